What follows belongs to an exercise in optimizing a design on an open flow for small area and a short achievable clock period; a production flow would make more cautious choices.
Where RTL was checked, it was by simulation tests only, not by an equivalence proof against the original.
The runs stand in the order in which they began. Some may have run side by side, so a run need not build on the results above it, and the first need not be the original design.
Some runs may be left out. An edit can pass the tests and still lose a function that they never use.
The RTL of runs 3 to 6, 8 and 11 was laid out without a check of its function.

### flow/run.sh
#!/bin/bash
# synth_recipe.tcl (not shown) runs the flow's synth.tcl, then flattens the netlist and writes it again
# the make line also repeats each setting of config.mk as NAME=value (left out here)
make -C /OpenROAD-flow-scripts/flow DESIGN_CONFIG=/design/flow/config.mk WORK_HOME=/design/flow/orfs CLKGATE_MAP_FILE= SYNTH_SCRIPT=/design/flow/synth_recipe.tcl finish
### flow/config.mk
export PLATFORM = sky130hd
export DESIGN_NAME = dpu_pe_operator_top
export DESIGN_NICKNAME = dpu_pe_operator_top
export VERILOG_FILES = /design/flow/design.v
export SDC_FILE = /design/flow/constraint.sdc
export NUM_CORES = 4
export LEC_CHECK = 0
export CAP_MARGIN = 20
export CORE_MARGIN = 2
export CORE_UTILIZATION = 40
export SLEW_MARGIN = 20
### flow/constraint.sdc
create_clock -name core_clock -period 30.0 [get_ports {clk}]
set_input_delay 6.0000 -clock core_clock [delete_from_list [all_inputs] [get_ports {clk}]]
set_output_delay 6.0000 -clock core_clock [all_outputs]
set_load 0.01 [all_outputs]
### flow/design.v
module posit_decode (
  input  logic [31:0]     x,
  input  logic            m16,
  input  logic            m8,
  output logic [24:0]     mw,
  output logic [11:0]     e32,
  output logic [1:0][8:0] e16,
  output logic [3:0][5:0] e8
);
  logic            m32;
  logic [3:0]      f;           
  logic [5:0][31:0] c;          
  logic [4:0][3:0] d;           
  logic            f32;
  logic [1:0]      f16;
  logic [3:0]      f8;
  logic            nz32;
  logic [1:0]      nz16;
  logic [3:0]      nz8;
  logic [4:0]      run32;
  logic [1:0][3:0] run16;
  logic [3:0][2:0] run8;
  logic [5:0]      r32;
  logic [1:0][4:0] r16;
  logic [3:0][3:0] r8;
  assign m32 = ~m16 & ~m8;
  assign f32 = x[31];
  assign f16 = {x[31], x[15]};
  assign f8  = {x[31], x[23], x[15], x[7]};
  assign nz32 = |x;
  assign nz16 = {|x[31:16], |x[15:0]};
  assign nz8  = {|x[31:24], |x[23:16], |x[15:8], |x[7:0]};
  function automatic logic alleq(input logic [15:0] v, input integer k, input logic b);
    alleq = ((v ^ {16{b}}) & ((17'd1 << k) - 17'd1)) == 16'd0;
  endfunction
  always_comb begin
    c[0] = x;
    for (integer t = 0; t < 5; t = t + 1) begin
      integer k;
      k = 16 >> t;
      for (integer s = 0; s < 4; s = s + 1) begin
        logic c32, c16, c8;
        c32 = alleq(16'(c[t][31 -: 16] >> (16 - k)), k, f32);
        c16 = (k <= 8)  ? alleq(16'(c[t][16*(s/2)+15 -: 16] >> (16 - k)), k, f16[s/2]) : 1'b0;
        c8  = (k <= 4)  ? alleq(16'({8'b0, c[t][8*s+7 -: 8]} >> (8 - k)), k, f8[s]) : 1'b0;
        d[t][s] = m8 ? c8 : (m16 ? c16 : c32);
      end
      for (integer j = 0; j < 32; j = j + 1) begin
        logic src;
        integer s;
        s = j / 8;
        if (j - k >= 8 * s)            src = c[t][j-k];
        else if (j - k >= 16 * (s/2))  src = m8 ? 1'b0 : c[t][j-k];
        else if (j - k >= 0)           src = m32 ? c[t][j-k] : 1'b0;
        else                           src = 1'b0;
        c[t+1][j] = d[t][s] ? src : c[t][j];
      end
    end
  end
  assign run32 = {d[0][3], d[1][3], d[2][3], d[3][3], d[4][3]};
  assign run16[1] = {d[1][3], d[2][3], d[3][3], d[4][3]};
  assign run16[0] = {d[1][1], d[2][1], d[3][1], d[4][1]};
  always_comb begin
    for (integer i = 0; i < 4; i = i + 1) run8[i] = {d[2][i], d[3][i], d[4][i]};
  end
  assign r32 = f32 ? ({1'b0, run32} - 6'd1) : (6'd0 - {1'b0, run32});
  always_comb begin
    for (integer i = 0; i < 2; i = i + 1)
      r16[i] = f16[i] ? ({1'b0, run16[i]} - 5'd1) : (5'd0 - {1'b0, run16[i]});
    for (integer i = 0; i < 4; i = i + 1)
      r8[i] = f8[i] ? ({1'b0, run8[i]} - 4'd1) : (4'd0 - {1'b0, run8[i]});
  end
  assign e32 = {r32, c[5][30:25]};
  assign e16[1] = {r16[1], c[5][30:27]};
  assign e16[0] = {r16[0], c[5][14:11]};
  always_comb begin
    for (integer i = 0; i < 4; i = i + 1) e8[i] = {r8[i], c[5][8*i+6 -: 2]};
  end
  always_comb begin
    if (m8) begin
      mw = '0;
      for (integer i = 0; i < 4; i = i + 1) mw[5*i +: 5] = {nz8[i], c[5][8*i+4 -: 4]};
    end else if (m16) begin
      mw = '0;
      mw[10:0]  = {nz16[0], c[5][10:1]};
      mw[24:14] = {nz16[1], c[5][26:17]};
    end else begin
      mw = {nz32, c[5][24:1]};
    end
  end
endmodule
module posit_mul_mant (
  input  logic [24:0] a,
  input  logic [24:0] b,
  input  logic        m16,
  input  logic        m8,
  output logic [49:0] p
);
  logic m32;
  assign m32 = ~m16 & ~m8;
  function automatic integer lane16(input integer i);
    lane16 = (i <= 12) ? 0 : 1;
  endfunction
  function automatic integer lane8(input integer i);
    lane8 = i / 5;
  endfunction
  logic [24:0][49:0] rows;
  always_comb begin
    for (integer i = 0; i < 25; i = i + 1) begin
      rows[i] = '0;
      for (integer j = 0; j < 25; j = j + 1) begin
        logic en;
        en = m32 | (m16 & (lane16(i) == lane16(j))) | (m8 & (lane8(i) == lane8(j)));
        rows[i][i+j] = a[i] & b[j] & en;
      end
    end
    p = '0;
    for (integer i = 0; i < 25; i = i + 1) p = p + rows[i];
  end
endmodule
module posit_add_mant (
  input  logic [27:0]     big,
  input  logic [27:0]     sml,
  input  logic [4:0]      sh32,      
  input  logic [1:0][3:0] sh16,      
  input  logic [3:0][2:0] sh8,       
  input  logic            m16,
  input  logic            m8,
  output logic [27:0]     sum
);
  logic m32;
  logic [5:0][27:0] c;
  logic [4:0][3:0]  d;
  assign m32 = ~m16 & ~m8;
  always_comb begin
    for (integer s = 0; s < 4; s = s + 1) begin
      d[0][s] = m32 & sh32[4];
      d[1][s] = m8 ? 1'b0 : (m16 ? sh16[s/2][3] : sh32[3]);
      d[2][s] = m8 ? sh8[s][2] : (m16 ? sh16[s/2][2] : sh32[2]);
      d[3][s] = m8 ? sh8[s][1] : (m16 ? sh16[s/2][1] : sh32[1]);
      d[4][s] = m8 ? sh8[s][0] : (m16 ? sh16[s/2][0] : sh32[0]);
    end
    c[0] = sml;
    for (integer t = 0; t < 5; t = t + 1) begin
      integer k;
      k = 16 >> t;
      for (integer j = 0; j < 28; j = j + 1) begin
        logic src;
        integer s;
        s = j / 7;
        if (j + k > 27)                     src = 1'b0;
        else if (j + k <= 7 * s + 6)        src = c[t][j+k];
        else if (j + k <= 14 * (s/2) + 13)  src = m8 ? 1'b0 : c[t][j+k];
        else                                src = m32 ? c[t][j+k] : 1'b0;
        c[t+1][j] = d[t][s] ? src : c[t][j];
      end
    end
    sum = big + c[5];
  end
endmodule
module posit_encode (
  input  logic [31:0]     w,
  input  logic [3:0]      g,         
  input  logic [4:0]      s32,
  input  logic [1:0][3:0] s16,
  input  logic [3:0][2:0] s8,
  input  logic            m16,
  input  logic            m8,
  output logic [31:0]     out
);
  logic m32;
  logic [5:0][31:0] c;
  logic [5:0]       r32;
  logic [5:0][1:0]  r16;
  logic [5:0][3:0]  r8;
  logic [4:0][3:0]  d;
  logic [3:0]       fill;
  logic [31:0]      rb;
  assign m32 = ~m16 & ~m8;
  always_comb begin
    for (integer s = 0; s < 4; s = s + 1) begin
      d[0][s] = m32 & s32[4];
      d[1][s] = m8 ? 1'b0 : (m16 ? s16[s/2][3] : s32[3]);
      d[2][s] = m8 ? s8[s][2] : (m16 ? s16[s/2][2] : s32[2]);
      d[3][s] = m8 ? s8[s][1] : (m16 ? s16[s/2][1] : s32[1]);
      d[4][s] = m8 ? s8[s][0] : (m16 ? s16[s/2][0] : s32[0]);
      fill[s] = m8 ? w[8*s+7] : (m16 ? w[16*(s/2)+15] : w[31]);
    end
    c[0] = w;
    r32[0] = g[0];
    r16[0] = {g[2], g[0]};
    r8[0]  = g;
    for (integer t = 0; t < 5; t = t + 1) begin
      integer k;
      k = 16 >> t;
      for (integer j = 0; j < 32; j = j + 1) begin
        logic src;
        integer s;
        s = j / 8;
        if (j + k > 31)                     src = fill[s];
        else if (j + k <= 8 * s + 7)        src = c[t][j+k];
        else if (j + k <= 16 * (s/2) + 15)  src = m8 ? fill[s] : c[t][j+k];
        else                                src = m32 ? c[t][j+k] : fill[s];
        c[t+1][j] = d[t][s] ? src : c[t][j];
      end
      r32[t+1] = d[t][0] ? c[t][k-1] : r32[t];
      for (integer i = 0; i < 2; i = i + 1)
        r16[t+1][i] = (k <= 8 && d[t][2*i]) ? c[t][16*i + k - 1] : r16[t][i];
      for (integer i = 0; i < 4; i = i + 1)
        r8[t+1][i] = (k <= 4 && d[t][i]) ? c[t][8*i + ((k <= 4) ? k : 1) - 1] : r8[t][i];
    end
    rb = '0;
    rb[0]  = m8 ? r8[5][0] : (m16 ? r16[5][0] : r32[5]);
    rb[8]  = m8 ? r8[5][1] : 1'b0;
    rb[16] = m8 ? r8[5][2] : (m16 ? r16[5][1] : 1'b0);
    rb[24] = m8 ? r8[5][3] : 1'b0;
    out = c[5] + rb;
  end
endmodule
module posit_unit (
  input  logic [31:0] in_0,
  input  logic [31:0] in_1,
  input  logic        mul,
  input  logic        m16,
  input  logic        m8,
  output logic [31:0] out
);
  logic m32;
  assign m32 = ~m16 & ~m8;
  logic [24:0]     mw0, mw1;
  logic [11:0]     e32_0, e32_1;
  logic [1:0][8:0] e16_0, e16_1;
  logic [3:0][5:0] e8_0, e8_1;
  posit_decode DEC0 (.x(in_0), .m16(m16), .m8(m8), .mw(mw0), .e32(e32_0), .e16(e16_0), .e8(e8_0));
  posit_decode DEC1 (.x(in_1), .m16(m16), .m8(m8), .mw(mw1), .e32(e32_1), .e16(e16_1), .e8(e8_1));
  logic [49:0] p;
  posit_mul_mant MUL (.a(mw0), .b(mw1), .m16(m16), .m8(m8), .p(p));
  logic [26:0]      pm32;
  logic [1:0][12:0] pm16;
  logic [3:0][6:0]  pm8;
  assign pm32    = p[49:23];
  assign pm16[0] = p[21:9];
  assign pm16[1] = p[49:37];
  always_comb for (integer i = 0; i < 4; i = i + 1) pm8[i] = p[10*i+3 +: 7];
  logic [24:0]      a32_0, a32_1;
  logic [1:0][10:0] a16_0, a16_1;
  logic [3:0][4:0]  a8_0, a8_1;
  assign a32_0 = mw0;
  assign a32_1 = mw1;
  assign a16_0[0] = mw0[10:0];
  assign a16_0[1] = mw0[24:14];
  assign a16_1[0] = mw1[10:0];
  assign a16_1[1] = mw1[24:14];
  always_comb for (integer i = 0; i < 4; i = i + 1) begin
    a8_0[i] = mw0[5*i +: 5];
    a8_1[i] = mw1[5*i +: 5];
  end
  logic            sel32;
  logic [1:0]      sel16;
  logic [3:0]      sel8;
  logic [12:0]     dd32;
  logic [1:0][9:0] dd16;
  logic [3:0][6:0] dd8;
  logic [12:0]     ad32;
  logic [1:0][9:0] ad16;
  logic [3:0][6:0] ad8;
  logic [4:0]      sh32;
  logic [1:0][3:0] sh16;
  logic [3:0][2:0] sh8;
  logic            kill32;
  logic [1:0]      kill16;
  logic [3:0]      kill8;
  logic [11:0]     eb32;
  logic [1:0][8:0] eb16;
  logic [3:0][5:0] eb8;
  always_comb begin
    dd32 = {e32_0[11], e32_0} - {e32_1[11], e32_1};
    sel32 = ~(~mw1[24] | (mw0[24] & ~dd32[12] & (dd32 != 0)));
    ad32 = sel32 ? (13'd0 - dd32) : dd32;
    kill32 = (ad32 > 13'd26);
    sh32 = ad32[4:0];
    eb32 = sel32 ? e32_1 : e32_0;
    for (integer i = 0; i < 2; i = i + 1) begin
      dd16[i] = {e16_0[i][8], e16_0[i]} - {e16_1[i][8], e16_1[i]};
      sel16[i] = ~(~a16_1[i][10] | (a16_0[i][10] & ~dd16[i][9] & (dd16[i] != 0)));
      ad16[i] = sel16[i] ? (10'd0 - dd16[i]) : dd16[i];
      kill16[i] = (ad16[i] > 10'd12);
      sh16[i] = ad16[i][3:0];
      eb16[i] = sel16[i] ? e16_1[i] : e16_0[i];
    end
    for (integer i = 0; i < 4; i = i + 1) begin
      dd8[i] = {e8_0[i][5], e8_0[i]} - {e8_1[i][5], e8_1[i]};
      sel8[i] = ~(~a8_1[i][4] | (a8_0[i][4] & ~dd8[i][6] & (dd8[i] != 0)));
      ad8[i] = sel8[i] ? (7'd0 - dd8[i]) : dd8[i];
      kill8[i] = (ad8[i] > 7'd6);
      sh8[i] = ad8[i][2:0];
      eb8[i] = sel8[i] ? e8_1[i] : e8_0[i];
    end
  end
  logic [27:0] fbig, fsmall, fsum;
  always_comb begin
    fbig = '0;
    fsmall = '0;
    if (m8) begin
      for (integer i = 0; i < 4; i = i + 1) begin
        fbig[7*i+1 +: 5]   = sel8[i] ? a8_1[i] : a8_0[i];
        fsmall[7*i+1 +: 5] = kill8[i] ? 5'd0 : (sel8[i] ? a8_0[i] : a8_1[i]);
      end
    end else if (m16) begin
      for (integer i = 0; i < 2; i = i + 1) begin
        fbig[14*i+1 +: 11]   = sel16[i] ? a16_1[i] : a16_0[i];
        fsmall[14*i+1 +: 11] = kill16[i] ? 11'd0 : (sel16[i] ? a16_0[i] : a16_1[i]);
      end
    end else begin
      fbig[1 +: 25]   = sel32 ? a32_1 : a32_0;
      fsmall[1 +: 25] = kill32 ? 25'd0 : (sel32 ? a32_0 : a32_1);
    end
  end
  posit_add_mant ADD (.big(fbig), .sml(fsmall), .sh32(sh32), .sh16(sh16), .sh8(sh8),
                      .m16(m16), .m8(m8), .sum(fsum));
  logic [26:0]      mo32;
  logic [1:0][12:0] mo16;
  logic [3:0][6:0]  mo8;
  logic [12:0]      eo32;
  logic [1:0][9:0]  eo16;
  logic [3:0][6:0]  eo8;
  always_comb begin
    mo32 = mul ? pm32 : fsum[26:0];
    eo32 = mul ? ({e32_0[11], e32_0} + {e32_1[11], e32_1}) : {eb32[11], eb32};
    for (integer i = 0; i < 2; i = i + 1) begin
      mo16[i] = mul ? pm16[i] : fsum[14*i +: 13];
      eo16[i] = mul ? ({e16_0[i][8], e16_0[i]} + {e16_1[i][8], e16_1[i]}) : {eb16[i][8], eb16[i]};
    end
    for (integer i = 0; i < 4; i = i + 1) begin
      mo8[i] = mul ? pm8[i] : fsum[7*i +: 7];
      eo8[i] = mul ? ({e8_0[i][5], e8_0[i]} + {e8_1[i][5], e8_1[i]}) : {eb8[i][5], eb8[i]};
    end
  end
  logic [12:0]      en32;
  logic [1:0][9:0]  en16;
  logic [3:0][6:0]  en8;
  logic [25:0]      mn32;
  logic [1:0][11:0] mn16;
  logic [3:0][5:0]  mn8;
  always_comb begin
    en32 = eo32 + {12'd0, mo32[26]};
    mn32 = mo32[26] ? mo32[26:1] : mo32[25:0];
    for (integer i = 0; i < 2; i = i + 1) begin
      en16[i] = eo16[i] + {9'd0, mo16[i][12]};
      mn16[i] = mo16[i][12] ? mo16[i][12:1] : mo16[i][11:0];
    end
    for (integer i = 0; i < 4; i = i + 1) begin
      en8[i] = eo8[i] + {6'd0, mo8[i][6]};
      mn8[i] = mo8[i][6] ? mo8[i][6:1] : mo8[i][5:0];
    end
  end
  logic            z32;
  logic [1:0]      z16;
  logic [3:0]      z8;
  logic [32:0]     wd32;
  logic [1:0][16:0] wd16;
  logic [3:0][8:0] wd8;
  logic [4:0]      s32;
  logic [1:0][3:0] s16;
  logic [3:0][2:0] s8;
  always_comb begin
    z32 = ~mn32[25] | ($signed(en32) > $signed(13'd1920)) | ($signed(en32) < $signed(-13'd1984));
    s32 = en32[12] ? ~en32[10:6] : en32[10:6];
    wd32 = z32 ? 33'd0 : {~en32[12], en32[12], en32[5:0], mn32[24:0]};
    for (integer i = 0; i < 2; i = i + 1) begin
      z16[i] = ~mn16[i][11] | ($signed(en16[i]) > $signed(10'd224)) | ($signed(en16[i]) < $signed(-10'd240));
      s16[i] = en16[i][9] ? ~en16[i][7:4] : en16[i][7:4];
      wd16[i] = z16[i] ? 17'd0 : {~en16[i][9], en16[i][9], en16[i][3:0], mn16[i][10:0]};
    end
    for (integer i = 0; i < 4; i = i + 1) begin
      z8[i] = ~mn8[i][5] | ($signed(en8[i]) > $signed(7'd24)) | ($signed(en8[i]) < $signed(-7'd28));
      s8[i] = en8[i][6] ? ~en8[i][4:2] : en8[i][4:2];
      wd8[i] = z8[i] ? 9'd0 : {~en8[i][6], en8[i][6], en8[i][1:0], mn8[i][4:0]};
    end
  end
  logic [31:0] ew;
  logic [3:0]  eg;
  always_comb begin
    if (m8) begin
      for (integer i = 0; i < 4; i = i + 1) begin
        ew[8*i +: 8] = wd8[i][8:1];
        eg[i] = wd8[i][0];
      end
    end else if (m16) begin
      ew = {wd16[1][16:1], wd16[0][16:1]};
      eg = {1'b0, wd16[1][0], 1'b0, wd16[0][0]};
    end else begin
      ew = wd32[32:1];
      eg = {3'b0, wd32[0]};
    end
  end
  posit_encode ENC (.w(ew), .g(eg), .s32(s32), .s16(s16), .s8(s8), .m16(m16), .m8(m8), .out(out));
endmodule
module dpu_pe_operator_top (
  input               clk,
  input        [31:0] in_0,
  input        [31:0] in_1,
  input        [3:0]  opcode,
  input        [1:0]  precision_config,
  output logic [31:0] out
);
  logic [31:0] in_0_q;
  logic [31:0] in_1_q;
  logic [3:0]  opcode_q;
  logic [1:0]  precision_config_q;
  logic [31:0] out_d;
  logic [31:0] posit_out;
  logic        in_0_bigger;
  always_ff @(posedge clk) begin
    in_0_q             <= in_0;
    in_1_q             <= in_1;
    opcode_q           <= opcode;
    precision_config_q <= precision_config;
    out                <= out_d;
  end
  posit_unit PU (.in_0(in_0_q), .in_1(in_1_q), .mul(opcode_q == 4'd2),
                 .m16(precision_config_q == 2'd1), .m8(precision_config_q == 2'd2),
                 .out(posit_out));
  assign in_0_bigger = in_0_q > in_1_q;
  always_comb begin
    case (opcode_q)
      4'd1, 4'd2: out_d = posit_out;
      4'd6:       out_d = in_0_q;
      4'd7:       out_d = in_0_bigger ? in_0_q : in_1_q;
      4'd8:       out_d = in_0_bigger ? in_1_q : in_0_q;
      default:    out_d = '0;
    endcase
  end
endmodule
==> impl_metrics.env, run 1 <==
export IMPL_async_flop_share_pct=0
export IMPL_timing_final_crit_share_pct=86.0
export IMPL_cts_hold_buf=0
export IMPL_postCtsSetupBuffers=0
export IMPL_die_x_um=376
export IMPL_fin_skew_ns=0.0195
export IMPL_syn_area_per_cell_um2=7.29
export IMPL_clockBufferDepth=2
export IMPL_setup_viol=0
export IMPL_dieArea_um2=141000
export IMPL_final_hold_viol_count=0
export IMPL_path_clk_slew_ns=0.08
export IMPL_cts_tree="built"
export IMPL_slew_violations=0
export IMPL_synth_top_area_share_pct=19.0
export IMPL_synthesis_area_um2=55300
export IMPL_start_util_pct=40.3
export IMPL_place_detailed_hpwl_um=234000
export IMPL_drv_cap=0
export IMPL_drt_antenna_violating_nets=0
export IMPL_cp_max_fo=31
export IMPL_worstSetupPathType="register to register"
export IMPL_synth_cell_type_count=154
export IMPL_slowest_stage="o21ai_0"
export IMPL_core_area_um2=137000
export IMPL_design_area_um2=58600
export IMPL_wire_per_inst_um=31.1
export IMPL_grt_max_degree=110
export IMPL_grt_pass1_wl_um=413000
export IMPL_io_buffers=102
export IMPL_final_util_pct=42.7
export IMPL_io_pins=103
export IMPL_drc_errors=0
export IMPL_dieHeight_um=376
export IMPL_antenna_found_initial=15
export IMPL_synthTopCellsByArea="fa_1 19%, ha_1 8.3%, nand2_1 6.2%, inv_1 4.8%, nor2_1 4.7%"
export IMPL_wl_um=288000
export IMPL_crit_path_start_kind="register"
export IMPL_synth_edff_count=0
export IMPL_nets=8404
export IMPL_status="complete, no violations"
export IMPL_synthesis_nets=8555
export IMPL_htree_num_levels=3
export IMPL_syn2layout_area_growth_pct=5.83
export IMPL_hold_class="register to register"
export IMPL_drtIter0Drc=9126
export IMPL_place_gp_congestion=1.10
export IMPL_worst_pin_slew_ns=1.36
export IMPL_required_ns=30.32
export IMPL_synth_ff_type="dfxtp_1"
export IMPL_cts_buffers=9
export IMPL_first_global_vias=57647
export IMPL_finalSetupTns_ns=0
export IMPL_vias=61895
export IMPL_slew_headroom_pct=9.30
export IMPL_cts_root_buf="clkbuf_16"
export IMPL_ctsResizeCount=0
export IMPL_clkLatencyLatePin_ns=0.39
export IMPL_period_needed_ns=25.80
export IMPL_netlist_instances=7594
export IMPL_rsz0062_at_grt="false"
export IMPL_drive_gt1_share_pct=7.55
export IMPL_place_area_um2=58200
export IMPL_synth_top_area_cell="fa_1"
export IMPL_fill_cells=14256
export IMPL_critPathCaptureType="register"
export IMPL_dr_pass1_iters=7
export IMPL_grt_util_all_layers_pct=39.4
export IMPL_yosysWarnings=6
export IMPL_ys_seq_elements=102
export IMPL_std_cell_rows=136
export IMPL_clock_fmax_ghz=0.0388
export IMPL_clock_sink_count=102
export IMPL_instances_no_fill=9251
export IMPL_grt_ovfl_total=0
export IMPL_critPathMostFrequentCell="a21oi_1"
export IMPL_vias_per_cell=6.69
export IMPL_ys_seq_area_share_pct=3.69
export IMPL_max_stage_delay_ns=0.96
export IMPL_dp_cells=9225
export IMPL_critPathArrivalTime_ns=26.13
==> cell usage in the layout, fill, tap and decap left out, types with 102 or more instances in the layout <==
cell type,count
nand3_1,197
dfxtp_1,102
a21oi_1,462
o21ai_0,329
nor2_1,683
inv_1,710
clkdlybuf4s50_1,102
buf_4,177
fa_1,525
nor3_1,209
xnor2_1,205
and2_1,113
a31oi_1,112
nand2_1,918
mux2i_1,173
a21o_1,103
o211ai_1,102
ha_1,363
==> synthesized netlist by cell type, types with 52 or more instances <==
master	number
a31oi_1	112
inv_1	712
clkbuf_1	294
a211oi_1	85
o21bai_1	56
nor4_1	71
nand2b_1	66
xor2_1	64
a21oi_1	465
o31ai_1	52
and3_1	80
xnor2_1	205
nand4_1	86
o21ai_0	334
a21o_1	103
ha_1	365
nor2b_1	58
fa_1	525
nand2_1	919
o21a_1	65
dfxtp_1	102
buf_2	58
and2_1	113
nor3_1	211
a22oi_1	54
mux2i_1	176
nor2_1	689
or3_1	58
o211ai_1	102
o22ai_1	63
mux2_2	71
nand3_1	197
==> final cells by class <==
class	instances	area (um^2)	share of cell area, %
antenna	9	22.5	0.0385
clock buffer	9	225	0.385
clock inverter	7	76.3	0.130
inverter	734	2760	4.72
multi-input combinational	6313	48800	83.3
sequential	102	2040	3.49
tap	1794	2240	3.83
timing repair buffer	283	2420	4.13
==> flip-flops by register name, indices dropped and copies added, names as in the netlist <==
name / flops
in_1_q: 32
in_0_q: 32
out: 32
precision_config_q: 2
opcode_q: 4
==> critical path, delay by kind of cell (launching register included) <==
family          cells  cell delay [ns]
flops               1             0.49
xor+xnor            2             0.55
compound gates     46            12.01
mux                 2             0.28
fa+ha+maj          13             5.38
buf+inv             8             1.50
simple gates       23             5.44
==> path summary, 6_finish.rpt <==
path | from | to | slack (ns) | cells past startpoint
worst min-delay path | opcode_q[3] | out[1] | 0.64 | 1
worst max register to register | in_1_q[30] | out[19] | 4.20 | 94
worst max-delay path | in_1_q[30] | out[19] | 4.20 | 94
worst min register to register | opcode_q[3] | out[1] | 0.64 | 1
==> stage by stage <==
stage	hold WS (ns)	setup slack, ns
finish	0.640	4.20
global route	0.680	3.05
CTS	0.652	4.95
detailed placement	0.630	5.02
global placement	0.647	5.31
floorplan	0.506	10.21
==> kinds of logic (layout without fill, tap and decap cells) <==
family	Yosys count	count (layout)	share of synthesized area, %
AO/OA/AOI/OAI	2145	2145	27.6
XOR/XNOR	271	271	4.32
adder cells (fa/ha/maj)	890	890	27.2
buffers and inverters	1179	1033	8.56
flip-flops	102	102	3.69
multiplexers	260	260	4.99
other	0	9	0
AND/OR/NAND/NOR	2747	2747	23.6
==> per-layer routing <==
layer / up-vias / part of all wire, % / wire [um] / track usage [%]
met5: - / 0.094 / 270 / 0.755
met4: 20 / 5.0 / 14400 / 15.7
met2: 4050 / 40 / 116000 / 56.4
met3: 656 / 13 / 36500 / 11.0
met1: 30400 / 42 / 121000 / 55.4
li1: 26769 / - / - / -
Power of run 1 is not shown: default switching activity piles up to over one toggle a cycle in this logic, so the estimate is an artifact.
==> run 2: too many edits to list; what changed since run 1 <==
flow/design.v: 434 -> 3997 lines; modules unchanged: 1
  posit_mul_mant: edited, 29 -> 3471 lines, shown in part
  posit_decode: edited, 91 -> 72 lines
  posit_expo: new, 36 lines
  lane_add28: new, 16 lines
  posit_encode: edited, 59 -> 61 lines
  posit_core: new, 218 lines
  dpu_pe_operator_top: edited, 36 -> 83 lines
  removed: posit_unit
==> module posit_mul_mant, changes in run 2, first 82 of 3493 lines <==
@@ -3,27 +3,3469 @@
   input  logic [24:0] b,
-  input  logic        m16,
-  input  logic        m8,
+  input  logic        m32,    
+  input  logic        n8,     
+  input  logic        n16,    
   output logic [49:0] p
 );
-  logic m32;
-  assign m32 = ~m16 & ~m8;
-  function automatic integer lane16(input integer i);
-    lane16 = (i <= 12) ? 0 : 1;
-  endfunction
-  function automatic integer lane8(input integer i);
-    lane8 = i / 5;
-  endfunction
-  logic [24:0][49:0] rows;
-  always_comb begin
-    for (integer i = 0; i < 25; i = i + 1) begin
-      rows[i] = '0;
-      for (integer j = 0; j < 25; j = j + 1) begin
-        logic en;
-        en = m32 | (m16 & (lane16(i) == lane16(j))) | (m8 & (lane8(i) == lane8(j)));
-        rows[i][i+j] = a[i] & b[j] & en;
-      end
-    end
-    p = '0;
-    for (integer i = 0; i < 25; i = i + 1) p = p + rows[i];
-  end
+  logic pp_0_0;
+  logic pp_0_1;
+  logic pp_0_2;
+  logic pp_0_3;
+  logic pp_0_4;
+  logic pp_0_5;
+  logic pp_0_6;
+  logic pp_0_7;
+  logic pp_0_8;
+  logic pp_0_9;
+  logic pp_0_10;
+  logic pp_0_11;
+  logic pp_0_12;
+  logic pp_0_13;
+  logic pp_0_14;
+  logic pp_0_15;
+  logic pp_0_16;
+  logic pp_0_17;
+  logic pp_0_18;
+  logic pp_0_19;
+  logic pp_0_20;
+  logic pp_0_21;
+  logic pp_0_22;
+  logic pp_0_23;
+  logic pp_0_24;
+  logic pp_1_0;
+  logic pp_1_1;
+  logic pp_1_2;
+  logic pp_1_3;
+  logic pp_1_4;
+  logic pp_1_5;
+  logic pp_1_6;
+  logic pp_1_7;
+  logic pp_1_8;
+  logic pp_1_9;
+  logic pp_1_10;
+  logic pp_1_11;
+  logic pp_1_12;
+  logic pp_1_13;
+  logic pp_1_14;
+  logic pp_1_15;
+  logic pp_1_16;
+  logic pp_1_17;
+  logic pp_1_18;
+  logic pp_1_19;
+  logic pp_1_20;
+  logic pp_1_21;
+  logic pp_1_22;
+  logic pp_1_23;
+  logic pp_1_24;
+  logic pp_2_0;
+  logic pp_2_1;
==> module posit_decode as of run 2 <==
module posit_decode (
  input  logic [31:0] x,
  input  logic        m16,
  input  logic        m8,
  output logic [24:0] mw,
  output logic [7:0]  esw,
  output logic [14:0] dr,
  output logic [3:0]  fl
);
  logic             m32;
  logic [5:0][31:0] c;          
  logic [4:0][3:0]  d;          
  logic             f32;
  logic [1:0]       f16;
  logic [3:0]       f8;
  logic             nz32;
  logic [1:0]       nz16;
  logic [3:0]       nz8;
  assign m32 = ~m16 & ~m8;
  assign f32 = x[31];
  assign f16 = {x[31], x[15]};
  assign f8  = {x[31], x[23], x[15], x[7]};
  assign fl  = f8;
  assign nz8  = {|x[31:24], |x[23:16], |x[15:8], |x[7:0]};
  assign nz16 = {nz8[3] | nz8[2], nz8[1] | nz8[0]};
  assign nz32 = |nz8;
  function automatic logic alleq(input logic [15:0] v, input integer k, input logic b);
    alleq = ((v ^ {16{b}}) & ((17'd1 << k) - 17'd1)) == 16'd0;
  endfunction
  always_comb begin
    c[0] = x;
    for (integer t = 0; t < 5; t = t + 1) begin
      integer k;
      k = 16 >> t;
      for (integer s = 0; s < 4; s = s + 1) begin
        logic c32, c16, c8;
        c32 = alleq(16'(c[t][31 -: 16] >> (16 - k)), k, f32);
        c16 = (k <= 8)  ? alleq(16'(c[t][16*(s/2)+15 -: 16] >> (16 - k)), k, f16[s/2]) : 1'b0;
        c8  = (k <= 4)  ? alleq(16'({8'b0, c[t][8*s+7 -: 8]} >> (8 - k)), k, f8[s]) : 1'b0;
        d[t][s] = m8 ? c8 : (m16 ? c16 : c32);
      end
      for (integer j = 0; j < 32; j = j + 1) begin
        logic src;
        integer s;
        s = j / 8;
        if (j - k >= 8 * s)            src = c[t][j-k];
        else if (j - k >= 16 * (s/2))  src = m8 ? 1'b0 : c[t][j-k];
        else if (j - k >= 0)           src = m32 ? c[t][j-k] : 1'b0;
        else                           src = 1'b0;
        c[t+1][j] = d[t][s] ? src : c[t][j];
      end
    end
  end
  assign dr = {d[0][3], d[1][3], d[1][1], d[2], d[3], d[4]};
  always_comb begin
    if (m8) begin
      mw = '0;
      for (integer i = 0; i < 4; i = i + 1) begin
        mw[5*i +: 5]  = {nz8[i], c[5][8*i+4 -: 4]};
        esw[2*i +: 2] = c[5][8*i+6 -: 2];
      end
    end else if (m16) begin
      mw = '0;
      mw[10:0]  = {nz16[0], c[5][10:1]};
      mw[24:14] = {nz16[1], c[5][26:17]};
      esw = {c[5][30:27], c[5][14:11]};
    end else begin
      mw = {nz32, c[5][24:1]};
      esw = {2'b0, c[5][30:25]};
    end
  end
endmodule
==> module posit_expo as of run 2 <==
module posit_expo (
  input  logic [7:0]  esw,
  input  logic [14:0] dr,
  input  logic [3:0]  fl,
  input  logic        m16,
  input  logic        m8,
  output logic [27:0] ew
);
  logic [4:0]      run32;
  logic [1:0][3:0] run16;
  logic [3:0][2:0] run8;
  logic [5:0]      r32;
  logic [1:0][4:0] r16;
  logic [3:0][3:0] r8;
  logic [3:0]      d4, d2, d1;
  assign {d4, d2, d1} = dr[11:0];
  assign run32    = {dr[14], dr[13], d4[3], d2[3], d1[3]};
  assign run16[1] = {dr[13], d4[3], d2[3], d1[3]};
  assign run16[0] = {dr[12], d4[1], d2[1], d1[1]};
  always_comb begin
    for (integer i = 0; i < 4; i = i + 1) run8[i] = {d4[i], d2[i], d1[i]};
    r32 = fl[3] ? ({1'b0, run32} - 6'd1) : (6'd0 - {1'b0, run32});
    for (integer i = 0; i < 2; i = i + 1)
      r16[i] = fl[2*i+1] ? ({1'b0, run16[i]} - 5'd1) : (5'd0 - {1'b0, run16[i]});
    for (integer i = 0; i < 4; i = i + 1)
      r8[i] = fl[i] ? ({1'b0, run8[i]} - 4'd1) : (4'd0 - {1'b0, run8[i]});
    ew = '0;
    if (m8) begin
      for (integer i = 0; i < 4; i = i + 1) ew[7*i +: 7] = {r8[i][3], r8[i], esw[2*i +: 2]};
    end else if (m16) begin
      for (integer i = 0; i < 2; i = i + 1) ew[14*i +: 14] = {{5{r16[i][4]}}, r16[i], esw[4*i +: 4]};
    end else begin
      ew[13:0] = {{2{r32[5]}}, r32, esw[5:0]};
    end
  end
endmodule
==> module lane_add28 as of run 2 <==
module lane_add28 (
  input  logic [27:0] a,
  input  logic [27:0] b,
  input  logic [3:0]  cin,
  input  logic        brk,
  output logic [27:0] s
);
  logic [15:0] x0, y0, z0, x1, y1, z1;
  assign x0 = {a[13:7],  brk ? cin[1] : 1'b1, a[6:0],   cin[0]};
  assign y0 = {b[13:7],  brk & cin[1],        b[6:0],   cin[0]};
  assign x1 = {a[27:21], brk ? cin[3] : 1'b1, a[20:14], cin[2]};
  assign y1 = {b[27:21], brk & cin[3],        b[20:14], cin[2]};
  assign z0 = x0 + y0;
  assign z1 = x1 + y1;
  assign s = {z1[15:9], z1[7:1], z0[15:9], z0[7:1]};
endmodule
==> module posit_encode as of run 2 <==
module posit_encode (
  input  logic [31:0] w,
  input  logic [3:0]  g,
  input  logic        d16,         
  input  logic [1:0]  d8,          
  input  logic [3:0]  d4,          
  input  logic [3:0]  d2,
  input  logic [3:0]  d1,
  input  logic        m16,
  input  logic        m8,
  output logic [31:0] out
);
  logic m32;
  logic [5:0][31:0] c;
  logic [5:0]       r32;
  logic [5:0][1:0]  r16;
  logic [5:0][3:0]  r8;
  logic [4:0][3:0]  d;
  logic [3:0]       fill;
  logic [31:0]      rb;
  assign m32 = ~m16 & ~m8;
  always_comb begin
    for (integer s = 0; s < 4; s = s + 1) begin
      d[0][s] = d16;
      d[1][s] = d8[s/2];
      d[2][s] = d4[s];
      d[3][s] = d2[s];
      d[4][s] = d1[s];
      fill[s] = m8 ? w[8*s+7] : (m16 ? w[16*(s/2)+15] : w[31]);
    end
    c[0] = w;
    r32[0] = g[0];
    r16[0] = {g[2], g[0]};
    r8[0]  = g;
    for (integer t = 0; t < 5; t = t + 1) begin
      integer k;
      k = 16 >> t;
      for (integer j = 0; j < 32; j = j + 1) begin
        logic src;
        integer s;
        s = j / 8;
        if (j + k > 31)                     src = fill[s];
        else if (j + k <= 8 * s + 7)        src = c[t][j+k];
        else if (j + k <= 16 * (s/2) + 15)  src = m8 ? fill[s] : c[t][j+k];
        else                                src = m32 ? c[t][j+k] : fill[s];
        c[t+1][j] = d[t][s] ? src : c[t][j];
      end
      r32[t+1] = d[t][0] ? c[t][k-1] : r32[t];
      for (integer i = 0; i < 2; i = i + 1)
        r16[t+1][i] = (k <= 8 && d[t][2*i]) ? c[t][16*i + k - 1] : r16[t][i];
      for (integer i = 0; i < 4; i = i + 1)
        r8[t+1][i] = (k <= 4 && d[t][i]) ? c[t][8*i + ((k <= 4) ? k : 1) - 1] : r8[t][i];
    end
    rb = '0;
    rb[0]  = m8 ? r8[5][0] : (m16 ? r16[5][0] : r32[5]);
    rb[8]  = m8 & r8[5][1];
    rb[16] = m8 ? r8[5][2] : (m16 & r16[5][1]);
    rb[24] = m8 & r8[5][3];
    out = c[5] + rb;
  end
endmodule
==> module posit_core as of run 2 <==
module posit_core (
  input  logic [24:0] mw0,
  input  logic [24:0] mw1,
  input  logic [7:0]  esw0,
  input  logic [7:0]  esw1,
  input  logic [14:0] dr0,
  input  logic [14:0] dr1,
  input  logic [3:0]  fl0,
  input  logic [3:0]  fl1,
  input  logic [31:0] np,
  input  logic        posit,
  input  logic        mul,
  input  logic        m16,
  input  logic        m8,
  input  logic        mm32,        
  input  logic        mn8,         
  input  logic        mn16,        
  output logic [31:0] w,
  output logic [3:0]  g,
  output logic        d16,
  output logic [1:0]  d8,
  output logic [3:0]  d4,
  output logic [3:0]  d2,
  output logic [3:0]  d1
);
  logic       m32;
  assign m32 = ~m16 & ~m8;
  logic       nz0_32, nz1_32;
  logic [1:0] nz0_16, nz1_16;
  logic [3:0] nz0_8,  nz1_8;
  assign nz0_32 = mw0[24];
  assign nz1_32 = mw1[24];
  assign nz0_16 = {mw0[24], mw0[10]};
  assign nz1_16 = {mw1[24], mw1[10]};
  assign nz0_8  = {mw0[19], mw0[14], mw0[9], mw0[4]};
  assign nz1_8  = {mw1[19], mw1[14], mw1[9], mw1[4]};
  logic [27:0] ew0, ew1;
  posit_expo EXP0 (.esw(esw0), .dr(dr0), .fl(fl0), .m16(m16), .m8(m8), .ew(ew0));
  posit_expo EXP1 (.esw(esw1), .dr(dr1), .fl(fl1), .m16(m16), .m8(m8), .ew(ew1));
  logic [49:0] p;
  posit_mul_mant MUL (.a(mw0), .b(mw1), .m32(mm32), .n8(mn8), .n16(mn16), .p(p));
  logic [27:0] dd;
  lane_add28 SUB (.a(ew0), .b(~ew1), .cin(4'b1111), .brk(m8), .s(dd));
  logic       sel32;
  logic [1:0] sel16;
  logic [3:0] sel8;
  logic [3:0] sels;      
  always_comb begin
    sel32 = nz1_32 & (~nz0_32 | dd[13]);
    for (integer i = 0; i < 2; i = i + 1) sel16[i] = nz1_16[i] & (~nz0_16[i] | dd[14*i+13]);
    for (integer i = 0; i < 4; i = i + 1) sel8[i]  = nz1_8[i]  & (~nz0_8[i]  | dd[7*i+6]);
    for (integer s = 0; s < 4; s = s + 1) sels[s] = m8 ? sel8[s] : ((m16 || s >= 2) ? sel16[s/2] : sel32);
  end
  logic [27:0]     ad;
  logic [4:0]      sh32;
  logic [1:0][3:0] sh16;
  logic [3:0][2:0] sh8;
  logic            kill32;
  logic [1:0]      kill16;
  logic [3:0]      kill8;
  always_comb begin
    for (integer s = 0; s < 4; s = s + 1) ad[7*s +: 7] = dd[7*s +: 7] ^ {7{sels[s]}};
    sh32 = ad[4:0];
    kill32 = |ad[13:5];
    for (integer i = 0; i < 2; i = i + 1) begin
      sh16[i] = ad[14*i +: 4];
      kill16[i] = |ad[14*i+4 +: 10];
    end
    for (integer i = 0; i < 4; i = i + 1) begin
      sh8[i] = ad[7*i +: 3];
      kill8[i] = |ad[7*i+3 +: 4];
    end
  end
  logic [24:0]      a32_0, a32_1;
  logic [1:0][10:0] a16_0, a16_1;
  logic [3:0][4:0]  a8_0, a8_1;
  assign a32_0 = mw0;
  assign a32_1 = mw1;
  assign a16_0[0] = mw0[10:0];
  assign a16_0[1] = mw0[24:14];
  assign a16_1[0] = mw1[10:0];
  assign a16_1[1] = mw1[24:14];
  always_comb for (integer i = 0; i < 4; i = i + 1) begin
    a8_0[i] = mw0[5*i +: 5];
    a8_1[i] = mw1[5*i +: 5];
  end
  logic [27:0] fbig, fsml, fsum;
  always_comb begin
    fbig = '0;
    fsml = '0;
    if (m8) begin
      for (integer i = 0; i < 4; i = i + 1) begin
        fbig[7*i+1 +: 5] = sel8[i] ? a8_1[i] : a8_0[i];
        if (!kill8[i]) begin
          if (sel8[i]) fsml[7*i +: 5]   = a8_0[i];
          else         fsml[7*i+1 +: 5] = a8_1[i];
        end
      end
    end else if (m16) begin
      for (integer i = 0; i < 2; i = i + 1) begin
        fbig[14*i+1 +: 11] = sel16[i] ? a16_1[i] : a16_0[i];
        if (!kill16[i]) begin
          if (sel16[i]) fsml[14*i +: 11]   = a16_0[i];
          else          fsml[14*i+1 +: 11] = a16_1[i];
        end
      end
    end else begin
      fbig[1 +: 25] = sel32 ? a32_1 : a32_0;
      if (!kill32) begin
        if (sel32) fsml[0 +: 25] = a32_0;
        else       fsml[1 +: 25] = a32_1;
      end
    end
  end
  posit_add_mant ADD (.big(fbig), .sml(fsml), .sh32(sh32), .sh16(sh16), .sh8(sh8),
                      .m16(m16), .m8(m8), .sum(fsum));
  logic [27:0] ea, eb, en0, en1;
  always_comb begin
    for (integer s = 0; s < 4; s = s + 1) begin
      ea[7*s +: 7] = (mul | ~sels[s]) ? ew0[7*s +: 7] : ew1[7*s +: 7];
      eb[7*s +: 7] = mul ? ew1[7*s +: 7] : 7'd0;
    end
  end
  lane_add28 EADD0 (.a(ea), .b(eb), .cin(4'b0000), .brk(m8), .s(en0));
  lane_add28 EADD1 (.a(ea), .b(eb), .cin(4'b1111), .brk(m8), .s(en1));
  logic [26:0]      mo32;
  logic [1:0][12:0] mo16;
  logic [3:0][6:0]  mo8;
  always_comb begin
    mo32 = mul ? p[49:23] : fsum[26:0];
    mo16[0] = mul ? p[21:9]  : fsum[12:0];
    mo16[1] = mul ? p[49:37] : fsum[26:14];
    for (integer i = 0; i < 4; i = i + 1) mo8[i] = mul ? p[10*i+3 +: 7] : fsum[7*i +: 7];
  end
  logic [1:0][32:0]      wd32_n;
  logic [1:0][4:0]       s32_n;
  logic [1:0][1:0][16:0] wd16_n;
  logic [1:0][1:0][3:0]  s16_n;
  logic [1:0][3:0][8:0]  wd8_n;
  logic [1:0][3:0][2:0]  s8_n;
  always_comb begin
    for (integer n = 0; n < 2; n = n + 1) begin
      logic [27:0] e;
      logic        z;
      e = n ? en1 : en0;
      z = ~mo32[25 + n] | ($signed(e[12:0]) > $signed(13'd1920)) | ($signed(e[12:0]) < $signed(-13'd1984));
      s32_n[n]  = e[12] ? ~e[10:6] : e[10:6];
      wd32_n[n] = z ? 33'd0 : {~e[12], e[12], e[5:0], mo32[n +: 25]};
      for (integer i = 0; i < 2; i = i + 1) begin
        logic [9:0] el;
        el = e[14*i +: 10];
        z = ~mo16[i][11 + n] | ($signed(el) > $signed(10'd224)) | ($signed(el) < $signed(-10'd240));
        s16_n[n][i]  = el[9] ? ~el[7:4] : el[7:4];
        wd16_n[n][i] = z ? 17'd0 : {~el[9], el[9], el[3:0], mo16[i][n +: 11]};
      end
      for (integer i = 0; i < 4; i = i + 1) begin
        logic [6:0] el;
        el = e[7*i +: 7];
        z = ~mo8[i][5 + n] | ($signed(el) > $signed(7'd24)) | ($signed(el) < $signed(-7'd28));
        s8_n[n][i]  = el[6] ? ~el[4:2] : el[4:2];
        wd8_n[n][i] = z ? 9'd0 : {~el[6], el[6], el[1:0], mo8[i][n +: 5]};
      end
    end
  end
  logic [32:0]      wd32;
  logic [4:0]       s32;
  logic [1:0][16:0] wd16;
  logic [1:0][3:0]  s16;
  logic [3:0][8:0]  wd8;
  logic [3:0][2:0]  s8;
  always_comb begin
    wd32 = mo32[26] ? wd32_n[1] : wd32_n[0];
    s32  = mo32[26] ? s32_n[1]  : s32_n[0];
    for (integer i = 0; i < 2; i = i + 1) begin
      wd16[i] = mo16[i][12] ? wd16_n[1][i] : wd16_n[0][i];
      s16[i]  = mo16[i][12] ? s16_n[1][i]  : s16_n[0][i];
    end
    for (integer i = 0; i < 4; i = i + 1) begin
      wd8[i] = mo8[i][6] ? wd8_n[1][i] : wd8_n[0][i];
      s8[i]  = mo8[i][6] ? s8_n[1][i]  : s8_n[0][i];
    end
  end
  always_comb begin
    w = np;
    g = '0;
    d16 = 1'b0;
    d8 = '0;
    d4 = '0;
    d2 = '0;
    d1 = '0;
    if (posit) begin
      if (m8) begin
        for (integer i = 0; i < 4; i = i + 1) begin
          w[8*i +: 8] = wd8[i][8:1];
          g[i]  = wd8[i][0];
          d4[i] = s8[i][2];
          d2[i] = s8[i][1];
          d1[i] = s8[i][0];
        end
      end else if (m16) begin
        w = {wd16[1][16:1], wd16[0][16:1]};
        g = {1'b0, wd16[1][0], 1'b0, wd16[0][0]};
        d8 = {s16[1][3], s16[0][3]};
        d4 = {{2{s16[1][2]}}, {2{s16[0][2]}}};
        d2 = {{2{s16[1][1]}}, {2{s16[0][1]}}};
        d1 = {{2{s16[1][0]}}, {2{s16[0][0]}}};
      end else begin
        w = wd32[32:1];
        g = {3'b0, wd32[0]};
        d16 = s32[4];
        d8 = {2{s32[3]}};
        d4 = {4{s32[2]}};
        d2 = {4{s32[1]}};
        d1 = {4{s32[0]}};
      end
    end
  end
endmodule
==> module dpu_pe_operator_top as of run 2 <==
module dpu_pe_operator_top (
  input               clk,
  input        [31:0] in_0,
  input        [31:0] in_1,
  input        [3:0]  opcode,
  input        [1:0]  precision_config,
  output logic [31:0] out
);
  logic        m16_a, m8_a;
  logic [24:0] mw0_a, mw1_a;
  logic [7:0]  esw0_a, esw1_a;
  logic [14:0] dr0_a, dr1_a;
  logic [3:0]  fl0_a, fl1_a;
  logic [31:0] np_a;
  logic        in_0_bigger;
  assign m16_a = (precision_config == 2'd1);
  assign m8_a  = (precision_config == 2'd2);
  posit_decode DEC0 (.x(in_0), .m16(m16_a), .m8(m8_a), .mw(mw0_a), .esw(esw0_a), .dr(dr0_a), .fl(fl0_a));
  posit_decode DEC1 (.x(in_1), .m16(m16_a), .m8(m8_a), .mw(mw1_a), .esw(esw1_a), .dr(dr1_a), .fl(fl1_a));
  assign in_0_bigger = in_0 > in_1;
  always_comb begin
    case (opcode)
      4'd6:    np_a = in_0;
      4'd7:    np_a = in_0_bigger ? in_0 : in_1;
      4'd8:    np_a = in_0_bigger ? in_1 : in_0;
      default: np_a = '0;
    endcase
  end
  logic [24:0] mw0_q, mw1_q;
  logic [7:0]  esw0_q, esw1_q;
  logic [14:0] dr0_q, dr1_q;
  logic [3:0]  fl0_q, fl1_q;
  logic [31:0] np_q;
  logic        posit_q, mul_q, m16_q, m8_q;
  logic        mm32_q, mn8_q, mn16_q;
  always_ff @(posedge clk) begin
    mw0_q   <= mw0_a;
    mw1_q   <= mw1_a;
    esw0_q  <= esw0_a;
    esw1_q  <= esw1_a;
    dr0_q   <= dr0_a;
    dr1_q   <= dr1_a;
    fl0_q   <= fl0_a;
    fl1_q   <= fl1_a;
    np_q    <= np_a;
    posit_q <= (opcode == 4'd1) | (opcode == 4'd2);
    mul_q   <= (opcode == 4'd2);
    m16_q   <= m16_a;
    m8_q    <= m8_a;
    mm32_q  <= (precision_config == 2'd0);
    mn8_q   <= (precision_config != 2'd2);
    mn16_q  <= (precision_config != 2'd1);
  end
  logic [31:0] w_b;
  logic [3:0]  g_b;
  logic        d16_b;
  logic [1:0]  d8_b;
  logic [3:0]  d4_b, d2_b, d1_b;
  posit_core CORE (.mw0(mw0_q), .mw1(mw1_q), .esw0(esw0_q), .esw1(esw1_q), .dr0(dr0_q), .dr1(dr1_q),
                   .fl0(fl0_q), .fl1(fl1_q), .np(np_q),
                   .posit(posit_q), .mul(mul_q), .m16(m16_q), .m8(m8_q),
                   .mm32(mm32_q), .mn8(mn8_q), .mn16(mn16_q),
                   .w(w_b), .g(g_b), .d16(d16_b), .d8(d8_b), .d4(d4_b), .d2(d2_b), .d1(d1_b));
  logic [31:0] w_q;
  logic [3:0]  g_q;
  logic        d16_q;
  logic [1:0]  d8_q;
  logic [3:0]  d4_q, d2_q, d1_q;
  logic        m16_qq, m8_qq;
  always_ff @(posedge clk) begin
    w_q    <= w_b;
    g_q    <= g_b;
    d16_q  <= d16_b;
    d8_q   <= d8_b;
    d4_q   <= d4_b;
    d2_q   <= d2_b;
    d1_q   <= d1_b;
    m16_qq <= m16_q;
    m8_qq  <= m8_q;
  end
  posit_encode ENC (.w(w_q), .g(g_q), .d16(d16_q), .d8(d8_q), .d4(d4_q), .d2(d2_q), .d1(d1_q),
                    .m16(m16_qq), .m8(m8_qq), .out(out));
endmodule
--- a/flow/config.mk
+++ b/flow/config.mk
@@ -7,2 +7,3 @@
 export LEC_CHECK = 0
+export ABC_AREA = 1
 export CAP_MARGIN = 20
==> run 2 against run 1 <==
Cell area down 14%. Sequential share of layout area up 4.3 points. First-iteration DRC count down 31%. Non-clock buffer count down 82. Register-to-register slack better by 14 ns. Die area down 14%. Critical path depth down 67. Critical endpoint is now out[30]. Still clean. Setup slack better by 13 ns. Sequential cell count up 94. Wire length down 27%. Largest cell class unchanged.
==> impl_metrics.env, run 2 <==
export IMPL_required_ns=24.00
export IMPL_drc_errors=0
export IMPL_synth_ff_type="dfxtp_1"
export IMPL_dr_pass1_iters=9
export IMPL_use_met1_pct=44.3
export IMPL_slew_headroom_pct=13.8
export IMPL_clock_sink_count=196
export IMPL_synth_edff_count=0
export IMPL_clockBufferDepth=2
export IMPL_worstSetupPathType="register to primary output"
export IMPL_setup_viol=0
export IMPL_ctsResizeCount=0
export IMPL_async_flop_share_pct=0
export IMPL_ys_seq_area_share_pct=8.27
export IMPL_critPathArrivalTime_ns=6.81
export IMPL_synth_common_cells="1892 x nand2_1, 1366 x inv_1, 659 x nor2_1"
export IMPL_io_pins=103
export IMPL_wl_um=209000
export IMPL_drv_cap=0
export IMPL_fin_skew_ns=0.0292
export IMPL_die_x_um=348
export IMPL_cts_tree="built"
export IMPL_syn2layout_area_growth_pct=6.51
export IMPL_grt_util_all_layers_pct=33.9
export IMPL_synth_cell_type_count=74
export IMPL_grt_ovfl_total=0
export IMPL_finalSetupTns_ns=0
export IMPL_htree_num_levels=4
export IMPL_path_clk_slew_ns=0.09
export IMPL_cts_buffers=17
export IMPL_synth_top_area_cell="fa_1"
export IMPL_holdWs_ns=0.490
export IMPL_drt_antenna_violating_nets=0
export IMPL_std_cell_rows=126
export IMPL_start_util_pct=40.3
export IMPL_grt_max_degree=101
export IMPL_cp_max_fo=27
export IMPL_grt_busiest_layer="met2"
export IMPL_vias=52059
export IMPL_grt_pass1_wl_um=312000
export IMPL_postCtsSetupBuffers=0
export IMPL_synth_top_area_share_pct=22.6
export IMPL_place_gp_congestion=1.05
export IMPL_largestRegisters="np_q (32), w_q (32)"
export IMPL_hold_class="register to register"
export IMPL_place_ws_ns=17.45
export IMPL_io_buffers=102
export IMPL_setup_slack_ns=17.19
export IMPL_dieHeight_um=348
export IMPL_worst_pin_slew_ns=1.28
export IMPL_synthTopCellsByArea="fa_1 23%, nand2_1 15%, inv_1 11%, dfxtp_1 8.3%, o21ai_0 6.7%"
export IMPL_yosysWarnings=6
export IMPL_layout_commonest_cell="nand2_1"
export IMPL_synthesis_nets=8394
export IMPL_synthesis_area_um2=47500
export IMPL_timing_final_crit_share_pct=42.7
export IMPL_drive_gt1_share_pct=4.11
export IMPL_drtIter0Drc=6333
export IMPL_clock_fmax_ghz=0.0781
export IMPL_vias_per_cell=5.75
export IMPL_cts_hold_buf=0
export IMPL_slew_violations=0
export IMPL_nets=8317
export IMPL_status="complete, no violations"
export IMPL_dieArea_um2=121000
export IMPL_grt_util_met3_pct=7.77
export IMPL_first_global_vias=50151
export IMPL_wire_per_inst_um=23.1
export IMPL_grt_util_met2_pct=53.5
export IMPL_netlist_instances=7585
export IMPL_core_area_um2=118000
export IMPL_rsz0062_at_grt="false"
export IMPL_cts_root_buf="clkbuf_16"
export IMPL_place_detailed_hpwl_um=167000
export IMPL_critPathCaptureType="primary output"
export IMPL_layout_common_cells="1891 x nand2_1, 1365 x inv_1, 656 x nor2_1"
export IMPL_syn_area_per_cell_um2=6.26
export IMPL_clkLatencyLatePin_ns=0.52
export IMPL_yosysMostFrequentCell="nand2_1"
export IMPL_crit_path_start_kind="register"
export IMPL_ys_seq_elements=196
export IMPL_period_needed_ns=12.81
export IMPL_antenna_found_initial=6
export IMPL_final_hold_viol_count=0
-- run 2: logic make-up after synthesis --
group           count (synthesis)  share of synthesized area, %
fa+ha+maj                     738                          27.9
buf+inv                      1725                          13.9
mux                            17                         0.366
flops                         196                          8.27
simple gates                 3317                          29.3
xor+xnor                      170                          3.15
compound gates               1422                          17.1
-- run 2: final cells by class --
type / instances / area, um^2
well taps: 1536 / 1920
multi-input cells: 5664 / 37000
repair buffers: 201 / 1760
clock inverters: 15 / 186
inverters: 1428 / 5360
fillers: 12824 / 67400
clock buffers: 17 / 425
diodes: 3 / 7.51
flip-flops and latches: 196 / 3930
-- run 2: path summary, 6_finish.rpt --
| kind | from | cells after the start | slack (ns) | to |
|---|---|---|---|---|
| min reg2reg | np_q[24] | 2 | 0.49 | w_q[24] |
| max reg2reg | m16_q | 57 | 17.74 | w_q[31] |
| max | m8_qq | 27 | 17.19 | out[30] |
| min | np_q[24] | 2 | 0.49 | w_q[24] |
-- run 2: layer usage --
layer	share of wire (%)	vias up	wire, um
li1	-	23796	-
met1	41	24860	85100
met2	44	2823	91900
met3	10	578	21700
met4	5.2	2	10800
met5	0.0067	-	14
-- run 2: worst max-delay path: stages (launching register included) --
cell	delay, ns
dfxtp_1	0.89
inv_1	0.49
nand2_1	0.62
o21ai_0	0.15
nand2_1	0.13
o21ai_0	0.08
o21ai_0	0.14
inv_1	0.08
o21ai_0	0.25
o21ai_0	0.16
o21ai_0	0.20
ha_1	0.20
ha_1	0.19
nand4_1	0.15
nor2_1	0.21
nand3_1	0.15
o21ai_1	0.31
inv_1	0.10
nor3_1	0.33
nand2_1	0.10
nand2_1	0.09
nand2_1	0.09
nor2_1	0.16
nand2_1	0.07
nand2_1	0.12
nand4_1	0.11
xnor2_1	0.17
clkdlybuf4s50_1	0.55
-- run 2: through the flow --
step	instances	area, um^2	util [%]
6_report	9060	50600	42.9
5_1_grt	9057	50600	42.9
4_1_cts	9057	50600	42.9
3_5_place_dp	9025	49900	42.3
3_3_place_gp	9025	49900	42.3
2_1_floorplan	7585	47500	-
Power of run 2 is left out for the same reason.
## Run 3: large edit since run 2, in outline
flow/design.v: 3997 -> 2705 lines; modules unchanged: 4
  posit_mul_mant: edited, 3471 -> 2179 lines, shown in part
  posit_decode: edited, 72 -> 72 lines
  posit_expo: edited, 36 -> 36 lines
  posit_core: edited, 218 -> 218 lines
==> module posit_mul_mant as of run 3, first 118 of 2179 lines <==
module posit_mul_mant (
  input  logic [24:0] a,
  input  logic [24:0] b,
  input  logic        m32,    
  input  logic        n8,     
  input  logic        n16,    
  output logic [49:0] p
);
  logic one0;
  logic two0;
  logic neg0;
  logic pp1;
  logic pp2;
  logic pp3;
  logic pp4;
  logic pp5;
  logic pp6;
  logic one0_n8;
  logic pp7;
  logic two0_n8;
  logic pp8;
  logic pp9;
  logic pp10;
  logic pp11;
  logic pp12;
  logic pp13;
  logic pp14;
  logic one0_m32;
  logic pp15;
  logic two0_m32;
  logic pp16;
  logic pp17;
  logic one0_n16;
  logic pp18;
  logic two0_n16;
  logic pp19;
  logic pp20;
  logic pp21;
  logic pp22;
  logic pp23;
  logic pp24;
  logic pp25;
  logic pp26;
  logic sx27;
  logic one1;
  logic two1;
  logic neg1;
  logic pp28;
  logic pp29;
  logic pp30;
  logic pp31;
  logic pp32;
  logic pp33;
  logic one1_n8;
  logic pp34;
  logic two1_n8;
  logic pp35;
  logic pp36;
  logic pp37;
  logic pp38;
  logic pp39;
  logic pp40;
  logic pp41;
  logic one1_m32;
  logic pp42;
  logic two1_m32;
  logic pp43;
  logic pp44;
  logic one1_n16;
  logic pp45;
  logic two1_n16;
  logic pp46;
  logic pp47;
  logic pp48;
  logic pp49;
  logic pp50;
  logic pp51;
  logic pp52;
  logic pp53;
  logic sx54;
  logic one2;
  logic two2;
  logic neg2;
  logic pp55;
  logic pp56;
  logic pp57;
  logic pp58;
  logic pp59;
  logic pp60;
  logic one2_n8;
  logic pp61;
  logic two2_n8;
  logic pp62;
  logic pp63;
  logic pp64;
  logic pp65;
  logic pp66;
  logic pp67;
  logic pp68;
  logic one2_m32;
  logic pp69;
  logic two2_m32;
  logic pp70;
  logic pp71;
  logic one2_n16;
  logic pp72;
  logic two2_n16;
  logic pp73;
  logic pp74;
  logic pp75;
  logic pp76;
  logic pp77;
  logic pp78;
  logic pp79;
  logic pp80;
  logic sx81;
  logic one3;
  logic two3;
==> module posit_decode, changes in run 3 <==
@@ -36,5 +36,5 @@
         logic c32, c16, c8;
-        c32 = alleq(16'(c[t][31 -: 16] >> (16 - k)), k, f32);
-        c16 = (k <= 8)  ? alleq(16'(c[t][16*(s/2)+15 -: 16] >> (16 - k)), k, f16[s/2]) : 1'b0;
-        c8  = (k <= 4)  ? alleq(16'({8'b0, c[t][8*s+7 -: 8]} >> (8 - k)), k, f8[s]) : 1'b0;
+        c32 = alleq(16'(c[t][30 -: 16] >> (16 - k)), k, f32);
+        c16 = (k <= 8)  ? alleq(16'({1'b0, c[t][16*(s/2)+14 -: 15]} >> (15 - k)), k, f16[s/2]) : 1'b0;
+        c8  = (k <= 4)  ? alleq(16'({9'b0, c[t][8*s+6 -: 7]} >> (7 - k)), k, f8[s]) : 1'b0;
         d[t][s] = m8 ? c8 : (m16 ? c16 : c32);
@@ -58,4 +58,4 @@
       for (integer i = 0; i < 4; i = i + 1) begin
-        mw[5*i +: 5]  = {nz8[i], c[5][8*i+4 -: 4]};
-        esw[2*i +: 2] = c[5][8*i+6 -: 2];
+        mw[6*i +: 5]  = {nz8[i], c[5][8*i+3 -: 4]};
+        esw[2*i +: 2] = c[5][8*i+5 -: 2];
       end
@@ -63,8 +63,8 @@
       mw = '0;
-      mw[10:0]  = {nz16[0], c[5][10:1]};
-      mw[24:14] = {nz16[1], c[5][26:17]};
-      esw = {c[5][30:27], c[5][14:11]};
+      mw[10:0]  = {nz16[0], c[5][9:0]};
+      mw[24:14] = {nz16[1], c[5][25:16]};
+      esw = {c[5][29:26], c[5][13:10]};
     end else begin
-      mw = {nz32, c[5][24:1]};
-      esw = {2'b0, c[5][30:25]};
+      mw = {nz32, c[5][23:0]};
+      esw = {2'b0, c[5][29:24]};
     end
==> module posit_expo, changes in run 3 <==
@@ -21,7 +21,7 @@
     for (integer i = 0; i < 4; i = i + 1) run8[i] = {d4[i], d2[i], d1[i]};
-    r32 = fl[3] ? ({1'b0, run32} - 6'd1) : (6'd0 - {1'b0, run32});
+    r32 = {~fl[3], run32 ^ {5{~fl[3]}}};
     for (integer i = 0; i < 2; i = i + 1)
-      r16[i] = fl[2*i+1] ? ({1'b0, run16[i]} - 5'd1) : (5'd0 - {1'b0, run16[i]});
+      r16[i] = {~fl[2*i+1], run16[i] ^ {4{~fl[2*i+1]}}};
     for (integer i = 0; i < 4; i = i + 1)
-      r8[i] = fl[i] ? ({1'b0, run8[i]} - 4'd1) : (4'd0 - {1'b0, run8[i]});
+      r8[i] = {~fl[i], run8[i] ^ {3{~fl[i]}}};
     ew = '0;
==> module posit_core, changes in run 3 <==
@@ -34,4 +34,4 @@
   assign nz1_16 = {mw1[24], mw1[10]};
-  assign nz0_8  = {mw0[19], mw0[14], mw0[9], mw0[4]};
-  assign nz1_8  = {mw1[19], mw1[14], mw1[9], mw1[4]};
+  assign nz0_8  = {mw0[22], mw0[16], mw0[10], mw0[4]};
+  assign nz1_8  = {mw1[22], mw1[16], mw1[10], mw1[4]};
   logic [27:0] ew0, ew1;
@@ -83,4 +83,4 @@
   always_comb for (integer i = 0; i < 4; i = i + 1) begin
-    a8_0[i] = mw0[5*i +: 5];
-    a8_1[i] = mw1[5*i +: 5];
+    a8_0[i] = mw0[6*i +: 5];
+    a8_1[i] = mw1[6*i +: 5];
   end
@@ -132,3 +132,3 @@
     mo16[1] = mul ? p[49:37] : fsum[26:14];
-    for (integer i = 0; i < 4; i = i + 1) mo8[i] = mul ? p[10*i+3 +: 7] : fsum[7*i +: 7];
+    for (integer i = 0; i < 4; i = i + 1) mo8[i] = mul ? p[12*i+3 +: 7] : fsum[7*i +: 7];
   end
removed: flow/run.sh
==> flow/flow/run.sh (new file) <==
#!/bin/bash
# Standard layout (standard.sh: the standard synthesis and ORFS
# steps at the design's clock period and constraints), with the timing
# repair steps asked to keep a larger setup slack margin so that they size
# and buffer the critical paths. The log of the whole run is standard.log.
bash standard.sh SETUP_SLACK_MARGIN=20 finish > standard.log 2>&1
==> flow/standard.sh (new file) <==
#!/bin/bash
# synth_recipe.tcl (not shown) runs the flow's synth.tcl, then flattens the netlist and writes it again
# the make line also repeats each setting of config.mk as NAME=value (left out here)
make -C /OpenROAD-flow-scripts/flow DESIGN_CONFIG=/design/flow/config.mk WORK_HOME=/design/flow/orfs CLKGATE_MAP_FILE= SYNTH_SCRIPT=/design/flow/synth_recipe.tcl "${@:-finish}"
==> run 3 against run 2 <==
Clock skew is 0.0033 ns higher. Cell count is 4.1% lower. Critical endpoint is now out[26]. Sequential share of layout area hardly changed. Setup slack better by 1.9 ns. Non-clock buffer count is 225 higher. Wire length is 2.2% lower. Die area is 7.6% lower. Register-to-register slack better by 2.4 ns. Largest cell class unchanged. Still clean. Via count is 0.50% lower. Core utilization is 3.6 points higher.
==> impl_metrics.env, run 3 <==
export IMPL_status="complete, no violations"
export IMPL_dp_cells=8397
export IMPL_path_clk_slew_ns=0.09
export IMPL_synthesis_nets=7677
export IMPL_layout_commonest_cell="nand2_1"
export IMPL_std_cell_rows=121
export IMPL_io_buffers=102
export IMPL_grt_pass1_wl_um=302000
export IMPL_reg2reg_to="w_q[28]"
export IMPL_topRoutingLayerUsed="met5"
export IMPL_syn_area_per_cell_um2=6.15
export IMPL_htree_num_levels=4
export IMPL_final_util_pct=46.5
export IMPL_fin_skew_ns=0.0326
export IMPL_drive_gt1_share_pct=12.2
export IMPL_netlist_instances=7130
export IMPL_timing_final_crit_share_pct=36.3
export IMPL_hold_class="register to register"
export IMPL_place_detailed_hpwl_um=159000
export IMPL_synth_common_cells="1636 x nand2_1, 942 x inv_1, 550 x o21ai_0"
export IMPL_multiInputGateArea_um2=36600
export IMPL_critPathCaptureType="primary output"
export IMPL_slowest_stage="dfxtp_4"
export IMPL_regToRegSetupSlack_ns=20.15
export IMPL_wire_per_inst_um=23.6
export IMPL_reg2reg_from="mw1_q[13]"
export IMPL_dieArea_um2=112000
export IMPL_synth_top_area_cell="nand2_1"
export IMPL_setup_worst_path_end="out[26]"
export IMPL_critPathArrivalTime_ns=4.89
export IMPL_finalSetupTns_ns=0
export IMPL_yosysMostFrequentCell="nand2_1"
export IMPL_synthTopCellsByArea="nand2_1 14%, fa_1 12%, dfxtp_1 9.0%, xor2_1 8.2%, inv_1 8.1%"
export IMPL_rsz0062_at_grt="true"
export IMPL_ys_seq_area_share_pct=8.95
export IMPL_vias=51800
export IMPL_largestRegisters="np_q (32), w_q (32)"
export IMPL_die_x_um=335
export IMPL_drt_met1_wl_um=83300
export IMPL_io_pins=103
export IMPL_grt_max_degree=77
export IMPL_grt_util_all_layers_pct=35.2
export IMPL_cts_root_buf="clkbuf_16"
export IMPL_fill_cells=11401
export IMPL_worstSetupPathType="register to primary output"
export IMPL_drc_errors=0
export IMPL_nets=7806
export IMPL_cts_buffers=17
export IMPL_synth_top_area_share_pct=14.0
export IMPL_synth_ff_type="dfxtp_1"
export IMPL_met3_length_um=20100
export IMPL_setup_viol=0
export IMPL_slew_violations=0
export IMPL_clock_sink_count=196
export IMPL_antenna_found_initial=10
export IMPL_start_util_pct=40.3
export IMPL_synth_edff_count=0
export IMPL_period_needed_ns=10.89
export IMPL_syn2layout_area_growth_pct=15.3
export IMPL_instances_no_fill=8688
export IMPL_clock_fmax_ghz=0.0918
export IMPL_critPathLaunch="m8_qq"
export IMPL_cts_tree="built"
export IMPL_synth_cell_type_count=83
export IMPL_core_area_um2=109000
export IMPL_vias_per_cell=5.96
export IMPL_dr_pass1_iters=9
export IMPL_wl_met2_um=88700
export IMPL_worst_pin_slew_ns=1.25
export IMPL_cts_hold_buf=0
export IMPL_place_gp_congestion=1.04
export IMPL_max_stage_delay_ns=0.40
export IMPL_drtIter0Drc=6223
export IMPL_regArea_um2=3940
export IMPL_drv_cap=0
export IMPL_drt_antenna_violating_nets=0
export IMPL_synthesis_area_um2=43800
export IMPL_final_hold_viol_count=0
export IMPL_hold_start="np_q[20]"
export IMPL_dieHeight_um=335
export IMPL_r2r_cells=37
export IMPL_clockBufferDepth=2
export IMPL_yosysWarnings=6
export IMPL_design_area_um2=50600
export IMPL_place_area_um2=45900
export IMPL_grt_ovfl_total=0
export IMPL_first_global_vias=48235
export IMPL_crit_path_start_kind="register"
export IMPL_clkLatencyLatePin_ns=0.52
export IMPL_layout_common_cells="1554 x nand2_1, 911 x inv_1, 504 x nor2_1"
export IMPL_required_ns=24.00
export IMPL_cp_max_fo=7
export IMPL_wl_um=205000
export IMPL_async_flop_share_pct=0
export IMPL_ys_seq_elements=196
export IMPL_slew_headroom_pct=15.9
run 3: how the worst min path moves through the flow:
| stage | endpoint | depth (start not counted) |
|---|---|---|
| 6_report | w_q[20] | 2 |
| 5_1_grt | w_q[20] | 2 |
| 4_1_cts | w_q[20] | 2 |
| 3_5_place_dp | w_q[12] | 2 |
| 3_3_place_gp | w_q[20] | 2 |
| 2_1_floorplan | m8_qq | 0 |
run 3: layout make-up:
| type | count | share of cell area, % |
|---|---|---|
| multi-input combinational | 5599 | 72.3 |
| sequential | 196 | 7.80 |
| inverter | 1017 | 7.74 |
| timing repair buffer | 426 | 7.48 |
| tap | 1414 | 3.50 |
| clock buffer | 19 | 0.856 |
| clock inverter | 13 | 0.272 |
| timing repair inverter | 2 | 0.0247 |
| antenna | 2 | 0.00990 |
run 3: worst max-delay path: cells and delay by family (launching register included):
family	cells	cell delay [ns]
flip-flops	1	0.40
adder cells (fa/ha/maj)	1	0.19
XOR/XNOR	1	0.14
AO/OA/AOI/OAI	7	1.17
multiplexers	1	0.26
AND/OR/NAND/NOR	14	1.63
buffers and inverters	5	0.59
run 3: cell families after synthesis:
| family | share of synthesized area [%] |
|---|---|
| and+or+nand+nor | 28.8 |
| AOI/OAI and AO/OA | 22.6 |
| buffers and inverters | 12.1 |
| adders and majority gates | 18.1 |
| xor gates and xnor gates | 9.01 |
| DFF | 8.95 |
| muxes | 0.437 |
run 3: metrics by stage:
step,setup slack [ns],hold WS [ns]
2_1_floorplan,20.00,0.332
6_report,19.11,0.466
3_3_place_gp,16.89,0.456
3_5_place_dp,17.15,0.456
5_1_grt,18.83,0.479
4_1_cts,19.11,0.467
run 3: repair_timing:
action,4_1_cts,5_1_grt
cloned,15,8
resized for setup,418,356
setup buffers,144,90
pin swaps,101,133
endpoints found under the setup margin,175,147
run 3: per-layer routing:
metal | GRT usage (%) | up-vias
met5 | 0 | -
met3 | 6.67 | 601
met2 | 55.2 | 2861
li1 | - | 23977
met4 | 18.2 | 10
met1 | 45.9 | 24351
Power of run 3 is left out for the same reason.
==> inputs of run 4 (changes only) <==
==> flow/run.sh (new file) <==
#!/bin/bash
# synth_recipe.tcl (not shown) runs the flow's synth.tcl, then flattens the netlist and writes it again
# the make line also repeats each setting of config.mk as NAME=value (left out here)
make -C /OpenROAD-flow-scripts/flow DESIGN_CONFIG=/design/flow/config.mk WORK_HOME=/design/flow/orfs CLKGATE_MAP_FILE= SYNTH_SCRIPT=/design/flow/synth_recipe.tcl finish
--- a/flow/config.mk
+++ b/flow/config.mk
@@ -8,5 +8,5 @@
 export ABC_AREA = 1
-export CAP_MARGIN = 20
+export CAP_MARGIN = 60
 export CORE_MARGIN = 2
 export CORE_UTILIZATION = 40
-export SLEW_MARGIN = 20
+export SLEW_MARGIN = 80
removed: flow/flow/run.sh
removed: flow/standard.sh
==> run 4 against run 3 <==
Maximum frequency down 9.8%. Non-clock buffer count down 117. Critical path type unchanged. Cell area up 1.7%.
==> impl_metrics.env, run 4 <==
export IMPL_status="complete, no violations"
export IMPL_first_global_vias=47967
export IMPL_io_pins=103
export IMPL_cts_root_buf="clkbuf_16"
export IMPL_yosysWarnings=6
export IMPL_drive_gt1_share_pct=14.1
export IMPL_whs_path_depth=2
export IMPL_period_needed_ns=12.07
export IMPL_clock_sink_count=196
export IMPL_drt_antenna_violating_nets=0
export IMPL_hold_start="np_q[12]"
export IMPL_core_area_um2=109000
export IMPL_design_area_um2=51400
export IMPL_multiInputGateArea_um2=37800
export IMPL_wl_um=199000
export IMPL_regArea_um2=4040
export IMPL_synth_common_cells="1636 x nand2_1, 942 x inv_1, 550 x o21ai_0"
export IMPL_vias_per_cell=5.96
export IMPL_synthAdderAreaFrac_pct=18.1
export IMPL_drtIter0Drc=6081
export IMPL_slew_headroom_pct=76.6
export IMPL_layout_common_cells="1577 x nand2_1, 896 x inv_1, 477 x nor2_1"
export IMPL_place_detailed_hpwl_um=162000
export IMPL_synth_ff_type="dfxtp_1"
export IMPL_synthTopCellsByArea="nand2_1 14%, fa_1 12%, dfxtp_1 9.0%, xor2_1 8.2%, inv_1 8.1%"
export IMPL_dieHeight_um=335
export IMPL_required_ns=24.00
export IMPL_ys_seq_elements=196
export IMPL_r2r_cells=57
export IMPL_drc_errors=0
export IMPL_max_stage_delay_ns=0.57
export IMPL_antenna_found_initial=4
export IMPL_worst_pin_slew_ns=0.351
export IMPL_drv_cap=0
export IMPL_cp_max_fo=20
export IMPL_fill_cells=11384
export IMPL_crit_path_start_kind="register"
export IMPL_dr_pass1_iters=8
export IMPL_netlist_instances=7130
export IMPL_yosysMostFrequentCell="nand2_1"
export IMPL_nets=7670
export IMPL_fin_skew_ns=0.0231
export IMPL_rsz0062_at_grt="false"
export IMPL_synth_xor_area_share_pct=9.01
export IMPL_critPathMostFrequentCell="nand2_1"
export IMPL_async_flop_share_pct=0
export IMPL_grt_pass1_wl_um=298000
export IMPL_ys_seq_area_share_pct=8.95
export IMPL_finalSetupTns_ns=0
export IMPL_cts_tree="built"
export IMPL_syn_area_per_cell_um2=6.15
export IMPL_reg2reg_to="w_q[8]"
export IMPL_std_cell_rows=121
export IMPL_synthesis_nets=7677
export IMPL_clock_fmax_ghz=0.0828
export IMPL_synth_compound_area_share_pct=22.6
export IMPL_hold_class="register to register"
export IMPL_syn2layout_area_growth_pct=17.3
export IMPL_layout_commonest_cell="nand2_1"
export IMPL_synth_area_mux_share_pct=0.437
export IMPL_vias=50976
export IMPL_io_buffers=102
export IMPL_largestRegisters="np_q (32), w_q (32)"
export IMPL_start_util_pct=40.3
export IMPL_dieArea_um2=112000
export IMPL_die_x_um=335
export IMPL_clockBufferDepth=2
export IMPL_critPathArrivalTime_ns=6.07
export IMPL_final_hold_viol_count=0
export IMPL_place_area_um2=49700
export IMPL_worstSetupPathType="register to primary output"
export IMPL_synth_edff_count=0
export IMPL_synth_simple_area_share_pct=28.8
export IMPL_grt_ovfl_total=0
export IMPL_synth_cell_type_count=83
export IMPL_htree_num_levels=4
export IMPL_ctsResizeCount=0
export IMPL_path_clk_slew_ns=0.08
export IMPL_synth_top_family_by_area="simple AND/OR/NAND/NOR gates"
export IMPL_critPathCaptureType="primary output"
export IMPL_timing_final_crit_share_pct=40.2
export IMPL_regToRegSetupSlack_ns=19.75
export IMPL_wire_per_inst_um=23.3
export IMPL_synth_top_area_cell="nand2_1"
export IMPL_cts_hold_buf=0
export IMPL_place_gp_congestion=1.07
export IMPL_slew_violations=0
export IMPL_reg2reg_from="m8_q"
export IMPL_num_antenna_cells=0
export IMPL_grt_max_degree=51
export IMPL_synth_top_area_share_pct=14.0
export IMPL_holdPathEnd="w_q[12]"
export IMPL_synthesis_area_um2=43800
export IMPL_postCtsSetupBuffers=0
export IMPL_slowest_stage="clkdlybuf4s50_1"
export IMPL_clkLatencyLatePin_ns=0.51
export IMPL_grt_util_all_layers_pct=34.6
export IMPL_cts_buffers=17
export IMPL_setup_viol=0
==> run 4: cell counts after synthesis <==
Identical to the previous run, type by type.
==> run 4: stage by stage <==
stage                     util [%]  std cells  setup slack (ns)  hold slack, ns
after global placement        42.2       8404             17.90           0.451
after CTS                     46.3       8529             17.93           0.462
after global routing          47.3       8550             17.18           0.472
after floorplan                  -       7130             19.97           0.332
after detailed placement      45.7       8497             18.27           0.450
final                         47.3       8550             17.93           0.468
==> run 4: worst max-delay path by stage <==
stage | from | to | slack [ns] | cells after the start
2_1_floorplan | m8_qq | out[28] | 19.97 | 27
3_3_place_gp | in_1[15] | mw1_q[15] | 17.90 | 30
6_report | m8_qq | out[28] | 17.93 | 28
4_1_cts | m8_qq | out[28] | 17.93 | 28
5_1_grt | m8_qq | out[28] | 17.18 | 28
3_5_place_dp | in_1[17] | esw1_q[5] | 18.27 | 31
==> run 4: cell type report <==
type | instances | share of cell area, %
clock buffers | 18 | 0.835
clock inverters | 14 | 0.370
inverters | 1017 | 7.63
multi-input cells | 5582 | 73.6
flip-flops and latches | 196 | 7.86
well taps | 1414 | 3.44
repair buffers | 309 | 6.28
==> run 4: logic make-up (layout without fill, tap and decap cells) <==
family                     after synthesis  count (layout)
muxes                                   19              19
and+or+nand+nor                       2944            2944
adders and majority gates              476             476
buffers and inverters                 1352            1358
AOI/OAI and AO/OA                     1693            1693
DFF                                    196             196
xor gates and xnor gates               450             450
==> run 4: metal layers <==
layer | global-route usage [%] | up-vias | part of all wire [%]
met5 | 0 | - | 0.0070
met4 | 18.0 | 2 | 6.1
met3 | 6.02 | 561 | 9.6
met2 | 53.9 | 2866 | 43
met1 | 45.6 | 23831 | 41
li1 | - | 23716 | -
==> run 4: critical path: cells and delay by family (launching register included) <==
kind / cells / cell delay (ns)
xor gates and xnor gates: 1 / 0.15
buffers and inverters: 3 / 0.88
DFF: 1 / 0.44
and+or+nand+nor: 15 / 2.25
adders and majority gates: 2 / 0.37
AOI/OAI and AO/OA: 7 / 1.46
Power of run 4 is left out for the same reason.
==> inputs of run 5 (changes only) <==
--- a/flow/design.v
+++ b/flow/design.v
@@ -2177,3 +2177,63 @@
   assign y = {c972, c970, c968, c966, c964, c962, c960, c958, c956, c954, c952, c950, c948, c946, c944, c942, c940, c938, c936, c934, c932, c930, c928, c926, c924, c922, c920, c918, c916, c914, c912, c910, c908, c906, c904, c902, c900, c898, c896, c894, c892, c890, c888, c886, c884, c882, c880, s879, 1'b0, neg0};
-  assign p = x + y;
+  logic co;
+  padd #(.N(50), .BK(0)) CPA (.a(x), .b(y), .ci(1'b0), .s(p), .co(co));
+endmodule
+module padd #(parameter N = 32, parameter BK = 0) (
+  input  logic [N-1:0] a,
+  input  logic [N-1:0] b,
+  input  logic         ci,
+  output logic [N-1:0] s,
+  output logic         co
+);
+  localparam L = $clog2(N + 1);
+  logic [N:0] g0, p0;
+  logic [2*L:0][N:0] gl, pl;
+  assign g0 = {a & b, ci};
+  assign p0 = {a ^ b, 1'b0};
+  always_comb begin
+    gl = '0;
+    pl = '0;
+    gl[0] = g0;
+    pl[0] = p0;
+    if (BK == 0) begin
+      for (integer l = 0; l < L; l = l + 1) begin
+        for (integer i = 0; i <= N; i = i + 1) begin
+          if ((i >> l) & 1) begin
+            gl[l+1][i] = gl[l][i] | (pl[l][i] & gl[l][((i >> l) << l) - 1]);
+            pl[l+1][i] = pl[l][i] & pl[l][((i >> l) << l) - 1];
+          end else begin
+            gl[l+1][i] = gl[l][i];
+            pl[l+1][i] = pl[l][i];
+          end
+        end
+      end
+      for (integer l = L; l < 2 * L; l = l + 1) begin
+        gl[l+1] = gl[l];
+        pl[l+1] = pl[l];
+      end
+    end else begin
+      for (integer l = 0; l < L; l = l + 1) begin
+        gl[l+1] = gl[l];
+        pl[l+1] = pl[l];
+        for (integer i = 0; i <= N; i = i + 1)
+          if (((i + 1) % (2 << l)) == 0) begin
+            gl[l+1][i] = gl[l][i] | (pl[l][i] & gl[l][i - (1 << l)]);
+            pl[l+1][i] = pl[l][i] & pl[l][i - (1 << l)];
+          end
+      end
+      for (integer l = L - 1; l >= 1; l = l - 1) begin
+        gl[2*L-l] = gl[2*L-l-1];
+        pl[2*L-l] = pl[2*L-l-1];
+        for (integer i = 0; i <= N; i = i + 1)
+          if (((i + 1) % (1 << l)) == (1 << (l - 1)) && i >= (1 << l)) begin
+            gl[2*L-l][i] = gl[2*L-l-1][i] | (pl[2*L-l-1][i] & gl[2*L-l-1][i - (1 << (l-1))]);
+            pl[2*L-l][i] = pl[2*L-l-1][i] & pl[2*L-l-1][i - (1 << (l-1))];
+          end
+      end
+      gl[2*L] = gl[2*L-1];
+      pl[2*L] = pl[2*L-1];
+    end
+  end
+  assign s  = p0[N:1] ^ gl[2*L][N-1:0];
+  assign co = gl[2*L][N];
 endmodule
@@ -2324,4 +2384,5 @@
     end
-    sum = big + c[5];
   end
+  logic co;
+  padd #(.N(28), .BK(0)) ADD (.a(big), .b(c[5]), .ci(1'b0), .s(sum), .co(co));
 endmodule
@@ -2339,4 +2400,5 @@
   assign y1 = {b[27:21], brk & cin[3],        b[20:14], cin[2]};
-  assign z0 = x0 + y0;
-  assign z1 = x1 + y1;
+  logic co0, co1;
+  padd #(.N(16), .BK(0)) ADD0 (.a(x0), .b(y0), .ci(1'b0), .s(z0), .co(co0));
+  padd #(.N(16), .BK(0)) ADD1 (.a(x1), .b(y1), .ci(1'b0), .s(z1), .co(co1));
   assign s = {z1[15:9], z1[7:1], z0[15:9], z0[7:1]};
@@ -2401,4 +2463,5 @@
     rb[24] = m8 & r8[5][3];
-    out = c[5] + rb;
   end
+  logic co;
+  padd #(.N(32), .BK(0)) INC (.a(c[5]), .b(rb), .ci(1'b0), .s(out), .co(co));
 endmodule
@@ -2641,3 +2704,4 @@
   posit_decode DEC1 (.x(in_1), .m16(m16_a), .m8(m8_a), .mw(mw1_a), .esw(esw1_a), .dr(dr1_a), .fl(fl1_a));
-  assign in_0_bigger = in_0 > in_1;
+  logic [31:0] cmp_s;
+  padd #(.N(32), .BK(1)) CMP (.a(in_0), .b(~in_1), .ci(1'b0), .s(cmp_s), .co(in_0_bigger));
   always_comb begin
==> flow/flow/run.sh (new file) <==
#!/bin/bash
# Standard layout (standard.sh: the standard synthesis and ORFS
# steps at the design's clock period and constraints), with the timing
# repair steps asked to keep a larger setup slack margin so that they size
# and buffer the critical paths. The log of the whole run is standard.log.
bash standard.sh SETUP_SLACK_MARGIN=18.5 finish > standard.log 2>&1
==> flow/standard.sh (new file) <==
#!/bin/bash
# synth_recipe.tcl (not shown) runs the flow's synth.tcl, then flattens the netlist and writes it again
# the make line also repeats each setting of config.mk as NAME=value (left out here)
make -C /OpenROAD-flow-scripts/flow DESIGN_CONFIG=/design/flow/config.mk WORK_HOME=/design/flow/orfs CLKGATE_MAP_FILE= SYNTH_SCRIPT=/design/flow/synth_recipe.tcl "${@:-finish}"
--- a/flow/config.mk
+++ b/flow/config.mk
@@ -8,5 +8,5 @@
 export ABC_AREA = 1
-export CAP_MARGIN = 60
+export CAP_MARGIN = 20
 export CORE_MARGIN = 2
 export CORE_UTILIZATION = 40
-export SLEW_MARGIN = 80
+export SLEW_MARGIN = 20
removed: flow/run.sh
==> run 5 against run 4 <==
Setup slack better by 0.98 ns. Hold slack improved by 0.13 ns. Die area is 3.0% lower. Maximum frequency is 8.9% higher. Area after synthesis is 3.0% lower. Synthesized cell count is 3.3% lower. Sequential share of layout area grew 0.73 points. Sequential cell count did not move. Cell area decreased by 11%. Cell count is 3.7% lower. Critical endpoint is now out[17]. Largest cell class unchanged.
==> impl_metrics.env, run 5 <==
export IMPL_synth_cell_type_count=74
export IMPL_topRoutingLayerUsed="met5"
export IMPL_ys_seq_elements=196
export IMPL_period_needed_ns=11.09
export IMPL_cts_buffers=17
export IMPL_r2r_cells=58
export IMPL_path_clk_slew_ns=0.09
export IMPL_netlist_instances=6896
export IMPL_async_flop_share_pct=0
export IMPL_place_gp_congestion=1.03
export IMPL_slew_violations=0
export IMPL_reg2reg_from="m16_q"
export IMPL_antenna_found_initial=8
export IMPL_core_area_um2=105000
export IMPL_drv_cap=0
export IMPL_worstSetupPathType="register to primary output"
export IMPL_synthesis_area_um2=42500
export IMPL_synth_top_area_share_pct=14.8
export IMPL_htree_num_levels=4
export IMPL_drive_gt1_share_pct=5.54
export IMPL_io_buffers=102
export IMPL_vias_per_cell=5.84
export IMPL_clock_sink_count=196
export IMPL_regToRegSetupSlack_ns=19.24
export IMPL_final_hold_viol_count=0
export IMPL_clockBufferDepth=2
export IMPL_clkLatencyLatePin_ns=0.49
export IMPL_grt_ovfl_total=0
export IMPL_hold_class="register to register"
export IMPL_critPathArrivalTime_ns=5.09
export IMPL_start_util_pct=40.4
export IMPL_layout_commonest_cell="nand2_1"
export IMPL_largestRegisters="np_q (32), w_q (32)"
export IMPL_die_x_um=330
export IMPL_layout_common_cells="1665 x nand2_1, 929 x inv_1, 553 x o21ai_0"
export IMPL_dieArea_um2=109000
export IMPL_cp_max_fo=14
export IMPL_holdWs_ns=0.599
export IMPL_fin_skew_ns=0.0201
export IMPL_wire_per_inst_um=23.4
export IMPL_first_global_vias=45164
export IMPL_grt_pass1_wl_um=284000
export IMPL_met3_length_um=18500
export IMPL_clock_fmax_ghz=0.0902
export IMPL_required_ns=24.00
export IMPL_grt_max_degree=110
export IMPL_drt_antenna_violating_nets=0
export IMPL_wl_met2_um=83900
export IMPL_critPathCaptureType="primary output"
export IMPL_wl_um=193000
export IMPL_finalSetupTns_ns=0
export IMPL_ys_seq_area_share_pct=9.23
export IMPL_setup_slack_ns=18.91
export IMPL_yosysWarnings=11
export IMPL_synth_common_cells="1676 x nand2_1, 941 x inv_1, 576 x o21ai_0"
export IMPL_cts_root_buf="clkbuf_16"
export IMPL_timing_final_crit_share_pct=37.0
export IMPL_slew_headroom_pct=25.8
export IMPL_syn_area_per_cell_um2=6.16
export IMPL_synthTopCellsByArea="nand2_1 15%, fa_1 13%, dfxtp_1 9.2%, inv_1 8.3%, xor2_1 8.0%"
export IMPL_worst_pin_slew_ns=1.10
export IMPL_crit_path_start_kind="register"
export IMPL_design_area_um2=45800
export IMPL_rsz0062_at_grt="true"
export IMPL_place_detailed_hpwl_um=154000
export IMPL_setup_viol=0
export IMPL_status="complete, no violations"
export IMPL_dr_pass1_iters=8
export IMPL_dieHeight_um=330
export IMPL_place_area_um2=44500
export IMPL_reg2reg_to="w_q[24]"
export IMPL_synth_top_area_cell="nand2_1"
export IMPL_vias=48051
export IMPL_io_pins=103
export IMPL_syn2layout_area_growth_pct=7.85
export IMPL_cts_tree="built"
export IMPL_yosysMostFrequentCell="nand2_1"
export IMPL_synthesis_nets=7460
export IMPL_place_ws_ns=17.48
export IMPL_std_cell_rows=119
export IMPL_hold_start="m16_q"
export IMPL_drt_met1_wl_um=78700
export IMPL_max_stage_delay_ns=0.47
export IMPL_synth_ff_type="dfxtp_1"
export IMPL_grt_util_all_layers_pct=34.5
export IMPL_critPathLaunch="m8_qq"
export IMPL_nets=7389
export IMPL_synth_edff_count=0
export IMPL_drtIter0Drc=5012
export IMPL_slowest_stage="clkdlybuf4s50_1"
export IMPL_drc_errors=0
export IMPL_setup_worst_path_end="out[17]"
run 5: cell families after synthesis:
group | count (synthesis) | share of synthesized area, %
buf+inv | 1331 | 12.3
mux | 12 | 0.283
simple gates | 2924 | 29.3
fa+ha+maj | 493 | 19.4
compound gates | 1502 | 20.5
flops | 196 | 9.23
xor+xnor | 438 | 9.04
run 5: through the flow:
| step | utilization (%) | instances |
|---|---|---|
| detailed placement | 42.3 | 8152 |
| finish | 43.5 | 8230 |
| global route | 43.5 | 8229 |
| CTS | 43.1 | 8202 |
| global placement | 42.3 | 8152 |
| floorplan | - | 6896 |
run 5: worst min-delay path by stage:
stage               endpoint  slack, ns  depth (start not counted)
global route         w_q[15]       0.60                          2
CTS                  w_q[15]       0.58                          2
detailed placement   w_q[22]       0.57                          2
floorplan              m8_qq       0.33                          0
global placement     w_q[13]       0.56                          2
finish                m16_qq       0.60                          1
run 5: routing by layer:
layer | global-route usage (%) | up-vias
met5 | 0 | -
met1 | 45.2 | 22513
met2 | 54.0 | 2546
met4 | 18.4 | 4
li1 | - | 22507
met3 | 6.22 | 481
run 5: worst max-delay path: cells and delay by family (launching register included):
family	cells	cell delay, ns
buffers and inverters	6	1.02
muxes	1	0.14
adders and majority gates	1	0.20
AOI/OAI and AO/OA	5	0.94
and+or+nand+nor	17	1.89
DFF	1	0.41
run 5: timing repair:
item                                    in CTS  in global routing
gates cloned                                 4                  4
buffers inserted                            14                 23
endpoints found under the setup margin     111                132
pin swaps                                    6                 13
resized for setup                           33                 94
hold buffers                                 0                  0
run 5: layout make-up:
cell class / count / area, um^2
Antenna cell: 1 / 2.50
Clock buffer: 19 / 453
Clock inverter: 13 / 138
Fill cell: 11454 / 59400
Inverter: 1008 / 3830
Multi-Input combinational cell: 5375 / 33700
Sequential cell: 196 / 3940
Tap cell: 1391 / 1740
Timing Repair Buffer: 226 / 2060
Timing Repair inverter: 1 / 5.00
Power of run 5 is left out for the same reason.
==> inputs of run 6 (changes only) <==
--- a/flow/design.v
+++ b/flow/design.v
@@ -2413,2 +2413,5 @@
   input  logic [3:0]  d1,
+  input  logic [3:0]  fill,        
+  input  logic        xh,          
+  input  logic        xf,          
   input  logic        m16,
@@ -2417,3 +2420,2 @@
 );
-  logic m32;
   logic [5:0][31:0] c;
@@ -2423,5 +2425,3 @@
   logic [4:0][3:0]  d;
-  logic [3:0]       fill;
   logic [31:0]      rb;
-  assign m32 = ~m16 & ~m8;
   always_comb begin
@@ -2433,3 +2433,2 @@
       d[4][s] = d1[s];
-      fill[s] = m8 ? w[8*s+7] : (m16 ? w[16*(s/2)+15] : w[31]);
     end
@@ -2448,4 +2447,4 @@
         else if (j + k <= 8 * s + 7)        src = c[t][j+k];
-        else if (j + k <= 16 * (s/2) + 15)  src = m8 ? fill[s] : c[t][j+k];
-        else                                src = m32 ? c[t][j+k] : fill[s];
+        else if (j + k <= 16 * (s/2) + 15)  src = xh ? c[t][j+k] : fill[s];
+        else                                src = xf ? c[t][j+k] : fill[s];
         c[t+1][j] = d[t][s] ? src : c[t][j];
@@ -2490,3 +2489,4 @@
   output logic [3:0]  d2,
-  output logic [3:0]  d1
+  output logic [3:0]  d1,
+  output logic [3:0]  fill
 );
@@ -2683,2 +2683,4 @@
     end
+    for (integer s = 0; s < 4; s = s + 1)
+      fill[s] = m8 ? w[8*s+7] : (m16 ? w[16*(s/2)+15] : w[31]);
   end
@@ -2744,2 +2746,3 @@
   logic [3:0]  d4_b, d2_b, d1_b;
+  logic [3:0]  fill_b;
   posit_core CORE (.mw0(mw0_q), .mw1(mw1_q), .esw0(esw0_q), .esw1(esw1_q), .dr0(dr0_q), .dr1(dr1_q),
@@ -2748,3 +2751,3 @@
                    .mm32(mm32_q), .mn8(mn8_q), .mn16(mn16_q),
-                   .w(w_b), .g(g_b), .d16(d16_b), .d8(d8_b), .d4(d4_b), .d2(d2_b), .d1(d1_b));
+                   .w(w_b), .g(g_b), .d16(d16_b), .d8(d8_b), .d4(d4_b), .d2(d2_b), .d1(d1_b), .fill(fill_b));
   logic [31:0] w_q;
@@ -2755,2 +2758,4 @@
   logic        m16_qq, m8_qq;
+  logic [3:0]  fill_q;
+  logic        xh_q, xf_q;
   always_ff @(posedge clk) begin
@@ -2765,4 +2770,8 @@
     m8_qq  <= m8_q;
+    fill_q <= fill_b;
+    xh_q   <= ~m8_q;
+    xf_q   <= ~m8_q & ~m16_q;
   end
   posit_encode ENC (.w(w_q), .g(g_q), .d16(d16_q), .d8(d8_q), .d4(d4_q), .d2(d2_q), .d1(d1_q),
+                    .fill(fill_q), .xh(xh_q), .xf(xf_q),
                     .m16(m16_qq), .m8(m8_qq), .out(out));
--- a/flow/flow/run.sh
+++ b/flow/flow/run.sh
@@ -5,2 +5,2 @@
 # and buffer the critical paths. The log of the whole run is standard.log.
-bash standard.sh SETUP_SLACK_MARGIN=18.5 finish > standard.log 2>&1
+bash standard.sh SETUP_SLACK_MARGIN=20 finish > standard.log 2>&1
==> run 6 against run 5 <==
Cell count is 0.34% higher. Highest routed layer unchanged. Global-route usage rose by 0.13 points. Register-to-register slack better by 1.1 ns. Via count increased by 1.8%. Setup slack improved by 0.66 ns. Cell area is 7.3% higher. Count of clock-buffer cells in the layout increased by 13. Core utilization rose by 3.8 points. Critical path depth fell by 2. Sequential cell count is 5 higher.
==> impl_metrics.env, run 6 <==
export IMPL_critPathBufInv=5
export IMPL_dieArea_um2=108000
export IMPL_synth_top_area_cell="nand2_1"
export IMPL_path_clk_slew_ns=0.07
export IMPL_synth_edff_count=0
export IMPL_io_buffers=102
export IMPL_grt_util_all_layers_pct=34.7
export IMPL_holdWs_ns=0.523
export IMPL_largestRegisters="np_q (32), w_q (32)"
export IMPL_crit_path_start_kind="register"
export IMPL_required_ns=24.00
export IMPL_syn2layout_area_growth_pct=16.8
export IMPL_regArea_um2=4050
export IMPL_final_hold_viol_count=0
export IMPL_first_global_vias=45464
export IMPL_antenna_found_initial=5
export IMPL_drive_gt1_share_pct=13.0
export IMPL_cts_root_buf="clkbuf_16"
export IMPL_finalSetupTns_ns=0
export IMPL_clockBufferDepth=3
export IMPL_place_gp_congestion=1.06
export IMPL_layout_commonest_cell="nand2_1"
export IMPL_start_util_pct=40.5
export IMPL_fill_cells=10897
export IMPL_vias=48939
export IMPL_ys_seq_elements=201
export IMPL_async_flop_share_pct=0
export IMPL_slowest_stage="dfxtp_4"
export IMPL_timing_final_crit_share_pct=34.8
export IMPL_place_detailed_hpwl_um=151000
export IMPL_vias_per_cell=5.93
export IMPL_die_x_um=328
export IMPL_multiInputGateArea_um2=34900
export IMPL_cp_max_fo=5
export IMPL_drv_cap=0
export IMPL_ys_seq_area_share_pct=9.56
export IMPL_synth_cell_type_count=68
export IMPL_htree_num_levels=1
export IMPL_cts_buffers=26
export IMPL_synth_top_area_share_pct=13.2
export IMPL_core_area_um2=104000
export IMPL_cts_tree="built"
export IMPL_clkLatencyLatePin_ns=0.59
export IMPL_synth_common_cells="1483 x nand2_1, 914 x inv_1, 548 x o21ai_0"
export IMPL_synthTopCellsByArea="nand2_1 13%, fa_1 13%, dfxtp_1 9.6%, xor2_1 8.3%, inv_1 8.2%"
export IMPL_yosysMostFrequentCell="nand2_1"
export IMPL_period_needed_ns=10.43
export IMPL_synth_ff_type="dfxtp_1"
export IMPL_clock_fmax_ghz=0.0959
export IMPL_dieHeight_um=328
export IMPL_setup_slack_ns=19.57
export IMPL_wire_per_inst_um=23.7
export IMPL_critPathArrivalTime_ns=4.43
export IMPL_fin_skew_ns=0.0426
export IMPL_io_pins=103
export IMPL_slew_headroom_pct=23.7
export IMPL_dr_pass1_iters=14
export IMPL_std_cell_rows=118
export IMPL_yosysWarnings=11
export IMPL_drc_errors=0
export IMPL_place_ws_ns=17.13
export IMPL_worst_pin_slew_ns=1.13
export IMPL_critical_path_top_delay_family="simple AND/OR/NAND/NOR gates"
export IMPL_syn_area_per_cell_um2=6.26
export IMPL_synthesis_nets=7290
export IMPL_max_stage_delay_ns=0.37
export IMPL_rsz0062_at_grt="true"
export IMPL_synthesis_area_um2=42100
export IMPL_drtIter0Drc=5881
export IMPL_wl_um=196000
export IMPL_netlist_instances=6726
export IMPL_critPathMostFrequentCell="nand2_2"
export IMPL_setup_viol=0
export IMPL_drt_antenna_violating_nets=0
export IMPL_final_util_pct=47.3
export IMPL_hold_class="register to register"
export IMPL_grt_pass1_wl_um=286000
export IMPL_slew_violations=0
export IMPL_layout_common_cells="1375 x nand2_1, 885 x inv_1, 478 x o21ai_0"
export IMPL_critPathCaptureType="primary output"
export IMPL_grt_ovfl_total=0
export IMPL_clock_sink_count=201
export IMPL_status="complete, no violations"
export IMPL_worstSetupPathType="register to primary output"
export IMPL_grt_max_degree=84
export IMPL_nets=7421
[run 6: cell families (layout without fill, tap and decap cells)]
family,after synthesis,in the layout,synth area share (%)
mux,6,6,0.143
compound gates,1546,1546,21.6
xor+xnor,456,456,9.53
other cells,0,1,0
simple gates,2713,2726,27.6
flops,201,201,9.56
buf+inv,1311,1449,12.0
fa+ha+maj,493,493,19.5
[run 6: cell type report]
type                    count  area share (%)
diodes                      1         0.00509
clock buffers              32            1.43
clock inverters            16           0.484
inverters                 994            7.84
multi-input cells        5227            71.0
flip-flops and latches    201            8.24
well taps                1380            3.51
repair buffers            403            7.42
repair inverters            4          0.0458
[run 6: worst paths after layout]
| path | startpoint | to | slack (ns) | cells past startpoint |
|---|---|---|---|---|
| max | d16_q | out[27] | 19.57 | 28 |
| min | np_q[22] | w_q[22] | 0.52 | 2 |
| max reg2reg | mw1_q[5] | g_q[2] | 20.36 | 32 |
| min reg2reg | np_q[22] | w_q[22] | 0.52 | 2 |
[run 6: what timing repair did]
| action | in CTS | in global routing |
|---|---|---|
| hold buffers | 0 | 0 |
| pin swaps | 70 | 152 |
| gates resized for setup | 367 | 419 |
| setup buffers | 105 | 111 |
| cloned | 8 | 12 |
| setup endpoints to repair | 180 | 163 |
[run 6: worst register-to-register path: cells and delay by family (launching register included)]
| kind | cells | cell delay [ns] |
|---|---|---|
| AND/OR/NAND/NOR | 8 | 1.33 |
| XOR/XNOR | 1 | 0.11 |
| buffers and inverters | 8 | 1.24 |
| adder cells (fa/ha/maj) | 7 | 3.37 |
| flip-flops | 1 | 0.73 |
| AO/OA/AOI/OAI | 8 | 2.81 |
[run 6: stage by stage]
stage | std cells | cell area, um^2
floorplan | 6726 | 42100
global placement | 7973 | 44100
detailed placement | 7973 | 44100
CTS | 8134 | 46800
global route | 8257 | 49200
finish | 8258 | 49200
[run 6: per-layer routing]
metal	share of wire (%)	routed length, um	vias to the layer above	global-route usage, %
met5	0.0056	11	-	0
met4	6.8	13400	2	18.9
met3	9.6	18700	615	5.67
met2	44	85600	2860	54.4
met1	40	78100	22914	45.3
li1	-	-	22548	-
Power of run 6 is left out for the same reason.
==> inputs of run 7 (changes only) <==
--- a/flow/design.v
+++ b/flow/design.v
@@ -2265,5 +2265,36 @@
   assign nz32 = |nz8;
-  function automatic logic alleq(input logic [15:0] v, input integer k, input logic b);
-    alleq = ((v ^ {16{b}}) & ((17'd1 << k) - 17'd1)) == 16'd0;
-  endfunction
+  logic [31:0]     y, yl;
+  logic [3:0]      z8;            
+  logic [3:0][2:0] c8;            
+  logic [4:0]      l32;
+  logic [1:0][3:0] l16;
+  logic [3:0][2:0] l8;
+  always_comb begin
+    for (integer j = 0; j < 32; j = j + 1)
+      y[j] = x[j] ^ (m8 ? f8[j/8] : (m16 ? f16[j/16] : f32));
+    yl = {y[30:0], 1'b1};
+    yl[8]  = m8 ? 1'b1 : y[7];
+    yl[16] = (m8 | m16) ? 1'b1 : y[15];
+    yl[24] = m8 ? 1'b1 : y[23];
+    for (integer s = 0; s < 4; s = s + 1) begin
+      z8[s] = (yl[8*s +: 8] == 8'd0);
+      c8[s] = 3'd7;
+      for (integer i = 0; i < 8; i = i + 1)
+        if (yl[8*s + i]) c8[s] = 3'(7 - i);
+    end
+    l8 = c8;
+    for (integer i = 0; i < 2; i = i + 1)
+      l16[i] = z8[2*i+1] ? {1'b1, c8[2*i]} : {1'b0, c8[2*i+1]};
+    if (!z8[3])      l32 = {2'b00, c8[3]};
+    else if (!z8[2]) l32 = {2'b01, c8[2]};
+    else if (!z8[1]) l32 = {2'b10, c8[1]};
+    else             l32 = {2'b11, c8[0]};
+    for (integer s = 0; s < 4; s = s + 1) begin
+      d[0][s] = m32 & l32[4];
+      d[1][s] = m8 ? 1'b0 : (m16 ? l16[s/2][3] : l32[3]);
+      d[2][s] = m8 ? l8[s][2] : (m16 ? l16[s/2][2] : l32[2]);
+      d[3][s] = m8 ? l8[s][1] : (m16 ? l16[s/2][1] : l32[1]);
+      d[4][s] = m8 ? l8[s][0] : (m16 ? l16[s/2][0] : l32[0]);
+    end
+  end
   always_comb begin
@@ -2273,9 +2304,2 @@
       k = 16 >> t;
-      for (integer s = 0; s < 4; s = s + 1) begin
-        logic c32, c16, c8;
-        c32 = alleq(16'(c[t][30 -: 16] >> (16 - k)), k, f32);
-        c16 = (k <= 8)  ? alleq(16'({1'b0, c[t][16*(s/2)+14 -: 15]} >> (15 - k)), k, f16[s/2]) : 1'b0;
-        c8  = (k <= 4)  ? alleq(16'({9'b0, c[t][8*s+6 -: 7]} >> (7 - k)), k, f8[s]) : 1'b0;
-        d[t][s] = m8 ? c8 : (m16 ? c16 : c32);
-      end
       for (integer j = 0; j < 32; j = j + 1) begin
--- a/flow/flow/run.sh
+++ b/flow/flow/run.sh
@@ -5,2 +5,2 @@
 # and buffer the critical paths. The log of the whole run is standard.log.
-bash standard.sh SETUP_SLACK_MARGIN=20 finish > standard.log 2>&1
+bash standard.sh SETUP_SLACK_MARGIN=19.5 finish > standard.log 2>&1
--- a/flow/config.mk
+++ b/flow/config.mk
@@ -10,3 +10,3 @@
 export CORE_MARGIN = 2
-export CORE_UTILIZATION = 40
+export CORE_UTILIZATION = 55
 export SLEW_MARGIN = 20
==> run 7 against run 6 <==
Critical endpoint is now np_q[1]. Clock skew up 0.019 ns. Wire length decreased by 4.9%. Setup slack improved by 0.085 ns. Still clean. Cell area fell by 8.2%.
==> impl_metrics.env, run 7 <==
export IMPL_status="complete, no violations"
export IMPL_grt_pass1_wl_um=277000
export IMPL_ys_seq_elements=201
export IMPL_critPathBufInv=3
export IMPL_cp_cell_sequence="clkdlybuf4s50_1, inv_1, ha_1, nand2_1, o311ai_0, nand4_1, nand4_1, nand4_1, a41oi_1, or2_4, buf_4, o21ai_0, o221ai_1"
export IMPL_syn2layout_area_growth_pct=6.72
export IMPL_dp_cells=7506
export IMPL_drt_antenna_violating_nets=0
export IMPL_grt_util_all_layers_pct=46.3
export IMPL_ys_seq_area_share_pct=9.52
export IMPL_place_detailed_hpwl_um=146000
export IMPL_setup_viol=0
export IMPL_yosysWarnings=11
export IMPL_grt_max_degree=74
export IMPL_crit_path_start_kind="primary input"
export IMPL_drtIter0Drc=6361
export IMPL_clock_fmax_ghz=0.0967
export IMPL_reg2reg_to="w_q[21]"
export IMPL_fill_cells=7569
export IMPL_critical_path_top_delay_family="buffers and inverters"
export IMPL_slowest_stage="clkdlybuf4s50_1"
export IMPL_max_stage_delay_ns=0.87
export IMPL_cp_max_fo=64
export IMPL_critPathMostFrequentCell="nand4_1"
export IMPL_r2r_cells=59
export IMPL_layout_common_cells="1512 x nand2_1, 855 x inv_1, 469 x o21ai_0"
export IMPL_fin_skew_ns=0.0611
export IMPL_start_util_pct=55.6
export IMPL_wire_per_inst_um=24.6
export IMPL_drv_cap=0
export IMPL_layout_commonest_cell="nand2_1"
export IMPL_regToRegSetupSlack_ns=20.13
export IMPL_design_area_um2=45100
export IMPL_drive_gt1_share_pct=6.40
export IMPL_hold_class="register to register"
export IMPL_synth_ff_type="dfxtp_1"
export IMPL_netlist_instances=6612
export IMPL_critPathCaptureType="register"
export IMPL_cts_hold_buf=0
export IMPL_std_cell_rows=101
export IMPL_nets=7089
export IMPL_holdPathEnd="w_q[4]"
export IMPL_syn_area_per_cell_um2=6.39
export IMPL_synth_cell_type_count=87
export IMPL_die_x_um=281
export IMPL_synth_top_area_share_pct=13.5
export IMPL_regArea_um2=4050
export IMPL_vias_per_cell=6.33
export IMPL_vias=47969
export IMPL_synth_edff_count=0
export IMPL_slew_headroom_pct=29.7
export IMPL_rsz0062_at_grt="true"
export IMPL_final_hold_viol_count=0
export IMPL_first_global_vias=44975
export IMPL_cts_tree="built"
export IMPL_core_area_um2=76100
export IMPL_finalSetupTns_ns=0
export IMPL_timing_final_crit_share_pct=34.5
export IMPL_io_pins=103
export IMPL_synth_top_area_cell="nand2_1"
export IMPL_dieArea_um2=79100
export IMPL_dieHeight_um=281
export IMPL_worst_pin_slew_ns=1.05
export IMPL_async_flop_share_pct=0
export IMPL_multiInputGateArea_um2=33400
export IMPL_slew_violations=0
export IMPL_cts_root_buf="clkbuf_16"
export IMPL_synthTopCellsByArea="nand2_1 13%, fa_1 13%, dfxtp_1 9.5%, xor2_1 9.0%, inv_1 7.6%"
export IMPL_synthesis_area_um2=42300
export IMPL_yosysMostFrequentCell="nand2_1"
export IMPL_io_buffers=102
export IMPL_path_clk_slew_ns=0.07
export IMPL_synthesis_nets=7176
export IMPL_clockBufferDepth=3
export IMPL_critPathArrivalTime_ns=10.73
export IMPL_antenna_found_initial=12
export IMPL_htree_num_levels=1
export IMPL_whs_path_depth=2
export IMPL_cts_buffers=25
export IMPL_place_gp_congestion=1.08
export IMPL_period_needed_ns=10.35
export IMPL_clkLatencyLatePin_ns=0.59
export IMPL_drc_errors=0
export IMPL_grt_ovfl_total=0
export IMPL_required_ns=30.39
export IMPL_dr_pass1_iters=9
export IMPL_largestRegisters="np_q (32), w_q (32)"
export IMPL_instances_no_fill=7577
export IMPL_final_util_pct=59.3
export IMPL_clock_sink_count=201
export IMPL_synth_common_cells="1516 x nand2_1, 861 x inv_1, 479 x o21ai_0"
export IMPL_reg2reg_from="m8_q"
export IMPL_wl_um=186000
export IMPL_worstSetupPathType="primary input to register"
export IMPL_place_area_um2=43800
export IMPL_hold_start="np_q[4]"
[run 7: cell count changes after synthesis, sizes merged, moves of 15 or more]
cell | before | now
inv | 955 | 923
nand2 | 1531 | 1572
clkbuf | 226 | 183
o211ai | 49 | 109
nand3 | 495 | 357
xor2 | 399 | 437
buf | 91 | 128
o22ai | 381 | 396
nor2 | 500 | 411
[run 7: what timing repair did]
item                                    CTS  global route
pin swaps                                 0             7
setup buffers                             8            10
endpoints found under the setup margin   58           140
cloned                                    1             1
resized for setup                        26            77
[run 7: worst max-delay path by stage]
stage,to,slack [ns],startpoint,cells after the start
after global routing,out[24],19.46,xf_q,29
after global placement,esw1_q[0],18.68,precision_config[0],23
after detailed placement,esw1_q[0],18.70,precision_config[0],23
after CTS,out[29],19.50,d16_q,23
after floorplan,out[24],20.96,xf_q,27
final,np_q[1],19.65,in_1[7],13
[run 7: routing by layer]
layer	global-route usage, %	routed length (um)	vias up
met3	11.6	21900	940
li1	-	-	21776
met1	55.3	67500	22004
met4	37.9	19200	18
met2	70.4	77400	3231
met5	0	142	-
[run 7: through the flow]
stage                     hold WS (ns)  worst slack [ns]
final                            0.503             19.65
after detailed placement         0.490             18.70
after CTS                        0.501             19.50
after global placement           0.487             18.68
after floorplan                  0.351             20.96
after global routing             0.506             19.46
[run 7: kinds of logic (layout without fill, tap and decap cells)]
family | Yosys count | after routing | synth area share, %
flip-flops | 201 | 201 | 9.52
other | 0 | 3 | 0
multiplexers | 17 | 17 | 0.405
AND/OR/NAND/NOR | 2528 | 2529 | 25.6
buffers and inverters | 1270 | 1201 | 11.9
XOR/XNOR | 490 | 490 | 10.3
adder cells (fa/ha/maj) | 493 | 493 | 19.5
AO/OA/AOI/OAI | 1613 | 1613 | 22.9
[run 7: worst reg2reg max path, delay by kind of cell, from the launching register on]
| family | cells | cell delay, ns |
|---|---|---|
| AND/OR/NAND/NOR | 38 | 4.90 |
| buffers and inverters | 9 | 1.91 |
| AO/OA/AOI/OAI | 10 | 1.55 |
| adder cells (fa/ha/maj) | 2 | 0.79 |
| flip-flops | 1 | 0.56 |
[run 7: layout make-up]
cell class                 count  share of cell area, %
clock inverter                16                  0.416
sequential                   201                   8.97
tap                         1030                   2.86
timing repair buffer         195                   3.97
timing repair inverter         1                 0.0111
antenna                        3                 0.0166
multi-input combinational   5142                   74.1
inverter                     959                   8.13
clock buffer                  30                   1.49
Power of run 7 is left out for the same reason.
==> inputs of run 8 (changes only) <==
--- a/flow/design.v
+++ b/flow/design.v
@@ -1083,10 +1083,2 @@
   logic c966;
-  logic s967;
-  logic c968;
-  logic s969;
-  logic c970;
-  logic s971;
-  logic c972;
-  logic s973;
-  logic c974;
   logic [49:0] x, y;
@@ -1551,628 +1543,620 @@
   assign pp350 = ((two12 & a[24])) ^ neg12;
-  assign s351 = pp25 ^ pp50;
-  assign c352 = pp25 & pp50;
-  assign s353 = pp26 ^ pp51;
-  assign c354 = pp26 & pp51;
-  assign s355 = sx27 ^ pp52 ^ pp77;
-  assign c356 = (sx27 & pp52) | (sx27 & pp77) | (pp52 & pp77);
-  assign s357 = pp53 ^ pp78;
-  assign c358 = pp53 & pp78;
-  assign s359 = pp17 ^ pp42;
-  assign c360 = pp17 & pp42;
-  assign s361 = pp18 ^ pp43;
-  assign c362 = pp18 & pp43;
-  assign s363 = pp19 ^ pp44 ^ pp69;
-  assign c364 = (pp19 & pp44) | (pp19 & pp69) | (pp44 & pp69);
-  assign s365 = pp94 ^ pp119;
-  assign c366 = pp94 & pp119;
-  assign s367 = pp20 ^ pp45 ^ pp70;
-  assign c368 = (pp20 & pp45) | (pp20 & pp70) | (pp45 & pp70);
-  assign s369 = pp95 ^ pp120;
-  assign c370 = pp95 & pp120;
-  assign s371 = pp21 ^ pp46 ^ pp71;
-  assign c372 = (pp21 & pp46) | (pp21 & pp71) | (pp46 & pp71);
-  assign s373 = pp96 ^ pp121 ^ pp146;
-  assign c374 = (pp96 & pp121) | (pp96 & pp146) | (pp121 & pp146);
-  assign s375 = pp171 ^ pp196;
-  assign c376 = pp171 & pp196;
-  assign s377 = pp22 ^ pp47 ^ pp72;
-  assign c378 = (pp22 & pp47) | (pp22 & pp72) | (pp47 & pp72);
-  assign s379 = pp97 ^ pp122 ^ pp147;
-  assign c380 = (pp97 & pp122) | (pp97 & pp147) | (pp122 & pp147);
-  assign s381 = pp172 ^ pp197;
-  assign c382 = pp172 & pp197;
-  assign s383 = pp23 ^ pp48 ^ pp73;
-  assign c384 = (pp23 & pp48) | (pp23 & pp73) | (pp48 & pp73);
-  assign s385 = pp98 ^ pp123 ^ pp148;
-  assign c386 = (pp98 & pp123) | (pp98 & pp148) | (pp123 & pp148);
-  assign s387 = pp173 ^ pp198 ^ pp223;
-  assign c388 = (pp173 & pp198) | (pp173 & pp223) | (pp198 & pp223);
-  assign s389 = pp248 ^ pp273;
-  assign c390 = pp248 & pp273;
-  assign s391 = pp24 ^ pp49 ^ pp74;
-  assign c392 = (pp24 & pp49) | (pp24 & pp74) | (pp49 & pp74);
-  assign s393 = pp99 ^ pp124 ^ pp149;
-  assign c394 = (pp99 & pp124) | (pp99 & pp149) | (pp124 & pp149);
-  assign s395 = pp174 ^ pp199 ^ pp224;
-  assign c396 = (pp174 & pp199) | (pp174 & pp224) | (pp199 & pp224);
-  assign s397 = pp249 ^ pp274;
-  assign c398 = pp249 & pp274;
-  assign s399 = pp75 ^ pp100 ^ pp125;
-  assign c400 = (pp75 & pp100) | (pp75 & pp125) | (pp100 & pp125);
-  assign s401 = pp150 ^ pp175 ^ pp200;
-  assign c402 = (pp150 & pp175) | (pp150 & pp200) | (pp175 & pp200);
-  assign s403 = pp225 ^ pp250 ^ pp275;
-  assign c404 = (pp225 & pp250) | (pp225 & pp275) | (pp250 & pp275);
-  assign s405 = pp300 ^ pp325 ^ neg12;
-  assign c406 = (pp300 & pp325) | (pp300 & neg12) | (pp325 & neg12);
-  assign s407 = pp76 ^ pp101 ^ pp126;
-  assign c408 = (pp76 & pp101) | (pp76 & pp126) | (pp101 & pp126);
-  assign s409 = pp151 ^ pp176 ^ pp201;
-  assign c410 = (pp151 & pp176) | (pp151 & pp201) | (pp176 & pp201);
-  assign s411 = pp226 ^ pp251 ^ pp276;
-  assign c412 = (pp226 & pp251) | (pp226 & pp276) | (pp251 & pp276);
-  assign s413 = pp301 ^ pp326 ^ s353;
-  assign c414 = (pp301 & pp326) | (pp301 & s353) | (pp326 & s353);
-  assign s415 = pp102 ^ pp127 ^ pp152;
-  assign c416 = (pp102 & pp127) | (pp102 & pp152) | (pp127 & pp152);
-  assign s417 = pp177 ^ pp202 ^ pp227;
-  assign c418 = (pp177 & pp202) | (pp177 & pp227) | (pp202 & pp227);
-  assign s419 = pp252 ^ pp277 ^ pp302;
-  assign c420 = (pp252 & pp277) | (pp252 & pp302) | (pp277 & pp302);
-  assign s421 = pp327 ^ 1'b1 ^ s355;
-  assign c422 = (pp327 & 1'b1) | (pp327 & s355) | (1'b1 & s355);
-  assign s423 = pp103 ^ pp128 ^ pp153;
-  assign c424 = (pp103 & pp128) | (pp103 & pp153) | (pp128 & pp153);
-  assign s425 = pp178 ^ pp203 ^ pp228;
-  assign c426 = (pp178 & pp203) | (pp178 & pp228) | (pp203 & pp228);
-  assign s427 = pp253 ^ pp278 ^ pp303;
-  assign c428 = (pp253 & pp278) | (pp253 & pp303) | (pp278 & pp303);
-  assign s429 = pp328 ^ 1'b1 ^ s357;
-  assign c430 = (pp328 & 1'b1) | (pp328 & s357) | (1'b1 & s357);
-  assign s431 = sx54 ^ pp79 ^ pp104;
-  assign c432 = (sx54 & pp79) | (sx54 & pp104) | (pp79 & pp104);
-  assign s433 = pp129 ^ pp154 ^ pp179;
-  assign c434 = (pp129 & pp154) | (pp129 & pp179) | (pp154 & pp179);
-  assign s435 = pp204 ^ pp229 ^ pp254;
-  assign c436 = (pp204 & pp229) | (pp204 & pp254) | (pp229 & pp254);
-  assign s437 = pp279 ^ pp304 ^ pp329;
-  assign c438 = (pp279 & pp304) | (pp279 & pp329) | (pp304 & pp329);
-  assign s439 = pp80 ^ pp105 ^ pp130;
-  assign c440 = (pp80 & pp105) | (pp80 & pp130) | (pp105 & pp130);
-  assign s441 = pp155 ^ pp180 ^ pp205;
-  assign c442 = (pp155 & pp180) | (pp155 & pp205) | (pp180 & pp205);
-  assign s443 = pp230 ^ pp255 ^ pp280;
-  assign c444 = (pp230 & pp255) | (pp230 & pp280) | (pp255 & pp280);
-  assign s445 = pp305 ^ pp330;
-  assign c446 = pp305 & pp330;
-  assign s447 = sx81 ^ pp106 ^ pp131;
-  assign c448 = (sx81 & pp106) | (sx81 & pp131) | (pp106 & pp131);
-  assign s449 = pp156 ^ pp181 ^ pp206;
-  assign c450 = (pp156 & pp181) | (pp156 & pp206) | (pp181 & pp206);
-  assign s451 = pp231 ^ pp256 ^ pp281;
-  assign c452 = (pp231 & pp256) | (pp231 & pp281) | (pp256 & pp281);
-  assign s453 = pp107 ^ pp132 ^ pp157;
-  assign c454 = (pp107 & pp132) | (pp107 & pp157) | (pp132 & pp157);
-  assign s455 = pp182 ^ pp207 ^ pp232;
-  assign c456 = (pp182 & pp207) | (pp182 & pp232) | (pp207 & pp232);
-  assign s457 = pp257 ^ pp282;
-  assign c458 = pp257 & pp282;
-  assign s459 = sx108 ^ pp133 ^ pp158;
-  assign c460 = (sx108 & pp133) | (sx108 & pp158) | (pp133 & pp158);
-  assign s461 = pp183 ^ pp208 ^ pp233;
-  assign c462 = (pp183 & pp208) | (pp183 & pp233) | (pp208 & pp233);
-  assign s463 = pp134 ^ pp159 ^ pp184;
-  assign c464 = (pp134 & pp159) | (pp134 & pp184) | (pp159 & pp184);
-  assign s465 = pp209 ^ pp234;
-  assign c466 = pp209 & pp234;
-  assign s467 = sx135 ^ pp160 ^ pp185;
-  assign c468 = (sx135 & pp160) | (sx135 & pp185) | (pp160 & pp185);
-  assign s469 = pp161 ^ pp186;
-  assign c470 = pp161 & pp186;
-  assign s471 = pp11 ^ pp36;
-  assign c472 = pp11 & pp36;
-  assign s473 = pp12 ^ pp37;
-  assign c474 = pp12 & pp37;
-  assign s475 = pp13 ^ pp38 ^ pp63;
-  assign c476 = (pp13 & pp38) | (pp13 & pp63) | (pp38 & pp63);
-  assign s477 = pp88 ^ pp113;
-  assign c478 = pp88 & pp113;
-  assign s479 = pp14 ^ pp39 ^ pp64;
-  assign c480 = (pp14 & pp39) | (pp14 & pp64) | (pp39 & pp64);
-  assign s481 = pp89 ^ pp114;
-  assign c482 = pp89 & pp114;
-  assign s483 = pp15 ^ pp40 ^ pp65;
-  assign c484 = (pp15 & pp40) | (pp15 & pp65) | (pp40 & pp65);
-  assign s485 = pp90 ^ pp115 ^ pp140;
-  assign c486 = (pp90 & pp115) | (pp90 & pp140) | (pp115 & pp140);
-  assign s487 = pp165 ^ pp190;
-  assign c488 = pp165 & pp190;
-  assign s489 = pp16 ^ pp41 ^ pp66;
-  assign c490 = (pp16 & pp41) | (pp16 & pp66) | (pp41 & pp66);
-  assign s491 = pp91 ^ pp116 ^ pp141;
-  assign c492 = (pp91 & pp116) | (pp91 & pp141) | (pp116 & pp141);
-  assign s493 = pp166 ^ pp191;
-  assign c494 = pp166 & pp191;
-  assign s495 = pp67 ^ pp92 ^ pp117;
-  assign c496 = (pp67 & pp92) | (pp67 & pp117) | (pp92 & pp117);
-  assign s497 = pp142 ^ pp167 ^ pp192;
-  assign c498 = (pp142 & pp167) | (pp142 & pp192) | (pp167 & pp192);
-  assign s499 = pp217 ^ neg8 ^ s359;
-  assign c500 = (pp217 & neg8) | (pp217 & s359) | (neg8 & s359);
-  assign s501 = pp68 ^ pp93 ^ pp118;
-  assign c502 = (pp68 & pp93) | (pp68 & pp118) | (pp93 & pp118);
-  assign s503 = pp143 ^ pp168 ^ pp193;
-  assign c504 = (pp143 & pp168) | (pp143 & pp193) | (pp168 & pp193);
-  assign s505 = pp218 ^ s361 ^ c360;
-  assign c506 = (pp218 & s361) | (pp218 & c360) | (s361 & c360);
-  assign s507 = pp144 ^ pp169 ^ pp194;
-  assign c508 = (pp144 & pp169) | (pp144 & pp194) | (pp169 & pp194);
-  assign s509 = pp219 ^ pp244 ^ neg9;
-  assign c510 = (pp219 & pp244) | (pp219 & neg9) | (pp244 & neg9);
-  assign s511 = s363 ^ s365 ^ c362;
-  assign c512 = (s363 & s365) | (s363 & c362) | (s365 & c362);
-  assign s513 = pp145 ^ pp170 ^ pp195;
-  assign c514 = (pp145 & pp170) | (pp145 & pp195) | (pp170 & pp195);
-  assign s515 = pp220 ^ pp245 ^ s367;
-  assign c516 = (pp220 & pp245) | (pp220 & s367) | (pp245 & s367);
-  assign s517 = s369 ^ c364 ^ c366;
-  assign c518 = (s369 & c364) | (s369 & c366) | (c364 & c366);
-  assign s519 = pp221 ^ pp246 ^ pp271;
-  assign c520 = (pp221 & pp246) | (pp221 & pp271) | (pp246 & pp271);
-  assign s521 = neg10 ^ s371 ^ s373;
-  assign c522 = (neg10 & s371) | (neg10 & s373) | (s371 & s373);
-  assign s523 = s375 ^ c368 ^ c370;
-  assign c524 = (s375 & c368) | (s375 & c370) | (c368 & c370);
-  assign s525 = pp222 ^ pp247 ^ pp272;
-  assign c526 = (pp222 & pp247) | (pp222 & pp272) | (pp247 & pp272);
-  assign s527 = s377 ^ s379 ^ s381;
-  assign c528 = (s377 & s379) | (s377 & s381) | (s379 & s381);
-  assign s529 = c372 ^ c374 ^ c376;
-  assign c530 = (c372 & c374) | (c372 & c376) | (c374 & c376);
-  assign s531 = pp298 ^ neg11 ^ s383;
-  assign c532 = (pp298 & neg11) | (pp298 & s383) | (neg11 & s383);
-  assign s533 = s385 ^ s387 ^ s389;
-  assign c534 = (s385 & s387) | (s385 & s389) | (s387 & s389);
-  assign s535 = c378 ^ c380 ^ c382;
-  assign c536 = (c378 & c380) | (c378 & c382) | (c380 & c382);
-  assign s537 = pp299 ^ s391 ^ s393;
-  assign c538 = (pp299 & s391) | (pp299 & s393) | (s391 & s393);
-  assign s539 = s395 ^ s397 ^ c384;
-  assign c540 = (s395 & s397) | (s395 & c384) | (s397 & c384);
-  assign s541 = c386 ^ c388 ^ c390;
-  assign c542 = (c386 & c388) | (c386 & c390) | (c388 & c390);
-  assign s543 = s351 ^ s399 ^ s401;
-  assign c544 = (s351 & s399) | (s351 & s401) | (s399 & s401);
-  assign s545 = s403 ^ s405 ^ c392;
-  assign c546 = (s403 & s405) | (s403 & c392) | (s405 & c392);
-  assign s547 = c394 ^ c396 ^ c398;
-  assign c548 = (c394 & c396) | (c394 & c398) | (c396 & c398);
-  assign s549 = c352 ^ s407 ^ s409;
-  assign c550 = (c352 & s407) | (c352 & s409) | (s407 & s409);
-  assign s551 = s411 ^ s413 ^ c400;
-  assign c552 = (s411 & s413) | (s411 & c400) | (s413 & c400);
-  assign s553 = c402 ^ c404 ^ c406;
-  assign c554 = (c402 & c404) | (c402 & c406) | (c404 & c406);
-  assign s555 = c354 ^ s415 ^ s417;
-  assign c556 = (c354 & s415) | (c354 & s417) | (s415 & s417);
-  assign s557 = s419 ^ s421 ^ c408;
-  assign c558 = (s419 & s421) | (s419 & c408) | (s421 & c408);
-  assign s559 = c410 ^ c412 ^ c414;
-  assign c560 = (c410 & c412) | (c410 & c414) | (c412 & c414);
-  assign s561 = c356 ^ s423 ^ s425;
-  assign c562 = (c356 & s423) | (c356 & s425) | (s423 & s425);
-  assign s563 = s427 ^ s429 ^ c416;
-  assign c564 = (s427 & s429) | (s427 & c416) | (s429 & c416);
-  assign s565 = c418 ^ c420 ^ c422;
-  assign c566 = (c418 & c420) | (c418 & c422) | (c420 & c422);
-  assign s567 = c358 ^ s431 ^ s433;
-  assign c568 = (c358 & s431) | (c358 & s433) | (s431 & s433);
-  assign s569 = s435 ^ s437 ^ c424;
-  assign c570 = (s435 & s437) | (s435 & c424) | (s437 & c424);
-  assign s571 = c426 ^ c428 ^ c430;
-  assign c572 = (c426 & c428) | (c426 & c430) | (c428 & c430);
-  assign s573 = 1'b1 ^ s439 ^ s441;
-  assign c574 = (1'b1 & s439) | (1'b1 & s441) | (s439 & s441);
-  assign s575 = s443 ^ s445 ^ c432;
-  assign c576 = (s443 & s445) | (s443 & c432) | (s445 & c432);
-  assign s577 = c434 ^ c436 ^ c438;
-  assign c578 = (c434 & c436) | (c434 & c438) | (c436 & c438);
-  assign s579 = pp306 ^ pp331 ^ s447;
-  assign c580 = (pp306 & pp331) | (pp306 & s447) | (pp331 & s447);
-  assign s581 = s449 ^ s451 ^ c440;
-  assign c582 = (s449 & s451) | (s449 & c440) | (s451 & c440);
-  assign s583 = c442 ^ c444 ^ c446;
-  assign c584 = (c442 & c444) | (c442 & c446) | (c444 & c446);
-  assign s585 = pp307 ^ pp332 ^ 1'b1;
-  assign c586 = (pp307 & pp332) | (pp307 & 1'b1) | (pp332 & 1'b1);
-  assign s587 = s453 ^ s455 ^ s457;
-  assign c588 = (s453 & s455) | (s453 & s457) | (s455 & s457);
-  assign s589 = c448 ^ c450 ^ c452;
-  assign c590 = (c448 & c450) | (c448 & c452) | (c450 & c452);
-  assign s591 = pp258 ^ pp283 ^ pp308;
-  assign c592 = (pp258 & pp283) | (pp258 & pp308) | (pp283 & pp308);
-  assign s593 = pp333 ^ s459 ^ s461;
-  assign c594 = (pp333 & s459) | (pp333 & s461) | (s459 & s461);
-  assign s595 = c454 ^ c456 ^ c458;
-  assign c596 = (c454 & c456) | (c454 & c458) | (c456 & c458);
-  assign s597 = pp259 ^ pp284 ^ pp309;
-  assign c598 = (pp259 & pp284) | (pp259 & pp309) | (pp284 & pp309);
-  assign s599 = pp334 ^ 1'b1 ^ s463;
-  assign c600 = (pp334 & 1'b1) | (pp334 & s463) | (1'b1 & s463);
-  assign s601 = s465 ^ c460 ^ c462;
-  assign c602 = (s465 & c460) | (s465 & c462) | (c460 & c462);
-  assign s603 = pp210 ^ pp235 ^ pp260;
-  assign c604 = (pp210 & pp235) | (pp210 & pp260) | (pp235 & pp260);
-  assign s605 = pp285 ^ pp310 ^ pp335;
-  assign c606 = (pp285 & pp310) | (pp285 & pp335) | (pp310 & pp335);
-  assign s607 = s467 ^ c464 ^ c466;
-  assign c608 = (s467 & c464) | (s467 & c466) | (c464 & c466);
-  assign s609 = pp211 ^ pp236 ^ pp261;
-  assign c610 = (pp211 & pp236) | (pp211 & pp261) | (pp236 & pp261);
-  assign s611 = pp286 ^ pp311 ^ pp336;
-  assign c612 = (pp286 & pp311) | (pp286 & pp336) | (pp311 & pp336);
-  assign s613 = 1'b1 ^ s469 ^ c468;
-  assign c614 = (1'b1 & s469) | (1'b1 & c468) | (s469 & c468);
-  assign s615 = sx162 ^ pp187 ^ pp212;
-  assign c616 = (sx162 & pp187) | (sx162 & pp212) | (pp187 & pp212);
-  assign s617 = pp237 ^ pp262 ^ pp287;
-  assign c618 = (pp237 & pp262) | (pp237 & pp287) | (pp262 & pp287);
-  assign s619 = pp312 ^ pp337 ^ c470;
-  assign c620 = (pp312 & pp337) | (pp312 & c470) | (pp337 & c470);
-  assign s621 = pp188 ^ pp213 ^ pp238;
-  assign c622 = (pp188 & pp213) | (pp188 & pp238) | (pp213 & pp238);
-  assign s623 = pp263 ^ pp288 ^ pp313;
-  assign c624 = (pp263 & pp288) | (pp263 & pp313) | (pp288 & pp313);
-  assign s625 = pp338 ^ 1'b1;
-  assign c626 = pp338 & 1'b1;
-  assign s627 = sx189 ^ pp214 ^ pp239;
-  assign c628 = (sx189 & pp214) | (sx189 & pp239) | (pp214 & pp239);
-  assign s629 = pp264 ^ pp289 ^ pp314;
-  assign c630 = (pp264 & pp289) | (pp264 & pp314) | (pp289 & pp314);
-  assign s631 = pp215 ^ pp240 ^ pp265;
-  assign c632 = (pp215 & pp240) | (pp215 & pp265) | (pp240 & pp265);
-  assign s633 = pp290 ^ pp315;
-  assign c634 = pp290 & pp315;
-  assign s635 = sx216 ^ pp241 ^ pp266;
-  assign c636 = (sx216 & pp241) | (sx216 & pp266) | (pp241 & pp266);
-  assign s637 = pp242 ^ pp267;
-  assign c638 = pp242 & pp267;
-  assign s639 = pp7 ^ pp32;
-  assign c640 = pp7 & pp32;
-  assign s641 = pp8 ^ pp33;
-  assign c642 = pp8 & pp33;
-  assign s643 = pp9 ^ pp34 ^ pp59;
-  assign c644 = (pp9 & pp34) | (pp9 & pp59) | (pp34 & pp59);
-  assign s645 = pp84 ^ pp109;
-  assign c646 = pp84 & pp109;
-  assign s647 = pp10 ^ pp35 ^ pp60;
-  assign c648 = (pp10 & pp35) | (pp10 & pp60) | (pp35 & pp60);
-  assign s649 = pp85 ^ pp110;
-  assign c650 = pp85 & pp110;
-  assign s651 = pp61 ^ pp86 ^ pp111;
-  assign c652 = (pp61 & pp86) | (pp61 & pp111) | (pp86 & pp111);
-  assign s653 = pp136 ^ neg5 ^ s471;
-  assign c654 = (pp136 & neg5) | (pp136 & s471) | (neg5 & s471);
-  assign s655 = pp62 ^ pp87 ^ pp112;
-  assign c656 = (pp62 & pp87) | (pp62 & pp112) | (pp87 & pp112);
-  assign s657 = pp137 ^ s473 ^ c472;
-  assign c658 = (pp137 & s473) | (pp137 & c472) | (s473 & c472);
-  assign s659 = pp138 ^ pp163 ^ neg6;
-  assign c660 = (pp138 & pp163) | (pp138 & neg6) | (pp163 & neg6);
-  assign s661 = s475 ^ s477 ^ c474;
-  assign c662 = (s475 & s477) | (s475 & c474) | (s477 & c474);
-  assign s663 = pp139 ^ pp164 ^ s479;
-  assign c664 = (pp139 & pp164) | (pp139 & s479) | (pp164 & s479);
-  assign s665 = s481 ^ c476 ^ c478;
-  assign c666 = (s481 & c476) | (s481 & c478) | (c476 & c478);
-  assign s667 = neg7 ^ s483 ^ s485;
-  assign c668 = (neg7 & s483) | (neg7 & s485) | (s483 & s485);
-  assign s669 = s487 ^ c480 ^ c482;
-  assign c670 = (s487 & c480) | (s487 & c482) | (c480 & c482);
-  assign s671 = s489 ^ s491 ^ s493;
-  assign c672 = (s489 & s491) | (s489 & s493) | (s491 & s493);
-  assign s673 = c484 ^ c486 ^ c488;
-  assign c674 = (c484 & c486) | (c484 & c488) | (c486 & c488);
-  assign s675 = s495 ^ s497 ^ s499;
-  assign c676 = (s495 & s497) | (s495 & s499) | (s497 & s499);
-  assign s677 = c490 ^ c492 ^ c494;
-  assign c678 = (c490 & c492) | (c490 & c494) | (c492 & c494);
-  assign s679 = s501 ^ s503 ^ s505;
-  assign c680 = (s501 & s503) | (s501 & s505) | (s503 & s505);
-  assign s681 = c496 ^ c498 ^ c500;
-  assign c682 = (c496 & c498) | (c496 & c500) | (c498 & c500);
-  assign s683 = s507 ^ s509 ^ s511;
-  assign c684 = (s507 & s509) | (s507 & s511) | (s509 & s511);
-  assign s685 = c502 ^ c504 ^ c506;
-  assign c686 = (c502 & c504) | (c502 & c506) | (c504 & c506);
-  assign s687 = s513 ^ s515 ^ s517;
-  assign c688 = (s513 & s515) | (s513 & s517) | (s515 & s517);
-  assign s689 = c508 ^ c510 ^ c512;
-  assign c690 = (c508 & c510) | (c508 & c512) | (c510 & c512);
-  assign s691 = s519 ^ s521 ^ s523;
-  assign c692 = (s519 & s521) | (s519 & s523) | (s521 & s523);
-  assign s693 = c514 ^ c516 ^ c518;
-  assign c694 = (c514 & c516) | (c514 & c518) | (c516 & c518);
-  assign s695 = s525 ^ s527 ^ s529;
-  assign c696 = (s525 & s527) | (s525 & s529) | (s527 & s529);
-  assign s697 = c520 ^ c522 ^ c524;
-  assign c698 = (c520 & c522) | (c520 & c524) | (c522 & c524);
-  assign s699 = s531 ^ s533 ^ s535;
-  assign c700 = (s531 & s533) | (s531 & s535) | (s533 & s535);
-  assign s701 = c526 ^ c528 ^ c530;
-  assign c702 = (c526 & c528) | (c526 & c530) | (c528 & c530);
-  assign s703 = s537 ^ s539 ^ s541;
-  assign c704 = (s537 & s539) | (s537 & s541) | (s539 & s541);
-  assign s705 = c532 ^ c534 ^ c536;
-  assign c706 = (c532 & c534) | (c532 & c536) | (c534 & c536);
-  assign s707 = s543 ^ s545 ^ s547;
-  assign c708 = (s543 & s545) | (s543 & s547) | (s545 & s547);
-  assign s709 = c538 ^ c540 ^ c542;
-  assign c710 = (c538 & c540) | (c538 & c542) | (c540 & c542);
-  assign s711 = s549 ^ s551 ^ s553;
-  assign c712 = (s549 & s551) | (s549 & s553) | (s551 & s553);
-  assign s713 = c544 ^ c546 ^ c548;
-  assign c714 = (c544 & c546) | (c544 & c548) | (c546 & c548);
-  assign s715 = s555 ^ s557 ^ s559;
-  assign c716 = (s555 & s557) | (s555 & s559) | (s557 & s559);
-  assign s717 = c550 ^ c552 ^ c554;
-  assign c718 = (c550 & c552) | (c550 & c554) | (c552 & c554);
-  assign s719 = s561 ^ s563 ^ s565;
-  assign c720 = (s561 & s563) | (s561 & s565) | (s563 & s565);
-  assign s721 = c556 ^ c558 ^ c560;
-  assign c722 = (c556 & c558) | (c556 & c560) | (c558 & c560);
-  assign s723 = s567 ^ s569 ^ s571;
-  assign c724 = (s567 & s569) | (s567 & s571) | (s569 & s571);
-  assign s725 = c562 ^ c564 ^ c566;
-  assign c726 = (c562 & c564) | (c562 & c566) | (c564 & c566);
-  assign s727 = s573 ^ s575 ^ s577;
-  assign c728 = (s573 & s575) | (s573 & s577) | (s575 & s577);
-  assign s729 = c568 ^ c570 ^ c572;
-  assign c730 = (c568 & c570) | (c568 & c572) | (c570 & c572);
-  assign s731 = s579 ^ s581 ^ s583;
-  assign c732 = (s579 & s581) | (s579 & s583) | (s581 & s583);
-  assign s733 = c574 ^ c576 ^ c578;
-  assign c734 = (c574 & c576) | (c574 & c578) | (c576 & c578);
-  assign s735 = s585 ^ s587 ^ s589;
-  assign c736 = (s585 & s587) | (s585 & s589) | (s587 & s589);
-  assign s737 = c580 ^ c582 ^ c584;
-  assign c738 = (c580 & c582) | (c580 & c584) | (c582 & c584);
-  assign s739 = s591 ^ s593 ^ s595;
-  assign c740 = (s591 & s593) | (s591 & s595) | (s593 & s595);
-  assign s741 = c586 ^ c588 ^ c590;
-  assign c742 = (c586 & c588) | (c586 & c590) | (c588 & c590);
-  assign s743 = s597 ^ s599 ^ s601;
-  assign c744 = (s597 & s599) | (s597 & s601) | (s599 & s601);
-  assign s745 = c592 ^ c594 ^ c596;
-  assign c746 = (c592 & c594) | (c592 & c596) | (c594 & c596);
-  assign s747 = s603 ^ s605 ^ s607;
-  assign c748 = (s603 & s605) | (s603 & s607) | (s605 & s607);
-  assign s749 = c598 ^ c600 ^ c602;
-  assign c750 = (c598 & c600) | (c598 & c602) | (c600 & c602);
-  assign s751 = s609 ^ s611 ^ s613;
-  assign c752 = (s609 & s611) | (s609 & s613) | (s611 & s613);
-  assign s753 = c604 ^ c606 ^ c608;
-  assign c754 = (c604 & c606) | (c604 & c608) | (c606 & c608);
-  assign s755 = s615 ^ s617 ^ s619;
-  assign c756 = (s615 & s617) | (s615 & s619) | (s617 & s619);
-  assign s757 = c610 ^ c612 ^ c614;
-  assign c758 = (c610 & c612) | (c610 & c614) | (c612 & c614);
-  assign s759 = s621 ^ s623 ^ s625;
-  assign c760 = (s621 & s623) | (s621 & s625) | (s623 & s625);
-  assign s761 = c616 ^ c618 ^ c620;
-  assign c762 = (c616 & c618) | (c616 & c620) | (c618 & c620);
-  assign s763 = pp339 ^ s627 ^ s629;
-  assign c764 = (pp339 & s627) | (pp339 & s629) | (s627 & s629);
-  assign s765 = c622 ^ c624 ^ c626;
-  assign c766 = (c622 & c624) | (c622 & c626) | (c624 & c626);
-  assign s767 = pp340 ^ 1'b1 ^ s631;
-  assign c768 = (pp340 & 1'b1) | (pp340 & s631) | (1'b1 & s631);
-  assign s769 = s633 ^ c628 ^ c630;
-  assign c770 = (s633 & c628) | (s633 & c630) | (c628 & c630);
-  assign s771 = pp291 ^ pp316 ^ pp341;
-  assign c772 = (pp291 & pp316) | (pp291 & pp341) | (pp316 & pp341);
-  assign s773 = s635 ^ c632 ^ c634;
-  assign c774 = (s635 & c632) | (s635 & c634) | (c632 & c634);
-  assign s775 = pp292 ^ pp317 ^ pp342;
-  assign c776 = (pp292 & pp317) | (pp292 & pp342) | (pp317 & pp342);
-  assign s777 = 1'b1 ^ s637 ^ c636;
-  assign c778 = (1'b1 & s637) | (1'b1 & c636) | (s637 & c636);
-  assign s779 = sx243 ^ pp268 ^ pp293;
-  assign c780 = (sx243 & pp268) | (sx243 & pp293) | (pp268 & pp293);
-  assign s781 = pp318 ^ pp343 ^ c638;
-  assign c782 = (pp318 & pp343) | (pp318 & c638) | (pp343 & c638);
-  assign s783 = pp269 ^ pp294 ^ pp319;
-  assign c784 = (pp269 & pp294) | (pp269 & pp319) | (pp294 & pp319);
-  assign s785 = pp344 ^ 1'b1;
-  assign c786 = pp344 & 1'b1;
-  assign s787 = sx270 ^ pp295 ^ pp320;
-  assign c788 = (sx270 & pp295) | (sx270 & pp320) | (pp295 & pp320);
-  assign s789 = pp296 ^ pp321;
-  assign c790 = pp296 & pp321;
-  assign s791 = pp5 ^ pp30;
-  assign c792 = pp5 & pp30;
-  assign s793 = pp6 ^ pp31;
-  assign c794 = pp6 & pp31;
-  assign s795 = pp57 ^ pp82 ^ neg3;
-  assign c796 = (pp57 & pp82) | (pp57 & neg3) | (pp82 & neg3);
-  assign s797 = pp58 ^ pp83 ^ s641;
-  assign c798 = (pp58 & pp83) | (pp58 & s641) | (pp83 & s641);
-  assign s799 = neg4 ^ s643 ^ s645;
-  assign c800 = (neg4 & s643) | (neg4 & s645) | (s643 & s645);
-  assign s801 = s647 ^ s649 ^ c644;
-  assign c802 = (s647 & s649) | (s647 & c644) | (s649 & c644);
-  assign s803 = s651 ^ s653 ^ c648;
-  assign c804 = (s651 & s653) | (s651 & c648) | (s653 & c648);
-  assign s805 = s655 ^ s657 ^ c652;
-  assign c806 = (s655 & s657) | (s655 & c652) | (s657 & c652);
-  assign s807 = s659 ^ s661 ^ c656;
-  assign c808 = (s659 & s661) | (s659 & c656) | (s661 & c656);
-  assign s809 = s663 ^ s665 ^ c660;
-  assign c810 = (s663 & s665) | (s663 & c660) | (s665 & c660);
-  assign s811 = s667 ^ s669 ^ c664;
-  assign c812 = (s667 & s669) | (s667 & c664) | (s669 & c664);
-  assign s813 = s671 ^ s673 ^ c668;
-  assign c814 = (s671 & s673) | (s671 & c668) | (s673 & c668);
-  assign s815 = s675 ^ s677 ^ c672;
-  assign c816 = (s675 & s677) | (s675 & c672) | (s677 & c672);
-  assign s817 = s679 ^ s681 ^ c676;
-  assign c818 = (s679 & s681) | (s679 & c676) | (s681 & c676);
-  assign s819 = s683 ^ s685 ^ c680;
-  assign c820 = (s683 & s685) | (s683 & c680) | (s685 & c680);
-  assign s821 = s687 ^ s689 ^ c684;
-  assign c822 = (s687 & s689) | (s687 & c684) | (s689 & c684);
-  assign s823 = s691 ^ s693 ^ c688;
-  assign c824 = (s691 & s693) | (s691 & c688) | (s693 & c688);
-  assign s825 = s695 ^ s697 ^ c692;
-  assign c826 = (s695 & s697) | (s695 & c692) | (s697 & c692);
-  assign s827 = s699 ^ s701 ^ c696;
-  assign c828 = (s699 & s701) | (s699 & c696) | (s701 & c696);
-  assign s829 = s703 ^ s705 ^ c700;
-  assign c830 = (s703 & s705) | (s703 & c700) | (s705 & c700);
-  assign s831 = s707 ^ s709 ^ c704;
-  assign c832 = (s707 & s709) | (s707 & c704) | (s709 & c704);
-  assign s833 = s711 ^ s713 ^ c708;
-  assign c834 = (s711 & s713) | (s711 & c708) | (s713 & c708);
-  assign s835 = s715 ^ s717 ^ c712;
-  assign c836 = (s715 & s717) | (s715 & c712) | (s717 & c712);
-  assign s837 = s719 ^ s721 ^ c716;
-  assign c838 = (s719 & s721) | (s719 & c716) | (s721 & c716);
-  assign s839 = s723 ^ s725 ^ c720;
-  assign c840 = (s723 & s725) | (s723 & c720) | (s725 & c720);
-  assign s841 = s727 ^ s729 ^ c724;
-  assign c842 = (s727 & s729) | (s727 & c724) | (s729 & c724);
-  assign s843 = s731 ^ s733 ^ c728;
-  assign c844 = (s731 & s733) | (s731 & c728) | (s733 & c728);
-  assign s845 = s735 ^ s737 ^ c732;
-  assign c846 = (s735 & s737) | (s735 & c732) | (s737 & c732);
-  assign s847 = s739 ^ s741 ^ c736;
-  assign c848 = (s739 & s741) | (s739 & c736) | (s741 & c736);
-  assign s849 = s743 ^ s745 ^ c740;
-  assign c850 = (s743 & s745) | (s743 & c740) | (s745 & c740);
-  assign s851 = s747 ^ s749 ^ c744;
-  assign c852 = (s747 & s749) | (s747 & c744) | (s749 & c744);
-  assign s853 = s751 ^ s753 ^ c748;
-  assign c854 = (s751 & s753) | (s751 & c748) | (s753 & c748);
-  assign s855 = s755 ^ s757 ^ c752;
-  assign c856 = (s755 & s757) | (s755 & c752) | (s757 & c752);
-  assign s857 = s759 ^ s761 ^ c756;
-  assign c858 = (s759 & s761) | (s759 & c756) | (s761 & c756);
-  assign s859 = s763 ^ s765 ^ c760;
-  assign c860 = (s763 & s765) | (s763 & c760) | (s765 & c760);
-  assign s861 = s767 ^ s769 ^ c764;
-  assign c862 = (s767 & s769) | (s767 & c764) | (s769 & c764);
-  assign s863 = s771 ^ s773 ^ c768;
-  assign c864 = (s771 & s773) | (s771 & c768) | (s773 & c768);
-  assign s865 = s775 ^ s777 ^ c772;
-  assign c866 = (s775 & s777) | (s775 & c772) | (s777 & c772);
-  assign s867 = s779 ^ s781 ^ c776;
-  assign c868 = (s779 & s781) | (s779 & c776) | (s781 & c776);
-  assign s869 = s783 ^ s785 ^ c780;
-  assign c870 = (s783 & s785) | (s783 & c780) | (s785 & c780);
-  assign s871 = pp345 ^ s787 ^ c784;
-  assign c872 = (pp345 & s787) | (pp345 & c784) | (s787 & c784);
-  assign s873 = pp346 ^ 1'b1 ^ s789;
-  assign c874 = (pp346 & 1'b1) | (pp346 & s789) | (1'b1 & s789);
-  assign s875 = sx297 ^ pp322 ^ pp347;
-  assign c876 = (sx297 & pp322) | (sx297 & pp347) | (pp322 & pp347);
-  assign s877 = pp323 ^ pp348;
-  assign c878 = pp323 & pp348;
-  assign s879 = pp3 ^ pp28;
-  assign c880 = pp3 & pp28;
-  assign s881 = pp4 ^ pp29;
-  assign c882 = pp4 & pp29;
-  assign s883 = pp55 ^ neg2 ^ s791;
-  assign c884 = (pp55 & neg2) | (pp55 & s791) | (neg2 & s791);
-  assign s885 = pp56 ^ s793 ^ c792;
-  assign c886 = (pp56 & s793) | (pp56 & c792) | (s793 & c792);
-  assign s887 = s639 ^ s795 ^ c794;
-  assign c888 = (s639 & s795) | (s639 & c794) | (s795 & c794);
-  assign s889 = c640 ^ s797 ^ c796;
-  assign c890 = (c640 & s797) | (c640 & c796) | (s797 & c796);
-  assign s891 = c642 ^ s799 ^ c798;
-  assign c892 = (c642 & s799) | (c642 & c798) | (s799 & c798);
-  assign s893 = c646 ^ s801 ^ c800;
-  assign c894 = (c646 & s801) | (c646 & c800) | (s801 & c800);
-  assign s895 = c650 ^ s803 ^ c802;
-  assign c896 = (c650 & s803) | (c650 & c802) | (s803 & c802);
-  assign s897 = c654 ^ s805 ^ c804;
-  assign c898 = (c654 & s805) | (c654 & c804) | (s805 & c804);
-  assign s899 = c658 ^ s807 ^ c806;
-  assign c900 = (c658 & s807) | (c658 & c806) | (s807 & c806);
-  assign s901 = c662 ^ s809 ^ c808;
-  assign c902 = (c662 & s809) | (c662 & c808) | (s809 & c808);
-  assign s903 = c666 ^ s811 ^ c810;
-  assign c904 = (c666 & s811) | (c666 & c810) | (s811 & c810);
-  assign s905 = c670 ^ s813 ^ c812;
-  assign c906 = (c670 & s813) | (c670 & c812) | (s813 & c812);
-  assign s907 = c674 ^ s815 ^ c814;
-  assign c908 = (c674 & s815) | (c674 & c814) | (s815 & c814);
-  assign s909 = c678 ^ s817 ^ c816;
-  assign c910 = (c678 & s817) | (c678 & c816) | (s817 & c816);
-  assign s911 = c682 ^ s819 ^ c818;
-  assign c912 = (c682 & s819) | (c682 & c818) | (s819 & c818);
-  assign s913 = c686 ^ s821 ^ c820;
-  assign c914 = (c686 & s821) | (c686 & c820) | (s821 & c820);
-  assign s915 = c690 ^ s823 ^ c822;
-  assign c916 = (c690 & s823) | (c690 & c822) | (s823 & c822);
-  assign s917 = c694 ^ s825 ^ c824;
-  assign c918 = (c694 & s825) | (c694 & c824) | (s825 & c824);
-  assign s919 = c698 ^ s827 ^ c826;
-  assign c920 = (c698 & s827) | (c698 & c826) | (s827 & c826);
-  assign s921 = c702 ^ s829 ^ c828;
-  assign c922 = (c702 & s829) | (c702 & c828) | (s829 & c828);
-  assign s923 = c706 ^ s831 ^ c830;
-  assign c924 = (c706 & s831) | (c706 & c830) | (s831 & c830);
-  assign s925 = c710 ^ s833 ^ c832;
-  assign c926 = (c710 & s833) | (c710 & c832) | (s833 & c832);
-  assign s927 = c714 ^ s835 ^ c834;
-  assign c928 = (c714 & s835) | (c714 & c834) | (s835 & c834);
-  assign s929 = c718 ^ s837 ^ c836;
-  assign c930 = (c718 & s837) | (c718 & c836) | (s837 & c836);
-  assign s931 = c722 ^ s839 ^ c838;
-  assign c932 = (c722 & s839) | (c722 & c838) | (s839 & c838);
-  assign s933 = c726 ^ s841 ^ c840;
-  assign c934 = (c726 & s841) | (c726 & c840) | (s841 & c840);
-  assign s935 = c730 ^ s843 ^ c842;
-  assign c936 = (c730 & s843) | (c730 & c842) | (s843 & c842);
-  assign s937 = c734 ^ s845 ^ c844;
-  assign c938 = (c734 & s845) | (c734 & c844) | (s845 & c844);
-  assign s939 = c738 ^ s847 ^ c846;
-  assign c940 = (c738 & s847) | (c738 & c846) | (s847 & c846);
-  assign s941 = c742 ^ s849 ^ c848;
-  assign c942 = (c742 & s849) | (c742 & c848) | (s849 & c848);
-  assign s943 = c746 ^ s851 ^ c850;
-  assign c944 = (c746 & s851) | (c746 & c850) | (s851 & c850);
-  assign s945 = c750 ^ s853 ^ c852;
-  assign c946 = (c750 & s853) | (c750 & c852) | (s853 & c852);
-  assign s947 = c754 ^ s855 ^ c854;
-  assign c948 = (c754 & s855) | (c754 & c854) | (s855 & c854);
-  assign s949 = c758 ^ s857 ^ c856;
-  assign c950 = (c758 & s857) | (c758 & c856) | (s857 & c856);
-  assign s951 = c762 ^ s859 ^ c858;
-  assign c952 = (c762 & s859) | (c762 & c858) | (s859 & c858);
-  assign s953 = c766 ^ s861 ^ c860;
-  assign c954 = (c766 & s861) | (c766 & c860) | (s861 & c860);
-  assign s955 = c770 ^ s863 ^ c862;
-  assign c956 = (c770 & s863) | (c770 & c862) | (s863 & c862);
-  assign s957 = c774 ^ s865 ^ c864;
-  assign c958 = (c774 & s865) | (c774 & c864) | (s865 & c864);
-  assign s959 = c778 ^ s867 ^ c866;
-  assign c960 = (c778 & s867) | (c778 & c866) | (s867 & c866);
-  assign s961 = c782 ^ s869 ^ c868;
-  assign c962 = (c782 & s869) | (c782 & c868) | (s869 & c868);
-  assign s963 = c786 ^ s871 ^ c870;
-  assign c964 = (c786 & s871) | (c786 & c870) | (s871 & c870);
-  assign s965 = c788 ^ s873 ^ c872;
-  assign c966 = (c788 & s873) | (c788 & c872) | (s873 & c872);
-  assign s967 = c790 ^ s875 ^ c874;
-  assign c968 = (c790 & s875) | (c790 & c874) | (s875 & c874);
-  assign s969 = 1'b1 ^ s877 ^ c876;
-  assign c970 = (1'b1 & s877) | (1'b1 & c876) | (s877 & c876);
-  assign s971 = sx324 ^ pp349 ^ c878;
-  assign c972 = (sx324 & pp349) | (sx324 & c878) | (pp349 & c878);
-  assign s973 = pp350 ^ 1'b1;
-  assign c974 = pp350 & 1'b1;
-  assign x = {s973, s971, s969, s967, s965, s963, s961, s959, s957, s955, s953, s951, s949, s947, s945, s943, s941, s939, s937, s935, s933, s931, s929, s927, s925, s923, s921, s919, s917, s915, s913, s911, s909, s907, s905, s903, s901, s899, s897, s895, s893, s891, s889, s887, s885, s883, s881, neg1, pp2, pp1};
-  assign y = {c972, c970, c968, c966, c964, c962, c960, c958, c956, c954, c952, c950, c948, c946, c944, c942, c940, c938, c936, c934, c932, c930, c928, c926, c924, c922, c920, c918, c916, c914, c912, c910, c908, c906, c904, c902, c900, c898, c896, c894, c892, c890, c888, c886, c884, c882, c880, s879, 1'b0, neg0};
+  assign s351 = pp17 ^ pp42;
+  assign c352 = pp17 & pp42;
+  assign s353 = pp18 ^ pp43;
+  assign c354 = pp18 & pp43;
+  assign s355 = pp19 ^ pp44 ^ pp69;
+  assign c356 = (pp19 & pp44) | (pp19 & pp69) | (pp44 & pp69);
+  assign s357 = pp94 ^ pp119;
+  assign c358 = pp94 & pp119;
+  assign s359 = pp20 ^ pp45 ^ pp70;
+  assign c360 = (pp20 & pp45) | (pp20 & pp70) | (pp45 & pp70);
+  assign s361 = pp95 ^ pp120;
+  assign c362 = pp95 & pp120;
+  assign s363 = pp21 ^ pp46 ^ pp71;
+  assign c364 = (pp21 & pp46) | (pp21 & pp71) | (pp46 & pp71);
+  assign s365 = pp96 ^ pp121 ^ pp146;
+  assign c366 = (pp96 & pp121) | (pp96 & pp146) | (pp121 & pp146);
+  assign s367 = pp171 ^ pp196;
+  assign c368 = pp171 & pp196;
+  assign s369 = pp22 ^ pp47 ^ pp72;
+  assign c370 = (pp22 & pp47) | (pp22 & pp72) | (pp47 & pp72);
+  assign s371 = pp97 ^ pp122 ^ pp147;
+  assign c372 = (pp97 & pp122) | (pp97 & pp147) | (pp122 & pp147);
+  assign s373 = pp172 ^ pp197;
+  assign c374 = pp172 & pp197;
+  assign s375 = pp23 ^ pp48 ^ pp73;
+  assign c376 = (pp23 & pp48) | (pp23 & pp73) | (pp48 & pp73);
+  assign s377 = pp98 ^ pp123 ^ pp148;
+  assign c378 = (pp98 & pp123) | (pp98 & pp148) | (pp123 & pp148);
+  assign s379 = pp173 ^ pp198 ^ pp223;
+  assign c380 = (pp173 & pp198) | (pp173 & pp223) | (pp198 & pp223);
+  assign s381 = pp248 ^ pp273;
+  assign c382 = pp248 & pp273;
+  assign s383 = pp24 ^ pp49 ^ pp74;
+  assign c384 = (pp24 & pp49) | (pp24 & pp74) | (pp49 & pp74);
+  assign s385 = pp99 ^ pp124 ^ pp149;
+  assign c386 = (pp99 & pp124) | (pp99 & pp149) | (pp124 & pp149);
+  assign s387 = pp174 ^ pp199 ^ pp224;
+  assign c388 = (pp174 & pp199) | (pp174 & pp224) | (pp199 & pp224);
+  assign s389 = pp249 ^ pp274;
+  assign c390 = pp249 & pp274;
+  assign s391 = pp25 ^ pp50 ^ pp75;
+  assign c392 = (pp25 & pp50) | (pp25 & pp75) | (pp50 & pp75);
+  assign s393 = pp100 ^ pp125 ^ pp150;
+  assign c394 = (pp100 & pp125) | (pp100 & pp150) | (pp125 & pp150);
+  assign s395 = pp175 ^ pp200 ^ pp225;
+  assign c396 = (pp175 & pp200) | (pp175 & pp225) | (pp200 & pp225);
+  assign s397 = pp250 ^ pp275 ^ pp300;
+  assign c398 = (pp250 & pp275) | (pp250 & pp300) | (pp275 & pp300);
+  assign s399 = pp26 ^ pp51 ^ pp76;
+  assign c400 = (pp26 & pp51) | (pp26 & pp76) | (pp51 & pp76);
+  assign s401 = pp101 ^ pp126 ^ pp151;
+  assign c402 = (pp101 & pp126) | (pp101 & pp151) | (pp126 & pp151);
+  assign s403 = pp176 ^ pp201 ^ pp226;
+  assign c404 = (pp176 & pp201) | (pp176 & pp226) | (pp201 & pp226);
+  assign s405 = pp251 ^ pp276 ^ pp301;
+  assign c406 = (pp251 & pp276) | (pp251 & pp301) | (pp276 & pp301);
+  assign s407 = neg0 ^ pp52 ^ pp77;
+  assign c408 = (neg0 & pp52) | (neg0 & pp77) | (pp52 & pp77);
+  assign s409 = pp102 ^ pp127 ^ pp152;
+  assign c410 = (pp102 & pp127) | (pp102 & pp152) | (pp127 & pp152);
+  assign s411 = pp177 ^ pp202 ^ pp227;
+  assign c412 = (pp177 & pp202) | (pp177 & pp227) | (pp202 & pp227);
+  assign s413 = pp252 ^ pp277 ^ pp302;
+  assign c414 = (pp252 & pp277) | (pp252 & pp302) | (pp277 & pp302);
+  assign s415 = neg0 ^ pp53 ^ pp78;
+  assign c416 = (neg0 & pp53) | (neg0 & pp78) | (pp53 & pp78);
+  assign s417 = pp103 ^ pp128 ^ pp153;
+  assign c418 = (pp103 & pp128) | (pp103 & pp153) | (pp128 & pp153);
+  assign s419 = pp178 ^ pp203 ^ pp228;
+  assign c420 = (pp178 & pp203) | (pp178 & pp228) | (pp203 & pp228);
+  assign s421 = pp253 ^ pp278 ^ pp303;
+  assign c422 = (pp253 & pp278) | (pp253 & pp303) | (pp278 & pp303);
+  assign s423 = sx27 ^ sx54 ^ pp79;
+  assign c424 = (sx27 & sx54) | (sx27 & pp79) | (sx54 & pp79);
+  assign s425 = pp104 ^ pp129 ^ pp154;
+  assign c426 = (pp104 & pp129) | (pp104 & pp154) | (pp129 & pp154);
+  assign s427 = pp179 ^ pp204 ^ pp229;
+  assign c428 = (pp179 & pp204) | (pp179 & pp229) | (pp204 & pp229);
+  assign s429 = pp254 ^ pp279 ^ pp304;
+  assign c430 = (pp254 & pp279) | (pp254 & pp304) | (pp279 & pp304);
+  assign s431 = 1'b1 ^ pp80 ^ pp105;
+  assign c432 = (1'b1 & pp80) | (1'b1 & pp105) | (pp80 & pp105);
+  assign s433 = pp130 ^ pp155 ^ pp180;
+  assign c434 = (pp130 & pp155) | (pp130 & pp180) | (pp155 & pp180);
+  assign s435 = pp205 ^ pp230 ^ pp255;
+  assign c436 = (pp205 & pp230) | (pp205 & pp255) | (pp230 & pp255);
+  assign s437 = pp280 ^ pp305;
+  assign c438 = pp280 & pp305;
+  assign s439 = sx81 ^ pp106 ^ pp131;
+  assign c440 = (sx81 & pp106) | (sx81 & pp131) | (pp106 & pp131);
+  assign s441 = pp156 ^ pp181 ^ pp206;
+  assign c442 = (pp156 & pp181) | (pp156 & pp206) | (pp181 & pp206);
+  assign s443 = pp231 ^ pp256 ^ pp281;
+  assign c444 = (pp231 & pp256) | (pp231 & pp281) | (pp256 & pp281);
+  assign s445 = 1'b1 ^ pp107 ^ pp132;
+  assign c446 = (1'b1 & pp107) | (1'b1 & pp132) | (pp107 & pp132);
+  assign s447 = pp157 ^ pp182 ^ pp207;
+  assign c448 = (pp157 & pp182) | (pp157 & pp207) | (pp182 & pp207);
+  assign s449 = pp232 ^ pp257;
+  assign c450 = pp232 & pp257;
+  assign s451 = sx108 ^ pp133 ^ pp158;
+  assign c452 = (sx108 & pp133) | (sx108 & pp158) | (pp133 & pp158);
+  assign s453 = pp183 ^ pp208 ^ pp233;
+  assign c454 = (pp183 & pp208) | (pp183 & pp233) | (pp208 & pp233);
+  assign s455 = 1'b1 ^ pp134 ^ pp159;
+  assign c456 = (1'b1 & pp134) | (1'b1 & pp159) | (pp134 & pp159);
+  assign s457 = pp184 ^ pp209;
+  assign c458 = pp184 & pp209;
+  assign s459 = sx135 ^ pp160 ^ pp185;
+  assign c460 = (sx135 & pp160) | (sx135 & pp185) | (pp160 & pp185);
+  assign s461 = 1'b1 ^ pp161;
+  assign c462 = 1'b1 & pp161;
+  assign s463 = pp11 ^ pp36;
+  assign c464 = pp11 & pp36;
+  assign s465 = pp12 ^ pp37;
+  assign c466 = pp12 & pp37;
+  assign s467 = pp13 ^ pp38 ^ pp63;
+  assign c468 = (pp13 & pp38) | (pp13 & pp63) | (pp38 & pp63);
+  assign s469 = pp88 ^ pp113;
+  assign c470 = pp88 & pp113;
+  assign s471 = pp14 ^ pp39 ^ pp64;
+  assign c472 = (pp14 & pp39) | (pp14 & pp64) | (pp39 & pp64);
+  assign s473 = pp89 ^ pp114;
+  assign c474 = pp89 & pp114;
+  assign s475 = pp15 ^ pp40 ^ pp65;
+  assign c476 = (pp15 & pp40) | (pp15 & pp65) | (pp40 & pp65);
+  assign s477 = pp90 ^ pp115 ^ pp140;
+  assign c478 = (pp90 & pp115) | (pp90 & pp140) | (pp115 & pp140);
+  assign s479 = pp165 ^ pp190;
+  assign c480 = pp165 & pp190;
+  assign s481 = pp16 ^ pp41 ^ pp66;
+  assign c482 = (pp16 & pp41) | (pp16 & pp66) | (pp41 & pp66);
+  assign s483 = pp91 ^ pp116 ^ pp141;
+  assign c484 = (pp91 & pp116) | (pp91 & pp141) | (pp116 & pp141);
+  assign s485 = pp166 ^ pp191;
+  assign c486 = pp166 & pp191;
+  assign s487 = pp67 ^ pp92 ^ pp117;
+  assign c488 = (pp67 & pp92) | (pp67 & pp117) | (pp92 & pp117);
+  assign s489 = pp142 ^ pp167 ^ pp192;
+  assign c490 = (pp142 & pp167) | (pp142 & pp192) | (pp167 & pp192);
+  assign s491 = pp217 ^ neg8 ^ s351;
+  assign c492 = (pp217 & neg8) | (pp217 & s351) | (neg8 & s351);
+  assign s493 = pp68 ^ pp93 ^ pp118;
+  assign c494 = (pp68 & pp93) | (pp68 & pp118) | (pp93 & pp118);
+  assign s495 = pp143 ^ pp168 ^ pp193;
+  assign c496 = (pp143 & pp168) | (pp143 & pp193) | (pp168 & pp193);
+  assign s497 = pp218 ^ s353 ^ c352;
+  assign c498 = (pp218 & s353) | (pp218 & c352) | (s353 & c352);
+  assign s499 = pp144 ^ pp169 ^ pp194;
+  assign c500 = (pp144 & pp169) | (pp144 & pp194) | (pp169 & pp194);
+  assign s501 = pp219 ^ pp244 ^ neg9;
+  assign c502 = (pp219 & pp244) | (pp219 & neg9) | (pp244 & neg9);
+  assign s503 = s355 ^ s357 ^ c354;
+  assign c504 = (s355 & s357) | (s355 & c354) | (s357 & c354);
+  assign s505 = pp145 ^ pp170 ^ pp195;
+  assign c506 = (pp145 & pp170) | (pp145 & pp195) | (pp170 & pp195);
+  assign s507 = pp220 ^ pp245 ^ s359;
+  assign c508 = (pp220 & pp245) | (pp220 & s359) | (pp245 & s359);
+  assign s509 = s361 ^ c356 ^ c358;
+  assign c510 = (s361 & c356) | (s361 & c358) | (c356 & c358);
+  assign s511 = pp221 ^ pp246 ^ pp271;
+  assign c512 = (pp221 & pp246) | (pp221 & pp271) | (pp246 & pp271);
+  assign s513 = neg10 ^ s363 ^ s365;
+  assign c514 = (neg10 & s363) | (neg10 & s365) | (s363 & s365);
+  assign s515 = s367 ^ c360 ^ c362;
+  assign c516 = (s367 & c360) | (s367 & c362) | (c360 & c362);
+  assign s517 = pp222 ^ pp247 ^ pp272;
+  assign c518 = (pp222 & pp247) | (pp222 & pp272) | (pp247 & pp272);
+  assign s519 = s369 ^ s371 ^ s373;
+  assign c520 = (s369 & s371) | (s369 & s373) | (s371 & s373);
+  assign s521 = c364 ^ c366 ^ c368;
+  assign c522 = (c364 & c366) | (c364 & c368) | (c366 & c368);
+  assign s523 = pp298 ^ neg11 ^ s375;
+  assign c524 = (pp298 & neg11) | (pp298 & s375) | (neg11 & s375);
+  assign s525 = s377 ^ s379 ^ s381;
+  assign c526 = (s377 & s379) | (s377 & s381) | (s379 & s381);
+  assign s527 = c370 ^ c372 ^ c374;
+  assign c528 = (c370 & c372) | (c370 & c374) | (c372 & c374);
+  assign s529 = pp299 ^ s383 ^ s385;
+  assign c530 = (pp299 & s383) | (pp299 & s385) | (s383 & s385);
+  assign s531 = s387 ^ s389 ^ c376;
+  assign c532 = (s387 & s389) | (s387 & c376) | (s389 & c376);
+  assign s533 = c378 ^ c380 ^ c382;
+  assign c534 = (c378 & c380) | (c378 & c382) | (c380 & c382);
+  assign s535 = pp325 ^ s391 ^ s393;
+  assign c536 = (pp325 & s391) | (pp325 & s393) | (s391 & s393);
+  assign s537 = s395 ^ s397 ^ c384;
+  assign c538 = (s395 & s397) | (s395 & c384) | (s397 & c384);
+  assign s539 = c386 ^ c388 ^ c390;
+  assign c540 = (c386 & c388) | (c386 & c390) | (c388 & c390);
+  assign s541 = pp326 ^ s399 ^ s401;
+  assign c542 = (pp326 & s399) | (pp326 & s401) | (s399 & s401);
+  assign s543 = s403 ^ s405 ^ c392;
+  assign c544 = (s403 & s405) | (s403 & c392) | (s405 & c392);
+  assign s545 = c394 ^ c396 ^ c398;
+  assign c546 = (c394 & c396) | (c394 & c398) | (c396 & c398);
+  assign s547 = pp327 ^ s407 ^ s409;
+  assign c548 = (pp327 & s407) | (pp327 & s409) | (s407 & s409);
+  assign s549 = s411 ^ s413 ^ c400;
+  assign c550 = (s411 & s413) | (s411 & c400) | (s413 & c400);
+  assign s551 = c402 ^ c404 ^ c406;
+  assign c552 = (c402 & c404) | (c402 & c406) | (c404 & c406);
+  assign s553 = pp328 ^ s415 ^ s417;
+  assign c554 = (pp328 & s415) | (pp328 & s417) | (s415 & s417);
+  assign s555 = s419 ^ s421 ^ c408;
+  assign c556 = (s419 & s421) | (s419 & c408) | (s421 & c408);
+  assign s557 = c410 ^ c412 ^ c414;
+  assign c558 = (c410 & c412) | (c410 & c414) | (c412 & c414);
+  assign s559 = pp329 ^ s423 ^ s425;
+  assign c560 = (pp329 & s423) | (pp329 & s425) | (s423 & s425);
+  assign s561 = s427 ^ s429 ^ c416;
+  assign c562 = (s427 & s429) | (s427 & c416) | (s429 & c416);
+  assign s563 = c418 ^ c420 ^ c422;
+  assign c564 = (c418 & c420) | (c418 & c422) | (c420 & c422);
+  assign s565 = pp330 ^ s431 ^ s433;
+  assign c566 = (pp330 & s431) | (pp330 & s433) | (s431 & s433);
+  assign s567 = s435 ^ s437 ^ c424;
+  assign c568 = (s435 & s437) | (s435 & c424) | (s437 & c424);
+  assign s569 = c426 ^ c428 ^ c430;
+  assign c570 = (c426 & c428) | (c426 & c430) | (c428 & c430);
+  assign s571 = pp306 ^ pp331 ^ s439;
+  assign c572 = (pp306 & pp331) | (pp306 & s439) | (pp331 & s439);
+  assign s573 = s441 ^ s443 ^ c432;
+  assign c574 = (s441 & s443) | (s441 & c432) | (s443 & c432);
+  assign s575 = c434 ^ c436 ^ c438;
+  assign c576 = (c434 & c436) | (c434 & c438) | (c436 & c438);
+  assign s577 = pp282 ^ pp307 ^ pp332;
+  assign c578 = (pp282 & pp307) | (pp282 & pp332) | (pp307 & pp332);
+  assign s579 = s445 ^ s447 ^ s449;
+  assign c580 = (s445 & s447) | (s445 & s449) | (s447 & s449);
+  assign s581 = c440 ^ c442 ^ c444;
+  assign c582 = (c440 & c442) | (c440 & c444) | (c442 & c444);
+  assign s583 = pp258 ^ pp283 ^ pp308;
+  assign c584 = (pp258 & pp283) | (pp258 & pp308) | (pp283 & pp308);
+  assign s585 = pp333 ^ s451 ^ s453;
+  assign c586 = (pp333 & s451) | (pp333 & s453) | (s451 & s453);
+  assign s587 = c446 ^ c448 ^ c450;
+  assign c588 = (c446 & c448) | (c446 & c450) | (c448 & c450);
+  assign s589 = pp234 ^ pp259 ^ pp284;
+  assign c590 = (pp234 & pp259) | (pp234 & pp284) | (pp259 & pp284);
+  assign s591 = pp309 ^ pp334 ^ s455;
+  assign c592 = (pp309 & pp334) | (pp309 & s455) | (pp334 & s455);
+  assign s593 = s457 ^ c452 ^ c454;
+  assign c594 = (s457 & c452) | (s457 & c454) | (c452 & c454);
+  assign s595 = pp210 ^ pp235 ^ pp260;
+  assign c596 = (pp210 & pp235) | (pp210 & pp260) | (pp235 & pp260);
+  assign s597 = pp285 ^ pp310 ^ pp335;
+  assign c598 = (pp285 & pp310) | (pp285 & pp335) | (pp310 & pp335);
+  assign s599 = s459 ^ c456 ^ c458;
+  assign c600 = (s459 & c456) | (s459 & c458) | (c456 & c458);
+  assign s601 = pp186 ^ pp211 ^ pp236;
+  assign c602 = (pp186 & pp211) | (pp186 & pp236) | (pp211 & pp236);
+  assign s603 = pp261 ^ pp286 ^ pp311;
+  assign c604 = (pp261 & pp286) | (pp261 & pp311) | (pp286 & pp311);
+  assign s605 = pp336 ^ s461 ^ c460;
+  assign c606 = (pp336 & s461) | (pp336 & c460) | (s461 & c460);
+  assign s607 = sx162 ^ pp187 ^ pp212;
+  assign c608 = (sx162 & pp187) | (sx162 & pp212) | (pp187 & pp212);
+  assign s609 = pp237 ^ pp262 ^ pp287;
+  assign c610 = (pp237 & pp262) | (pp237 & pp287) | (pp262 & pp287);
+  assign s611 = pp312 ^ pp337 ^ c462;
+  assign c612 = (pp312 & pp337) | (pp312 & c462) | (pp337 & c462);
+  assign s613 = 1'b1 ^ pp188 ^ pp213;
+  assign c614 = (1'b1 & pp188) | (1'b1 & pp213) | (pp188 & pp213);
+  assign s615 = pp238 ^ pp263 ^ pp288;
+  assign c616 = (pp238 & pp263) | (pp238 & pp288) | (pp263 & pp288);
+  assign s617 = pp313 ^ pp338;
+  assign c618 = pp313 & pp338;
+  assign s619 = sx189 ^ pp214 ^ pp239;
+  assign c620 = (sx189 & pp214) | (sx189 & pp239) | (pp214 & pp239);
+  assign s621 = pp264 ^ pp289 ^ pp314;
+  assign c622 = (pp264 & pp289) | (pp264 & pp314) | (pp289 & pp314);
+  assign s623 = 1'b1 ^ pp215 ^ pp240;
+  assign c624 = (1'b1 & pp215) | (1'b1 & pp240) | (pp215 & pp240);
+  assign s625 = pp265 ^ pp290;
+  assign c626 = pp265 & pp290;
+  assign s627 = sx216 ^ pp241 ^ pp266;
+  assign c628 = (sx216 & pp241) | (sx216 & pp266) | (pp241 & pp266);
+  assign s629 = 1'b1 ^ pp242;
+  assign c630 = 1'b1 & pp242;
+  assign s631 = pp7 ^ pp32;
+  assign c632 = pp7 & pp32;
+  assign s633 = pp8 ^ pp33;
+  assign c634 = pp8 & pp33;
+  assign s635 = pp9 ^ pp34 ^ pp59;
+  assign c636 = (pp9 & pp34) | (pp9 & pp59) | (pp34 & pp59);
+  assign s637 = pp84 ^ pp109;
+  assign c638 = pp84 & pp109;
+  assign s639 = pp10 ^ pp35 ^ pp60;
+  assign c640 = (pp10 & pp35) | (pp10 & pp60) | (pp35 & pp60);
+  assign s641 = pp85 ^ pp110;
+  assign c642 = pp85 & pp110;
+  assign s643 = pp61 ^ pp86 ^ pp111;
+  assign c644 = (pp61 & pp86) | (pp61 & pp111) | (pp86 & pp111);
+  assign s645 = pp136 ^ neg5 ^ s463;
+  assign c646 = (pp136 & neg5) | (pp136 & s463) | (neg5 & s463);
+  assign s647 = pp62 ^ pp87 ^ pp112;
+  assign c648 = (pp62 & pp87) | (pp62 & pp112) | (pp87 & pp112);
+  assign s649 = pp137 ^ s465 ^ c464;
+  assign c650 = (pp137 & s465) | (pp137 & c464) | (s465 & c464);
+  assign s651 = pp138 ^ pp163 ^ neg6;
+  assign c652 = (pp138 & pp163) | (pp138 & neg6) | (pp163 & neg6);
+  assign s653 = s467 ^ s469 ^ c466;
+  assign c654 = (s467 & s469) | (s467 & c466) | (s469 & c466);
+  assign s655 = pp139 ^ pp164 ^ s471;
+  assign c656 = (pp139 & pp164) | (pp139 & s471) | (pp164 & s471);
+  assign s657 = s473 ^ c468 ^ c470;
+  assign c658 = (s473 & c468) | (s473 & c470) | (c468 & c470);
+  assign s659 = neg7 ^ s475 ^ s477;
+  assign c660 = (neg7 & s475) | (neg7 & s477) | (s475 & s477);
+  assign s661 = s479 ^ c472 ^ c474;
+  assign c662 = (s479 & c472) | (s479 & c474) | (c472 & c474);
+  assign s663 = s481 ^ s483 ^ s485;
+  assign c664 = (s481 & s483) | (s481 & s485) | (s483 & s485);
+  assign s665 = c476 ^ c478 ^ c480;
+  assign c666 = (c476 & c478) | (c476 & c480) | (c478 & c480);
+  assign s667 = s487 ^ s489 ^ s491;
+  assign c668 = (s487 & s489) | (s487 & s491) | (s489 & s491);
+  assign s669 = c482 ^ c484 ^ c486;
+  assign c670 = (c482 & c484) | (c482 & c486) | (c484 & c486);
+  assign s671 = s493 ^ s495 ^ s497;
+  assign c672 = (s493 & s495) | (s493 & s497) | (s495 & s497);
+  assign s673 = c488 ^ c490 ^ c492;
+  assign c674 = (c488 & c490) | (c488 & c492) | (c490 & c492);
+  assign s675 = s499 ^ s501 ^ s503;
+  assign c676 = (s499 & s501) | (s499 & s503) | (s501 & s503);
+  assign s677 = c494 ^ c496 ^ c498;
+  assign c678 = (c494 & c496) | (c494 & c498) | (c496 & c498);
+  assign s679 = s505 ^ s507 ^ s509;
+  assign c680 = (s505 & s507) | (s505 & s509) | (s507 & s509);
+  assign s681 = c500 ^ c502 ^ c504;
+  assign c682 = (c500 & c502) | (c500 & c504) | (c502 & c504);
+  assign s683 = s511 ^ s513 ^ s515;
+  assign c684 = (s511 & s513) | (s511 & s515) | (s513 & s515);
+  assign s685 = c506 ^ c508 ^ c510;
+  assign c686 = (c506 & c508) | (c506 & c510) | (c508 & c510);
+  assign s687 = s517 ^ s519 ^ s521;
+  assign c688 = (s517 & s519) | (s517 & s521) | (s519 & s521);
+  assign s689 = c512 ^ c514 ^ c516;
+  assign c690 = (c512 & c514) | (c512 & c516) | (c514 & c516);
+  assign s691 = s523 ^ s525 ^ s527;
+  assign c692 = (s523 & s525) | (s523 & s527) | (s525 & s527);
+  assign s693 = c518 ^ c520 ^ c522;
+  assign c694 = (c518 & c520) | (c518 & c522) | (c520 & c522);
+  assign s695 = s529 ^ s531 ^ s533;
+  assign c696 = (s529 & s531) | (s529 & s533) | (s531 & s533);
+  assign s697 = c524 ^ c526 ^ c528;
+  assign c698 = (c524 & c526) | (c524 & c528) | (c526 & c528);
+  assign s699 = s535 ^ s537 ^ s539;
+  assign c700 = (s535 & s537) | (s535 & s539) | (s537 & s539);
+  assign s701 = c530 ^ c532 ^ c534;
+  assign c702 = (c530 & c532) | (c530 & c534) | (c532 & c534);
+  assign s703 = s541 ^ s543 ^ s545;
+  assign c704 = (s541 & s543) | (s541 & s545) | (s543 & s545);
+  assign s705 = c536 ^ c538 ^ c540;
+  assign c706 = (c536 & c538) | (c536 & c540) | (c538 & c540);
+  assign s707 = s547 ^ s549 ^ s551;
+  assign c708 = (s547 & s549) | (s547 & s551) | (s549 & s551);
+  assign s709 = c542 ^ c544 ^ c546;
+  assign c710 = (c542 & c544) | (c542 & c546) | (c544 & c546);
+  assign s711 = s553 ^ s555 ^ s557;
+  assign c712 = (s553 & s555) | (s553 & s557) | (s555 & s557);
+  assign s713 = c548 ^ c550 ^ c552;
+  assign c714 = (c548 & c550) | (c548 & c552) | (c550 & c552);
+  assign s715 = s559 ^ s561 ^ s563;
+  assign c716 = (s559 & s561) | (s559 & s563) | (s561 & s563);
+  assign s717 = c554 ^ c556 ^ c558;
+  assign c718 = (c554 & c556) | (c554 & c558) | (c556 & c558);
+  assign s719 = s565 ^ s567 ^ s569;
+  assign c720 = (s565 & s567) | (s565 & s569) | (s567 & s569);
+  assign s721 = c560 ^ c562 ^ c564;
+  assign c722 = (c560 & c562) | (c560 & c564) | (c562 & c564);
+  assign s723 = s571 ^ s573 ^ s575;
+  assign c724 = (s571 & s573) | (s571 & s575) | (s573 & s575);
+  assign s725 = c566 ^ c568 ^ c570;
+  assign c726 = (c566 & c568) | (c566 & c570) | (c568 & c570);
+  assign s727 = s577 ^ s579 ^ s581;
+  assign c728 = (s577 & s579) | (s577 & s581) | (s579 & s581);
+  assign s729 = c572 ^ c574 ^ c576;
+  assign c730 = (c572 & c574) | (c572 & c576) | (c574 & c576);
+  assign s731 = s583 ^ s585 ^ s587;
+  assign c732 = (s583 & s585) | (s583 & s587) | (s585 & s587);
+  assign s733 = c578 ^ c580 ^ c582;
+  assign c734 = (c578 & c580) | (c578 & c582) | (c580 & c582);
+  assign s735 = s589 ^ s591 ^ s593;
+  assign c736 = (s589 & s591) | (s589 & s593) | (s591 & s593);
+  assign s737 = c584 ^ c586 ^ c588;
+  assign c738 = (c584 & c586) | (c584 & c588) | (c586 & c588);
+  assign s739 = s595 ^ s597 ^ s599;
+  assign c740 = (s595 & s597) | (s595 & s599) | (s597 & s599);
+  assign s741 = c590 ^ c592 ^ c594;
+  assign c742 = (c590 & c592) | (c590 & c594) | (c592 & c594);
+  assign s743 = s601 ^ s603 ^ s605;
+  assign c744 = (s601 & s603) | (s601 & s605) | (s603 & s605);
+  assign s745 = c596 ^ c598 ^ c600;
+  assign c746 = (c596 & c598) | (c596 & c600) | (c598 & c600);
+  assign s747 = s607 ^ s609 ^ s611;
+  assign c748 = (s607 & s609) | (s607 & s611) | (s609 & s611);
+  assign s749 = c602 ^ c604 ^ c606;
+  assign c750 = (c602 & c604) | (c602 & c606) | (c604 & c606);
+  assign s751 = s613 ^ s615 ^ s617;
+  assign c752 = (s613 & s615) | (s613 & s617) | (s615 & s617);
+  assign s753 = c608 ^ c610 ^ c612;
+  assign c754 = (c608 & c610) | (c608 & c612) | (c610 & c612);
+  assign s755 = pp339 ^ s619 ^ s621;
+  assign c756 = (pp339 & s619) | (pp339 & s621) | (s619 & s621);
+  assign s757 = c614 ^ c616 ^ c618;
+  assign c758 = (c614 & c616) | (c614 & c618) | (c616 & c618);
+  assign s759 = pp315 ^ pp340 ^ s623;
+  assign c760 = (pp315 & pp340) | (pp315 & s623) | (pp340 & s623);
+  assign s761 = s625 ^ c620 ^ c622;
+  assign c762 = (s625 & c620) | (s625 & c622) | (c620 & c622);
+  assign s763 = pp291 ^ pp316 ^ pp341;
+  assign c764 = (pp291 & pp316) | (pp291 & pp341) | (pp316 & pp341);
+  assign s765 = s627 ^ c624 ^ c626;
+  assign c766 = (s627 & c624) | (s627 & c626) | (c624 & c626);
+  assign s767 = pp267 ^ pp292 ^ pp317;
+  assign c768 = (pp267 & pp292) | (pp267 & pp317) | (pp292 & pp317);
+  assign s769 = pp342 ^ s629 ^ c628;
+  assign c770 = (pp342 & s629) | (pp342 & c628) | (s629 & c628);
+  assign s771 = sx243 ^ pp268 ^ pp293;
+  assign c772 = (sx243 & pp268) | (sx243 & pp293) | (pp268 & pp293);
+  assign s773 = pp318 ^ pp343 ^ c630;
+  assign c774 = (pp318 & pp343) | (pp318 & c630) | (pp343 & c630);
+  assign s775 = 1'b1 ^ pp269 ^ pp294;
+  assign c776 = (1'b1 & pp269) | (1'b1 & pp294) | (pp269 & pp294);
+  assign s777 = pp319 ^ pp344;
+  assign c778 = pp319 & pp344;
+  assign s779 = sx270 ^ pp295 ^ pp320;
+  assign c780 = (sx270 & pp295) | (sx270 & pp320) | (pp295 & pp320);
+  assign s781 = 1'b1 ^ pp296;
+  assign c782 = 1'b1 & pp296;
+  assign s783 = pp5 ^ pp30;
+  assign c784 = pp5 & pp30;
+  assign s785 = pp6 ^ pp31;
+  assign c786 = pp6 & pp31;
+  assign s787 = pp57 ^ pp82 ^ neg3;
+  assign c788 = (pp57 & pp82) | (pp57 & neg3) | (pp82 & neg3);
+  assign s789 = pp58 ^ pp83 ^ s633;
+  assign c790 = (pp58 & pp83) | (pp58 & s633) | (pp83 & s633);
+  assign s791 = neg4 ^ s635 ^ s637;
+  assign c792 = (neg4 & s635) | (neg4 & s637) | (s635 & s637);
+  assign s793 = s639 ^ s641 ^ c636;
+  assign c794 = (s639 & s641) | (s639 & c636) | (s641 & c636);
+  assign s795 = s643 ^ s645 ^ c640;
+  assign c796 = (s643 & s645) | (s643 & c640) | (s645 & c640);
+  assign s797 = s647 ^ s649 ^ c644;
+  assign c798 = (s647 & s649) | (s647 & c644) | (s649 & c644);
+  assign s799 = s651 ^ s653 ^ c648;
+  assign c800 = (s651 & s653) | (s651 & c648) | (s653 & c648);
+  assign s801 = s655 ^ s657 ^ c652;
+  assign c802 = (s655 & s657) | (s655 & c652) | (s657 & c652);
+  assign s803 = s659 ^ s661 ^ c656;
+  assign c804 = (s659 & s661) | (s659 & c656) | (s661 & c656);
+  assign s805 = s663 ^ s665 ^ c660;
+  assign c806 = (s663 & s665) | (s663 & c660) | (s665 & c660);
+  assign s807 = s667 ^ s669 ^ c664;
+  assign c808 = (s667 & s669) | (s667 & c664) | (s669 & c664);
+  assign s809 = s671 ^ s673 ^ c668;
+  assign c810 = (s671 & s673) | (s671 & c668) | (s673 & c668);
+  assign s811 = s675 ^ s677 ^ c672;
+  assign c812 = (s675 & s677) | (s675 & c672) | (s677 & c672);
+  assign s813 = s679 ^ s681 ^ c676;
+  assign c814 = (s679 & s681) | (s679 & c676) | (s681 & c676);
+  assign s815 = s683 ^ s685 ^ c680;
+  assign c816 = (s683 & s685) | (s683 & c680) | (s685 & c680);
+  assign s817 = s687 ^ s689 ^ c684;
+  assign c818 = (s687 & s689) | (s687 & c684) | (s689 & c684);
+  assign s819 = s691 ^ s693 ^ c688;
+  assign c820 = (s691 & s693) | (s691 & c688) | (s693 & c688);
+  assign s821 = s695 ^ s697 ^ c692;
+  assign c822 = (s695 & s697) | (s695 & c692) | (s697 & c692);
+  assign s823 = s699 ^ s701 ^ c696;
+  assign c824 = (s699 & s701) | (s699 & c696) | (s701 & c696);
+  assign s825 = s703 ^ s705 ^ c700;
+  assign c826 = (s703 & s705) | (s703 & c700) | (s705 & c700);
+  assign s827 = s707 ^ s709 ^ c704;
+  assign c828 = (s707 & s709) | (s707 & c704) | (s709 & c704);
+  assign s829 = s711 ^ s713 ^ c708;
+  assign c830 = (s711 & s713) | (s711 & c708) | (s713 & c708);
+  assign s831 = s715 ^ s717 ^ c712;
+  assign c832 = (s715 & s717) | (s715 & c712) | (s717 & c712);
+  assign s833 = s719 ^ s721 ^ c716;
+  assign c834 = (s719 & s721) | (s719 & c716) | (s721 & c716);
+  assign s835 = s723 ^ s725 ^ c720;
+  assign c836 = (s723 & s725) | (s723 & c720) | (s725 & c720);
+  assign s837 = s727 ^ s729 ^ c724;
+  assign c838 = (s727 & s729) | (s727 & c724) | (s729 & c724);
+  assign s839 = s731 ^ s733 ^ c728;
+  assign c840 = (s731 & s733) | (s731 & c728) | (s733 & c728);
+  assign s841 = s735 ^ s737 ^ c732;
+  assign c842 = (s735 & s737) | (s735 & c732) | (s737 & c732);
+  assign s843 = s739 ^ s741 ^ c736;
+  assign c844 = (s739 & s741) | (s739 & c736) | (s741 & c736);
+  assign s845 = s743 ^ s745 ^ c740;
+  assign c846 = (s743 & s745) | (s743 & c740) | (s745 & c740);
+  assign s847 = s747 ^ s749 ^ c744;
+  assign c848 = (s747 & s749) | (s747 & c744) | (s749 & c744);
+  assign s849 = s751 ^ s753 ^ c748;
+  assign c850 = (s751 & s753) | (s751 & c748) | (s753 & c748);
+  assign s851 = s755 ^ s757 ^ c752;
+  assign c852 = (s755 & s757) | (s755 & c752) | (s757 & c752);
+  assign s853 = s759 ^ s761 ^ c756;
+  assign c854 = (s759 & s761) | (s759 & c756) | (s761 & c756);
+  assign s855 = s763 ^ s765 ^ c760;
+  assign c856 = (s763 & s765) | (s763 & c760) | (s765 & c760);
+  assign s857 = s767 ^ s769 ^ c764;
+  assign c858 = (s767 & s769) | (s767 & c764) | (s769 & c764);
+  assign s859 = s771 ^ s773 ^ c768;
+  assign c860 = (s771 & s773) | (s771 & c768) | (s773 & c768);
+  assign s861 = s775 ^ s777 ^ c772;
+  assign c862 = (s775 & s777) | (s775 & c772) | (s777 & c772);
+  assign s863 = pp345 ^ s779 ^ c776;
+  assign c864 = (pp345 & s779) | (pp345 & c776) | (s779 & c776);
+  assign s865 = pp321 ^ pp346 ^ s781;
+  assign c866 = (pp321 & pp346) | (pp321 & s781) | (pp346 & s781);
+  assign s867 = sx297 ^ pp322 ^ pp347;
+  assign c868 = (sx297 & pp322) | (sx297 & pp347) | (pp322 & pp347);
+  assign s869 = 1'b1 ^ pp323;
+  assign c870 = 1'b1 & pp323;
+  assign s871 = pp3 ^ pp28;
+  assign c872 = pp3 & pp28;
+  assign s873 = pp4 ^ pp29;
+  assign c874 = pp4 & pp29;
+  assign s875 = pp55 ^ neg2 ^ s783;
+  assign c876 = (pp55 & neg2) | (pp55 & s783) | (neg2 & s783);
+  assign s877 = pp56 ^ s785 ^ c784;
+  assign c878 = (pp56 & s785) | (pp56 & c784) | (s785 & c784);
+  assign s879 = s631 ^ s787 ^ c786;
+  assign c880 = (s631 & s787) | (s631 & c786) | (s787 & c786);
+  assign s881 = c632 ^ s789 ^ c788;
+  assign c882 = (c632 & s789) | (c632 & c788) | (s789 & c788);
+  assign s883 = c634 ^ s791 ^ c790;
+  assign c884 = (c634 & s791) | (c634 & c790) | (s791 & c790);
+  assign s885 = c638 ^ s793 ^ c792;
+  assign c886 = (c638 & s793) | (c638 & c792) | (s793 & c792);
+  assign s887 = c642 ^ s795 ^ c794;
+  assign c888 = (c642 & s795) | (c642 & c794) | (s795 & c794);
+  assign s889 = c646 ^ s797 ^ c796;
+  assign c890 = (c646 & s797) | (c646 & c796) | (s797 & c796);
+  assign s891 = c650 ^ s799 ^ c798;
+  assign c892 = (c650 & s799) | (c650 & c798) | (s799 & c798);
+  assign s893 = c654 ^ s801 ^ c800;
+  assign c894 = (c654 & s801) | (c654 & c800) | (s801 & c800);
+  assign s895 = c658 ^ s803 ^ c802;
+  assign c896 = (c658 & s803) | (c658 & c802) | (s803 & c802);
+  assign s897 = c662 ^ s805 ^ c804;
+  assign c898 = (c662 & s805) | (c662 & c804) | (s805 & c804);
+  assign s899 = c666 ^ s807 ^ c806;
+  assign c900 = (c666 & s807) | (c666 & c806) | (s807 & c806);
+  assign s901 = c670 ^ s809 ^ c808;
+  assign c902 = (c670 & s809) | (c670 & c808) | (s809 & c808);
+  assign s903 = c674 ^ s811 ^ c810;
+  assign c904 = (c674 & s811) | (c674 & c810) | (s811 & c810);
+  assign s905 = c678 ^ s813 ^ c812;
+  assign c906 = (c678 & s813) | (c678 & c812) | (s813 & c812);
+  assign s907 = c682 ^ s815 ^ c814;
+  assign c908 = (c682 & s815) | (c682 & c814) | (s815 & c814);
+  assign s909 = c686 ^ s817 ^ c816;
+  assign c910 = (c686 & s817) | (c686 & c816) | (s817 & c816);
+  assign s911 = c690 ^ s819 ^ c818;
+  assign c912 = (c690 & s819) | (c690 & c818) | (s819 & c818);
+  assign s913 = c694 ^ s821 ^ c820;
+  assign c914 = (c694 & s821) | (c694 & c820) | (s821 & c820);
+  assign s915 = c698 ^ s823 ^ c822;
+  assign c916 = (c698 & s823) | (c698 & c822) | (s823 & c822);
+  assign s917 = c702 ^ s825 ^ c824;
+  assign c918 = (c702 & s825) | (c702 & c824) | (s825 & c824);
+  assign s919 = c706 ^ s827 ^ c826;
+  assign c920 = (c706 & s827) | (c706 & c826) | (s827 & c826);
+  assign s921 = c710 ^ s829 ^ c828;
+  assign c922 = (c710 & s829) | (c710 & c828) | (s829 & c828);
+  assign s923 = c714 ^ s831 ^ c830;
+  assign c924 = (c714 & s831) | (c714 & c830) | (s831 & c830);
+  assign s925 = c718 ^ s833 ^ c832;
+  assign c926 = (c718 & s833) | (c718 & c832) | (s833 & c832);
+  assign s927 = c722 ^ s835 ^ c834;
+  assign c928 = (c722 & s835) | (c722 & c834) | (s835 & c834);
+  assign s929 = c726 ^ s837 ^ c836;
+  assign c930 = (c726 & s837) | (c726 & c836) | (s837 & c836);
+  assign s931 = c730 ^ s839 ^ c838;
+  assign c932 = (c730 & s839) | (c730 & c838) | (s839 & c838);
+  assign s933 = c734 ^ s841 ^ c840;
+  assign c934 = (c734 & s841) | (c734 & c840) | (s841 & c840);
+  assign s935 = c738 ^ s843 ^ c842;
+  assign c936 = (c738 & s843) | (c738 & c842) | (s843 & c842);
+  assign s937 = c742 ^ s845 ^ c844;
+  assign c938 = (c742 & s845) | (c742 & c844) | (s845 & c844);
+  assign s939 = c746 ^ s847 ^ c846;
+  assign c940 = (c746 & s847) | (c746 & c846) | (s847 & c846);
+  assign s941 = c750 ^ s849 ^ c848;
+  assign c942 = (c750 & s849) | (c750 & c848) | (s849 & c848);
+  assign s943 = c754 ^ s851 ^ c850;
+  assign c944 = (c754 & s851) | (c754 & c850) | (s851 & c850);
+  assign s945 = c758 ^ s853 ^ c852;
+  assign c946 = (c758 & s853) | (c758 & c852) | (s853 & c852);
+  assign s947 = c762 ^ s855 ^ c854;
+  assign c948 = (c762 & s855) | (c762 & c854) | (s855 & c854);
+  assign s949 = c766 ^ s857 ^ c856;
+  assign c950 = (c766 & s857) | (c766 & c856) | (s857 & c856);
+  assign s951 = c770 ^ s859 ^ c858;
+  assign c952 = (c770 & s859) | (c770 & c858) | (s859 & c858);
+  assign s953 = c774 ^ s861 ^ c860;
+  assign c954 = (c774 & s861) | (c774 & c860) | (s861 & c860);
+  assign s955 = c778 ^ s863 ^ c862;
+  assign c956 = (c778 & s863) | (c778 & c862) | (s863 & c862);
+  assign s957 = c780 ^ s865 ^ c864;
+  assign c958 = (c780 & s865) | (c780 & c864) | (s865 & c864);
+  assign s959 = c782 ^ s867 ^ c866;
+  assign c960 = (c782 & s867) | (c782 & c866) | (s867 & c866);
+  assign s961 = pp348 ^ s869 ^ c868;
+  assign c962 = (pp348 & s869) | (pp348 & c868) | (s869 & c868);
+  assign s963 = sx324 ^ pp349 ^ c870;
+  assign c964 = (sx324 & pp349) | (sx324 & c870) | (pp349 & c870);
+  assign s965 = 1'b1 ^ pp350;
+  assign c966 = 1'b1 & pp350;
+  assign x = {s965, s963, s961, s959, s957, s955, s953, s951, s949, s947, s945, s943, s941, s939, s937, s935, s933, s931, s929, s927, s925, s923, s921, s919, s917, s915, s913, s911, s909, s907, s905, s903, s901, s899, s897, s895, s893, s891, s889, s887, s885, s883, s881, s879, s877, s875, s873, neg1, pp2, pp1};
+  assign y = {c964, c962, c960, c958, c956, c954, c952, c950, c948, c946, c944, c942, c940, c938, c936, c934, c932, c930, c928, c926, c924, c922, c920, c918, c916, c914, c912, c910, c908, c906, c904, c902, c900, c898, c896, c894, c892, c890, c888, c886, c884, c882, c880, c878, c876, c874, c872, s871, 1'b0, neg0};
   logic co;
@@ -2504,2 +2488,4 @@
   input  logic        m8,
+  input  logic        m16p,        
+  input  logic        m8p,
   input  logic        mm32,        
@@ -2682,3 +2668,3 @@
     if (posit) begin
-      if (m8) begin
+      if (m8p) begin
         for (integer i = 0; i < 4; i = i + 1) begin
@@ -2690,3 +2676,3 @@
         end
-      end else if (m16) begin
+      end else if (m16p) begin
         w = {wd16[1][16:1], wd16[0][16:1]};
@@ -2708,3 +2694,3 @@
     for (integer s = 0; s < 4; s = s + 1)
-      fill[s] = m8 ? w[8*s+7] : (m16 ? w[16*(s/2)+15] : w[31]);
+      fill[s] = m8p ? w[8*s+7] : (m16p ? w[16*(s/2)+15] : w[31]);
   end
@@ -2731,11 +2717,7 @@
   logic [31:0] cmp_s;
-  padd #(.N(32), .BK(1)) CMP (.a(in_0), .b(~in_1), .ci(1'b0), .s(cmp_s), .co(in_0_bigger));
-  always_comb begin
-    case (opcode)
-      4'd6:    np_a = in_0;
-      4'd7:    np_a = in_0_bigger ? in_0 : in_1;
-      4'd8:    np_a = in_0_bigger ? in_1 : in_0;
-      default: np_a = '0;
-    endcase
-  end
+  logic        take0, take1;
+  padd #(.N(32), .BK(0)) CMP (.a(in_0), .b(~in_1), .ci(1'b0), .s(cmp_s), .co(in_0_bigger));
+  assign take0 = (opcode == 4'd6) | ((opcode == 4'd7) & in_0_bigger) | ((opcode == 4'd8) & ~in_0_bigger);
+  assign take1 = ((opcode == 4'd7) & ~in_0_bigger) | ((opcode == 4'd8) & in_0_bigger);
+  assign np_a  = ({32{take0}} & in_0) | ({32{take1}} & in_1);
   logic [24:0] mw0_q, mw1_q;
@@ -2745,3 +2727,3 @@
   logic [31:0] np_q;
-  logic        posit_q, mul_q, m16_q, m8_q;
+  logic        posit_q, mul_q, m16_q, m8_q, m16p_q, m8p_q;
   logic        mm32_q, mn8_q, mn16_q;
@@ -2761,2 +2743,4 @@
     m8_q    <= m8_a;
+    m16p_q  <= precision_config[0];    
+    m8p_q   <= precision_config[1];    
     mm32_q  <= (precision_config == 2'd0);
@@ -2774,3 +2758,3 @@
                    .posit(posit_q), .mul(mul_q), .m16(m16_q), .m8(m8_q),
-                   .mm32(mm32_q), .mn8(mn8_q), .mn16(mn16_q),
+                   .m16p(m16p_q), .m8p(m8p_q), .mm32(mm32_q), .mn8(mn8_q), .mn16(mn16_q),
                    .w(w_b), .g(g_b), .d16(d16_b), .d8(d8_b), .d4(d4_b), .d2(d2_b), .d1(d1_b), .fill(fill_b));
==> flow/flow/run.sh (replaced) <==
#!/bin/bash
# Standard layout (standard.sh: the standard synthesis and ORFS
# steps at the design's clock period and constraints) with two changes to
# how it is optimised:
#  - every input and output port still gets its buffer, but a plain buf_2
#    instead of the delay-cell buffer the default picks;
#  - the timing repair steps keep a larger setup slack margin, so that they
#    size and buffer the critical paths.
# The make output is in standard.log, each step's log under orfs/logs.
bash standard.sh "BUFFER_PORTS_ARGS=-buffer_cell sky130_fd_sc_hd__buf_2" \
  SETUP_SLACK_MARGIN=19.5 finish > standard.log 2>&1
==> run 8 against run 7 <==
Sequential share of layout area grew 0.38 points. Cell count fell by 1.7%. Die area down 2.1%. Synthesized cell count is 1.3% lower. Clock skew decreased by 0.011 ns. Area after synthesis shrank 2.2%. Cell area fell by 3.3%. Count of clock-buffer cells in the layout grew 3. Critical path type is now register to primary output. Critical endpoint is now out[20]. Largest cell class unchanged.
==> impl_metrics.env, run 8 <==
export IMPL_synth_common_cells="1595 x nand2_1, 863 x inv_1, 478 x o21ai_0"
export IMPL_slew_headroom_pct=7.87
export IMPL_layout_commonest_cell="nand2_1"
export IMPL_place_gp_congestion=1.08
export IMPL_syn2layout_area_growth_pct=5.48
export IMPL_ys_seq_area_share_pct=9.83
export IMPL_fin_skew_ns=0.0498
export IMPL_io_buffers=102
export IMPL_dr_pass1_iters=9
export IMPL_yosysWarnings=10
export IMPL_synth_area_mux_share_pct=0.266
export IMPL_drtIter0Drc=6366
export IMPL_nets=7017
export IMPL_vias_per_cell=6.25
export IMPL_io_pins=103
export IMPL_synth_compound_area_share_pct=22.1
export IMPL_rsz0062_at_grt="false"
export IMPL_grt_ovfl_total=0
export IMPL_crit_path_start_kind="register"
export IMPL_antenna_found_initial=7
export IMPL_die_x_um=278
export IMPL_ys_seq_elements=203
export IMPL_synth_xor_area_share_pct=10.4
export IMPL_fill_cells=7580
export IMPL_regArea_um2=4080
export IMPL_dp_cells=7390
export IMPL_cp_max_fo=12
export IMPL_place_ws_ns=18.68
export IMPL_largestRegisters="np_q (32), w_q (32)"
export IMPL_worst_pin_slew_ns=1.37
export IMPL_htree_num_levels=1
export IMPL_cts_tree="built"
export IMPL_grt_pass1_wl_um=265000
export IMPL_synth_simple_area_share_pct=26.3
export IMPL_drv_cap=0
export IMPL_cts_buffers=26
export IMPL_critPathCaptureType="primary output"
export IMPL_multiInputGateArea_um2=32700
export IMPL_clock_fmax_ghz=0.0982
export IMPL_core_area_um2=74400
export IMPL_max_stage_delay_ns=0.40
export IMPL_clockBufferDepth=3
export IMPL_slowest_stage="dfxtp_4"
export IMPL_std_cell_rows=100
export IMPL_clock_sink_count=203
export IMPL_wl_um=176000
export IMPL_setup_viol=0
export IMPL_synth_top_family_by_area="simple AND/OR/NAND/NOR gates"
export IMPL_dieHeight_um=278
export IMPL_dieArea_um2=77400
export IMPL_timing_final_crit_share_pct=34.0
export IMPL_place_detailed_hpwl_um=142000
export IMPL_yosysMostFrequentCell="nand2_1"
export IMPL_path_clk_slew_ns=0.07
export IMPL_status="complete, no violations"
export IMPL_layout_common_cells="1592 x nand2_1, 860 x inv_1, 473 x o21ai_0"
export IMPL_finalSetupTns_ns=0
export IMPL_netlist_instances=6528
export IMPL_grt_max_degree=49
export IMPL_cts_root_buf="clkbuf_16"
export IMPL_grt_util_all_layers_pct=44.5
export IMPL_worstSetupPathType="register to primary output"
export IMPL_critPathArrivalTime_ns=4.19
export IMPL_synthTopCellsByArea="nand2_1 14%, fa_1 13%, dfxtp_1 9.8%, xor2_1 8.9%, inv_1 7.8%"
export IMPL_synth_ff_type="dfxtp_1"
export IMPL_instances_no_fill=7451
export IMPL_synthesis_nets=7083
export IMPL_drt_antenna_violating_nets=0
export IMPL_hold_class="register to register"
export IMPL_synth_edff_count=0
export IMPL_vias=46574
export IMPL_synth_top_area_cell="nand2_1"
export IMPL_final_hold_viol_count=0
export IMPL_synthAdderAreaFrac_pct=19.7
export IMPL_required_ns=24.00
export IMPL_critPathMostFrequentCell="nand2_1"
export IMPL_drive_gt1_share_pct=6.82
export IMPL_period_needed_ns=10.19
export IMPL_syn_area_per_cell_um2=6.34
export IMPL_synth_cell_type_count=75
export IMPL_async_flop_share_pct=0
export IMPL_setup_slack_ns=19.81
export IMPL_wire_per_inst_um=23.7
export IMPL_start_util_pct=55.6
export IMPL_first_global_vias=43782
export IMPL_synth_top_area_share_pct=14.5
export IMPL_cp_cell_sequence="buf_4, o21ai_4, a21oi_1, o21bai_1, a22oi_1, nand2_1, nand3_1, o21ai_0, o21ai_1, ha_1, nand2_1, nor2_2, nand2_1, nor2_2, nand2_2, o21ai_4, nand2_1, nand2_1, nand2_2, nor2_4, nand2_1, xnor2_1, buf_2"
export IMPL_synthesis_area_um2=41400
export IMPL_num_antenna_cells=0
export IMPL_clkLatencyLatePin_ns=0.59
export IMPL_drc_errors=0
export IMPL_slew_violations=0
-- run 8: cell count changes in the layout (fill, tap and decap cells not counted), moves of 21 or more --
| cell | previous run | this run |
|---|---|---|
| a21oi_1 | 262 | 236 |
| buf_2 | 1 | 102 |
| clkdlybuf4s50_1 | 86 | 0 |
| nand2_1 | 1512 | 1592 |
| nand2_2 | 48 | 22 |
| o211ai_1 | 108 | 54 |
| nor2_1 | 377 | 398 |
-- run 8: final cells by class --
cell class              count  share of cell area (%)
multi-input cells        5097                    75.0
flip-flops and latches    203                    9.34
inverters                 946                    8.20
well taps                 969                    2.78
repair buffers            188                    2.68
clock buffers              33                    1.67
clock inverters            15                   0.379
-- run 8: logic make-up (layout without fill, tap and decap cells) --
| family | Yosys count | in the layout |
|---|---|---|
| compound gates | 1533 | 1533 |
| xor+xnor | 485 | 485 |
| fa+ha+maj | 484 | 484 |
| buf+inv | 1229 | 1182 |
| flops | 203 | 203 |
| mux | 11 | 11 |
| simple gates | 2583 | 2584 |
-- run 8: routing by layer --
| layer | wire length (um) | global-route usage (%) | vias to the layer above | part of all wire (%) |
|---|---|---|---|---|
| met2 | 75400 | 69.4 | 2968 | 43 |
| met5 | 0 | 0 | - | 0 |
| met3 | 20200 | 9.96 | 620 | 11 |
| met1 | 66700 | 55.2 | 21605 | 38 |
| li1 | - | - | 21381 | - |
| met4 | 14100 | 28.9 | 0 | 8.0 |
-- run 8: final timing paths --
check        startpoint  endpoint  slack, ns  cells after the start
max                xf_q   out[20]      19.81                     23
min            np_q[10]   w_q[10]       0.50                      2
max reg2reg       m16_q   w_q[19]      20.07                     50
min reg2reg    np_q[10]   w_q[10]       0.50                      2
-- run 8: repair_timing --
item,CTS,global route
resized for setup,5,43
pin swaps,0,4
endpoints found under the setup margin,46,116
gates cloned,0,1
setup buffers,0,12
hold buffers,0,0
-- run 8: critical path: cells and delay by family (launching register included) --
family          cells  cell delay [ns]
fa+ha+maj           1             0.18
simple gates       12             1.30
compound gates      7             1.23
xor+xnor            1             0.15
buf+inv             2             0.35
flops               1             0.40
-- run 8: metrics by stage --
step	instance area [um^2]	hold WS, ns	utilization, %
after floorplan	41400	0.326	-
after global placement	42500	0.452	57.0
after detailed placement	42500	0.469	57.0
after CTS	43400	0.485	58.2
after global routing	43600	0.521	58.6
final	43600	0.499	58.6
Power of run 8 is left out for the same reason.
==> inputs of run 9 (changes only) <==
--- a/flow/design.v
+++ b/flow/design.v
@@ -2711,2 +2711,4 @@
   logic [31:0] np_a;
+  logic        posit_a;
+  assign posit_a = (opcode == 4'd1) | (opcode == 4'd2);
   logic        in_0_bigger;
@@ -2726,3 +2728,2 @@
   logic [3:0]  fl0_q, fl1_q;
-  logic [31:0] np_q;
   logic        posit_q, mul_q, m16_q, m8_q, m16p_q, m8p_q;
@@ -2730,5 +2731,5 @@
   always_ff @(posedge clk) begin
-    mw0_q   <= mw0_a;
+    mw0_q   <= posit_a ? mw0_a : np_a[24:0];
     mw1_q   <= mw1_a;
-    esw0_q  <= esw0_a;
+    esw0_q  <= posit_a ? esw0_a : {1'b0, np_a[31:25]};
     esw1_q  <= esw1_a;
@@ -2738,4 +2739,3 @@
     fl1_q   <= fl1_a;
-    np_q    <= np_a;
-    posit_q <= (opcode == 4'd1) | (opcode == 4'd2);
+    posit_q <= posit_a;
     mul_q   <= (opcode == 4'd2);
@@ -2756,3 +2756,3 @@
   posit_core CORE (.mw0(mw0_q), .mw1(mw1_q), .esw0(esw0_q), .esw1(esw1_q), .dr0(dr0_q), .dr1(dr1_q),
-                   .fl0(fl0_q), .fl1(fl1_q), .np(np_q),
+                   .fl0(fl0_q), .fl1(fl1_q), .np({esw0_q[6:0], mw0_q}),
                    .posit(posit_q), .mul(mul_q), .m16(m16_q), .m8(m8_q),
--- a/flow/flow/run.sh
+++ b/flow/flow/run.sh
@@ -10,2 +10,2 @@
 bash standard.sh "BUFFER_PORTS_ARGS=-buffer_cell sky130_fd_sc_hd__buf_2" \
-  SETUP_SLACK_MARGIN=19.5 finish > standard.log 2>&1
+  SETUP_SLACK_MARGIN=20.5 finish > standard.log 2>&1
==> run 9 against run 8 <==
Highest routed layer is now met5. First-iteration DRC count is 1.4% higher. Register-to-register slack better by 0.85 ns. Largest cell class unchanged. Wire length is 0.84% higher. Still clean.
==> impl_metrics.env, run 9 <==
export IMPL_largest_reg_flops=32
export IMPL_synth_top_area_share_pct=14.8
export IMPL_setup_viol=0
export IMPL_die_x_um=278
export IMPL_drive_gt1_share_pct=10.8
export IMPL_layout_commonest_cell="nand2_1"
export IMPL_clkLatencyLatePin_ns=0.51
export IMPL_largestRegisters="w_q (32), mw0_q (25), mw1_q (25)"
export IMPL_grt_pass1_wl_um=264000
export IMPL_core_area_um2=74300
export IMPL_timing_final_crit_share_pct=32.8
export IMPL_slew_violations=0
export IMPL_grt_util_met3_pct=11.5
export IMPL_synth_top_area_cell="nand2_1"
export IMPL_required_ns=24.00
export IMPL_grt_max_degree=70
export IMPL_status="complete, no violations"
export IMPL_rsz0062_at_grt="true"
export IMPL_clock_sink_count=171
export IMPL_synth_ff_type="dfxtp_1"
export IMPL_nets=7135
export IMPL_yosysWarnings=10
export IMPL_use_met1_pct=56.8
export IMPL_grt_busiest_layer="met2"
export IMPL_clock_fmax_ghz=0.102
export IMPL_cts_tree="built"
export IMPL_antenna_found_initial=11
export IMPL_ys_seq_elements=171
export IMPL_drc_errors=0
export IMPL_drv_cap=0
export IMPL_crit_path_start_kind="register"
export IMPL_whs_path_depth=0
export IMPL_vias_per_cell=6.25
export IMPL_grt_util_met2_pct=67.4
export IMPL_wire_per_inst_um=23.5
export IMPL_cts_buffers=17
export IMPL_netlist_instances=6566
export IMPL_fin_skew_ns=0.0239
export IMPL_dieArea_um2=77200
export IMPL_period_needed_ns=9.83
export IMPL_synthesis_area_um2=41200
export IMPL_synth_edff_count=0
export IMPL_clockBufferDepth=2
export IMPL_layout_common_cells="1594 x nand2_1, 833 x inv_1, 427 x xor2_1"
export IMPL_final_hold_viol_count=0
export IMPL_htree_num_levels=4
export IMPL_worst_pin_slew_ns=1.20
export IMPL_dr_pass1_iters=9
export IMPL_syn2layout_area_growth_pct=8.76
export IMPL_regToRegSetupSlack_ns=20.92
export IMPL_synth_cell_type_count=89
export IMPL_yosysMostFrequentCell="nand2_1"
export IMPL_start_util_pct=55.5
export IMPL_critPathCaptureType="primary output"
export IMPL_largest_register="w_q"
export IMPL_ys_seq_area_share_pct=8.30
export IMPL_syn_area_per_cell_um2=6.28
export IMPL_dieHeight_um=278
export IMPL_cp_max_fo=6
export IMPL_r2r_cells=31
export IMPL_grt_ovfl_total=0
export IMPL_synthesis_nets=7121
export IMPL_hold_class="register to register"
export IMPL_io_buffers=102
export IMPL_first_global_vias=43677
export IMPL_path_clk_slew_ns=0.09
export IMPL_finalSetupTns_ns=0
export IMPL_io_pins=103
export IMPL_std_cell_rows=100
export IMPL_wl_um=178000
export IMPL_critPathArrivalTime_ns=3.83
export IMPL_async_flop_share_pct=0
export IMPL_vias=47306
export IMPL_synth_common_cells="1625 x nand2_1, 849 x inv_1, 437 x xor2_1"
export IMPL_place_detailed_hpwl_um=138000
export IMPL_drt_antenna_violating_nets=0
export IMPL_synthTopCellsByArea="nand2_1 15%, fa_1 13%, xor2_1 9.3%, dfxtp_1 8.3%, inv_1 7.7%"
export IMPL_slew_headroom_pct=19.0
export IMPL_worstSetupPathType="register to primary output"
export IMPL_drtIter0Drc=6457
export IMPL_place_gp_congestion=1.06
export IMPL_cts_root_buf="clkbuf_16"
export IMPL_grt_util_all_layers_pct=44.5
-- run 9: cell count changes in the layout (fill, tap and decap cells not counted), sizes merged, moves of 22 or more --
| cell | change |
|---|---|
| nand2 | +47 |
| nand4 | -22 |
| dfxtp | -32 |
| nand3 | +23 |
| o21ai | -61 |
| a21oi | +45 |
| nor2 | +27 |
| buf | +89 |
-- run 9: logic make-up (layout without fill, tap and decap cells) --
group	Yosys count	in the layout	synth area share, %
buffers and inverters	1238	1259	11.7
xor gates and xnor gates	492	492	10.7
DFF	171	171	8.30
AOI/OAI and AO/OA	1513	1513	22.1
and+or+nand+nor	2650	2656	27.0
muxes	18	18	0.437
other	0	3	0
adders and majority gates	484	484	19.7
-- run 9: final timing paths --
kind / startpoint / to
setup / recovery: xf_q / out[18]
setup reg to reg: mw1_q[7] / g_q[2]
hold / removal: m8_q / m8_qq
hold reg to reg: m8_q / m8_qq
-- run 9: final cells by class --
type	count	area, um^2
multi-input cells	5163	33900
fillers	7462	29500
inverters	946	3660
flip-flops and latches	171	3450
repair buffers	280	2030
well taps	969	1210
clock buffers	19	453
clock inverters	13	150
repair inverters	1	7.51
diodes	3	7.51
-- run 9: layer usage --
layer	wire, um	up-vias	part of all wire, %
met3	22300	758	13
met2	74200	3152	42
met4	13400	16	7.5
li1	-	21662	-
met1	67800	21718	38
met5	113	-	0.064
-- run 9: worst max-delay path: stages (launching register included) --
cell,delay [ns]
dfxtp_4,0.48
clkinvlp_4,0.19
or2_2,0.31
a22o_1,0.22
nand2_1,0.09
nand3_1,0.10
o21ai_2,0.09
o21a_1,0.17
a211oi_1,0.08
ha_1,0.34
nand2_2,0.08
nor2_4,0.12
nand2_2,0.07
o32ai_4,0.20
buf_4,0.18
buf_6,0.10
nand3_2,0.07
a21oi_2,0.15
nor2_1,0.06
nor2_1,0.08
buf_2,0.13
-- run 9: timing repair --
item                                    in CTS  in global routing
pin swaps                                   22                 45
gates cloned                                 5                  5
hold buffers                                 0                  0
resized for setup                           95                198
endpoints found under the setup margin     153                142
hold endpoints to repair                     0                  0
buffers inserted                            28                 83
-- run 9: stage by stage --
step	instance area [um^2]	std cells	setup WS (ns)	hold slack (ns)	util, %
after floorplan	41200	6566	20.91	0.329	-
after global placement	42200	7409	18.73	0.629	56.8
after detailed placement	42200	7409	18.65	0.631	56.8
after CTS	43400	7474	20.14	0.586	58.4
after global routing	44800	7562	19.93	0.592	60.3
final	44800	7565	20.17	0.584	60.3
Power of run 9 is left out for the same reason.
==> inputs of run 10 (changes only) <==
--- a/flow/flow/run.sh
+++ b/flow/flow/run.sh
@@ -10,2 +10,2 @@
 bash standard.sh "BUFFER_PORTS_ARGS=-buffer_cell sky130_fd_sc_hd__buf_2" \
-  SETUP_SLACK_MARGIN=20.5 finish > standard.log 2>&1
+  SETUP_SLACK_MARGIN=20 finish > standard.log 2>&1
==> run 10 against run 9 <==
Still clean on timing, DRC and antenna. Wire length down 0.92%. Critical path depth rose by 1. Cell area is 1.9% lower. Area after synthesis is the same. Global-route usage shrank 0.24 points. Sequential share of layout area up 0.13 points. Core utilization down 1.2 points. Via count fell by 0.58%. Count of clock-buffer cells in the layout did not move. First-iteration DRC count is 4.0% lower. Maximum frequency down 0.44%. Largest cell class unchanged.
==> impl_metrics.env, run 10 <==
export IMPL_critPathArrivalTime_ns=3.88
export IMPL_synthesis_area_um2=41200
export IMPL_drv_cap=0
export IMPL_core_area_um2=74300
export IMPL_hold_class="register to register"
export IMPL_vias=47031
export IMPL_critPathBufInv=4
export IMPL_crit_path_start_kind="register"
export IMPL_wire_per_inst_um=23.4
export IMPL_synth_cell_type_count=89
export IMPL_nets=7086
export IMPL_dr_pass1_iters=7
export IMPL_grt_pass1_wl_um=262000
export IMPL_rsz0062_at_grt="true"
export IMPL_synth_ff_type="dfxtp_1"
export IMPL_slowest_stage="dfxtp_4"
export IMPL_drt_antenna_violating_nets=0
export IMPL_timing_final_crit_share_pct=32.9
export IMPL_dieHeight_um=278
export IMPL_setup_viol=0
export IMPL_cts_hold_buf=0
export IMPL_std_cell_rows=100
export IMPL_netlist_instances=6566
export IMPL_clock_sink_count=171
export IMPL_critical_path_top_delay_family="compound AO/OA/AOI/OAI gates"
export IMPL_required_ns=24.00
export IMPL_drive_gt1_share_pct=9.18
export IMPL_synth_top_area_cell="nand2_1"
export IMPL_grt_util_all_layers_pct=44.3
export IMPL_critPathMostFrequentCell="nand2_2"
export IMPL_cts_buffers=17
export IMPL_path_clk_slew_ns=0.08
export IMPL_layout_commonest_cell="nand2_1"
export IMPL_fin_skew_ns=0.0297
export IMPL_vias_per_cell=6.26
export IMPL_place_detailed_hpwl_um=138000
export IMPL_drc_errors=0
export IMPL_grt_max_degree=70
export IMPL_slew_headroom_pct=25.1
export IMPL_io_buffers=102
export IMPL_max_stage_delay_ns=0.37
export IMPL_synthTopCellsByArea="nand2_1 15%, fa_1 13%, xor2_1 9.3%, dfxtp_1 8.3%, inv_1 7.7%"
export IMPL_drtIter0Drc=6199
export IMPL_synth_common_cells="1625 x nand2_1, 849 x inv_1, 437 x xor2_1"
export IMPL_die_x_um=278
export IMPL_synth_edff_count=0
export IMPL_hold_start="m16_q"
export IMPL_layout_common_cells="1602 x nand2_1, 838 x inv_1, 437 x xor2_1"
export IMPL_clock_fmax_ghz=0.101
export IMPL_worstSetupPathType="register to primary output"
export IMPL_syn_area_per_cell_um2=6.28
export IMPL_first_global_vias=43406
export IMPL_largestRegisters="w_q (32), mw0_q (25), mw1_q (25)"
export IMPL_critPathLaunch="d16_q"
export IMPL_place_gp_congestion=1.06
export IMPL_start_util_pct=55.5
export IMPL_clkLatencyLatePin_ns=0.51
export IMPL_cp_cell_sequence="buf_4, nand2_2, clkinvlp_4, buf_12, a21oi_4, nand2_2, a22oi_2, mux2i_1, nand2_1, o21a_1, a211oi_1, ha_1, nand2_2, nor2_4, nand2_2, o32ai_4, nand4_1, a21boi_2, a21oi_1, nor2_1, buf_2"
export IMPL_largest_reg_flops=32
export IMPL_async_flop_share_pct=0
export IMPL_largest_register="w_q"
export IMPL_io_pins=103
export IMPL_wl_um=176000
export IMPL_slew_violations=0
export IMPL_fill_cells=7554
export IMPL_worst_pin_slew_ns=1.11
export IMPL_syn2layout_area_growth_pct=6.65
export IMPL_ys_seq_elements=171
export IMPL_synth_top_area_share_pct=14.8
export IMPL_htree_num_levels=4
export IMPL_finalSetupTns_ns=0
export IMPL_status="complete, no violations"
export IMPL_ys_seq_area_share_pct=8.30
export IMPL_grt_ovfl_total=0
export IMPL_cts_tree="built"
export IMPL_holdWs_ns=0.579
export IMPL_cp_max_fo=7
export IMPL_yosysMostFrequentCell="nand2_1"
export IMPL_period_needed_ns=9.88
export IMPL_critPathCaptureType="primary output"
export IMPL_clockBufferDepth=2
export IMPL_final_hold_viol_count=0
export IMPL_synthesis_nets=7121
export IMPL_yosysWarnings=10
export IMPL_dieArea_um2=77200
export IMPL_antenna_found_initial=9
export IMPL_reg2reg_from="m16_q"
export IMPL_cts_root_buf="clkbuf_16"
[run 10: repair_timing]
item | CTS | global route
buffers inserted | 9 | 57
cloned | 1 | 5
endpoints found under the setup margin | 121 | 135
gates resized for setup | 39 | 133
pin swaps | 5 | 33
[run 10: stage by stage]
| step | cell area [um^2] | utilization (%) | setup slack [ns] | std cells |
|---|---|---|---|---|
| floorplan | 41200 | - | 20.91 | 6566 |
| global placement | 42200 | 56.8 | 18.73 | 7409 |
| detailed placement | 42200 | 56.8 | 18.65 | 7409 |
| CTS | 43000 | 57.9 | 20.00 | 7451 |
| global route | 44000 | 59.2 | 19.87 | 7513 |
| finish | 44000 | 59.2 | 20.12 | 7516 |
[run 10: cell type report]
class | instances | area, um^2 | area share, %
multi-input cells | 5162 | 33500 | 76.3
inverters | 946 | 3610 | 8.21
flip-flops and latches | 171 | 3440 | 7.83
repair buffers | 232 | 1560 | 3.56
well taps | 969 | 1210 | 2.76
clock buffers | 19 | 453 | 1.03
clock inverters | 13 | 150 | 0.341
diodes | 3 | 7.51 | 0.0171
repair inverters | 1 | 5.00 | 0.0114
[run 10: cell families after synthesis]
logic type	synth area share, %
and+or+nand+nor	27.0
AOI/OAI and AO/OA	22.1
buffers and inverters	11.7
xor gates and xnor gates	10.7
adders and majority gates	19.7
DFF	8.30
muxes	0.437
[run 10: routing by layer]
metal  share of wire (%)  GRT usage (%)
met5               0.030              0
met4                 7.2           25.6
met3                  12           11.8
met2                  42           67.1
met1                  39           56.7
[run 10: final timing paths]
kind	slack (ns)	cells after the start	to
max	20.12	21	out[30]
min	0.58	1	m16_qq
max reg2reg	20.43	53	g_q[2]
min reg2reg	0.58	1	m16_qq
Power of run 10 is left out for the same reason.
==> inputs of run 11 (changes only) <==
--- a/flow/design.v
+++ b/flow/design.v
@@ -2488,2 +2488,4 @@
   input  logic        m8,
+  input  logic        m16e,        
+  input  logic        m8e,
   input  logic        m16p,        
@@ -2514,4 +2516,4 @@
   logic [27:0] ew0, ew1;
-  posit_expo EXP0 (.esw(esw0), .dr(dr0), .fl(fl0), .m16(m16), .m8(m8), .ew(ew0));
-  posit_expo EXP1 (.esw(esw1), .dr(dr1), .fl(fl1), .m16(m16), .m8(m8), .ew(ew1));
+  posit_expo EXP0 (.esw(esw0), .dr(dr0), .fl(fl0), .m16(m16e), .m8(m8e), .ew(ew0));
+  posit_expo EXP1 (.esw(esw1), .dr(dr1), .fl(fl1), .m16(m16e), .m8(m8e), .ew(ew1));
   logic [49:0] p;
@@ -2519,3 +2521,3 @@
   logic [27:0] dd;
-  lane_add28 SUB (.a(ew0), .b(~ew1), .cin(4'b1111), .brk(m8), .s(dd));
+  lane_add28 SUB (.a(ew0), .b(~ew1), .cin(4'b1111), .brk(m8e), .s(dd));
   logic       sel32;
@@ -2528,3 +2530,3 @@
     for (integer i = 0; i < 4; i = i + 1) sel8[i]  = nz1_8[i]  & (~nz0_8[i]  | dd[7*i+6]);
-    for (integer s = 0; s < 4; s = s + 1) sels[s] = m8 ? sel8[s] : ((m16 || s >= 2) ? sel16[s/2] : sel32);
+    for (integer s = 0; s < 4; s = s + 1) sels[s] = m8e ? sel8[s] : ((m16e || s >= 2) ? sel16[s/2] : sel32);
   end
@@ -2600,4 +2602,4 @@
   end
-  lane_add28 EADD0 (.a(ea), .b(eb), .cin(4'b0000), .brk(m8), .s(en0));
-  lane_add28 EADD1 (.a(ea), .b(eb), .cin(4'b1111), .brk(m8), .s(en1));
+  lane_add28 EADD0 (.a(ea), .b(eb), .cin(4'b0000), .brk(m8e), .s(en0));
+  lane_add28 EADD1 (.a(ea), .b(eb), .cin(4'b1111), .brk(m8e), .s(en1));
   logic [26:0]      mo32;
@@ -2728,3 +2730,3 @@
   logic [3:0]  fl0_q, fl1_q;
-  logic        posit_q, mul_q, m16_q, m8_q, m16p_q, m8p_q;
+  logic        posit_q, mul_q, m16_q, m8_q, m16p_q, m8p_q, m16e_q, m8e_q;
   logic        mm32_q, mn8_q, mn16_q;
@@ -2745,2 +2747,4 @@
     m8p_q   <= precision_config[1];    
+    m16e_q  <= precision_config[0] & (~precision_config[1] | opcode[3]);
+    m8e_q   <= precision_config[1] & (~precision_config[0] | opcode[3]);
     mm32_q  <= (precision_config == 2'd0);
@@ -2758,3 +2762,3 @@
                    .posit(posit_q), .mul(mul_q), .m16(m16_q), .m8(m8_q),
-                   .m16p(m16p_q), .m8p(m8p_q), .mm32(mm32_q), .mn8(mn8_q), .mn16(mn16_q),
+                   .m16e(m16e_q), .m8e(m8e_q), .m16p(m16p_q), .m8p(m8p_q), .mm32(mm32_q), .mn8(mn8_q), .mn16(mn16_q),
                    .w(w_b), .g(g_b), .d16(d16_b), .d8(d8_b), .d4(d4_b), .d2(d2_b), .d1(d1_b), .fill(fill_b));
==> run 11 against run 10 <==
Still clean on timing, DRC and antenna. Wire length rose by 1.7%. Via count grew 0.75%. Critical path depth rose by 4. Non-clock buffer count is 6 lower. Count of clock-buffer cells in the layout down 2. Cell area rose by 0.24%. Maximum frequency shrank 1.7%. Area after synthesis rose by 0.89%. Sequential cell count increased by 2. Sequential share of layout area up 0.058 points. Critical path type unchanged. Critical endpoint is now out[31].
==> impl_metrics.env, run 11 <==
export IMPL_status="complete, no violations"
export IMPL_nets=7122
export IMPL_largest_register="w_q"
export IMPL_wl_um=179000
export IMPL_fin_skew_ns=0.0295
export IMPL_slew_headroom_pct=32.0
export IMPL_std_cell_rows=100
export IMPL_dieHeight_um=279
export IMPL_drv_cap=0
export IMPL_cp_max_fo=6
export IMPL_setup_viol=0
export IMPL_ys_seq_elements=173
export IMPL_ys_seq_area_share_pct=8.33
export IMPL_clkLatencyLatePin_ns=0.52
export IMPL_start_util_pct=55.7
export IMPL_grt_pass1_wl_um=267000
export IMPL_cts_buffers=17
export IMPL_io_pins=103
export IMPL_grt_util_all_layers_pct=45.0
export IMPL_dieArea_um2=77900
export IMPL_dr_pass1_iters=10
export IMPL_vias_per_cell=6.28
export IMPL_max_stage_delay_ns=0.39
export IMPL_antenna_found_initial=4
export IMPL_first_global_vias=44171
export IMPL_die_x_um=279
export IMPL_largestRegisters="w_q (32), mw0_q (25), mw1_q (25)"
export IMPL_clock_sink_count=173
export IMPL_fill_cells=7480
export IMPL_synth_ff_type="dfxtp_1"
export IMPL_cts_root_buf="clkbuf_16"
export IMPL_slowest_stage="dfxtp_4"
export IMPL_yosysMostFrequentCell="nand2_1"
export IMPL_timing_final_crit_share_pct=33.5
export IMPL_drt_antenna_violating_nets=0
export IMPL_grt_max_degree=64
export IMPL_netlist_instances=6623
export IMPL_period_needed_ns=10.04
export IMPL_async_flop_share_pct=0
export IMPL_largest_reg_flops=32
export IMPL_clock_fmax_ghz=0.0996
export IMPL_path_clk_slew_ns=0.09
export IMPL_grt_ovfl_total=0
export IMPL_synth_common_cells="1582 x nand2_1, 904 x inv_1, 480 x o21ai_0"
export IMPL_rsz0062_at_grt="true"
export IMPL_crit_path_start_kind="register"
export IMPL_drtIter0Drc=6300
export IMPL_synth_edff_count=0
export IMPL_critPathBufInv=3
export IMPL_synthTopCellsByArea="nand2_1 14%, fa_1 13%, xor2_1 9.1%, dfxtp_1 8.3%, inv_1 8.2%"
export IMPL_drive_gt1_share_pct=8.31
export IMPL_syn2layout_area_growth_pct=5.96
export IMPL_critPathCaptureType="primary output"
export IMPL_core_area_um2=74700
export IMPL_critical_path_top_delay_family="simple AND/OR/NAND/NOR gates"
export IMPL_worstSetupPathType="register to primary output"
export IMPL_htree_num_levels=4
export IMPL_final_hold_viol_count=0
export IMPL_synth_top_area_cell="nand2_1"
export IMPL_vias=47384
export IMPL_critPathMostFrequentCell="nor2_4"
export IMPL_critPathArrivalTime_ns=4.04
export IMPL_clockBufferDepth=2
export IMPL_place_gp_congestion=1.07
export IMPL_required_ns=24.00
export IMPL_io_buffers=102
export IMPL_synth_cell_type_count=85
export IMPL_drc_errors=0
export IMPL_yosysWarnings=10
export IMPL_synthesis_nets=7178
export IMPL_worst_pin_slew_ns=1.02
export IMPL_synthesis_area_um2=41600
export IMPL_cts_tree="built"
export IMPL_layout_common_cells="1566 x nand2_1, 897 x inv_1, 464 x o21ai_0"
export IMPL_hold_class="register to register"
export IMPL_regToRegSetupSlack_ns=20.55
export IMPL_wire_per_inst_um=23.7
export IMPL_layout_commonest_cell="nand2_1"
export IMPL_slew_violations=0
export IMPL_finalSetupTns_ns=0
export IMPL_syn_area_per_cell_um2=6.28
export IMPL_place_detailed_hpwl_um=140000
export IMPL_synth_top_area_share_pct=14.3
-- run 11: cell count changes after synthesis, sizes merged, moves of 13 or more --
cell and delta:
o22ai +15, nand2 -48, a22oi +15, inv +30
o21ai +32, nor2 -19, clkbuf +13
-- run 11: path summary, 6_finish.rpt --
kind,from,to,cells after the start
hold reg to reg,esw0_q[1],w_q[26],2
hold / removal,esw0_q[1],w_q[26],2
setup reg to reg,mw1_q[17],fill_q[2],36
setup / recovery,xf_q,out[31],25
-- run 11: cell type report --
type | count | area [um^2] | share of cell area, %
inverters | 972 | 3700 | 8.40
multi-input cells | 5174 | 33600 | 76.1
flip-flops and latches | 173 | 3480 | 7.89
well taps | 969 | 1210 | 2.75
clock inverters | 15 | 176 | 0.400
clock buffers | 17 | 425 | 0.965
repair inverters | 3 | 20.0 | 0.0454
diodes | 2 | 5.00 | 0.0114
repair buffers | 226 | 1510 | 3.43
-- run 11: layer usage --
metal  share of wire, %  wire [um]  GRT usage [%]
met4                9.0      16000           32.1
met2                 42      74900           69.0
met3                 12      20900           10.6
met1                 38      67300           55.4
met5              0.031         56              0
-- run 11: kinds of logic after synthesis --
kind of cell    after synthesis  synth area share [%]
buf+inv                    1279                  12.1
mux                          16                 0.385
compound gates             1571                  22.6
xor+xnor                    493                  10.5
simple gates               2607                  26.5
fa+ha+maj                   484                  19.6
flops                       173                  8.33
-- run 11: worst register-to-register path: cells and delay by family (launching register included) --
family / cells / cell delay [ns]
AOI/OAI and AO/OA: 12 / 1.64
xor gates and xnor gates: 2 / 0.76
adders and majority gates: 7 / 3.21
buffers and inverters: 5 / 1.01
DFF: 1 / 0.98
and+or+nand+nor: 10 / 1.72
-- run 11: metrics by stage --
step | utilization, % | instance area (um^2) | worst slack (ns) | hold slack [ns] | cells
6_report | 59.0 | 44100 | 19.96 | 0.652 | 7551
5_1_grt | 59.0 | 44100 | 19.73 | 0.662 | 7549
2_1_floorplan | - | 41600 | 20.86 | 0.350 | 6623
3_3_place_gp | 56.9 | 42500 | 18.78 | 0.635 | 7463
3_5_place_dp | 56.9 | 42500 | 18.76 | 0.634 | 7463
4_1_cts | 58.2 | 43500 | 19.94 | 0.642 | 7515
-- run 11: timing repair --
action	4_1_cts	5_1_grt
endpoints found under the setup margin	136	127
cloned	2	5
hold buffers	0	0
pin swaps	18	23
resized for setup	51	96
buffers inserted	18	29
Power of run 11 is left out for the same reason.
==> inputs of run 12 (changes only) <==
--- a/flow/design.v
+++ b/flow/design.v
@@ -2488,4 +2488,2 @@
   input  logic        m8,
-  input  logic        m16e,        
-  input  logic        m8e,
   input  logic        m16p,        
@@ -2516,4 +2514,4 @@
   logic [27:0] ew0, ew1;
-  posit_expo EXP0 (.esw(esw0), .dr(dr0), .fl(fl0), .m16(m16e), .m8(m8e), .ew(ew0));
-  posit_expo EXP1 (.esw(esw1), .dr(dr1), .fl(fl1), .m16(m16e), .m8(m8e), .ew(ew1));
+  posit_expo EXP0 (.esw(esw0), .dr(dr0), .fl(fl0), .m16(m16), .m8(m8), .ew(ew0));
+  posit_expo EXP1 (.esw(esw1), .dr(dr1), .fl(fl1), .m16(m16), .m8(m8), .ew(ew1));
   logic [49:0] p;
@@ -2521,3 +2519,3 @@
   logic [27:0] dd;
-  lane_add28 SUB (.a(ew0), .b(~ew1), .cin(4'b1111), .brk(m8e), .s(dd));
+  lane_add28 SUB (.a(ew0), .b(~ew1), .cin(4'b1111), .brk(m8), .s(dd));
   logic       sel32;
@@ -2530,3 +2528,3 @@
     for (integer i = 0; i < 4; i = i + 1) sel8[i]  = nz1_8[i]  & (~nz0_8[i]  | dd[7*i+6]);
-    for (integer s = 0; s < 4; s = s + 1) sels[s] = m8e ? sel8[s] : ((m16e || s >= 2) ? sel16[s/2] : sel32);
+    for (integer s = 0; s < 4; s = s + 1) sels[s] = m8 ? sel8[s] : ((m16 || s >= 2) ? sel16[s/2] : sel32);
   end
@@ -2602,4 +2600,4 @@
   end
-  lane_add28 EADD0 (.a(ea), .b(eb), .cin(4'b0000), .brk(m8e), .s(en0));
-  lane_add28 EADD1 (.a(ea), .b(eb), .cin(4'b1111), .brk(m8e), .s(en1));
+  lane_add28 EADD0 (.a(ea), .b(eb), .cin(4'b0000), .brk(m8), .s(en0));
+  lane_add28 EADD1 (.a(ea), .b(eb), .cin(4'b1111), .brk(m8), .s(en1));
   logic [26:0]      mo32;
@@ -2730,3 +2728,3 @@
   logic [3:0]  fl0_q, fl1_q;
-  logic        posit_q, mul_q, m16_q, m8_q, m16p_q, m8p_q, m16e_q, m8e_q;
+  logic        posit_q, mul_q, m16_q, m8_q, m16p_q, m8p_q;
   logic        mm32_q, mn8_q, mn16_q;
@@ -2747,4 +2745,2 @@
     m8p_q   <= precision_config[1];    
-    m16e_q  <= precision_config[0] & (~precision_config[1] | opcode[3]);
-    m8e_q   <= precision_config[1] & (~precision_config[0] | opcode[3]);
     mm32_q  <= (precision_config == 2'd0);
@@ -2762,3 +2758,3 @@
                    .posit(posit_q), .mul(mul_q), .m16(m16_q), .m8(m8_q),
-                   .m16e(m16e_q), .m8e(m8e_q), .m16p(m16p_q), .m8p(m8p_q), .mm32(mm32_q), .mn8(mn8_q), .mn16(mn16_q),
+                   .m16p(m16p_q), .m8p(m8p_q), .mm32(mm32_q), .mn8(mn8_q), .mn16(mn16_q),
                    .w(w_b), .g(g_b), .d16(d16_b), .d8(d8_b), .d4(d4_b), .d2(d2_b), .d1(d1_b), .fill(fill_b));
--- a/flow/flow/run.sh
+++ b/flow/flow/run.sh
@@ -10,2 +10,2 @@
 bash standard.sh "BUFFER_PORTS_ARGS=-buffer_cell sky130_fd_sc_hd__buf_2" \
-  SETUP_SLACK_MARGIN=20 finish > standard.log 2>&1
+  SETUP_SLACK_MARGIN=20.2 finish > standard.log 2>&1
==> run 12 against run 11 <==
Global-route usage decreased by 0.58 points. Register-to-register slack improved by 0.03 ns. First-iteration DRC count grew 1.8%. Setup slack improved by 0.20 ns. Synthesized cell count fell by 0.86%. Maximum frequency is 2.0% higher. Cell count fell by 0.37%. Still clean on timing, DRC and antenna. Wire length fell by 1.3%. Sequential share of layout area is 0.093 points lower. Cell area increased by 0.25%. Critical path type unchanged.
==> impl_metrics.env, run 12 <==
export IMPL_layout_common_cells="1597 x nand2_1, 838 x inv_1, 436 x xor2_1"
export IMPL_dieHeight_um=278
export IMPL_synth_ff_type="dfxtp_1"
export IMPL_vias_per_cell=6.28
export IMPL_drv_cap=0
export IMPL_first_global_vias=43561
export IMPL_cts_tree="built"
export IMPL_synthesis_area_um2=41200
export IMPL_core_area_um2=74300
export IMPL_ys_seq_area_share_pct=8.30
export IMPL_slew_headroom_pct=21.9
export IMPL_io_buffers=102
export IMPL_nets=7096
export IMPL_cts_root_buf="clkbuf_16"
export IMPL_drt_antenna_violating_nets=0
export IMPL_synth_simple_area_share_pct=27.0
export IMPL_synth_compound_area_share_pct=22.1
export IMPL_io_pins=103
export IMPL_dr_pass1_iters=7
export IMPL_synth_area_mux_share_pct=0.437
export IMPL_dieArea_um2=77200
export IMPL_clock_fmax_ghz=0.102
export IMPL_final_hold_viol_count=0
export IMPL_synth_edff_count=0
export IMPL_synthTopCellsByArea="nand2_1 15%, fa_1 13%, xor2_1 9.3%, dfxtp_1 8.3%, inv_1 7.7%"
export IMPL_yosysMostFrequentCell="nand2_1"
export IMPL_cts_hold_buf=0
export IMPL_synth_cell_type_count=89
export IMPL_worst_pin_slew_ns=1.17
export IMPL_std_cell_rows=100
export IMPL_syn2layout_area_growth_pct=7.17
export IMPL_synthAdderAreaFrac_pct=19.7
export IMPL_hold_class="register to register"
export IMPL_synth_top_area_share_pct=14.8
export IMPL_clock_sink_count=171
export IMPL_async_flop_share_pct=0
export IMPL_r2r_cells=39
export IMPL_final_util_pct=59.5
export IMPL_grt_util_all_layers_pct=44.4
export IMPL_grt_max_degree=70
export IMPL_required_ns=24.00
export IMPL_layout_commonest_cell="nand2_1"
export IMPL_whs_path_depth=0
export IMPL_largestRegisters="w_q (32), mw0_q (25), mw1_q (25)"
export IMPL_rsz0062_at_grt="true"
export IMPL_fin_skew_ns=0.0264
export IMPL_place_gp_congestion=1.06
export IMPL_drtIter0Drc=6414
export IMPL_clkLatencyLatePin_ns=0.51
export IMPL_yosysWarnings=10
export IMPL_ys_seq_elements=171
export IMPL_synth_top_area_cell="nand2_1"
export IMPL_syn_area_per_cell_um2=6.28
export IMPL_htree_num_levels=4
export IMPL_synthesis_nets=7121
export IMPL_instances_no_fill=7523
export IMPL_wl_um=177000
export IMPL_synth_common_cells="1625 x nand2_1, 849 x inv_1, 437 x xor2_1"
export IMPL_timing_final_crit_share_pct=32.8
export IMPL_place_ws_ns=18.65
export IMPL_clockBufferDepth=2
export IMPL_worstSetupPathType="register to primary output"
export IMPL_cts_buffers=17
export IMPL_drive_gt1_share_pct=9.57
export IMPL_fill_cells=7518
export IMPL_setup_slack_ns=20.16
export IMPL_slew_violations=0
export IMPL_cp_max_fo=6
export IMPL_drc_errors=0
export IMPL_largest_register="w_q"
export IMPL_wire_per_inst_um=23.5
export IMPL_grt_ovfl_total=0
export IMPL_synth_xor_area_share_pct=10.7
export IMPL_critPathCaptureType="primary output"
export IMPL_period_needed_ns=9.84
export IMPL_die_x_um=278
export IMPL_grt_pass1_wl_um=263000
export IMPL_synth_top_family_by_area="simple AND/OR/NAND/NOR gates"
export IMPL_num_antenna_cells=0
export IMPL_place_detailed_hpwl_um=138000
export IMPL_setup_viol=0
export IMPL_largest_reg_flops=32
export IMPL_crit_path_start_kind="register"
export IMPL_path_clk_slew_ns=0.09
export IMPL_status="complete, no violations"
export IMPL_netlist_instances=6566
export IMPL_vias=47222
export IMPL_finalSetupTns_ns=0
export IMPL_critPathArrivalTime_ns=3.84
export IMPL_start_util_pct=55.5
export IMPL_antenna_found_initial=10
export IMPL_dp_cells=7409
==> run 12: cell types whose count changed after synthesis, sizes merged, moves of 8 or more <==
| cell | previous run | this run |
|---|---|---|
| a21oi | 297 | 289 |
| a22oi | 41 | 26 |
| a31oi | 41 | 30 |
| clkbuf | 187 | 174 |
| inv | 947 | 917 |
| nand2 | 1619 | 1667 |
| nand4 | 49 | 39 |
| nor2 | 433 | 452 |
| nor3 | 56 | 45 |
| o21ai | 592 | 560 |
| o22ai | 387 | 372 |
==> run 12: worst max-delay path, cell delays in order, from the launching register on <==
cell	delay (ns)
dfxtp_4	0.48
nor2_4	0.07
nor2_4	0.15
buf_4	0.15
o21ai_0	0.08
nand2_1	0.13
a22oi_2	0.08
mux2i_1	0.19
nand2_1	0.09
o21a_1	0.14
a211oi_1	0.22
ha_1	0.21
nand3_1	0.15
o32ai_4	0.42
nand4_1	0.21
a21boi_2	0.24
a21oi_1	0.09
nor2_1	0.09
buf_2	0.13
==> run 12: stage by stage <==
step	instance area [um^2]	hold WS (ns)
after global placement	42200	0.629
after CTS	43200	0.592
after floorplan	41200	0.329
final	44200	0.571
after global routing	44200	0.593
after detailed placement	42200	0.631
==> run 12: path summary, 6_finish.rpt <==
check	from	endpoint	slack, ns
max reg2reg	mw1_q[13]	fill_q[0]	20.58
min	m8_q	m8_qq	0.57
min reg2reg	m8_q	m8_qq	0.57
max	xf_q	out[30]	20.16
==> run 12: kinds of logic (layout without fill, tap and decap cells) <==
| logic type | Yosys count | after routing |
|---|---|---|
| xor+xnor | 492 | 492 |
| fa+ha+maj | 484 | 484 |
| buf+inv | 1238 | 1221 |
| compound gates | 1513 | 1513 |
| simple gates | 2650 | 2655 |
| mux | 18 | 18 |
| flops | 171 | 171 |
==> run 12: final cells by class <==
cell class | instances | area (um^2) | area share (%)
clock buffer | 19 | 453 | 1.02
clock inverter | 13 | 150 | 0.340
inverter | 946 | 3620 | 8.18
multi-input combinational | 5162 | 33600 | 76.1
sequential | 171 | 3440 | 7.79
tap | 969 | 1210 | 2.74
timing repair buffer | 242 | 1670 | 3.77
timing repair inverter | 1 | 7.51 | 0.0170
==> run 12: timing repair <==
action	in CTS	in global routing
resized for setup	68	147
gates cloned	2	5
pin swaps	17	36
setup buffers	23	52
setup endpoints to repair	145	133
==> run 12: routing by layer <==
| metal | wire (um) | global-route usage, % |
|---|---|---|
| met1 | 67800 | 57.0 |
| met2 | 73400 | 66.8 |
| met3 | 22200 | 11.4 |
| met4 | 13400 | 27.0 |
| met5 | 68 | 0 |
Power of run 12 is left out for the same reason.

re-timing with driven ports:
In the flow no input, the clock included, has a driving cell. The finished layouts below were timed again as built, in two steps.
Step 1 (the two cells are an assumption about what drives the block):
set clk [get_ports {clk}]
set_driving_cell -lib_cell sky130_fd_sc_hd__clkbuf_16 $clk
set_driving_cell -lib_cell sky130_fd_sc_hd__buf_2 [delete_from_list [all_inputs] $clk]
Step 2 adds t to the input delays and takes it off the output delays; t is the mean of the earliest and latest rising clock arrival at the registers after step 1. Input paths then give back, and output paths get back, about the clock's delay inside the block.
a / b / c = no drivers / after step 1 / after step 2; a / b = the first two.
run	shift t [ns]	setup slack, ns	worst setup path at the end
run 1	0.426	4.195 / 4.195 / 4.195	register to register
run 2	0.567	17.189 / 17.123 / 17.249	input to register
run 3	0.579	19.111 / 19.039 / 19.570	input to register
run 4	0.572	17.926 / 17.852 / 18.283	input to register
run 5	0.546	18.911 / 18.852 / 18.408	input to register
run 6	0.627	19.570 / 19.511 / 19.400	input to register
run 7	0.636	19.655 / 19.702 / 19.066	input to register
run 8	0.633	19.812 / 19.743 / 19.482	input to register
run 9	0.560	20.167 / 20.101 / 20.095	input to register
run 10	0.563	20.124 / 20.059 / 19.759	input to register
run 11	0.569	19.955 / 19.887 / 19.617	input to register
run 12	0.573	20.155 / 20.080 / 19.830	input to register
After both steps setup and hold are still met in every run listed. The setup slack of run 7, which loses most, moves by +0.047 ns with the drivers and by -0.589 ns with both steps.
